This design comes from an exercise in tuning for small area on the open sky130 flow, not from production work.
At most, simulation tests tie the RTL to the original design; equivalence was not proved.
Runs are listed by start time; runs that overlapped did not see each other's results, and the first one shown may already differ from the original design.
Not every run is shown, and edits may drop behaviour that the tests do not exercise.
For runs 5, 6 and 21, only the layout was checked, not whether the RTL still works.
The clock port is modelled as an ideal driver; clocking choices that lean on that would not hold on a real chip.
Power and IR drop assume default switching activity.

<file path="flow/config.mk">
export PLATFORM = sky130hd
export DESIGN_NAME = fifo
export DESIGN_NICKNAME = fifo
export VERILOG_FILES = /design/flow/design.v
export SDC_FILE = /design/flow/constraint.sdc
export NUM_CORES = 4
export LEC_CHECK = 0
export CAP_MARGIN = 20
export CORE_MARGIN = 2
export CORE_UTILIZATION = 40
export PLACE_DENSITY = 0.6
export SLEW_MARGIN = 20
</file>
<file path="flow/constraint.sdc">
create_clock -name core_clock -period 5.0 [get_ports {clk}]
set_input_delay 1.0000 -clock core_clock [delete_from_list [all_inputs] [get_ports {clk}]]
set_output_delay 1.0000 -clock core_clock [all_outputs]
set_load 0.01 [all_outputs]
</file>
<file path="flow/design.v">
module fifo (clk,reset,renb,wenb,din,dout,empty,full);
  input logic clk, reset;
  input logic renb, wenb;
  input logic [7:0] din;
  output logic [7:0] dout;
  output logic empty, full;
  integer i;
  logic [7:0] mem[16];
  logic [4:0] rpr, wpr;
  always @(posedge clk) begin
    if (reset) begin
      rpr  <= 5'b0;
      wpr <= 5'b0;
    end else if (renb && ~empty) begin
      rpr <= rpr + 1;
    end else if (wenb && ~full) begin
      wpr <= wpr + 1;
    end
  end
  always @(posedge clk) begin
    if (reset) begin
      for (i = 0; i < 16; i = i + 1) begin
        mem[i]   <= 8'b0;
        dout <= 8'b0;
      end
    end else begin
      if (renb && ~empty) dout <= mem[rpr[3:0]];
      else if (wenb && ~full) mem[wpr[3:0]] <= din;
    end
  end
  assign empty = (rpr == wpr);
  assign full  = (rpr == {~wpr[4], wpr[3:0]});
endmodule
</file>
<file path="flow/run.sh">
#!/bin/bash
# synth_recipe.tcl (not shown) runs the flow's synth.tcl, then flattens the netlist and writes it again
# the make line also repeats each setting of config.mk as NAME=value (left out here)
make -C /OpenROAD-flow-scripts/flow DESIGN_CONFIG=/design/flow/config.mk WORK_HOME=/design/flow/orfs CLKGATE_MAP_FILE= SYNTH_SCRIPT=/design/flow/synth_recipe.tcl finish
</file>
==> notes.md, run 1 <==
* First-pass GRT wire length at around 24,000 um
* Max Clock Freq at 325.0 MHz
* Largest net degree at the start of global routing at 46
* Total Wirelength at approximately 16,000 um
* Avg Inst Size Synth at 13.22 um^2
* CP required at approximately 4 ns
* Die height at 132.8 um
* CP delay by family, top: flip-flops
* Aggregate global routing overflow at 0
* Worst setup EP type: primary output
* Final setup vio count at 0
* DRC Markers at 0
* PortBufs at 21
* Number of synthesized flops with an enable pin at around 130
* Final Instance Area at 7652 um^2
* Number of antenna violations at the first check in global routing at 0
* Clk slew on worst S/H paths at roughly 0.060 ns
* Post-DP Area at 6987 um^2
* CP Launch Type: register
* Ys async rst share at 0%
* Final slew viol count at 0
* CORE AREA at ~16,000 um^2
* Post_cts resized at 0
* Cells along the critical path: xnor2_1 -> nand4_1 -> nor2_1 -> clkdlybuf4s50_1
* Unrepaired setup endpoints after global routing: no
* Fin Setup TNS at 0 ns
* Util after Layout at 46.64%
* Die width at around 130 um
* PwrDens at between 400 and 500 nW/um^2
* Worst Skew at roughly 0.0076 ns
* Leak Pwr at around 2.6 nW
* Die Area at approximately 18,000 um^2
* Crit path kind: register to primary output
* Via density at between 5 and 6
* H-tree depth at 4
* Tot GR Track Use at between 10% and 20%
* Clock tree buffer depth at 2
* VDD IR max at 0.2642 mV
* Layout overhead on the synthesized area at 15.33%
* Wire length per cell at roughly 21 um
* Post-route setup slack at ~1.9 ns
* Status: no timing/DRC/antenna violations
* Measured slew at the worst slew-check pin at between 0.6 and 0.7 ns
* Buf/Inv on CP at 1
* Initial DRC count at about 430
* CTS Sinks at 146
* Clk latency of the worst-skew pair at between 0.4 and 0.5 ns
* GPL Wtd Cong at ~0.86
* Post-synth cell types at 39
* Dpl cells at 712
* Most used DFF post-synth: edfxtp_1
* Worst min path class: register to register
* CP max FO at 8
* DR pass1 iterations at 5
* Part of the Yosys area used for sequential elements at 63.36%
* Yosys reg bits at between 100 and 150
* Final Non-Filler Cells at 744
* DRT antenna net count at 0
* Boundary Pins at 22
* Endpoints failing hold at 0
* Post-Place Worst Slack at ~1.6 ns
* Max_slew headroom at 53.18%
* Period utilization at 61.54%
* Setup bufs post-CTS at 0
* Post-Syn Area at 6635 um^2
* Max_cap viols at 0
* Fill cells at around 1,400
* TritonCTS Buffers at 17
* Root buf cell: clkbuf_16
* Number of global-route vias before repair at 4,134
* Synth warn at 1
* Syn Nets at 519
* Initial Util at between 40 and 50%
* Fraction of layout cells with a size suffix above 1 at between 10% and 20%
* Nets at 528
* Max incr delay on CP at 0.56 ns
* DP HPWL at approximately 11,000 um
* Final min period at about 3.1 ns
* FP Rows at 47
* CP arrival at ~2.1 ns
* Slowest CP cell: dfxtp_1
* Antenna cells at 0
* Routed vias at between 4,000 and 5,000
* Cells after Synth at approximately 500
* Post-CTS Hold Fix Bufs at 0
* CTS tree: built
## flip-flops by register name, summed over array words and instances, names as in the netlist
name  flops
wpr       5
mem     128
rpr       5
dout      8
## logic make-up after synthesis
| family | synth area share, % |
|---|---|
| compound gates | 5.884 |
| xor+xnor | 1.188 |
| fa+ha+maj | 0.9429 |
| buf+inv | 2.602 |
| flops | 63.36 |
| mux | 11.52 |
| simple gates | 14.50 |
## cell usage after synthesis, types with 5 or more instances
| master | instances | share of area [%] |
|---|---|---|
| nand2_1 | 33 | 1.9 |
| edfxtp_1 | 128 | 58 |
| xnor2_1 | 7 | 0.92 |
| mux4_2 | 32 | 11 |
| a21o_1 | 22 | 2.5 |
| clkbuf_1 | 14 | 0.79 |
| dfxtp_1 | 18 | 5.4 |
| a21oi_1 | 12 | 0.91 |
| a22oi_1 | 16 | 1.8 |
| nor2_1 | 137 | 7.8 |
| ha_1 | 5 | 0.94 |
| nor2b_1 | 7 | 0.66 |
| buf_2 | 17 | 1.3 |
| nand2b_1 | 13 | 1.2 |
## power breakdown
group	internal, mW	switching, mW
combinational	0.269	0.366
clock	0.955	0.483
sequential	1.40	0.0379
total	2.62	0.887
## layer usage
| metal | vias to the layer above | part of all wire, % | track usage [%] |
|---|---|---|---|
| met3 | 30 | 6.3 | 4.943 |
| met1 | 2095 | 44 | 25.62 |
| met2 | 147 | 47 | 30.31 |
| met4 | 0 | 2.4 | 7.168 |
| met5 | - | 0 | 0 |
| li1 | 1850 | - | - |
## worst reg2reg max path, stage by stage (launching register included)
cell and delay [ns]:
dfxtp_1 0.56, xnor2_1 0.19, and4_4 0.28, mux2i_4 0.62, nand4_2 0.40, nand2b_1 0.46
## layout make-up
cell class | count | area (um^2) | share of cell area (%)
clock inverters | 12 | 209.0 | 2.731
clock buffers | 20 | 456.7 | 5.968
repair buffers | 25 | 240.2 | 3.139
well taps | 220 | 275.3 | 3.597
inverters | 2 | 7.507 | 0.09810
flip-flops and latches | 146 | 4205 | 54.95
multi-input cells | 319 | 2258 | 29.51
## path summary, 6_finish.rpt
check | cells after the start | startpoint | slack (ns) | endpoint
hold reg to reg | 2 | dout[3] | 0.45 | dout[3]
setup reg to reg | 5 | rpr[3] | 2.14 | mem[7][5]
hold / removal | 2 | dout[3] | 0.45 | dout[3]
setup / recovery | 4 | rpr[3] | 1.92 | full
## through the flow
step                power (mW)  hold WS [ns]
global route             3.626        0.4739
global placement         2.083        0.4495
detailed placement       2.094        0.4499
finish                   3.507        0.4544
CTS                      3.514        0.4581
floorplan                1.906        0.4805
## cells in the final DEF, fill, tap and decap left out, types with 2 or more instances in the layout
master and count:
nor2_1 137, edfxtp_1 128, nand2_1 33, mux4_2 32
a21o_1 22, clkdlybuf4s50_1 21, clkbuf_16 17, dfxtp_1 17
a22oi_1 16, nand2b_1 13, a21oi_1 12, xnor2_1 7
nor2b_1 7, bufinv_16 6, ha_1 5, clkinv_2 5
and3_1 4, nand3_2 4, buf_4 4, nand4_2 3
nor3_1 3, nand3_1 3, inv_1 2, nand4_1 2
xor2_1 2, and2_1 2, clkbuf_8 2
==> run 2, diff against run 1 <==
==> flow/design.v (replaced) <==
module fifo (clk,reset,renb,wenb,din,dout,empty,full);
  input logic clk, reset;
  input logic renb, wenb;
  input logic [7:0] din;
  output logic [7:0] dout;
  output logic empty, full;
  logic [7:0] mem[16];
  logic [3:0] rp;
  logic rd, wr;
  assign rd = renb & ~empty;
  assign wr = wenb & ~full & ~rd;
  assign full = ~empty & (&rp);
  always @(posedge clk) begin
    if (reset) begin
      rp    <= 4'hf;
      empty <= 1'b1;
    end else if (rd) begin
      rp    <= rp - 4'd1;
      empty <= (rp == 4'd0);
    end else if (wr) begin
      rp    <= rp + 4'd1;
      empty <= 1'b0;
    end
  end
  always @(posedge clk) begin
    if (reset) dout <= 8'b0;
    else if (rd) dout <= mem[rp];
  end
  integer i;
  always @(posedge clk) begin
    if (wr & ~reset) begin
      mem[0] <= din;
      for (i = 1; i < 16; i = i + 1) mem[i] <= mem[i-1];
    end
  end
endmodule
==> run 2 against run 1 <==
Die area down 16%. Critical path depth unchanged. Combinational power down 23%. Critical path type unchanged. Highest routed layer unchanged.
==> notes.md, run 2 <==
* Largest register FFs at 128 (unchanged)
* Clk slew on worst S/H paths at 0.05 ns (about the same)
* Measured slew at the worst slew-check pin at 1.074 ns (+0.3862 ns)
* Ys async rst share at 0% (unchanged)
* PwrDens at 501.5 nW/um^2 (+9.4%)
* Post-Place Worst Slack at 1.566 ns (+0.008480 ns)
* Fraction of layout cells with a size suffix above 1 at 11.96% (-3.1 points)
* Initial DRC count at 249 (-42%)
* H-tree depth at 4 (unchanged)
* Initial Util at 41.29% (+0.85 points)
* DRT antenna net count at 0 (unchanged)
* Commonest non-fill, non-tap cells in the layout: edfxtp_1, clkdlybuf4s50_1, nand2_1
* Main combinational cell family by area after synthesis: compound AO/OA/AOI/OAI gates
* Util after Layout at 48.94% (+2.3 points)
* Post-synth top cells: edfxtp_1, nand2_1, buf_2, a22oi_1
* Clk latency of the worst-skew pair at 0.42 ns (about the same)
* Slowest CP cell: ha_1
* Largest net degree at the start of global routing at 65 (+41%)
* Die width at 121.4 um (-8.6%)
* Root buf cell: clkbuf_16
* CP max FO at 23 (+15)
* PortBufs at 21 (unchanged)
* CP Launch Type: register
* Max Clock Freq at 256.9 MHz (-21%)
* Yosys reg bits at 141 (-3.4%)
* Post-synth cell types at 50 (+28%)
* Aggregate global routing overflow at 0 (unchanged)
* Portion of netlist area occupied by mux cells at 1.975% (-9.5 points)
* Avg Inst Size Synth at 15.48 um^2 (+17%)
* Die height at 121.4 um (-8.6%)
* Most flops, register: mem
* GPL Wtd Cong at 0.7894 (-8.5%)
* Via density at 5.798 (+4.6%)
* CTS tree: built
* Number of global-route vias before repair at 3,282 (-21%)
* Worst setup EP type: primary output
* Max incr delay on CP at 0.90 ns (+0.34 ns)
* Cell with the most instances after synthesis: edfxtp_1
* Endpoints failing hold at 0 (unchanged)
* Final slew viol count at 0 (unchanged)
* CORE AREA at 13,350 um^2 (-19%)
* Syn Nets at 373 (-28%)
* Synth warn at 2 (+1)
* Unrepaired setup endpoints after global routing: no
* Top Registers: mem x128, dout x8, rp x4
* DR pass1 iterations at 5 (unchanged)
* Post-CTS Hold Fix Bufs at 0 (unchanged)
* Nets at 397 (-25%)
* VDD IR max at 0.1976 mV (-25%)
* Layout overhead on the synthesized area at 18.52%
* Most used DFF post-synth: edfxtp_1
* Wire length per cell at 20.48 um (-4.4%)
* Worst Skew at 0.008652 ns (+0.001006 ns)
* Routed vias at 3,299 (-20%)
* Number of synthesized flops with an enable pin at 128 (unchanged)
* CTS Sinks at 141 (-3.4%)
* FF+latch area at 4104 um^2 (-2.4%)
* Fill cells at 1,158 (-19%)
* Area of the multi-input gates at 1271 um^2 (-44%)
* Post-route setup slack at 1.107 ns (-0.8156 ns)
* Boundary Pins at 22 (unchanged)
* Final min period at 3.893 ns (+0.8156 ns)
* Area fraction of the dominant cell type after synthesis at 69.74% (+12 points)
* DRC Markers at 0 (unchanged)
* Cells along the critical path: ha_1 -> nand2_2 -> nor3_1 -> clkdlybuf4s50_1
* Crit path kind: register to primary output
* Part of the Yosys area used for sequential elements at 74.46% (+11 points)
* Compound-cell area share of the yosys netlist at 12.69% (+6.8 points)
* Area leader, netlist: edfxtp_1
* Final setup vio count at 0 (unchanged)
* Max_slew headroom at 28.42% (-25 points)
* Cells after Synth at 356 (-29%)
* Number of antenna violations at the first check in global routing at 0 (unchanged)
* CP required at 4.00 ns (about the same)
* Setup bufs post-CTS at 0 (unchanged)
* Max_cap viols at 0 (unchanged)
* TritonCTS Buffers at 17 (unchanged)
* Period utilization at 77.86% (+16 points)
* CP arrival at 2.89 ns (+0.81 ns)
* Post_cts resized at 0 (unchanged)
* Antenna cells at 0 (unchanged)
* First-pass GRT wire length at 18,510 um (-23%)
* Most common cell after layout, fill and taps aside: edfxtp_1
* FP Rows at 42 (-11%)
* Buf/Inv on CP at 1 (unchanged)
* Dominant cells by area after synthesis: edfxtp_1, dfxtp_1, a22oi_1
* Clock tree buffer depth at 2 (unchanged)
* CP delay by family, top: adder cells
* Status: no timing/DRC/antenna violations
* Post-Syn Area at 5512 um^2 (-17%)
* Post-Synth Adder-Cell Area at 1.135% (+0.19 points)
* Fin Setup TNS at 0 ns (unchanged)
* Simple-gate share of the synthesized area at 6.583% (-7.9 points)
* Post-Synth XOR/XNOR Area at 0.4767% (-0.71 points)
* Worst min path class: register to register
* Tot GR Track Use at 16.99% (-2.2 points)
* Total Wirelength at 11,650 um (-27%)
* Die Area at 14,730 um^2 (-16%)
* DP HPWL at 6830 um (-41%)
* Leak Pwr at 2.168 nW (-17%)
[run 2: layout make-up]
type / count / share of cell area (%)
flip-flops and latches: 141 / 62.82
multi-input cells: 185 / 19.46
clock buffers: 20 / 6.838
repair buffers: 30 / 4.252
well taps: 176 / 3.371
clock inverters: 12 / 2.969
inverters: 5 / 0.2873
[run 2: where the power goes]
| part | total [mW] | switching [mW] | internal (mW) |
|---|---|---|---|
| clock | 1.36 | 0.466 | 0.895 |
| sequential | 1.43 | 0.0459 | 1.38 |
| combinational | 0.490 | 0.307 | 0.184 |
[run 2: metrics by stage]
| step | area, um^2 | total power, mW | cells | hold slack (ns) |
|---|---|---|---|---|
| floorplan | 5523 | 1.788 | 356 | 0.4187 |
| global placement | 5892 | 1.927 | 537 | 0.4273 |
| detailed placement | 5892 | 1.937 | 537 | 0.4319 |
| CTS | 6533 | 3.292 | 569 | 0.4485 |
| global route | 6533 | 3.401 | 569 | 0.4498 |
| finish | 6533 | 3.276 | 569 | 0.4468 |
[run 2: routing by layer]
metal / global-route usage, % / up-vias / part of all wire, %
li1: - / 1492 / -
met2: 25.04 / 120 / 46
met1: 24.32 / 1671 / 47
met3: 4.182 / 16 / 5.8
met5: 0 / - / 0
met4: 6.609 / 0 / 1.6
[run 2: worst paths after layout]
kind | from | end | slack [ns] | depth (start not counted)
min | mem[5][7] | mem[6][7] | 0.45 | 0
max reg2reg | rp[0] | mem[11][6] | 1.90 | 5
max | rp[0] | full | 1.11 | 4
min reg2reg | mem[5][7] | mem[6][7] | 0.45 | 0
[run 2: kinds of logic after synthesis]
| logic type | count (synthesis) |
|---|---|
| flops | 141 |
| mux | 10 |
| simple gates | 73 |
| fa+ha+maj | 5 |
| buf+inv | 30 |
| xor+xnor | 3 |
| compound gates | 94 |
==> run 3, diff against run 2 <==
==> flow/flow/run.sh (new file) <==
#!/bin/bash
# Standard ORFS layout with a lighter clock tree (small clock buffers, no dummy
# loads) and minimum-size port buffers. Each make run logs to its own file here.
set -euo pipefail
export CTS_ARGS="-sink_clustering_enable -repair_clock_nets -dont_use_dummy_load -buf_list sky130_fd_sc_hd__clkbuf_4"
export BUFFER_PORTS_ARGS="-buffer_cell sky130_fd_sc_hd__buf_1"
bash standard.sh synth > make_synth.log 2>&1
bash standard.sh finish > make_finish.log 2>&1
==> flow/standard.sh (new file) <==
#!/bin/bash
# synth_recipe.tcl (not shown) runs the flow's synth.tcl, then flattens the netlist and writes it again
# the make line also repeats each setting of config.mk as NAME=value (left out here)
make -C /OpenROAD-flow-scripts/flow DESIGN_CONFIG=/design/flow/config.mk WORK_HOME=/design/flow/orfs CLKGATE_MAP_FILE= SYNTH_SCRIPT=/design/flow/synth_recipe.tcl "${@:-finish}"
removed: flow/run.sh
==> run 3 against run 2 <==
Fmax up 32%. Final area down 9.8%. Area after synthesis unchanged. Final cell count down 2.5%. Sequential share of layout area up 6.8 points. Critical path depth down 1.
==> notes.md, run 3 <==
* Status: no timing/DRC/antenna violations
* Cells along the critical path: nand2_2 -> nor3_1 -> buf_1
* PortBufs at 21 (unchanged)
* Met1 Use GR at 24.30% (about the same)
* Tot GR Track Use at 16.79% (-0.20 points)
* Most flops, register: mem
* Clk slew on worst S/H paths at 0.12 ns (+0.07 ns)
* Max incr delay on CP at 0.71 ns (-0.19 ns)
* Yosys reg bits at 141 (unchanged)
* Syn Nets at 373 (unchanged)
* Grt peak-use layer: met1
* CP Launch Type: register
* Setup bufs post-CTS at 0 (unchanged)
* Aggregate global routing overflow at 0 (unchanged)
* Wire length per cell at 20.60 um (+0.57%)
* PwrDens at 404.7 nW/um^2 (-19%)
* Most used DFF post-synth: edfxtp_1
* Fraction of layout cells with a size suffix above 1 at 8.995% (-3.0 points)
* Boundary Pins at 22 (unchanged)
* Part of the Yosys area used for sequential elements at 74.46% (unchanged)
* Most common cell after layout, fill and taps aside: edfxtp_1
* DR pass1 iterations at 5 (unchanged)
* GRT met3 Usage at 4.370% (+0.19 points)
* Worst setup EP type: primary output
* Post-Syn Area at 5512 um^2 (unchanged)
* Tot Pwr at 2.384 mW (-27%)
* Area fraction of the dominant cell type after synthesis at 69.74% (unchanged)
* Total Wirelength at 11,430 um (-1.9%)
* Dominant cells by area after synthesis: edfxtp_1, dfxtp_1, a22oi_1
* GPL Wtd Cong at 0.7414 (-6.1%)
* FP Rows at 42 (unchanged)
* Final min period at 2.941 ns (-0.9520 ns)
* Largest register FFs at 128 (unchanged)
* Avg Inst Size Synth at 15.48 um^2 (unchanged)
* Initial Util at 41.29% (unchanged)
* Slowest CP cell: dfxtp_1
* CORE AREA at 13,350 um^2 (unchanged)
* Leak Pwr at 1.882 nW (-13%)
* Fin Setup TNS at 0 ns (unchanged)
* Die height at 121.4 um (unchanged)
* DP HPWL at 6731 um (-1.4%)
* Nets at 397 (unchanged)
* Cell with the most instances after synthesis: edfxtp_1
* Synth warn at 2 (unchanged)
* Clock tree buffer depth at 2 (unchanged)
* Max_slew headroom at 27.91% (-0.51 points)
* CP required at 4.00 ns (about the same)
* Via density at 5.773 (-0.43%)
* DRT antenna net count at 0 (unchanged)
* Post_cts resized at 0 (unchanged)
* Clk latency of the worst-skew pair at 0.54 ns (+0.12 ns)
* Met2 GRT Util at 23.88% (-1.2 points)
* Max Clock Freq at 340.0 MHz (+32%)
* Routed vias at 3,204 (-2.9%)
* Measured slew at the worst slew-check pin at 1.079 ns (+0.005400 ns)
* Crit path kind: register to primary output
* Number of global-route vias before repair at 3,263 (-0.58%)
* TritonCTS Buffers at 17 (unchanged)
* Final setup vio count at 0 (unchanged)
* Worst min path class: register to register
* Post-CTS Hold Fix Bufs at 0 (unchanged)
* Ys async rst share at 0% (unchanged)
* DRC Markers at 0 (unchanged)
* VDD IR max at 0.1823 mV (-7.7%)
* Post-synth top cells: edfxtp_1, nand2_1, buf_2, a22oi_1
* Buf/Inv on CP at 1 (unchanged)
* Largest net degree at the start of global routing at 77 (+18%)
* Endpoints failing hold at 0 (unchanged)
* Post-synth cell types at 50 (unchanged)
* Worst Skew at 0.02676 ns (+0.01811 ns)
* Top Registers: mem x128, dout x8, rp x4
* Number of synthesized flops with an enable pin at 128 (unchanged)
* Die width at 121.4 um (unchanged)
* CTS tree: built
* Unrepaired setup endpoints after global routing: no
* Commonest non-fill, non-tap cells in the layout: edfxtp_1, buf_1, nand2_1
* Layout overhead on the synthesized area at 6.879%
* Period utilization at 58.82% (-19 points)
* Die Area at 14,730 um^2 (unchanged)
* CTS Sinks at 141 (unchanged)
* Util after Layout at 44.13% (-4.8 points)
* CP delay by family, top: flip-flops
* Number of antenna violations at the first check in global routing at 1 (+1)
* Initial DRC count at 257 (+3.2%)
* First-pass GRT wire length at 18,230 um (-1.5%)
* Area leader, netlist: edfxtp_1
* CP max FO at 14 (-39%)
* Root buf cell: clkbuf_4
* Cells after Synth at 356 (unchanged)
* Final slew viol count at 0 (unchanged)
* CP arrival at 1.94 ns (-0.95 ns)
* Max_cap viols at 0 (unchanged)
* H-tree depth at 4 (unchanged)
[run 3: cell count changes in the layout (fill, tap and decap cells not counted), sizes merged]
cell           change
buf               +21
clkdlybuf4s50     -21
bufinv             -5
clkinv             -5
clkbuf             -3
clkinvlp           -2
diode              +1
[run 3: metal layers]
layer	vias up	wire length, um
met3	17	771
met1	1578	5402
met2	134	5034
li1	1475	-
met5	-	0
met4	0	223
[run 3: path summary, 6_finish.rpt]
check | end | start | slack [ns] | cells after the start
setup / recovery | full | rp[2] | 2.06 | 3
hold / removal | mem[15][0] | mem[14][0] | 0.44 | 0
setup reg to reg | mem[12][4] | rp[2] | 2.45 | 4
hold reg to reg | mem[15][0] | mem[14][0] | 0.44 | 0
[run 3: kinds of logic (layout without fill, tap and decap cells)]
| family | count (synthesis) | after routing | share of synthesized area (%) |
|---|---|---|---|
| buffers and inverters | 30 | 52 | 2.679 |
| other | 0 | 1 | 0 |
| XOR/XNOR | 3 | 3 | 0.4768 |
| AO/OA/AOI/OAI | 94 | 94 | 12.69 |
| AND/OR/NAND/NOR | 73 | 73 | 6.584 |
| adder cells (fa/ha/maj) | 5 | 5 | 1.135 |
| flip-flops | 141 | 141 | 74.46 |
| multiplexers | 10 | 10 | 1.975 |
[run 3: power breakdown]
| part | total, mW | switching [mW] | internal [mW] |
|---|---|---|---|
| combinational | 0.467 | 0.301 | 0.166 |
| clock | 0.487 | 0.332 | 0.155 |
| sequential | 1.43 | 0.0531 | 1.38 |
| total | 2.38 | 0.686 | 1.70 |
[run 3: through the flow]
stage	cells	hold WS (ns)	setup WS [ns]	cell area, um^2
2_1_floorplan	356	0.4187	0.1318	5523
3_3_place_gp	537	0.4305	2.257	5761
3_5_place_dp	537	0.4342	2.181	5761
4_1_cts	554	0.4473	2.054	5888
5_1_grt	555	0.4469	1.882	5891
6_report	555	0.4363	2.059	5891
[run 3: worst reg2reg max path, cell delays in order, from the launching register on]
cell	delay (ns)
dfxtp_1	0.71
nand2_2	0.32
o31ai_2	0.56
nor3_4	0.08
buf_4	0.41
[run 3: layout make-up]
cell class / count / area, um^2
fill: 1266 / 7457
clock buffer: 17 / 127.6
inverter: 5 / 18.77
sequential: 141 / 4104
timing repair buffer: 30 / 146.4
antenna: 1 / 2.502
tap: 176 / 220.2
multi-input combinational: 185 / 1271
==> run 4, diff against run 3 <==
--- a/flow/design.v
+++ b/flow/design.v
@@ -22,9 +22,14 @@
       empty <= 1'b0;
     end
   end
+  logic [7:0] rdata;
+  always_comb begin
+    rdata = 8'b0;
+    for (int k = 0; k < 16; k++)
+      rdata = rdata | ({8{~reset && rp == k}} & mem[k]);
+  end
   always @(posedge clk) begin
-    if (reset) dout <= 8'b0;
-    else if (rd) dout <= mem[rp];
+    if (rd | reset) dout <= rdata;
   end
   integer i;
   always @(posedge clk) begin
==> flow/flow/run.sh (replaced) <==
#!/bin/bash
# The standard layout with three changes:
#  - synthesis maps logic with an area-oriented ABC script (flow/synth.tcl);
#  - clock tree of small clock buffers without dummy loads;
#  - minimum-size port buffers.
# Each make run writes its full output to its own log file here.
set -euo pipefail
work=$(pwd)
export AREA_ABC_SCRIPT=$work/flow/area.abc
export FLOW_SYNTH_TCL=$work/synth_recipe.tcl
export CTS_ARGS="-sink_clustering_enable -repair_clock_nets -dont_use_dummy_load -buf_list sky130_fd_sc_hd__clkbuf_4"
export BUFFER_PORTS_ARGS="-buffer_cell sky130_fd_sc_hd__buf_1"
sed "s#SYNTH_SCRIPT=[^ ]*#SYNTH_SCRIPT=$work/flow/synth.tcl#" standard.sh > own_standard.sh
grep -q "SYNTH_SCRIPT=$work/flow/synth.tcl" own_standard.sh
bash own_standard.sh synth > make_synth.log 2>&1
bash own_standard.sh finish > make_finish.log 2>&1
==> flow/flow/area.abc (new file) <==
strash
&get -n
&st
&dch
&nf -R 1000
&put
strash
&get -n
&st
&dch
&nf -R 1000
&put
==> flow/flow/synth.tcl (new file) <==
# The standard synthesis (synth_recipe.tcl, sourced unchanged) with one
# difference: Yosys's abc call maps the logic with flow/area.abc, an
# area-oriented ABC script, in place of ORFS's speed script.
proc abc {args} {
  set i [lsearch -exact $args -script]
  if { $i >= 0 } { lset args [expr {$i + 1}] $::env(AREA_ABC_SCRIPT) }
  puts "abc (area script): $args"
  yosys abc {*}$args
}
source $::env(FLOW_SYNTH_TCL)
==> run 4 against run 3 <==
Synthesized cell count shrank 24%. Final cell count shrank 12%. Final area shrank 5.5%. Still clean on timing, DRC and antenna. Largest cell class unchanged. Routed wire length shrank 12%. First-iteration DRC count grew 30%. Non-clock buffer count shrank 5. Count of clock-buffer cells in the layout is the same.
==> notes.md, run 4 <==
* Area fraction of the dominant cell type after synthesis at 80.51% (+11 points)
* Total Wirelength at 10,080 um (-12%)
* GPL Wtd Cong at 0.7993 (+7.8%)
* Endpoints failing hold at 0 (unchanged)
* Max_cap viols at 0 (unchanged)
* DRT antenna net count at 0 (unchanged)
* Fin Setup TNS at 0 ns (unchanged)
* Max_slew headroom at 30.82% (+2.9 points)
* TritonCTS Buffers at 17 (unchanged)
* Root buf cell: clkbuf_4
* Most flops, register: mem
* Number of antenna violations at the first check in global routing at 0 (-1)
* R2R Setup Slk at 2.38 ns (-0.07 ns)
* H-tree depth at 4 (unchanged)
* VDD IR max at 0.1262 mV (-31%)
* Wire length per cell at 20.74 um (+0.70%)
* Initial Util at 40.52% (-0.77 points)
* Initial DRC count at 333 (+30%)
* Die width at 116.6 um (-3.9%)
* Post_cts resized at 0 (unchanged)
* Synth warn at 2 (unchanged)
* Crit path kind: primary input to register
* Clk slew on worst S/H paths at 0.11 ns (about the same)
* Period utilization at 55.86% (-3.0 points)
* CORE AREA at 12,520 um^2 (-6.2%)
* Fraction of layout cells with a size suffix above 1 at 7.348% (-1.6 points)
* Post-Syn Area at 5072 um^2 (-8.0%)
* Avg Inst Size Synth at 18.72 um^2 (+21%)
* Clock tree buffer depth at 2 (unchanged)
* Largest net degree at the start of global routing at 61 (-21%)
* Reg2reg end: mem[8][4]
* Final setup vio count at 0 (unchanged)
* Unrepaired setup endpoints after global routing: no
* Post-CTS Hold Fix Bufs at 0 (unchanged)
* Aggregate global routing overflow at 0 (unchanged)
* DRC Markers at 0 (unchanged)
* Final min period at 2.793 ns (-0.1479 ns)
* Area leader, netlist: edfxtp_1
* Cell with the most instances after synthesis: edfxtp_1
* Part of the Yosys area used for sequential elements at 82.49% (+8.0 points)
* CP max FO at 60 (+46)
* CP required at 5.21 ns (+1.21 ns)
* Largest register FFs at 128 (unchanged)
* Status: no timing/DRC/antenna violations
* CP Launch Type: primary input
* Tot GR Track Use at 15.85% (-0.94 points)
* Boundary Pins at 22 (unchanged)
* Area of the multi-input gates at 893.4 um^2 (-30%)
* Nets at 332 (-16%)
* Worst Setup EP: mem[8][4]
* Max Clock Freq at 358.0 MHz (+5.3%)
* Number of global-route vias before repair at 2,645 (-19%)
* CTS tree: built
* PortBufs at 21 (unchanged)
* Top Registers: mem x128, dout x8, rp x4
* Number of synthesized flops with an enable pin at 136 (+6.3%)
* Via density at 5.660 (-1.9%)
* Ys async rst share at 0% (unchanged)
* Dominant cells by area after synthesis: edfxtp_1, a222oi_1, a22oi_1
* DR pass1 iterations at 8 (+3)
* First-pass GRT wire length at 15,320 um (-16%)
* Tot Pwr at 2.087 mW (-12%)
* Measured slew at the worst slew-check pin at 1.035 ns (-0.04389 ns)
* R2r startpoint: empty
* Most used DFF post-synth: edfxtp_1
* CP arrival at 3.00 ns (+1.06 ns)
* Layout overhead on the synthesized area at 9.694%
* Post-synth cell types at 24 (-52%)
* FF+latch area at 4184 um^2 (+2.0%)
* PwrDens at 375.1 nW/um^2 (-7.3%)
* Worst Skew at 0.03544 ns (+0.008679 ns)
* Worst min path class: register to register
* Setup crit start: reset
* Commonest non-fill, non-tap cells in the layout: edfxtp_1, a222oi_1, a22oi_1, buf_1, clkbuf_4
* Setup bufs post-CTS at 0 (unchanged)
* Reg2Reg Depth at 4 (unchanged)
* Leak Pwr at 1.722 nW (-8.5%)
* Post-synth top cells: edfxtp_1, a222oi_1, a22oi_1, nor2_1, nand2_1
* DP HPWL at 6095 um (-9.5%)
* Clk latency of the worst-skew pair at 0.55 ns (about the same)
* Final slew viol count at 0 (unchanged)
* Die height at 116.6 um (-3.9%)
* Most common cell after layout, fill and taps aside: edfxtp_1
* FP Rows at 41 (-2.4%)
* Syn Nets at 288 (-23%)
* Fill cells at 1,128 (-11%)
* Yosys reg bits at 141 (unchanged)
* CTS Sinks at 141 (unchanged)
* Worst setup EP type: register
* Hold Startpoint: mem[3][2]
* Die Area at 13,600 um^2 (-7.7%)
* Cells after Synth at 271 (-24%)
* Routed vias at 2,751 (-14%)
run 4: critical path: stages:
cell,delay (ns)
buf_1,0.19
nand2b_1,0.47
nor2_4,0.91
buf_12,0.38
run 4: layout make-up:
cell class / count / share of cell area [%]
Tap cell: 172 / 3.868
Timing Repair Buffer: 25 / 2.406
Multi-Input combinational cell: 128 / 16.06
Clock buffer: 17 / 2.294
Antenna cell: 1 / 0.04497
Inverter: 2 / 0.1349
Sequential cell: 141 / 75.20
run 4: worst min path at each step:
stage,endpoint,slack [ns],cells after the start
6_report,mem[4][2],0.42,0
5_1_grt,mem[8][0],0.43,0
4_1_cts,mem[8][0],0.42,0
3_5_place_dp,mem[8][0],0.44,0
3_3_place_gp,mem[11][6],0.43,0
2_1_floorplan,mem[10][4],0.43,0
run 4: per-stage QoR:
stage	setup slack (ns)	instance area [um^2]	std cells	utilization (%)	hold WS, ns
after floorplan	1.261	5080	271	-	0.4252
after detailed placement	1.609	5434	468	43.41	0.4353
final	2.207	5564	486	44.45	0.4204
after global placement	1.756	5434	468	43.41	0.4279
after global routing	2.046	5562	485	44.43	0.4315
after CTS	2.186	5562	485	44.43	0.4186
run 4: cells by family after synthesis:
| logic type | Yosys count | synth area share [%] |
|---|---|---|
| and+or+nand+nor | 60 | 5.994 |
| xor gates and xnor gates | 1 | 0.1727 |
| buffers and inverters | 2 | 0.1481 |
| DFF | 141 | 82.49 |
| adders and majority gates | 5 | 1.233 |
| AOI/OAI and AO/OA | 62 | 9.965 |
run 4: power by group:
group | switching (mW) | internal (mW) | total, mW
Clock | 0.335 | 0.155 | 0.490
Combinational | 0.109 | 0.0531 | 0.162
Sequential | 0.0457 | 1.39 | 1.43
Total | 0.490 | 1.60 | 2.09
run 4: per-layer routing:
| layer | GRT usage [%] | up-vias | wire (um) |
|---|---|---|---|
| met1 | 21.10 | 1351 | 4300 |
| met5 | 0 | - | 0 |
| met3 | 6.902 | 12 | 1069 |
| met4 | 5.961 | 0 | 163 |
| li1 | - | 1240 | - |
| met2 | 23.22 | 148 | 4547 |
==> run 5, diff against run 4 <==
--- a/flow/design.v
+++ b/flow/design.v
@@ -11,22 +11,23 @@
   assign wr = wenb & ~full & ~rd;
   assign full = ~empty & (&rp);
   always @(posedge clk) begin
-    if (reset) begin
-      rp    <= 4'hf;
-      empty <= 1'b1;
-    end else if (rd) begin
-      rp    <= rp - 4'd1;
-      empty <= (rp == 4'd0);
-    end else if (wr) begin
-      rp    <= rp + 4'd1;
-      empty <= 1'b0;
+    if (reset | rd | wr) begin
+      rp    <= reset ? 4'hf : rd ? rp - 4'd1 : rp + 4'd1;
+      empty <= reset | (rd & (rp == 4'd0));
+    end
+  end
+  logic [3:0] lo, hi;
+  always_comb begin
+    for (int k = 0; k < 4; k++) begin
+      lo[k] = (rp[1:0] == k);
+      hi[k] = (rp[3:2] == k) & ~reset;
     end
   end
   logic [7:0] rdata;
   always_comb begin
     rdata = 8'b0;
     for (int k = 0; k < 16; k++)
-      rdata = rdata | ({8{~reset && rp == k}} & mem[k]);
+      rdata = rdata | ({8{hi[k/4] & lo[k%4]}} & mem[k]);
   end
   always @(posedge clk) begin
     if (rd | reset) dout <= rdata;
--- a/flow/flow/run.sh
+++ b/flow/flow/run.sh
@@ -1,12 +1,13 @@
 #!/bin/bash
 # The standard layout with three changes:
-#  - synthesis maps logic with an area-oriented ABC script (flow/synth.tcl);
+#  - synthesis maps logic with area-oriented ABC scripts (flow/synth.tcl);
 #  - clock tree of small clock buffers without dummy loads;
 #  - minimum-size port buffers.
 # Each make run writes its full output to its own log file here.
 set -euo pipefail
 work=$(pwd)
-export AREA_ABC_SCRIPT=$work/flow/area.abc
+export OWN_FLOW_DIR=$work/flow
+export OWN_FLOW_WORK=$work
 export FLOW_SYNTH_TCL=$work/synth_recipe.tcl
 export CTS_ARGS="-sink_clustering_enable -repair_clock_nets -dont_use_dummy_load -buf_list sky130_fd_sc_hd__clkbuf_4"
 export BUFFER_PORTS_ARGS="-buffer_cell sky130_fd_sc_hd__buf_1"
==> flow/flow/abc1.abc (new file) <==
strash
&get -n
&st
&dch
&nf -R 1000
&put
strash
&get -n
&st
&dch
&nf -R 1000
&put
==> flow/flow/abc2.abc (new file) <==
strash
&get -n
&st
&dc2
&dch -f
&nf -R 2000
&put
==> flow/flow/abc3.abc (new file) <==
strash
balance
rewrite
refactor
balance
rewrite
rewrite -z
balance
refactor -z
rewrite -z
balance
&get -n
&st
&dch
&nf -R 1000
&put
==> flow/flow/abc4.abc (new file) <==
strash
dch
amap
topo
==> flow/flow/synth.tcl (replaced) <==
# The standard synthesis (synth_recipe.tcl, sourced unchanged) with one
# difference: Yosys's abc call maps the logic with each of the area-oriented
# ABC scripts flow/abc*.abc in turn and keeps the mapping with the smallest
# cell area.
proc abc {args} {
  set i [lsearch -exact $args -script]
  set lib [lindex $args [expr {[lsearch -exact $args -liberty] + 1}]]
  yosys design -save my_pre_abc
  set best ""
  set best_area 1e18
  foreach s [lsort [glob $::env(OWN_FLOW_DIR)/abc*.abc]] {
    yosys design -load my_pre_abc
    set a $args
    lset a [expr {$i + 1}] $s
    yosys abc {*}$a
    yosys tee -q -o $::env(OWN_FLOW_WORK)/abc_try.txt stat -liberty $lib
    set f [open $::env(OWN_FLOW_WORK)/abc_try.txt]
    set txt [read $f]
    close $f
    regexp {Chip area for module[^:]*:\s*([0-9.]+)} $txt -> area
    puts "abc script $s: area $area"
    if { $area < $best_area } {
      set best_area $area
      set best $s
    }
  }
  puts "abc script chosen: $best (area $best_area)"
  yosys design -load my_pre_abc
  lset args [expr {$i + 1}] $best
  yosys abc {*}$args
}
source $::env(FLOW_SYNTH_TCL)
removed: flow/flow/area.abc
==> run 5 against run 4 <==
Largest power group unchanged. Still clean on timing, DRC and antenna. Register-to-register slack got worse by 0.06 ns. Clock power down 3%. Area after synthesis decreased by 0.25%.
==> notes.md, run 5 <==
* Worst Skew at 0.01805 ns (-0.01739 ns)
* Post-Synth Adder-Cell Area at 0.8902% (-0.34 points)
* Die Area at 13,570 um^2 (-0.24%)
* Area fraction of the dominant cell type after synthesis at 83.68% (+3.2 points)
* Largest net degree at the start of global routing at 70 (+15%)
* Fraction of layout cells with a size suffix above 1 at 6.931% (-0.42 points)
* Endpoints failing hold at 0 (unchanged)
* Final setup vio count at 0 (unchanged)
* H-tree depth at 4 (unchanged)
* Hold Startpoint: mem[1][7]
* Unrepaired setup endpoints after global routing: no
* DP HPWL at 5365 um (-12%)
* Simple-gate share of the synthesized area at 4.896% (-1.1 points)
* PwrDens at 373.8 nW/um^2 (-0.33%)
* Initial DRC count at 288 (-14%)
* Most used DFF post-synth: edfxtp_1
* DRC Markers at 0 (unchanged)
* Hold EP: mem[2][7]
* Nets at 320 (-3.6%)
* Commonest non-fill, non-tap cells in the layout: edfxtp_1, a22oi_1, buf_1
* CORE AREA at 12,470 um^2 (-0.41%)
* Area of the multi-input gates at 822.0 um^2 (-8.0%)
* Cell with the most instances after synthesis: edfxtp_1
* Tot Pwr at 2.059 mW (-1.3%)
* CP arrival at 3.19 ns (+0.19 ns)
* Post-CTS Hold Fix Bufs at 0 (unchanged)
* Setup crit start: reset
* R2r startpoint: rp[3]
* Dominant cells by area after synthesis: edfxtp_1, a22oi_1, a222oi_1
* Max_slew headroom at 28.91% (-1.9 points)
* DR pass1 iterations at 6 (-2)
* Antenna cells at 0 (-1)
* Main combinational cell family by area after synthesis: compound AO/OA/AOI/OAI gates
* Total Wirelength at 8101 um (-20%)
* CTS Sinks at 141 (unchanged)
* Post-Synth XOR/XNOR Area at 0.1731% (+0.00043 points)
* CP Launch Type: primary input
* Max_cap viols at 0 (unchanged)
* Via density at 5.394 (-4.7%)
* PortBufs at 21 (unchanged)
* Hold depth at 0 (unchanged)
* Max Clock Freq at 350.6 MHz (-2.1%)
* Worst setup EP type: register
* First-pass GRT wire length at 13,190 um (-14%)
* FP Rows at 41 (unchanged)
* Area leader, netlist: edfxtp_1
* Post-Place Worst Slack at 1.668 ns (+0.05859 ns)
* Most common cell after layout, fill and taps aside: edfxtp_1
* Fin Setup TNS at 0 ns (unchanged)
* Final min period at 2.853 ns (+0.05961 ns)
* Wire length per cell at 17.05 um (-18%)
* Syn Nets at 277 (-3.8%)
* Cells after Synth at 262 (-3.3%)
* CP required at 5.34 ns (+0.13 ns)
* Post-Syn Area at 5060 um^2 (-0.25%)
* Compound-cell area share of the yosys netlist at 10.14% (+0.17 points)
* CTS tree: built
* Post_cts resized at 0 (unchanged)
* Largest register FFs at 128 (unchanged)
* Die width at 116.5 um (-0.12%)
* Aggregate global routing overflow at 0 (unchanged)
* Number of synthesized flops with an enable pin at 141 (+3.7%)
* Period utilization at 57.05% (+1.2 points)
* Measured slew at the worst slew-check pin at 1.058 ns (+0.02296 ns)
* DRT antenna net count at 0 (unchanged)
* CP max FO at 10 (-83%)
* Setup bufs post-CTS at 0 (unchanged)
* Post-synth top cells: edfxtp_1, a22oi_1, a222oi_1, nor2_1
* Layout overhead on the synthesized area at 8.877%
* Routed vias at 2,562 (-6.9%)
* Worst min path class: register to register
* Avg Inst Size Synth at 19.31 um^2 (+3.2%)
* R2R Setup Slk at 2.32 ns (-0.06 ns)
* Most flops, register: mem
* Root buf cell: clkbuf_4
* Part of the Yosys area used for sequential elements at 83.68% (+1.2 points)
* Status: no timing/DRC/antenna violations
* Clk slew on worst S/H paths at 0.10 ns (about the same)
* Top Registers: mem x128, dout x8, rp x4
* Post-route setup slack at 2.147 ns (-0.05961 ns)
* Number of global-route vias before repair at 2,539 (-4.0%)
* Die height at 116.5 um (-0.12%)
* Clock tree buffer depth at 2 (unchanged)
* GPL Wtd Cong at 0.7341 (-8.2%)
* Synth warn at 2 (unchanged)
* Crit path kind: primary input to register
* Post-synth cell types at 21 (-13%)
* Portion of netlist area occupied by mux cells at 0% (unchanged)
* FF+latch area at 4234 um^2 (+1.2%)
* Tot GR Track Use at 13.05% (-2.8 points)
* Reg2reg end: dout[4]
* Reg2Reg Depth at 6 (+2)
* Initial Util at 40.59% (+0.066 points)
* Final slew viol count at 0 (unchanged)
* Yosys reg bits at 141 (unchanged)
* Boundary Pins at 22 (unchanged)
* Fill cells at 1,108 (-1.8%)
* Ys async rst share at 0% (unchanged)
* TritonCTS Buffers at 17 (unchanged)
* Number of antenna violations at the first check in global routing at 0 (unchanged)
* VDD IR max at 0.1846 mV (+46%)
* Clk latency of the worst-skew pair at 0.49 ns (-0.06 ns)
* Leak Pwr at 1.681 nW (-2.4%)
[run 5: changes by cell type after synthesis, sizes merged, moves of 4 or more]
cell / change
nand2: -5
a221oi: +4
nand3: +4
dfxtp: -5
a222oi: -9
edfxtp: +5
a22oi: +11
nand2b: -5
[run 5: through the flow]
step	cells	hold WS, ns	utilization [%]	instance area, um^2
2_1_floorplan	262	0.4252	-	5067
3_3_place_gp	457	0.4298	43.13	5376
3_5_place_dp	457	0.4349	43.13	5376
4_1_cts	474	0.4457	44.15	5504
5_1_grt	475	0.4626	44.19	5509
6_report	475	0.4442	44.19	5509
[run 5: logic make-up after synthesis]
group / count (synthesis)
buf+inv: 3
fa+ha+maj: 3
compound gates: 63
simple gates: 51
flops: 141
xor+xnor: 1
[run 5: critical path, stage by stage]
cell	delay [ns]
buf_1	0.18
or3_1	0.42
nor3_1	0.83
a222oi_1	0.34
nand4_1	0.21
a221oi_1	0.08
nand3_1	0.13
[run 5: worst max path at each step]
stage | slack (ns) | end | cells past startpoint
floorplan | 1.03 | mem[0][0] | 3
finish | 2.15 | dout[4] | 7
global placement | 1.74 | dout[3] | 7
detailed placement | 1.67 | dout[4] | 7
global route | 2.03 | dout[0] | 7
CTS | 2.20 | dout[0] | 7
[run 5: per-layer routing]
layer	wire [um]	track usage (%)
met5	0	0
met2	3700	18.76
met3	509	4.255
met1	3808	18.72
met4	82	4.762
[run 5: layout make-up]
type,instances,area share [%]
tap,172,3.906
inverter,3,0.2044
timing repair buffer,24,1.794
sequential,141,76.86
clock buffer,17,2.317
multi-input combinational,118,14.92
[run 5: power breakdown]
part           internal, mW  switching, mW
logic                0.0500          0.109
registers              1.39         0.0354
clock network         0.156          0.319
==> run 6, diff against run 5 <==
--- a/flow/config.mk
+++ b/flow/config.mk
@@ -7,6 +7,6 @@
 export LEC_CHECK = 0
 export CAP_MARGIN = 20
 export CORE_MARGIN = 2
-export CORE_UTILIZATION = 40
-export PLACE_DENSITY = 0.6
+export CORE_UTILIZATION = 65
+export PLACE_DENSITY = 0.8
 export SLEW_MARGIN = 20
==> run 6 against run 5 <==
First-iteration DRC count grew 20%. Clock power is 1% lower. Synthesized cell count did not move. Largest power group unchanged.
==> notes.md, run 6 <==
* Antenna cells at 0 (unchanged)
* Endpoints failing hold at 0 (unchanged)
* CP required at 5.34 ns (about the same)
* Final Instance Area at 5416 um^2 (-1.7%)
* Largest register FFs at 128 (unchanged)
* Post-Syn Area at 5060 um^2 (unchanged)
* DRT antenna net count at 0 (unchanged)
* FP Rows at 32 (-22%)
* Aggregate global routing overflow at 0 (unchanged)
* Number of synthesized flops with an enable pin at 141 (unchanged)
* Number of antenna violations at the first check in global routing at 0 (unchanged)
* Max_cap viols at 0 (unchanged)
* CTS tree: built
* CP max FO at 10 (unchanged)
* DRC Markers at 0 (unchanged)
* Cell with the most instances after synthesis: edfxtp_1
* Slowest CP cell: nor3_1
* Clk slew on worst S/H paths at 0.09 ns (about the same)
* GPL Wtd Cong at 0.7784 (+6.0%)
* Post-DP Area at 5289 um^2 (-1.6%)
* Post-Place Worst Slack at 1.778 ns (+0.1103 ns)
* Via density at 6.502 (+21%)
* Main combinational cell family by area after synthesis: compound AO/OA/AOI/OAI gates
* Final min period at 2.757 ns (-0.09554 ns)
* VDD IR max at 0.2184 mV (+18%)
* Post_cts resized at 0 (unchanged)
* CP Launch Type: primary input
* Leak Pwr at 1.675 nW (-0.33%)
* Measured slew at the worst slew-check pin at 1.038 ns (-0.02029 ns)
* CP delay by family, top: simple AND/OR/NAND/NOR gates
* Yosys reg bits at 141 (unchanged)
* Commonest non-fill, non-tap cells in the layout: edfxtp_1, a22oi_1, buf_1
* Clock tree buffer depth at 2 (unchanged)
* DP HPWL at 5510 um (+2.7%)
* Fin Setup TNS at 0 ns (unchanged)
* Ys async rst share at 0% (unchanged)
* Setup bufs post-CTS at 0 (unchanged)
* Part of the Yosys area used for sequential elements at 83.68% (unchanged)
* Syn Nets at 277 (unchanged)
* Total Wirelength at 8085 um (-0.20%)
* CP arrival at 3.10 ns (-0.09 ns)
* Final slew viol count at 0 (unchanged)
* Layout overhead on the synthesized area at 7.047%
* Area fraction of the dominant cell type after synthesis at 83.68% (unchanged)
* Max incr delay on CP at 0.78 ns (-0.05 ns)
* Worst min path class: register to register
* Max Clock Freq at 362.7 MHz (+3.5%)
* Simple-gate share of the synthesized area at 4.896% (unchanged)
* Worst setup EP type: register
* TritonCTS Buffers at 17 (unchanged)
* Clk latency of the worst-skew pair at 0.50 ns (about the same)
* Fraction of layout cells with a size suffix above 1 at 6.623% (-0.31 points)
* Dominant cells by area after synthesis: edfxtp_1, a22oi_1, a222oi_1
* Nets at 319 (-0.31%)
* CTS Sinks at 141 (unchanged)
* Post-Synth XOR/XNOR Area at 0.1731% (unchanged)
* Area of the multi-input gates at 822.0 um^2 (unchanged)
* FF+latch area at 4234 um^2 (unchanged)
* Post-Synth Adder-Cell Area at 0.8902% (unchanged)
* Post-synth top cells: edfxtp_1, a22oi_1, a222oi_1, nor2_1
* Post-route setup slack at 2.243 ns (+0.09554 ns)
* Unrepaired setup endpoints after global routing: no
* H-tree depth at 4 (unchanged)
* Most common cell after layout, fill and taps aside: edfxtp_1
* Fill cells at 479 (-57%)
* Area leader, netlist: edfxtp_1
* Boundary Pins at 22 (unchanged)
* Post-CTS Hold Fix Bufs at 0 (unchanged)
* PwrDens at 379.2 nW/um^2 (+1.4%)
* Max_slew headroom at 30.80% (+1.9 points)
* Final setup vio count at 0 (unchanged)
* Worst Skew at 0.03767 ns (+0.01962 ns)
* Wire length per cell at 20.01 um (+17%)
* Period utilization at 55.14% (-1.9 points)
* Root buf cell: clkbuf_4
* Cells after Synth at 262 (unchanged)
* Crit path kind: primary input to register
* Routed vias at 2,627 (+2.5%)
* Portion of netlist area occupied by mux cells at 0% (unchanged)
* CORE AREA at 7647 um^2 (-39%)
* Die Area at 8506 um^2 (-37%)
* PortBufs at 21 (unchanged)
* Die width at 92.23 um (-21%)
* Initial DRC count at 347 (+20%)
* DR pass1 iterations at 5 (-1)
* Synth warn at 2 (unchanged)
* Largest net degree at the start of global routing at 88 (+26%)
* Status: no timing/DRC/antenna violations
* Most flops, register: mem
* Cells along the critical path: buf_1 -> or3_1 -> nor3_1 -> a222oi_1 -> nand4_1 -> a221oi_1 -> nand3_1
* First-pass GRT wire length at 13,300 um (+0.79%)
* Top Registers: mem x128, dout x8, rp x4
* Initial Util at 66.16% (+26 points)
* Avg Inst Size Synth at 19.31 um^2 (unchanged)
* Number of global-route vias before repair at 2,674 (+5.3%)
* Die height at 92.23 um (-21%)
* Tot GR Track Use at 20.90% (+7.8 points)
* Compound-cell area share of the yosys netlist at 10.14% (unchanged)
* Buf/Inv on CP at 1 (unchanged)
* Post-synth cell types at 21 (unchanged)
* Most used DFF post-synth: edfxtp_1
==> run 6: area by class of cell <==
class	instances	area share [%]
flip-flops and latches	141	78.17
multi-input cells	118	15.18
clock buffers	17	2.356
well taps	102	2.356
repair buffers	23	1.733
inverters	3	0.2079
==> run 6: metal layers <==
metal | vias up | global-route usage [%] | share of wire, %
li1 | 1210 | - | -
met1 | 1297 | 27.98 | 42
met2 | 113 | 34.19 | 51
met3 | 7 | 4.355 | 6.4
met4 | 0 | 8.458 | 0.63
met5 | - | 0 | 0
==> run 6: final timing paths <==
check | from | to | slack (ns) | depth (start not counted)
max reg2reg | rp[3] | dout[3] | 2.39 | 6
min | mem[10][6] | mem[11][6] | 0.43 | 0
min reg2reg | mem[10][6] | mem[11][6] | 0.43 | 0
max | reset | dout[3] | 2.24 | 7
==> run 6: cell families after synthesis <==
family / after synthesis
AO/OA/AOI/OAI: 63
flip-flops: 141
adder cells (fa/ha/maj): 3
buffers and inverters: 3
AND/OR/NAND/NOR: 51
XOR/XNOR: 1
==> run 6: per-stage QoR <==
stage | utilization (%) | hold slack [ns] | cells | power (mW)
2_1_floorplan | - | 0.4252 | 262 | 1.552
3_3_place_gp | 69.16 | 0.4276 | 387 | 1.598
3_5_place_dp | 69.16 | 0.4343 | 387 | 1.612
4_1_cts | 70.83 | 0.4252 | 404 | 2.066
5_1_grt | 70.83 | 0.4513 | 404 | 2.135
6_report | 70.83 | 0.4256 | 404 | 2.054
==> run 6: where the power goes <==
part	leakage (nW)	switching, mW	total, mW	internal (mW)
Clock	0.0782	0.313	0.469	0.156
Sequential	1.32	0.0394	1.43	1.39
Combinational	0.281	0.105	0.155	0.0500
Total	1.68	0.457	2.05	1.60
==> run 6: worst reg2reg max path, stage by stage, from the launching register on <==
cell	delay, ns
edfxtp_1	0.51
or3_1	0.47
nor3_1	0.78
a222oi_1	0.34
nand4_1	0.19
a221oi_1	0.07
nand3_1	0.12
==> run 7, diff against run 6 <==
==> flow/design.v (replaced) <==
module fifo (clk,reset,renb,wenb,din,dout,empty,full);
  input logic clk, reset;
  input logic renb, wenb;
  input logic [7:0] din;
  output logic [7:0] dout;
  output logic empty, full;
  logic [7:0] mem[16];
  logic [3:0] rp;
  logic rd, wr;
  assign rd = renb & ~empty;
  assign wr = wenb & ~full & ~rd;
  assign full = ~empty & (&rp);
  always @(posedge clk) begin
    rp    <= (rp + {rd, rd, rd, rd | wr}) | {4{reset}};
    empty <= reset | (rd & (rp == 4'd0)) | (empty & ~wr);
  end
  logic [7:0] rdata;
  always_comb begin
    rdata = 8'b0;
    for (int k = 0; k < 16; k++)
      rdata = rdata | ({8{~reset && rp == k}} & mem[k]);
  end
  always @(posedge clk) begin
    if (rd | reset) dout <= rdata;
  end
  integer i;
  always @(posedge clk) begin
    if (wr) begin
      mem[0] <= din;
      for (i = 1; i < 16; i = i + 1) mem[i] <= mem[i-1];
    end
  end
endmodule
--- a/flow/config.mk
+++ b/flow/config.mk
@@ -7,6 +7,6 @@
 export LEC_CHECK = 0
 export CAP_MARGIN = 20
 export CORE_MARGIN = 2
-export CORE_UTILIZATION = 65
-export PLACE_DENSITY = 0.8
+export CORE_UTILIZATION = 40
+export PLACE_DENSITY = 0.6
 export SLEW_MARGIN = 20
==> run 7 against run 6 <==
Critical path depth decreased by 4. Register-to-register slack improved by 0.21 ns. First-iteration DRC count decreased by 11%. Largest power group unchanged.
==> notes.md, run 7 <==
* Status: no timing/DRC/antenna violations
* Simple-gate share of the synthesized area at 4.834% (-0.062 points)
* Post-Syn Area at 5021 um^2 (-0.77%)
* Fraction of layout cells with a size suffix above 1 at 7.309% (+0.69 points)
* Util after Layout at 45.25% (-26 points)
* H-tree depth at 4 (unchanged)
* Clk pwr share at 20.0% (-2.8 points)
* Final min period at 2.700 ns (-0.05681 ns)
* Most common cell after layout, fill and taps aside: edfxtp_1
* Aggregate global routing overflow at 0 (unchanged)
* CTS tree: built
* Max_slew headroom at 34.16% (+3.4 points)
* Switch Pwr at 0.5998 mW (+31%)
* Endpoints failing hold at 0 (unchanged)
* Ys async rst share at 0% (unchanged)
* Hold Startpoint: mem[12][1]
* Clk slew on worst S/H paths at 0.09 ns (about the same)
* VDD IR max at 0.1567 mV (-28%)
* PortBufs at 21 (unchanged)
* Compound-cell area share of the yosys netlist at 10.22% (+0.078 points)
* Setup bufs post-CTS at 0 (unchanged)
* Post-CTS Hold Fix Bufs at 0 (unchanged)
* CP Launch Type: register
* Main combinational cell family by area after synthesis: compound AO/OA/AOI/OAI gates
* FF+latch area at 4184 um^2 (-1.2%)
* First-pass GRT wire length at 13,400 um (+0.77%)
* FP Rows at 40 (+25%)
* Logic pwr share at 11.6% (+4.1 points)
* Cells after Synth at 262 (unchanged)
* Max Clock Freq at 370.3 MHz (+2.1%)
* Clk latency of the worst-skew pair at 0.51 ns (about the same)
* Total Wirelength at 8283 um (+2.4%)
* Final slew viol count at 0 (unchanged)
* DP HPWL at 5429 um (-1.5%)
* Measured slew at the worst slew-check pin at 0.9801 ns (-0.05788 ns)
* Synth warn at 2 (unchanged)
* Number of antenna violations at the first check in global routing at 0 (unchanged)
* Largest register FFs at 128 (unchanged)
* Nets at 319 (unchanged)
* R2r startpoint: rp[1]
* Tot GR Track Use at 13.52% (-7.4 points)
* CORE AREA at 12,110 um^2 (+58%)
* Area of the multi-input gates at 844.6 um^2 (+2.7%)
* Sequential Power Share at 68.3% (-1.3 points)
* Unrepaired setup endpoints after global routing: no
* Root buf cell: clkbuf_4
* Routed vias at 2,580 (-1.8%)
* Dominant cells by area after synthesis: edfxtp_1, a22oi_1, a222oi_1
* Layout overhead on the synthesized area at 9.145%
* CP max FO at 9 (-1)
* Fill cells at 1,102 (+130%)
* Worst setup EP type: primary output
* Yosys reg bits at 141 (unchanged)
* Period utilization at 54.01% (-1.1 points)
* CP required at 4.00 ns (-1.34 ns)
* Boundary Pins at 22 (unchanged)
* TritonCTS Buffers at 17 (unchanged)
* GPL Wtd Cong at 0.8158 (+4.8%)
* Wire length per cell at 17.66 um (-12%)
* Most used DFF post-synth: edfxtp_1
* CP arrival at 1.70 ns (-1.40 ns)
* PwrDens at 433.3 nW/um^2 (+14%)
* Via density at 5.501 (-15%)
* Worst min path class: register to register
* Commonest non-fill, non-tap cells in the layout: edfxtp_1, a22oi_1, buf_1
* Number of synthesized flops with an enable pin at 136 (-3.5%)
* CTS Sinks at 141 (unchanged)
* Int Power at 1.775 mW (+11%)
* DR pass1 iterations at 7 (+2)
* DRC Markers at 0 (unchanged)
* Die height at 116.0 um (+26%)
* Largest net degree at the start of global routing at 129 (+47%)
* Initial Util at 41.46% (-25 points)
* Post-synth top cells: edfxtp_1, a22oi_1, a222oi_1, nor2_1, nand3_1
* Worst Skew at 0.02357 ns (-0.01410 ns)
* Post-Synth XOR/XNOR Area at 0.1744% (+0.0013 points)
* Number of global-route vias before repair at 2,571 (-3.9%)
* Portion of netlist area occupied by mux cells at 0% (unchanged)
* Die Area at 13,470 um^2 (+58%)
* Area leader, netlist: edfxtp_1
* Post-synth cell types at 22 (+4.8%)
* Setup crit start: rp[3]
* Net Sw Frac at 25.26% (+3.0 points)
* Part of the Yosys area used for sequential elements at 83.33% (-0.35 points)
* Most flops, register: mem
* Clock tree buffer depth at 2 (unchanged)
* Initial DRC count at 310 (-11%)
* Final setup vio count at 0 (unchanged)
* Post-Synth Adder-Cell Area at 1.146% (+0.26 points)
* DRT antenna net count at 0 (unchanged)
* Antenna cells at 0 (unchanged)
* Syn Nets at 278 (+0.36%)
* Max_cap viols at 0 (unchanged)
* Avg Inst Size Synth at 19.16 um^2 (-0.77%)
* Area fraction of the dominant cell type after synthesis at 81.34% (-2.3 points)
* Post_cts resized at 0 (unchanged)
* Fin Setup TNS at 0 ns (unchanged)
* Crit path kind: register to primary output
* Leak Pwr at 1.719 nW (+2.6%)
* Die width at 116.0 um (+26%)
* Top Registers: mem x128, dout x8, rp x4
* Cell with the most instances after synthesis: edfxtp_1
## run 7: area by class of cell
cell class | instances | share of cell area, %
Clock buffer | 17 | 2.329
Sequential cell | 141 | 76.35
Inverter | 4 | 0.2740
Timing Repair Buffer | 22 | 1.804
Tap cell | 168 | 3.836
Multi-Input combinational cell | 117 | 15.41
## run 7: critical path, stage by stage, from the launching register on
cell,delay [ns]
dfxtp_1,0.55
nand2_1,0.21
nor3_1,0.27
buf_1,0.18
## run 7: layer usage
layer	global-route usage [%]	vias up	wire length, um
met3	4.289	10	496
met4	6.667	0	120
met5	0	-	0
met1	18.83	1278	3873
met2	19.30	85	3791
li1	-	1207	-
## run 7: path summary, 6_finish.rpt
kind,end,slack [ns],cells past startpoint
worst max-delay path,full,2.30,3
worst min-delay path,mem[13][1],0.44,0
worst max register to register,dout[6],2.60,7
worst min register to register,mem[13][1],0.44,0
## run 7: through the flow
step,power (mW),instances,worst slack [ns],instance area [um^2],hold slack (ns)
floorplan,1.813,262,1.294,5029,0.4252
global placement,1.907,452,1.625,5338,0.4290
detailed placement,1.931,452,1.959,5353,0.4347
CTS,2.401,469,2.273,5480,0.4413
global route,2.501,469,2.151,5480,0.4439
finish,2.374,469,2.300,5480,0.4386
## run 7: logic make-up after synthesis
kind of cell             count (synthesis)
AND/OR/NAND/NOR                         49
buffers and inverters                    4
flip-flops                             141
XOR/XNOR                                 1
AO/OA/AOI/OAI                           63
adder cells (fa/ha/maj)                  4
## run 7: power groups by stage
stage | clock, mW | combinational, mW | sequential (mW)
after detailed placement | 0 | 0.279 | 1.65
after global routing | 0.542 | 0.314 | 1.65
final | 0.476 | 0.276 | 1.62
after floorplan | 0 | 0.178 | 1.64
after global placement | 0 | 0.270 | 1.64
after CTS | 0.498 | 0.280 | 1.62
==> run 8, diff against run 7 <==
--- a/flow/config.mk
+++ b/flow/config.mk
@@ -5,8 +5,8 @@
 export SDC_FILE = /design/flow/constraint.sdc
 export NUM_CORES = 4
 export LEC_CHECK = 0
-export CAP_MARGIN = 20
+export CAP_MARGIN = 5
 export CORE_MARGIN = 2
 export CORE_UTILIZATION = 40
 export PLACE_DENSITY = 0.6
-export SLEW_MARGIN = 20
+export SLEW_MARGIN = 5
==> run 8 against run 7 <==
Combinational power barely moved. Synthesized cell count did not move. First-iteration DRC count up 21%. Worst setup slack got worse by 0.11 ns. Die area unchanged. Flip-flop and latch count stayed put. Clock skew increased by 0.0092 ns. Critical path depth rose by 4. Register-to-register slack got worse by 0.41 ns. Highest routed layer unchanged. Sequential share of layout area increased by 0.21 points. Final area decreased by 0.27%. Final cell count unchanged.
==> notes.md, run 8 <==
* Largest register FFs at 128 (unchanged)
* H-tree depth at 4 (unchanged)
* DR pass1 iterations at 5 (-2)
* Clk latency of the worst-skew pair at 0.51 ns (about the same)
* Post-synth cell types at 22 (unchanged)
* Fill cells at 1,095 (-0.64%)
* Switch Pwr at 0.5953 mW (-0.75%)
* CP max FO at 8 (-1)
* Part of the Yosys area used for sequential elements at 83.33% (unchanged)
* Wire length per cell at 17.63 um (-0.18%)
* Dominant cells by area after synthesis: edfxtp_1, a22oi_1, a222oi_1
* Largest net degree at the start of global routing at 129 (unchanged)
* Period utilization at 56.23% (+2.2 points)
* Final setup vio count at 0 (unchanged)
* Net Sw Frac at 25.12% (-0.14 points)
* Status: no timing/DRC/antenna violations
* Post-Synth XOR/XNOR Area at 0.1744% (unchanged)
* DP HPWL at 5424 um (about the same)
* Yosys reg bits at 141 (unchanged)
* Main combinational cell family by area after synthesis: compound AO/OA/AOI/OAI gates
* Worst Skew at 0.03272 ns (+0.009152 ns)
* Leak Pwr at 1.717 nW (about the same)
* Area of the multi-input gates at 829.5 um^2 (-1.8%)
* Initial DRC count at 376 (+21%)
* Max Clock Freq at 355.7 MHz (-4.0%)
* R2R Setup Slk at 2.19 ns (-0.41 ns)
* Logic pwr share at 11.6% (about the same)
* TritonCTS Buffers at 17 (unchanged)
* Ys async rst share at 0% (unchanged)
* Max_cap viols at 0 (unchanged)
* Int Power at 1.774 mW (about the same)
* Final slew viol count at 0 (unchanged)
* Syn Nets at 278 (unchanged)
* Fraction of layout cells with a size suffix above 1 at 6.312% (-1.0 points)
* Endpoints failing hold at 0 (unchanged)
* Cell with the most instances after synthesis: edfxtp_1
* Final min period at 2.811 ns (+0.1111 ns)
* DRC Markers at 0 (unchanged)
* Die height at 116.0 um (unchanged)
* CP required at 5.35 ns (+1.35 ns)
* Post-CTS Hold Fix Bufs at 0 (unchanged)
* Clk pwr share at 20.0% (about the same)
* Top Registers: mem x128, dout x8, rp x4
* Aggregate global routing overflow at 0 (unchanged)
* Number of global-route vias before repair at 2,455 (-4.5%)
* CTS Sinks at 141 (unchanged)
* PortBufs at 21 (unchanged)
* Boundary Pins at 22 (unchanged)
* Worst hold slack at 0.4279 ns (-0.01071 ns)
* VDD IR max at 0.2032 mV (+30%)
* Most used DFF post-synth: edfxtp_1
* Max_slew headroom at 23.42% (-11 points)
* Post_cts resized at 0 (unchanged)
* Unrepaired setup endpoints after global routing: no
* Sequential Power Share at 68.4% (about the same)
* Tot GR Track Use at 13.62% (+0.096 points)
* CP Launch Type: register
* Worst setup EP type: register
* DRT antenna net count at 0 (unchanged)
* Via density at 5.422 (-1.4%)
* Most flops, register: mem
* Area fraction of the dominant cell type after synthesis at 81.34% (unchanged)
* Portion of netlist area occupied by mux cells at 0% (unchanged)
* Nets at 319 (unchanged)
* Cells after Synth at 262 (unchanged)
* Number of antenna violations at the first check in global routing at 0 (unchanged)
* Simple-gate share of the synthesized area at 4.834% (unchanged)
* CTS tree: built
* Post-Synth Adder-Cell Area at 1.146% (unchanged)
* GPL Wtd Cong at 0.8158 (unchanged)
* FP Rows at 40 (unchanged)
* Commonest non-fill, non-tap cells in the layout: edfxtp_1, a22oi_1, buf_1
* Tot Pwr at 2.370 mW (-0.21%)
* Layout overhead on the synthesized area at 8.846%
* Initial Util at 41.46% (unchanged)
* Avg Inst Size Synth at 19.16 um^2 (unchanged)
* CORE AREA at 12,110 um^2 (unchanged)
* Most common cell after layout, fill and taps aside: edfxtp_1
* Total Wirelength at 8268 um (-0.18%)
* Area leader, netlist: edfxtp_1
* Clock tree buffer depth at 2 (unchanged)
* Post-Syn Area at 5021 um^2 (unchanged)
* Compound-cell area share of the yosys netlist at 10.22% (unchanged)
* Worst min path class: register to register
* Measured slew at the worst slew-check pin at 1.140 ns (+0.1598 ns)
* Synth warn at 2 (unchanged)
* CP arrival at 3.16 ns (+1.46 ns)
* Fin Setup TNS at 0 ns (unchanged)
* Setup bufs post-CTS at 0 (unchanged)
* Hold depth at 0 (unchanged)
* Antenna cells at 0 (unchanged)
* PwrDens at 433.6 nW/um^2 (about the same)
* Die Area at 13,470 um^2 (unchanged)
* Routed vias at 2,543 (-1.4%)
* First-pass GRT wire length at 13,230 um (-1.2%)
* FF+latch area at 4184 um^2 (unchanged)
* Root buf cell: clkbuf_4
* Clk slew on worst S/H paths at 0.10 ns (about the same)
* Reg2Reg Depth at 7 (unchanged)
* Die width at 116.0 um (unchanged)
* Number of synthesized flops with an enable pin at 136 (unchanged)
* Crit path kind: register to register
* Post-synth top cells: edfxtp_1, a22oi_1, a222oi_1, nor2_1, nand3_1
-- run 8: cell count changes in the layout (fill, tap and decap cells not counted) --
cell / delta
nor3_1: +3
nor3_2: -3
-- run 8: layout make-up --
| class | instances | area share [%] |
|---|---|---|
| Timing Repair Buffer | 22 | 1.809 |
| Inverter | 4 | 0.2747 |
| Multi-Input combinational cell | 117 | 15.18 |
| Sequential cell | 141 | 76.56 |
| Clock buffer | 17 | 2.335 |
| Tap cell | 168 | 3.846 |
-- run 8: path summary, 6_finish.rpt --
path              start         end
max               rp[1]     dout[6]
min          mem[10][6]  mem[11][6]
max reg2reg       rp[1]     dout[6]
min reg2reg  mem[10][6]  mem[11][6]
-- run 8: logic make-up after synthesis --
kind of cell             count (synthesis)
flip-flops                             141
AO/OA/AOI/OAI                           63
AND/OR/NAND/NOR                         49
buffers and inverters                    4
adder cells (fa/ha/maj)                  4
XOR/XNOR                                 1
-- run 8: power by group through the flow --
stage | Sequential [mW] | Clock [mW] | Combinational, mW
3_5_place_dp | 1.65 | 0 | 0.279
6_report | 1.62 | 0.474 | 0.275
3_3_place_gp | 1.64 | 0 | 0.270
5_1_grt | 1.64 | 0.552 | 0.312
2_1_floorplan | 1.64 | 0 | 0.178
4_1_cts | 1.62 | 0.501 | 0.279
-- run 8: through the flow --
stage	setup slack (ns)	instances	instance area (um^2)	utilization (%)
2_1_floorplan	1.294	262	5029	-
3_3_place_gp	1.625	452	5338	44.07
3_5_place_dp	1.660	452	5338	44.07
4_1_cts	2.195	469	5465	45.12
5_1_grt	2.015	469	5465	45.12
6_report	2.189	469	5465	45.12
-- run 8: critical path, cell delays in order (launching register included) --
cell and delay, ns:
dfxtp_1 0.43, clkinv_1 0.17, or3_1 0.47, nor3_1 0.89
a222oi_1 0.26, nand4_1 0.23, a221oi_1 0.08, nand3_1 0.13
-- run 8: metal layers --
layer | wire [um] | track usage, % | vias to the layer above
met5 | 0 | 0 | -
met4 | 89 | 4.524 | 0
met3 | 518 | 5.962 | 12
met2 | 3660 | 18.64 | 70
met1 | 4000 | 19.56 | 1252
li1 | - | - | 1209
==> run 9, diff against run 8 <==
--- a/flow/config.mk
+++ b/flow/config.mk
@@ -5,8 +5,8 @@
 export SDC_FILE = /design/flow/constraint.sdc
 export NUM_CORES = 4
 export LEC_CHECK = 0
-export CAP_MARGIN = 5
+export CAP_MARGIN = 0
 export CORE_MARGIN = 2
 export CORE_UTILIZATION = 40
 export PLACE_DENSITY = 0.6
-export SLEW_MARGIN = 5
+export SLEW_MARGIN = 0
==> run 9 against run 8 <==
Count of clock-buffer cells in the layout did not move. Critical path type unchanged. Critical path depth unchanged. Combinational power barely moved. Clock power hardly changed. Non-clock buffer count stayed put. Final area unchanged. Still clean on timing, DRC and antenna. Register-to-register slack about the same. First-iteration DRC count is the same. Largest power group unchanged. Sequential share of layout area did not move. Final cell count is the same. Global-route usage unchanged.
==> notes.md, run 9 <==
* Status: no timing/DRC/antenna violations
* Final min period at 2.811 ns (unchanged)
* Fill cells at 1,095 (unchanged)
* Period utilization at 56.23% (unchanged)
* Max_cap viols at 0 (unchanged)
* Post-synth cell types at 22 (unchanged)
* Routed vias at 2,543 (unchanged)
* FP Rows at 40 (unchanged)
* Most used DFF post-synth: edfxtp_1
* Worst setup EP type: register
* Number of antenna violations at the first check in global routing at 0 (unchanged)
* Area leader, netlist: edfxtp_1
* Post_cts resized at 0 (unchanged)
* Die height at 116.0 um (unchanged)
* Endpoints failing hold at 0 (unchanged)
* DRT antenna net count at 0 (unchanged)
* Initial DRC count at 376 (unchanged)
* Ys async rst share at 0% (unchanged)
* Clk latency of the worst-skew pair at 0.51 ns (about the same)
* Clk slew on worst S/H paths at 0.10 ns (about the same)
* Fin Setup TNS at 0 ns (unchanged)
* Total Wirelength at 8268 um (unchanged)
* Die width at 116.0 um (unchanged)
* Final setup vio count at 0 (unchanged)
* Tot GR Track Use at 13.62% (unchanged)
* Boundary Pins at 22 (unchanged)
* First-pass GRT wire length at 13,230 um (unchanged)
* CTS tree: built
* Post-Syn Area at 5021 um^2 (unchanged)
* VDD IR max at 0.2032 mV (unchanged)
* Cells after Synth at 262 (unchanged)
* Largest register FFs at 128 (unchanged)
* Antenna cells at 0 (unchanged)
* Fraction of layout cells with a size suffix above 1 at 6.312% (unchanged)
* Initial Util at 41.46% (unchanged)
* Commonest non-fill, non-tap cells in the layout: edfxtp_1, a22oi_1, buf_1
* Aggregate global routing overflow at 0 (unchanged)
* Area fraction of the dominant cell type after synthesis at 81.34% (unchanged)
* CTS Sinks at 141 (unchanged)
* TritonCTS Buffers at 17 (unchanged)
* Util after Layout at 45.12% (unchanged)
* Nets at 319 (unchanged)
* DR pass1 iterations at 5 (unchanged)
* Cells along the critical path: clkinv_1 -> or3_1 -> nor3_1 -> a222oi_1 -> nand4_1 -> a221oi_1 -> nand3_1
* Number of global-route vias before repair at 2,455 (unchanged)
* Largest net degree at the start of global routing at 129 (unchanged)
* PwrDens at 433.6 nW/um^2 (unchanged)
* Tot Pwr at 2.370 mW (unchanged)
* Clock tree buffer depth at 2 (unchanged)
* PortBufs at 21 (unchanged)
* R2R Setup Slk at 2.19 ns (about the same)
* DP HPWL at 5424 um (unchanged)
* Part of the Yosys area used for sequential elements at 83.33% (unchanged)
* Yosys reg bits at 141 (unchanged)
* Syn Nets at 278 (unchanged)
* Wire length per cell at 17.63 um (unchanged)
* Synth warn at 2 (unchanged)
* Post-CTS Hold Fix Bufs at 0 (unchanged)
* CP required at 5.35 ns (about the same)
* Worst Skew at 0.03272 ns (unchanged)
* CP max FO at 8 (unchanged)
* DRC Markers at 0 (unchanged)
* Cell with the most instances after synthesis: edfxtp_1
* Measured slew at the worst slew-check pin at 1.140 ns (unchanged)
* Number of synthesized flops with an enable pin at 136 (unchanged)
* Top Registers: mem x128, dout x8, rp x4
* Root buf cell: clkbuf_4
* Worst min path class: register to register
* Slowest CP cell: nor3_1
* Avg Inst Size Synth at 19.16 um^2 (unchanged)
* Post-synth top cells: edfxtp_1, a22oi_1, a222oi_1, nor2_1, nand3_1
* Leak Pwr at 1.717 nW (unchanged)
* Setup bufs post-CTS at 0 (unchanged)
* Most flops, register: mem
* Via density at 5.422 (unchanged)
* CP arrival at 3.16 ns (about the same)
* Layout overhead on the synthesized area at 8.846% (unchanged)
* Max incr delay on CP at 0.89 ns (about the same)
* Die Area at 13,470 um^2 (unchanged)
* Final slew viol count at 0 (unchanged)
* Unrepaired setup endpoints after global routing: no
* GPL Wtd Cong at 0.8158 (unchanged)
* CORE AREA at 12,110 um^2 (unchanged)
* Most common cell after layout, fill and taps aside: edfxtp_1
* Max Clock Freq at 355.7 MHz (unchanged)
* CP Launch Type: register
* Max_slew headroom at 23.42% (unchanged)
* Crit path kind: register to register
* Dominant cells by area after synthesis: edfxtp_1, a22oi_1, a222oi_1
* H-tree depth at 4 (unchanged)
==> run 9: cell counts after synthesis <==
Identical to the previous run, type by type.
==> run 9: power breakdown <==
part	switching (mW)	internal, mW	total (mW)
sequential	0.0903	1.53	1.62
clock	0.319	0.155	0.474
combinational	0.186	0.0894	0.275
==> run 9: cells by family (layout without fill, tap and decap cells) <==
kind of cell	Yosys count	count (layout)	synth area share, %
compound gates	63	63	10.22
xor+xnor	1	1	0.1745
fa+ha+maj	4	4	1.146
buf+inv	4	43	0.2989
flops	141	141	83.33
simple gates	49	49	4.834
==> run 9: through the flow <==
| step | std cells | hold slack (ns) | cell area [um^2] | setup WS (ns) |
|---|---|---|---|---|
| 6_report | 469 | 0.4279 | 5465 | 2.189 |
| 3_5_place_dp | 452 | 0.4370 | 5338 | 1.660 |
| 3_3_place_gp | 452 | 0.4290 | 5338 | 1.625 |
| 4_1_cts | 469 | 0.4302 | 5465 | 2.195 |
| 5_1_grt | 469 | 0.4473 | 5465 | 2.015 |
| 2_1_floorplan | 262 | 0.4252 | 5029 | 1.294 |
==> run 9: critical path: cells and delay by family, from the launching register on <==
| family | cells | cell delay, ns |
|---|---|---|
| AND/OR/NAND/NOR | 4 | 1.72 |
| flip-flops | 1 | 0.43 |
| AO/OA/AOI/OAI | 2 | 0.34 |
| buffers and inverters | 1 | 0.17 |
==> run 9: area by class of cell <==
| type | count | area [um^2] | area share [%] |
|---|---|---|---|
| sequential | 141 | 4184 | 76.56 |
| tap | 168 | 210.2 | 3.846 |
| timing repair buffer | 22 | 98.84 | 1.809 |
| multi-input combinational | 117 | 829.5 | 15.18 |
| clock buffer | 17 | 127.6 | 2.335 |
| inverter | 4 | 15.01 | 0.2747 |
==> run 9: layer usage <==
metal / global-route usage (%) / wire (um) / up-vias
met5: 0 / 0 / -
met4: 4.524 / 89 / 0
met3: 5.962 / 518 / 12
met2: 18.64 / 3660 / 70
met1: 19.56 / 4000 / 1252
li1: - / - / 1209
==> run 9: path summary, 6_finish.rpt <==
kind,cells after the start,end,from
worst max-delay path,7,dout[6],rp[1]
worst min-delay path,0,mem[11][6],mem[10][6]
worst min register to register,0,mem[11][6],mem[10][6]
worst max register to register,7,dout[6],rp[1]
==> run 10, diff against run 9 <==
--- a/flow/flow/run.sh
+++ b/flow/flow/run.sh
@@ -11,6 +11,7 @@
 export FLOW_SYNTH_TCL=$work/synth_recipe.tcl
 export CTS_ARGS="-sink_clustering_enable -repair_clock_nets -dont_use_dummy_load -buf_list sky130_fd_sc_hd__clkbuf_4"
 export BUFFER_PORTS_ARGS="-buffer_cell sky130_fd_sc_hd__buf_1"
+export RECOVER_POWER=100
 sed "s#SYNTH_SCRIPT=[^ ]*#SYNTH_SCRIPT=$work/flow/synth.tcl#" standard.sh > own_standard.sh
 grep -q "SYNTH_SCRIPT=$work/flow/synth.tcl" own_standard.sh
 bash own_standard.sh synth > make_synth.log 2>&1
--- a/flow/config.mk
+++ b/flow/config.mk
@@ -5,8 +5,8 @@
 export SDC_FILE = /design/flow/constraint.sdc
 export NUM_CORES = 4
 export LEC_CHECK = 0
-export CAP_MARGIN = 0
+export CAP_MARGIN = 5
 export CORE_MARGIN = 2
 export CORE_UTILIZATION = 40
 export PLACE_DENSITY = 0.6
-export SLEW_MARGIN = 0
+export SLEW_MARGIN = 5
==> run 10 against run 9 <==
Synthesized cell count is the same. Clock skew is essentially flat. Power is essentially flat. Critical endpoint unchanged. Non-clock buffer count is the same. Final cell count is the same. Still clean on timing, DRC and antenna. Largest cell class unchanged.
==> notes.md, run 10 <==
* Avg Inst Size Synth at 19.16 um^2 (unchanged)
* Top Registers: mem x128, dout x8, rp x4
* Nets at 319 (unchanged)
* Post-CTS Hold Fix Bufs at 0 (unchanged)
* Slowest CP cell: nor3_1
* Unrepaired setup endpoints after global routing: no
* Boundary Pins at 22 (unchanged)
* Cells along the critical path: clkinv_1 -> or3_1 -> nor3_1 -> a222oi_1 -> nand4_1 -> a221oi_1 -> nand3_1
* CP max FO at 8 (unchanged)
* Wire length per cell at 17.62 um (about the same)
* Initial Util at 41.46% (unchanged)
* Die Area at 13,470 um^2 (unchanged)
* CP arrival at 3.21 ns (+0.05 ns)
* Fraction of layout cells with a size suffix above 1 at 5.980% (-0.33 points)
* Reg2reg end: dout[6]
* Post_cts resized at 0 (unchanged)
* Status: no timing/DRC/antenna violations
* Max incr delay on CP at 0.92 ns (+0.03 ns)
* Aggregate global routing overflow at 0 (unchanged)
* Max Clock Freq at 350.5 MHz (-1.5%)
* Fill cells at 1,097 (+0.18%)
* Area of the multi-input gates at 822.0 um^2 (-0.91%)
* CP required at 5.35 ns (about the same)
* Largest net degree at the start of global routing at 129 (unchanged)
* Synth warn at 2 (unchanged)
* Number of antenna violations at the first check in global routing at 0 (unchanged)
* Post-Place Worst Slack at 1.660 ns (unchanged)
* Dpl cells at 452 (unchanged)
* Area leader, netlist: edfxtp_1
* CORE AREA at 12,110 um^2 (unchanged)
* Reg2Reg Depth at 7 (unchanged)
* Part of the Yosys area used for sequential elements at 83.33% (unchanged)
* Buf/Inv on CP at 1 (unchanged)
* Sequential Power Share at 68.4% (about the same)
* Largest register FFs at 128 (unchanged)
* Post-synth cell types at 22 (unchanged)
* Number of synthesized flops with an enable pin at 136 (unchanged)
* DP HPWL at 5424 um (unchanged)
* DRC Markers at 0 (unchanged)
* Layout overhead on the synthesized area at 8.697%
* Int Power at 1.774 mW (about the same)
* Post-Syn Area at 5021 um^2 (unchanged)
* GPL Wtd Cong at 0.8158 (unchanged)
* Final setup vio count at 0 (unchanged)
* Most used DFF post-synth: edfxtp_1
* Clk latency of the worst-skew pair at 0.51 ns (about the same)
* Clk slew on worst S/H paths at 0.10 ns (about the same)
* Yosys reg bits at 141 (unchanged)
* Final Non-Filler Cells at 469 (unchanged)
* Post-route setup slack at 2.147 ns (-0.04165 ns)
* Final min period at 2.853 ns (+0.04165 ns)
* CP Launch Type: register
* Final slew viol count at 0 (unchanged)
* Cells after Synth at 262 (unchanged)
* Worst Skew at 0.03273 ns (+0.00001150 ns)
* Logic pwr share at 11.6% (about the same)
* H-tree depth at 4 (unchanged)
* Clk pwr share at 20.0% (about the same)
* Worst setup EP type: register
* Setup bufs post-CTS at 0 (unchanged)
* Endpoints failing hold at 0 (unchanged)
* Measured slew at the worst slew-check pin at 1.174 ns (+0.03458 ns)
* CTS tree: built
* Hold depth at 0 (unchanged)
* Switch Pwr at 0.5937 mW (-0.28%)
* Via density at 5.441 (+0.35%)
* VDD IR max at 0.2032 mV (about the same)
* Hold EP: mem[11][6]
* Cell with the most instances after synthesis: edfxtp_1
* Crit path kind: register to register
* FP Rows at 40 (unchanged)
* PwrDens at 433.8 nW/um^2 (about the same)
* PortBufs at 21 (unchanged)
* Root buf cell: clkbuf_4
* Die width at 116.0 um (unchanged)
* CP delay by family, top: simple AND/OR/NAND/NOR gates
* First-pass GRT wire length at 13,230 um (unchanged)
* R2R Setup Slk at 2.15 ns (-0.04 ns)
* FF+latch area at 4184 um^2 (unchanged)
* Commonest non-fill, non-tap cells in the layout: edfxtp_1, a22oi_1, buf_1
* CTS Sinks at 141 (unchanged)
* Period utilization at 57.06% (+0.83 points)
* Initial DRC count at 377 (+0.27%)
* DRT antenna net count at 0 (unchanged)
* Tot GR Track Use at 13.62% (unchanged)
* Hold Startpoint: mem[10][6]
* R2r startpoint: rp[1]
* Max_cap viols at 0 (unchanged)
* Total Wirelength at 8266 um (about the same)
* Most flops, register: mem
* Post-synth top cells: edfxtp_1, a22oi_1, a222oi_1, nor2_1, nand3_1
* Dominant cells by area after synthesis: edfxtp_1, a22oi_1, a222oi_1
* DR pass1 iterations at 6 (+1)
* Most common cell after layout, fill and taps aside: edfxtp_1
* Net Sw Frac at 25.07% (-0.049 points)
* Antenna cells at 0 (unchanged)
* Area fraction of the dominant cell type after synthesis at 81.34% (unchanged)
* Syn Nets at 278 (unchanged)
* Number of global-route vias before repair at 2,455 (unchanged)
* Ys async rst share at 0% (unchanged)
* Fin Setup TNS at 0 ns (unchanged)
* Die height at 116.0 um (unchanged)
* Clock tree buffer depth at 2 (unchanged)
* Routed vias at 2,552 (+0.35%)
* Worst min path class: register to register
* Leak Pwr at 1.716 nW (about the same)
* TritonCTS Buffers at 17 (unchanged)
* Max_slew headroom at 21.10% (-2.3 points)
==> run 10: changes by cell type in the layout (fill, tap and decap cells not counted) <==
cell,change
buf_1,-1
clkbuf_1,+1
nor2_1,+1
nor2_4,-1
==> run 10: per-layer routing <==
layer,vias to the layer above,part of all wire (%),track usage [%]
li1,1210,-,-
met1,1256,49,19.56
met2,74,44,18.64
met3,12,6.0,5.962
met4,0,1.1,4.524
met5,-,0,0
==> run 10: worst max-delay path by stage <==
| stage | from | end | cells after the start |
|---|---|---|---|
| after global routing | rp[1] | dout[6] | 7 |
| final | rp[1] | dout[6] | 7 |
| after global placement | reset | dout[6] | 7 |
| after detailed placement | reset | dout[6] | 7 |
| after floorplan | renb | mem[0][0] | 3 |
| after CTS | reset | dout[6] | 7 |
==> run 10: metrics by stage <==
step                util [%]  area [um^2]  hold WS [ns]  power, mW
floorplan                  -         5029        0.4252      1.813
global placement       44.07         5338        0.4290      1.907
detailed placement     44.07         5338        0.4370      1.926
CTS                    45.12         5465        0.4302      2.400
global route           45.06         5458        0.4473      2.504
finish                 45.06         5458        0.4274      2.368
==> run 10: cell type report <==
class | instances | share of cell area, %
flip-flops and latches | 141 | 76.66
multi-input cells | 117 | 15.06
well taps | 168 | 3.851
clock buffers | 17 | 2.338
repair buffers | 22 | 1.811
inverters | 4 | 0.2751
==> run 10: cells by family (layout without fill, tap and decap cells) <==
group | Yosys count | after routing | synth area share [%]
flip-flops | 141 | 141 | 83.33
AO/OA/AOI/OAI | 63 | 63 | 10.22
AND/OR/NAND/NOR | 49 | 49 | 4.834
adder cells (fa/ha/maj) | 4 | 4 | 1.146
buffers and inverters | 4 | 43 | 0.2989
XOR/XNOR | 1 | 1 | 0.1745
==> run 10: worst register-to-register path, cell delays in order, from the launching register on <==
cell and delay (ns):
dfxtp_1 0.43, clkinv_1 0.17, or3_1 0.47, nor3_1 0.92, a222oi_1 0.28, nand4_1 0.23, a221oi_1 0.08, nand3_1 0.13
==> run 10: power groups by stage <==
stage | logic [mW] | registers [mW] | clock network (mW)
global route | 0.310 | 1.64 | 0.552
global placement | 0.270 | 1.64 | 0
CTS | 0.279 | 1.62 | 0.501
finish | 0.274 | 1.62 | 0.474
floorplan | 0.178 | 1.64 | 0
detailed placement | 0.279 | 1.65 | 0
==> run 11, diff against run 10 <==
--- a/flow/config.mk
+++ b/flow/config.mk
@@ -8,5 +8,6 @@
 export CAP_MARGIN = 5
 export CORE_MARGIN = 2
 export CORE_UTILIZATION = 40
+export GPL_TIMING_DRIVEN = 0
 export PLACE_DENSITY = 0.6
 export SLEW_MARGIN = 5
==> run 11 against run 10 <==
Clock skew hardly changed. Final cell count is 0.43% higher. Clock power is 0.8% higher. Flip-flop and latch count stayed put. Combinational power is 3% higher. Sequential share of layout area is 0.66 points lower. Area after synthesis stayed put. Register-to-register slack better by 0.06 ns. Highest routed layer unchanged. Fmax is 2.1% lower.
==> notes.md, run 11 <==
* Most used DFF post-synth: edfxtp_1
* Final slew viol count at 0 (unchanged)
* VDD IR max at 0.1918 mV (-5.6%)
* Part of the Yosys area used for sequential elements at 83.33% (unchanged)
* Post-synth cell types at 22 (unchanged)
* R2r startpoint: rp[3]
* Area fraction of the dominant cell type after synthesis at 81.34% (unchanged)
* CP required at 5.18 ns (-0.17 ns)
* Ys async rst share at 0% (unchanged)
* Simple-gate share of the synthesized area at 4.834% (unchanged)
* Switch Pwr at 0.5955 mW (+0.31%)
* Most common cell after layout, fill and taps aside: edfxtp_1
* Post_cts resized at 0 (unchanged)
* Largest register FFs at 128 (unchanged)
* CTS Sinks at 141 (unchanged)
* Commonest non-fill, non-tap cells in the layout: edfxtp_1, a22oi_1, buf_1
* DR WL met3 at 478 um (-4.2%)
* Util after Layout at 45.45% (+0.39 points)
* Clk pwr share at 20.1% (about the same)
* Hold depth at 0 (unchanged)
* Clock tree buffer depth at 2 (unchanged)
* Die width at 116.0 um (unchanged)
* Setup bufs post-CTS at 0 (unchanged)
* Int Power at 1.781 mW (+0.39%)
* Net Sw Frac at 25.06% (about the same)
* Wire length per cell at 16.87 um (-4.3%)
* Fraction of layout cells with a size suffix above 1 at 6.931% (+0.95 points)
* Hold EP: mem[11][3]
* Worst setup EP type: register
* DP HPWL at 5341 um (-1.5%)
* Via density at 5.433 (-0.15%)
* Status: no timing/DRC/antenna violations
* Die Area at 13,470 um^2 (unchanged)
* Post-Syn Area at 5021 um^2 (unchanged)
* TritonCTS Buffers at 17 (unchanged)
* Worst min path class: register to register
* CORE AREA at 12,110 um^2 (unchanged)
* Uppermost layer routed: met4
* Yosys reg bits at 141 (unchanged)
* PortBufs at 21 (unchanged)
* Met1 WL at 3882 um (-3.5%)
* Clk slew on worst S/H paths at 0.10 ns (about the same)
* Fin Setup TNS at 0 ns (unchanged)
* Compound-cell area share of the yosys netlist at 10.22% (unchanged)
* Largest net degree at the start of global routing at 35 (-73%)
* Total Wirelength at 7948 um (-3.8%)
* Cell with the most instances after synthesis: edfxtp_1
* Logic pwr share at 11.9% (+0.3 points)
* Avg Inst Size Synth at 19.16 um^2 (unchanged)
* Antenna cells at 0 (unchanged)
* GPL Wtd Cong at 0.7551 (-7.4%)
* First-pass GRT wire length at 13,110 um (-0.94%)
* Post-Synth XOR/XNOR Area at 0.1744% (unchanged)
* Area leader, netlist: edfxtp_1
* R2R Setup Slk at 2.21 ns (+0.06 ns)
* Root buf cell: clkbuf_4
* Post-CTS Hold Fix Bufs at 0 (unchanged)
* CTS tree: built
* Aggregate global routing overflow at 0 (unchanged)
* Unrepaired setup endpoints after global routing: no
* Period utilization at 58.26% (+1.2 points)
* Boundary Pins at 22 (unchanged)
* Dominant cells by area after synthesis: edfxtp_1, a22oi_1, a222oi_1
* CP arrival at 3.10 ns (-0.11 ns)
* Tot GR Track Use at 13.08% (-0.54 points)
* FP Rows at 40 (unchanged)
* Cells along the critical path: buf_1 -> nand2b_1 -> clkinv_1 -> nor2_4 -> buf_12 -> buf_12 -> buf_12
* CP max FO at 34 (+26)
* Slowest CP cell: nor2_4
* Number of synthesized flops with an enable pin at 136 (unchanged)
* Worst hold slack at 0.4339 ns (+0.006446 ns)
* Post-synth top cells: edfxtp_1, a22oi_1, a222oi_1, nor2_1, nand3_1
* Most frequent CP cell: buf_12
* Hold Startpoint: mem[10][3]
* Routed vias at 2,559 (+0.27%)
* Crit path kind: primary input to register
* Initial DRC count at 306 (-19%)
* PwrDens at 431.6 nW/um^2 (-0.50%)
* Initial Util at 41.46% (unchanged)
* Layout overhead on the synthesized area at 9.644%
* Post-Synth Adder-Cell Area at 1.146% (unchanged)
* Reg2reg end: mem[1][6]
* Clk latency of the worst-skew pair at 0.49 ns (-0.02 ns)
* Max Clock Freq at 343.3 MHz (-2.1%)
* Synth warn at 2 (unchanged)
* Leak Pwr at 1.736 nW (+1.1%)
* Number of antenna violations at the first check in global routing at 0 (unchanged)
* Max_slew headroom at 31.24% (+10 points)
* Cells after Synth at 262 (unchanged)
* Final min period at 2.913 ns (+0.05978 ns)
* Portion of netlist area occupied by mux cells at 0% (unchanged)
* Syn Nets at 278 (unchanged)
* Endpoints failing hold at 0 (unchanged)
* Measured slew at the worst slew-check pin at 1.024 ns (-0.1509 ns)
* DRC Markers at 0 (unchanged)
* Most flops, register: mem
* Max_cap viols at 0 (unchanged)
* Final setup vio count at 0 (unchanged)
* DR pass1 iterations at 6 (unchanged)
* Number of global-route vias before repair at 2,518 (+2.6%)
* Worst Skew at 0.03254 ns (-0.0001918 ns)
* Sequential Power Share at 68.0% (-0.4 points)
* H-tree depth at 4 (unchanged)
* Top Registers: mem x128, dout x8, rp x4
* DRT antenna net count at 0 (unchanged)
* Tot Pwr at 2.376 mW (+0.37%)
* Max incr delay on CP at 0.80 ns (-0.12 ns)
* Main combinational cell family by area after synthesis: compound AO/OA/AOI/OAI gates
* Met2 WL at 3516 um (-3.7%)
* Nets at 321 (+0.63%)
* Reg2Reg Depth at 7 (unchanged)
* CP Launch Type: primary input
* Die height at 116.0 um (unchanged)
-- run 11: changes by cell type in the layout (fill, tap and decap cells not counted), sizes merged --
| cell | previous run | this run |
|---|---|---|
| buf | 21 | 23 |
-- run 11: worst max path at each step --
| stage | slack [ns] | end | from | cells after the start |
|---|---|---|---|---|
| 6_report | 2.09 | mem[1][6] | renb | 7 |
| 5_1_grt | 1.94 | dout[4] | rp[1] | 7 |
| 3_3_place_gp | 0.48 | mem[1][6] | renb | 4 |
| 3_5_place_dp | 1.55 | mem[3][6] | renb | 7 |
| 4_1_cts | 2.11 | mem[6][4] | renb | 7 |
| 2_1_floorplan | 1.29 | mem[0][0] | renb | 3 |
-- run 11: cells by family after synthesis --
logic type | after synthesis
buf+inv | 4
xor+xnor | 1
fa+ha+maj | 4
flops | 141
compound gates | 63
simple gates | 49
-- run 11: power by group through the flow --
stage          clock [mW]  sequential [mW]  combinational (mW)
2_1_floorplan           0             1.64               0.178
3_3_place_gp            0             1.64               0.262
3_5_place_dp            0             1.64               0.287
4_1_cts             0.499             1.62               0.287
5_1_grt             0.548             1.64               0.321
6_report            0.478             1.61               0.283
-- run 11: cell type report --
cell class	count	area (um^2)
inverters	4	15.01
repair buffers	24	138.9
multi-input cells	117	829.5
well taps	168	210.2
fillers	1068	6606
flip-flops and latches	141	4184
clock buffers	17	127.6
-- run 11: worst max-delay path, delay by kind of cell --
kind	cells	cell delay [ns]
buffers and inverters	5	1.07
and+or+nand+nor	2	0.99
-- run 11: through the flow --
step | instances | setup WS [ns] | area (um^2)
global placement | 451 | 0.4764 | 5318
detailed placement | 454 | 1.547 | 5378
global route | 471 | 1.939 | 5505
floorplan | 262 | 1.294 | 5029
CTS | 471 | 2.112 | 5505
finish | 471 | 2.087 | 5505
-- run 11: per-layer routing --
metal	vias to the layer above	GRT usage (%)
met5	-	0
met4	0	4.127
met3	9	5.021
met2	83	18.64
met1	1253	18.69
li1	1214	-
==> run 12, diff against run 11 <==
==> flow/flow/run.sh (replaced) <==
#!/bin/bash
# The standard layout with these changes:
#  - synthesis maps logic with area-oriented ABC scripts (flow/synth.tcl);
#  - clock tree of small clock buffers without dummy loads;
#  - minimum-size port buffers;
#  - after clock tree synthesis, oversized logic cells are shrunk
#    (flow/post_cts.tcl, flow/downsize.tcl), and global routing's power
#    recovery downsizes cells off the critical path.
# Each make run writes its full output to its own log file here.
set -euo pipefail
work=$(pwd)
export OWN_FLOW_DIR=$work/flow
export OWN_FLOW_WORK=$work
export FLOW_SYNTH_TCL=$work/synth_recipe.tcl
export CTS_ARGS="-sink_clustering_enable -repair_clock_nets -dont_use_dummy_load -buf_list sky130_fd_sc_hd__clkbuf_4"
export BUFFER_PORTS_ARGS="-buffer_cell sky130_fd_sc_hd__buf_1"
export RECOVER_POWER=100
export POST_CTS_TCL=$work/flow/post_cts.tcl
sed "s#SYNTH_SCRIPT=[^ ]*#SYNTH_SCRIPT=$work/flow/synth.tcl#" standard.sh > own_standard.sh
grep -q "SYNTH_SCRIPT=$work/flow/synth.tcl" own_standard.sh
bash own_standard.sh synth > make_synth.log 2>&1
bash own_standard.sh finish > make_finish.log 2>&1
==> flow/flow/downsize.tcl (new file) <==
# Greedy area recovery: swap each logic cell to the smallest cell of the same
# family (same name stem, e.g. nor2_4 -> nor2_1) that keeps the design free of
# max-slew/max-cap violations (with margin) and keeps setup/hold slack above a
# floor.
proc own_downsize { {slack_floor 0.5} {margin 0.7} } {
  set dont_use_pat {*probe* *lpflow*}
  set changed 0
  foreach inst [get_cells *] {
    set name [get_property $inst name]
    set ref [get_property $inst ref_name]
    if { ![regexp {^(sky130_fd_sc_hd__[a-z0-9]+)_([0-9]+)$} $ref -> stem drive] } { continue }
    if { [string match "*df*" $stem] || [string match "*clk*" $stem] || [string match "*tap*" $stem] \
         || [string match "*fill*" $stem] || [string match "*decap*" $stem] || [string match "*diode*" $stem] \
         || [string match "*conb*" $stem] } { continue }
    set cands {}
    foreach lc [get_lib_cells ${stem}_*] {
      set n [get_property $lc name]
      if { ![regexp {_([0-9]+)$} $n -> d] } { continue }
      if { $d >= $drive } { continue }
      lappend cands [list $d $n]
    }
    foreach c [lsort -integer -index 0 $cands] {
      set new [lindex $c 1]
      replace_cell $inst $new
      estimate_parasitics -placement
      set ok 1
      if { [sta::max_slew_violation_count] > 0 || [sta::max_capacitance_violation_count] > 0 } { set ok 0 }
      if { $ok } {
        foreach pin [get_pins -of_objects $inst -filter "direction==output"] {
          set net [get_nets -of_objects $pin]
          if { [get_property $pin slew_max] > 1.5 * $margin } { set ok 0 }
        }
      }
      if { $ok && [sta::worst_slack -max] < $slack_floor } { set ok 0 }
      if { $ok && [sta::worst_slack -min] < 0.1 } { set ok 0 }
      if { $ok } {
        puts "downsize: $name $ref -> $new"
        incr changed
        break
      }
      replace_cell $inst $ref
    }
  }
  estimate_parasitics -placement
  puts "downsize: $changed cells downsized"
}
==> flow/flow/post_cts.tcl (new file) <==
# After clock tree synthesis and its timing repair: shrink logic cells that
# repair made larger than needed, then legalize again.
source $::env(OWN_FLOW_DIR)/downsize.tcl
own_downsize 0.5 0.7
detailed_placement
check_placement -verbose
--- a/flow/config.mk
+++ b/flow/config.mk
@@ -8,6 +8,5 @@
 export CAP_MARGIN = 5
 export CORE_MARGIN = 2
 export CORE_UTILIZATION = 40
-export GPL_TIMING_DRIVEN = 0
 export PLACE_DENSITY = 0.6
 export SLEW_MARGIN = 5
==> run 12 against run 11 <==
Clock power decreased by 0.8%. Count of clock-buffer cells in the layout unchanged. Fmax is 2.1% higher. Worst setup slack improved by 0.059 ns. Critical endpoint is now dout[6]. Largest cell class unchanged. Largest power group unchanged.
==> notes.md, run 12 <==
* Status: no timing/DRC/antenna violations
* Final min period at 2.854 ns (-0.05908 ns)
* Syn Nets at 278 (unchanged)
* Leak Pwr at 1.715 nW (-1.2%)
* Number of antenna violations at the first check in global routing at 0 (unchanged)
* CP required at 5.35 ns (+0.17 ns)
* DRC Markers at 0 (unchanged)
* R2R Setup Slk at 2.15 ns (-0.06 ns)
* Wire length per cell at 17.64 um (+4.5%)
* CORE AREA at 12,110 um^2 (unchanged)
* Number of synthesized flops with an enable pin at 136 (unchanged)
* Top Registers: mem x128, dout x8, rp x4
* Initial DRC count at 377 (+23%)
* Boundary Pins at 22 (unchanged)
* Hold depth at 0 (unchanged)
* Met1 WL at 4012 um (+3.3%)
* Avg Inst Size Synth at 19.16 um^2 (unchanged)
* Cells after Synth at 262 (unchanged)
* Unrepaired setup endpoints after global routing: no
* Most used DFF post-synth: edfxtp_1
* Nets at 319 (-0.62%)
* CTS Sinks at 141 (unchanged)
* Max incr delay on CP at 0.92 ns (+0.12 ns)
* DR pass1 iterations at 7 (+1)
* Fraction of layout cells with a size suffix above 1 at 5.980% (-0.95 points)
* R2r startpoint: rp[1]
* CP arrival at 3.21 ns (+0.11 ns)
* Largest net degree at the start of global routing at 129 (+270%)
* Post-synth cell types at 22 (unchanged)
* Most flops, register: mem
* Final slew viol count at 0 (unchanged)
* Dpl cells at 452 (-0.44%)
* Aggregate global routing overflow at 0 (unchanged)
* Final Non-Filler Cells at 469 (-0.42%)
* VDD IR max at 0.2033 mV (+6.0%)
* Reg2reg end: dout[6]
* DRT antenna net count at 0 (unchanged)
* Max_slew headroom at 21.07% (-10 points)
* Via density at 5.454 (+0.39%)
* Die Area at 13,470 um^2 (unchanged)
* Initial Util at 41.46% (unchanged)
* Met2 WL at 3654 um (+3.9%)
* Ys async rst share at 0% (unchanged)
* CP max FO at 8 (-76%)
* Clk slew on worst S/H paths at 0.10 ns (about the same)
* Commonest non-fill, non-tap cells in the layout: edfxtp_1, a22oi_1, buf_1
* Final setup vio count at 0 (unchanged)
* Hold EP: mem[11][6]
* Tot GR Track Use at 13.63% (+0.55 points)
* Final Instance Area at 5453 um^2 (-0.95%)
* Cell with the most instances after synthesis: edfxtp_1
* Buf/Inv on CP at 1 (-4)
* Uppermost layer routed: met4
* Worst Skew at 0.03273 ns (+0.0001917 ns)
* Area fraction of the dominant cell type after synthesis at 81.34% (unchanged)
* GPL Wtd Cong at 0.8158 (+8.0%)
* FP Rows at 40 (unchanged)
* Total Wirelength at 8271 um (+4.1%)
* Area leader, netlist: edfxtp_1
* DR WL met3 at 514 um (+7.5%)
* CP Launch Type: register
* Cells along the critical path: clkinv_1 -> or3_1 -> nor3_1 -> a222oi_1 -> nand4_1 -> a221oi_1 -> nand3_1
* Die height at 116.0 um (unchanged)
* Most common cell after layout, fill and taps aside: edfxtp_1
* Post-Syn Area at 5021 um^2 (unchanged)
* Fin Setup TNS at 0 ns (unchanged)
* Die width at 116.0 um (unchanged)
* Layout overhead on the synthesized area at 8.597%
* Synth warn at 2 (unchanged)
* Number of global-route vias before repair at 2,459 (-2.3%)
* PortBufs at 21 (unchanged)
* Dominant cells by area after synthesis: edfxtp_1, a22oi_1, a222oi_1
* Worst setup EP type: register
* Endpoints failing hold at 0 (unchanged)
* Slowest CP cell: nor3_1
* First-pass GRT wire length at 13,250 um (+1.1%)
* Util after Layout at 45.02% (-0.43 points)
* Routed vias at 2,558 (-0.039%)
* Yosys reg bits at 141 (unchanged)
* Period utilization at 57.07% (-1.2 points)
* DP HPWL at 5424 um (+1.6%)
* Worst min path class: register to register
* Clk latency of the worst-skew pair at 0.51 ns (+0.02 ns)
* Post-DP Area at 5338 um^2 (-0.74%)
* Part of the Yosys area used for sequential elements at 83.33% (unchanged)
* Post-synth top cells: edfxtp_1, a22oi_1, a222oi_1, nor2_1, nand3_1
* Fill cells at 1,097 (+2.7%)
* CP delay by family, top: simple AND/OR/NAND/NOR gates
* Hold Startpoint: mem[10][6]
* Crit path kind: register to register
* Reg2Reg Depth at 7 (unchanged)
* CTS tree: built
* Antenna cells at 0 (unchanged)
* Max Clock Freq at 350.4 MHz (+2.1%)
* Max_cap viols at 0 (unchanged)
* Largest register FFs at 128 (unchanged)
* Measured slew at the worst slew-check pin at 1.175 ns (+0.1513 ns)
* PwrDens at 434.1 nW/um^2 (+0.56%)
==> run 12: cell counts after synthesis <==
No cell type changed its count.
==> run 12: per-layer routing <==
metal / GRT usage (%) / vias to the layer above
li1: - / 1210
met2: 18.64 / 81
met4: 4.524 / 0
met5: 0 / -
met3: 5.962 / 12
met1: 19.59 / 1255
==> run 12: logic make-up (layout without fill, tap and decap cells) <==
family	after synthesis	in the layout	share of synthesized area [%]
AO/OA/AOI/OAI	63	63	10.22
buffers and inverters	4	43	0.2989
adder cells (fa/ha/maj)	4	4	1.146
flip-flops	141	141	83.33
AND/OR/NAND/NOR	49	49	4.834
XOR/XNOR	1	1	0.1745
==> run 12: how the worst max path moves through the flow <==
stage | to | start | cells after the start | slack [ns]
after floorplan | mem[0][0] | renb | 3 | 1.29
after global placement | dout[6] | reset | 7 | 1.63
after detailed placement | dout[6] | reset | 7 | 1.66
after global routing | dout[6] | rp[1] | 7 | 2.01
final | dout[6] | rp[1] | 7 | 2.15
==> run 12: power breakdown <==
part           switching (mW)  internal [mW]  total, mW  leakage [nW]
combinational           0.185         0.0874      0.272         0.283
clock                   0.318          0.155      0.474        0.0782
sequential             0.0901           1.53       1.62          1.35
total                   0.594           1.77       2.37          1.71
==> run 12: cell type report <==
class / count / area, um^2 / area share (%)
clock buffer: 17 / 127.6 / 2.341
inverter: 4 / 15.01 / 0.2754
multi-input combinational: 117 / 822.0 / 15.08
sequential: 141 / 4184 / 76.73
tap: 168 / 210.2 / 3.855
timing repair buffer: 22 / 93.84 / 1.721
==> run 12: through the flow <==
step	power, mW	hold slack, ns	setup slack, ns
after detailed placement	1.926	0.4370	1.660
after global routing	2.503	0.4473	2.015
after global placement	1.907	0.4290	1.625
final	2.367	0.4286	2.146
after floorplan	1.813	0.4252	1.294
==> run 12: worst reg2reg max path, delay by kind of cell (launching register included) <==
kind	cells	cell delay (ns)
simple gates	4	1.75
buf+inv	1	0.17
flops	1	0.43
compound gates	2	0.36
==> run 13, diff against run 12 <==
--- a/flow/config.mk
+++ b/flow/config.mk
@@ -7,6 +7,6 @@
 export LEC_CHECK = 0
 export CAP_MARGIN = 5
 export CORE_MARGIN = 2
-export CORE_UTILIZATION = 40
-export PLACE_DENSITY = 0.6
+export CORE_UTILIZATION = 70
+export PLACE_DENSITY = 0.9
 export SLEW_MARGIN = 5
==> run 13 against run 12 <==
Still clean on timing, DRC and antenna. Clock power shrank 2%. Sequential share of layout area is 1.3 points higher. Area after synthesis did not move. Global-route usage grew 9.7 points. Synthesized cell count unchanged. Worst hold slack got worse by 0.0016 ns. Core utilization grew 33 points. Critical path depth unchanged. First-iteration DRC count increased by 7.7%. Power about the same. Register-to-register slack better by 0.20 ns. Flip-flop and latch count is the same. Critical path type is now primary input to register. Largest cell class unchanged. Largest power group unchanged. Highest routed layer unchanged.
==> notes.md, run 13 <==
* Status: no timing/DRC/antenna violations
* Most common cell after layout, fill and taps aside: edfxtp_1
* Post-synth cell types at 22 (unchanged)
* Largest net degree at the start of global routing at 129 (unchanged)
* Fill cells at 379 (-65%)
* Clk slew on worst S/H paths at 0.09 ns (about the same)
* Routed vias at 2,670 (+4.4%)
* Final min period at 2.674 ns (-0.1800 ns)
* Total Wirelength at 8316 um (+0.54%)
* Final setup vio count at 0 (unchanged)
* Period utilization at 53.47% (-3.6 points)
* Cells after Synth at 262 (unchanged)
* Die width at 88.70 um (-24%)
* Aggregate global routing overflow at 0 (unchanged)
* Top Registers: mem x128, dout x8, rp x4
* DP HPWL at 5598 um (+3.2%)
* Largest register FFs at 128 (unchanged)
* Max_slew headroom at 29.51% (+8.4 points)
* Initial Util at 73.10% (+32 points)
* Final slew viol count at 0 (unchanged)
* Worst Skew at 0.03432 ns (+0.001586 ns)
* Measured slew at the worst slew-check pin at 1.049 ns (-0.1256 ns)
* Antenna cells at 0 (unchanged)
* Area of the multi-input gates at 822.0 um^2 (unchanged)
* Fraction of layout cells with a size suffix above 1 at 5.980% (unchanged)
* Clk latency of the worst-skew pair at 0.50 ns (about the same)
* Die Area at 7867 um^2 (-42%)
* Worst min path class: register to register
* Unrepaired setup endpoints after global routing: no
* Dominant cells by area after synthesis: edfxtp_1, a22oi_1, a222oi_1
* Part of the Yosys area used for sequential elements at 83.33% (unchanged)
* Layout overhead on the synthesized area at 6.803%
* FP Rows at 30 (-25%)
* Max Clock Freq at 374.0 MHz (+6.7%)
* Syn Nets at 278 (unchanged)
* Wire length per cell at 20.95 um (+19%)
* Nets at 319 (unchanged)
* Fin Setup TNS at 0 ns (unchanged)
* Yosys reg bits at 141 (unchanged)
* Endpoints failing hold at 0 (unchanged)
* Post-DP Area at 5248 um^2 (-1.7%)
* Post-synth top cells: edfxtp_1, a22oi_1, a222oi_1, nor2_1, nand3_1
* Most used DFF post-synth: edfxtp_1
* Avg Inst Size Synth at 19.16 um^2 (unchanged)
* Boundary Pins at 22 (unchanged)
* Via density at 6.725 (+23%)
* FF+latch area at 4184 um^2 (unchanged)
* GPL Wtd Cong at 0.8726 (+7.0%)
* CP max FO at 8 (unchanged)
* First-pass GRT wire length at 13,100 um (-1.1%)
* CP Launch Type: primary input
* Area fraction of the dominant cell type after synthesis at 81.34% (unchanged)
* PwrDens at 440.9 nW/um^2 (+1.6%)
* VDD IR max at 0.2567 mV (+26%)
* Synth warn at 2 (unchanged)
* Tot GR Track Use at 23.38% (+9.7 points)
* PortBufs at 21 (unchanged)
* Final Instance Area at 5363 um^2 (-1.7%)
* CTS Sinks at 141 (unchanged)
* DRT antenna net count at 0 (unchanged)
* Worst setup EP type: register
* Most flops, register: mem
* Number of global-route vias before repair at 2,547 (+3.6%)
* Post-Syn Area at 5021 um^2 (unchanged)
* CP required at 5.34 ns (about the same)
* Number of antenna violations at the first check in global routing at 0 (unchanged)
* DR pass1 iterations at 6 (-1)
* Max_cap viols at 0 (unchanged)
* Area leader, netlist: edfxtp_1
* Util after Layout at 78.07% (+33 points)
* Initial DRC count at 406 (+7.7%)
* Ys async rst share at 0% (unchanged)
* Number of synthesized flops with an enable pin at 136 (unchanged)
* DRC Markers at 0 (unchanged)
* CORE AREA at 6869 um^2 (-43%)
* CTS tree: built
* Crit path kind: primary input to register
* Die height at 88.70 um (-24%)
* Cell with the most instances after synthesis: edfxtp_1
* CP arrival at 3.01 ns (-0.20 ns)
* Leak Pwr at 1.715 nW (unchanged)
* Commonest non-fill, non-tap cells in the layout: edfxtp_1, a22oi_1, buf_1
==> run 13: path summary, 6_finish.rpt <==
kind	slack, ns	end	startpoint	depth (start not counted)
min	0.43	mem[12][1]	mem[11][1]	0
max reg2reg	2.35	dout[6]	rp[1]	7
min reg2reg	0.43	mem[12][1]	mem[11][1]	0
max	2.33	dout[6]	reset	7
==> run 13: critical path, cell delays in order <==
cell      delay (ns)
clkbuf_1        0.15
or3_1           0.40
nor3_1          0.78
a222oi_1        0.30
nand4_1         0.19
a221oi_1        0.07
nand3_1         0.13
==> run 13: logic make-up after synthesis <==
kind of cell / Yosys count / share of synthesized area, %
AOI/OAI and AO/OA: 63 / 10.22
xor gates and xnor gates: 1 / 0.1745
adders and majority gates: 4 / 1.146
buffers and inverters: 4 / 0.2989
DFF: 141 / 83.33
and+or+nand+nor: 49 / 4.834
==> run 13: layout make-up <==
type | count | area share, %
clock buffer | 17 | 2.380
inverter | 4 | 0.2800
multi-input combinational | 117 | 15.33
sequential | 141 | 78.02
tap | 96 | 2.240
timing repair buffer | 22 | 1.750
==> run 13: per-stage QoR <==
stage	cells	total power, mW	hold WS, ns	setup slack [ns]
after floorplan	262	1.813	0.4252	1.294
after global placement	380	1.900	0.4269	2.085
after detailed placement	380	1.929	0.4341	1.893
after global routing	397	2.473	0.4510	2.133
final	397	2.365	0.4270	2.326
==> run 13: routing by layer <==
metal  GRT usage (%)  routed length [um]  vias up
met2           34.12                3953      146
met4           7.851                  79        0
met1           33.67                3593     1308
met5               0                   0        -
met3           8.302                 690        9
li1                -                   -     1207
==> run 13: where the power goes <==
| part | switching, mW | leakage (nW) | total [mW] | internal [mW] |
|---|---|---|---|---|
| clock | 0.308 | 0.0782 | 0.464 | 0.156 |
| sequential | 0.100 | 1.35 | 1.63 | 1.53 |
| combinational | 0.182 | 0.283 | 0.269 | 0.0873 |
==> run 14, diff against run 13 <==
--- a/flow/design.v
+++ b/flow/design.v
@@ -10,15 +10,30 @@
   assign rd = renb & ~empty;
   assign wr = wenb & ~full & ~rd;
   assign full = ~empty & (&rp);
+  logic mv;
+  logic [3:0] t, rp_next;
+  assign mv = rd | wr;
+  assign t  = rp ^ {4{rd}};
+  assign rp_next[0] = rp[0] ^ mv;
+  assign rp_next[1] = rp[1] ^ (mv & t[0]);
+  assign rp_next[2] = rp[2] ^ (mv & t[0] & t[1]);
+  assign rp_next[3] = rp[3] ^ (mv & t[0] & t[1] & t[2]);
   always @(posedge clk) begin
-    rp    <= (rp + {rd, rd, rd, rd | wr}) | {4{reset}};
+    rp    <= rp_next | {4{reset}};
     empty <= reset | (rd & (rp == 4'd0)) | (empty & ~wr);
+  end
+  logic [3:0] lo, hi;
+  always_comb begin
+    for (int k = 0; k < 4; k++) begin
+      lo[k] = (rp[1:0] == k);
+      hi[k] = (rp[3:2] == k) & ~reset;
+    end
   end
   logic [7:0] rdata;
   always_comb begin
     rdata = 8'b0;
     for (int k = 0; k < 16; k++)
-      rdata = rdata | ({8{~reset && rp == k}} & mem[k]);
+      rdata = rdata | ({8{hi[k/4] & lo[k%4]}} & mem[k]);
   end
   always @(posedge clk) begin
     if (rd | reset) dout <= rdata;
==> flow/flow/abc3.abc (replaced) <==
strash
&get -n
&st
&dch
&nf -R 1000
&put
strash
&get -n
&st
&dch
&nf -R 1000
&put
strash
&get -n
&st
&dch
&nf -R 1000
&put
strash
&get -n
&st
&dch
&nf -R 1000
&put
==> flow/flow/abc4.abc (replaced) <==
strash
&get -n
&st
&dch
&nf -R 1000
&put
strash
&get -n
&st
&dch
&nf -R 1000
&put
strash
&get -n
&st
&dch
&nf -R 1000
&put
strash
&get -n
&st
&dch
&nf -R 1000
&put
strash
&get -n
&st
&dch
&nf -R 1000
&put
strash
&get -n
&st
&dch
&nf -R 1000
&put
strash
&get -n
&st
&dch
&nf -R 1000
&put
strash
&get -n
&st
&dch
&nf -R 1000
&put
==> flow/flow/abc5.abc (new file) <==
strash
&get -n
&st
&dch
&nf -R 1000
&put
strash
&get -n
&st
&dch
&nf -R 1000
&put
strash
&get -n
&st
&dch
&nf -R 1000
&put
strash
&get -n
&st
&dch
&nf -R 1000
&put
strash
&get -n
&st
&dch
&nf -R 1000
&put
strash
&get -n
&st
&dch
&nf -R 1000
&put
strash
&get -n
&st
&dch
&nf -R 1000
&put
strash
&get -n
&st
&dch
&nf -R 1000
&put
strash
&get -n
&st
&dch
&nf -R 1000
&put
strash
&get -n
&st
&dch
&nf -R 1000
&put
==> flow/flow/abc6.abc (new file) <==
strash
&get -n
&st
&dch
&nf -R 1000
&put
strash
&get -n
&st
&dch
&nf -R 1000
&put
strash
&get -n
&st
&dch
&nf -R 1000
&put
strash
&get -n
&st
&dch
&nf -R 1000
&put
strash
&get -n
&st
&dch
&nf -R 1000
&put
strash
&get -n
&st
&dch
&nf -R 1000
&put
strash
&get -n
&st
&dch
&nf -R 1000
&put
strash
&get -n
&st
&dch
&nf -R 1000
&put
strash
&get -n
&st
&dch
&nf -R 1000
&put
strash
&get -n
&st
&dch
&nf -R 1000
&put
strash
&get -n
&st
&dch
&nf -R 1000
&put
strash
&get -n
&st
&dch
&nf -R 1000
&put
strash
&get -n
&st
&dch
&nf -R 1000
&put
strash
&get -n
&st
&dch
&nf -R 1000
&put
strash
&get -n
&st
&dch
&nf -R 1000
&put
strash
&get -n
&st
&dch
&nf -R 1000
&put
strash
&get -n
&st
&dch
&nf -R 1000
&put
strash
&get -n
&st
&dch
&nf -R 1000
&put
strash
&get -n
&st
&dch
&nf -R 1000
&put
strash
&get -n
&st
&dch
&nf -R 1000
&put
==> run 14 against run 13 <==
Now fails the layout checks on max-capacitance violations, max-slew violations. Flip-flop and latch count stayed put. Final area is 0.96% lower. Area after synthesis is 1.3% lower. Fmax is 27% lower. Power is 8.0% lower. Critical path type is now register to register.
==> notes.md, run 14 <==
* Max Clock Freq at 272.4 MHz (-27%)
* CTS tree: built
* Unrepaired setup endpoints after global routing: no
* CORE AREA at 6832 um^2 (-0.55%)
* Area fraction of the dominant cell type after synthesis at 82.45% (+1.1 points)
* CTS Sinks at 141 (unchanged)
* PwrDens at 409.7 nW/um^2 (-7.1%)
* Worst min path class: register to register
* Setup crit start: rp[0]
* Slowest CP cell: clkbuf_1
* Initial DRC count at 548 (+35%)
* DR pass1 iterations at 7 (+1)
* DRC Markers at 0 (unchanged)
* Layout overhead on the synthesized area at 7.224%
* Antenna cells at 0 (unchanged)
* Routed vias at 2,830 (+6.0%)
* Yosys reg bits at 141 (unchanged)
* Leak Pwr at 1.700 nW (-0.86%)
* Final slew viol count at 108 (+108)
* Post-synth cell types at 18 (-18%)
* VDD IR max at 0.2505 mV (-2.4%)
* Commonest non-fill, non-tap cells in the layout: edfxtp_1, a222oi_1, buf_1
* Final min period at 3.671 ns (+0.9968 ns)
* Measured slew at the worst slew-check pin at 2.226 ns (+1.177 ns)
* CP max FO at 42 (+34)
* Tot Pwr at 2.176 mW (-8.0%)
* Initial Util at 72.51% (-0.59 points)
* Number of synthesized flops with an enable pin at 136 (unchanged)
* Post-Place Worst Slack at 2.015 ns (+0.1226 ns)
* Wire length per cell at 25.07 um (+20%)
* Dominant cells by area after synthesis: edfxtp_1, a222oi_1, dfxtp_1
* Synth warn at 2 (unchanged)
* Clk slew on worst S/H paths at 0.11 ns (+0.02 ns)
* Sequential Power Share at 70.7% (+1.7 points)
* Final Non-Filler Cells at 394 (-0.76%)
* CP Launch Type: register
* Int Power at 1.666 mW (-6.1%)
* Nets at 312 (-2.2%)
* Net Sw Frac at 23.42% (-1.5 points)
* Post-Syn Area at 4954 um^2 (-1.3%)
* Die height at 88.12 um (-0.65%)
* Boundary Pins at 22 (unchanged)
* Number of global-route vias before repair at 2,717 (+6.7%)
* PortBufs at 21 (unchanged)
* Worst Skew at 0.03665 ns (+0.002333 ns)
* Buf/Inv on CP at 1 (unchanged)
* Status: finished with violations
* Crit path kind: register to register
* Largest net degree at the start of global routing at 65 (-50%)
* Worst setup EP type: register
* Cells along the critical path: nand2_1 -> nor3_1 -> nand2b_1 -> nor2b_4 -> clkbuf_1
* Max_slew headroom at -48.41% (-78 points)
* Fill cells at 396 (+4.5%)
* Area leader, netlist: edfxtp_1
* Logic pwr share at 7.4% (-4.0 points)
* Post-route setup slack at 1.329 ns (-0.9968 ns)
* CP arrival at 3.74 ns (+0.73 ns)
* First-pass GRT wire length at 14,920 um (+14%)
* Part of the Yosys area used for sequential elements at 84.47% (+1.1 points)
* Hold Startpoint: mem[7][2]
* Period utilization at 73.41% (+20 points)
* Tot GR Track Use at 28.00% (+4.6 points)
* Fin Setup TNS at 0 ns (unchanged)
* GPL Wtd Cong at 0.8120 (-6.9%)
* Avg Inst Size Synth at 19.50 um^2 (+1.8%)
* DP HPWL at 6186 um (+10%)
* CP delay by family, top: buffers and inverters
* Most used DFF post-synth: edfxtp_1
* Aggregate global routing overflow at 0 (unchanged)
* Endpoints failing hold at 0 (unchanged)
* Die width at 88.12 um (-0.65%)
* Fraction of layout cells with a size suffix above 1 at 6.376% (+0.40 points)
* Cells after Synth at 254 (-3.1%)
* Max incr delay on CP at 1.65 ns (+0.87 ns)
* Largest register FFs at 128 (unchanged)
* CP required at 5.07 ns (-0.27 ns)
* Post-synth top cells: edfxtp_1, a222oi_1, nand3_1, nor2_1
* Max_cap viols at 2 (+2)
* Ys async rst share at 0% (unchanged)
* FP Rows at 30 (unchanged)
* Total Wirelength at 9876 um (+19%)
* SO Viols: max-capacitance violations, max-slew violations
* Cell with the most instances after synthesis: edfxtp_1
* Via density at 7.183 (+6.8%)
* Most flops, register: mem
* Dpl cells at 377 (-0.79%)
* Final setup vio count at 0 (unchanged)
* Clk latency of the worst-skew pair at 0.51 ns (about the same)
* Top Registers: mem x128, dout x8, rp x4
* Syn Nets at 266 (-4.3%)
* Most common cell after layout, fill and taps aside: edfxtp_1
* Number of antenna violations at the first check in global routing at 0 (unchanged)
* Switch Pwr at 0.5096 mW (-14%)
* DRT antenna net count at 0 (unchanged)
* Util after Layout at 77.75% (-0.32 points)
* Clk pwr share at 21.9% (+2.3 points)
* Die Area at 7765 um^2 (-1.3%)
* R2r startpoint: rp[0]
==> run 14: changes by cell type in the layout (fill, tap and decap cells not counted), moves of 3 or more <==
cell	before	now
a222oi_1	16	32
a22oi_1	32	8
clkbuf_1	1	5
clkinv_1	4	0
ha_1	3	0
nand3_1	10	17
nand4_1	8	0
nor2_1	13	17
==> run 14: area by class of cell <==
class | instances | area (um^2) | area share, %
clock buffers | 17 | 127.6 | 2.403
multi-input cells | 113 | 777.0 | 14.63
flip-flops and latches | 141 | 4184 | 78.78
repair buffers | 27 | 102.6 | 1.932
well taps | 96 | 120.1 | 2.261
==> run 14: final timing paths <==
path                    end  cells after the start  slack, ns
setup / recovery  mem[0][6]                      5       1.33
hold / removal    mem[8][2]                      0       0.45
setup reg to reg  mem[0][6]                      5       1.33
hold reg to reg   mem[8][2]                      0       0.45
==> run 14: metal layers <==
metal	wire [um]	global-route usage, %
met1	3805	37.90
met4	267	11.57
met2	4752	41.46
met3	1050	11.40
met5	0	0
==> run 14: kinds of logic (layout without fill, tap and decap cells) <==
logic type	Yosys count	count (layout)	share of synthesized area, %
buffers and inverters	0	44	0
AND/OR/NAND/NOR	54	54	5.128
flip-flops	141	141	84.47
XOR/XNOR	1	1	0.1768
AO/OA/AOI/OAI	58	58	10.23
==> run 14: through the flow <==
stage          cell area (um^2)  hold WS (ns)
3_5_place_dp               5218        0.4356
2_1_floorplan              4961        0.4252
6_report                   5311        0.4492
3_3_place_gp               5218        0.4306
5_1_grt                    5311        0.4637
==> run 14: power groups by stage <==
stage	clock, mW	sequential, mW	combinational (mW)
after floorplan	0	1.54	0.101
after global routing	0.524	1.55	0.175
final	0.476	1.54	0.161
after detailed placement	0	1.56	0.164
after global placement	0	1.55	0.156
==> run 15, diff against run 14 <==
==> flow/flow/run.sh (replaced) <==
#!/bin/bash
# The standard layout with these changes:
#  - synthesis maps logic with area-oriented ABC scripts (flow/synth.tcl);
#  - clock tree of small clock buffers without dummy loads;
#  - minimum-size port buffers;
#  - global routing's power recovery downsizes cells off the critical path.
# Each make run writes its full output to its own log file here.
set -euo pipefail
work=$(pwd)
export OWN_FLOW_DIR=$work/flow
export OWN_FLOW_WORK=$work
export FLOW_SYNTH_TCL=$work/synth_recipe.tcl
export CTS_ARGS="-sink_clustering_enable -repair_clock_nets -dont_use_dummy_load -buf_list sky130_fd_sc_hd__clkbuf_4"
export BUFFER_PORTS_ARGS="-buffer_cell sky130_fd_sc_hd__buf_1"
export RECOVER_POWER=100
sed "s#SYNTH_SCRIPT=[^ ]*#SYNTH_SCRIPT=$work/flow/synth.tcl#" standard.sh > own_standard.sh
grep -q "SYNTH_SCRIPT=$work/flow/synth.tcl" own_standard.sh
bash own_standard.sh synth > make_synth.log 2>&1
bash own_standard.sh finish > make_finish.log 2>&1
removed: flow/flow/downsize.tcl
removed: flow/flow/post_cts.tcl
==> run 15 against run 14 <==
Still fails the layout checks on max-capacitance violations, max-slew violations. Flip-flop and latch count unchanged. Highest routed layer unchanged. Power fell by 0.24%. Global-route usage is essentially flat. Clock skew is 0.0019 ns lower. First-iteration DRC count rose by 2.0%. Largest cell class unchanged. Non-clock buffer count stayed put. Clock power is 0.8% lower. Sequential power is essentially flat. Final cell count unchanged. Fmax grew 12%. Critical path depth stayed put.
==> notes.md, run 15 <==
* H-tree depth at 4
* Measured slew at the worst slew-check pin at 1.514 ns (-0.7125 ns)
* Crit path kind: register to register
* Commonest non-fill, non-tap cells in the layout: edfxtp_1, a222oi_1, buf_1
* R2r startpoint: rp[0]
* Post-route setup slack at 1.729 ns (+0.3995 ns)
* Clock tree buffer depth at 2
* Die height at 88.12 um (unchanged)
* Post_cts resized at 0
* First-pass GRT wire length at 14,940 um (+0.14%)
* Post-Place Worst Slack at 2.015 ns (unchanged)
* Final min period at 3.271 ns (-0.3995 ns)
* Worst setup EP type: register
* Hold depth at 0 (unchanged)
* Root buf cell: clkbuf_4
* Largest register FFs at 128 (unchanged)
* Portion of netlist area occupied by mux cells at 0% (unchanged)
* Hold Startpoint: mem[7][2]
* Number of synthesized flops with an enable pin at 136 (unchanged)
* Main combinational cell family by area after synthesis: compound AO/OA/AOI/OAI gates
* Max Clock Freq at 305.7 MHz (+12%)
* CP Launch Type: register
* Worst hold slack at 0.4479 ns (-0.001340 ns)
* DP HPWL at 6186 um (unchanged)
* Reg2Reg Depth at 5 (unchanged)
* DRC Markers at 0 (unchanged)
* Sequential Power Share at 70.8% (about the same)
* Status: finished with violations
* DR pass1 iterations at 6 (-1)
* Via density at 7.079 (-1.4%)
* Hold EP: mem[8][2]
* Final setup vio count at 0 (unchanged)
* Syn Nets at 266 (unchanged)
* Tot GR Track Use at 28.04% (+0.041 points)
* Leak Pwr at 1.712 nW (+0.73%)
* Part of the Yosys area used for sequential elements at 84.47% (unchanged)
* Area fraction of the dominant cell type after synthesis at 82.45% (unchanged)
* Logic pwr share at 7.4% (about the same)
* Post-Synth Adder-Cell Area at 0% (unchanged)
* VDD IR max at 0.2503 mV (about the same)
* Total Wirelength at 9822 um (-0.55%)
* Boundary Pins at 22 (unchanged)
* Post-CTS Hold Fix Bufs at 0
* Endpoints failing hold at 0 (unchanged)
* Period utilization at 65.42% (-8.0 points)
* DRT antenna net count at 0 (unchanged)
* Final slew viol count at 65 (-40%)
* CTS Sinks at 141 (unchanged)
* GPL Wtd Cong at 0.8120 (unchanged)
* Layout overhead on the synthesized area at 7.451%
* Switch Pwr at 0.5054 mW (-0.84%)
* Most common cell after layout, fill and taps aside: edfxtp_1
* Routed vias at 2,789 (-1.4%)
* Final Instance Area at 5323 um^2 (+0.21%)
* Max_slew headroom at -0.9137% (+47 points)
* Int Power at 1.665 mW (about the same)
* Initial Util at 72.51% (unchanged)
* TritonCTS Buffers at 17
* PortBufs at 21 (unchanged)
* Most used DFF post-synth: edfxtp_1
* Compound-cell area share of the yosys netlist at 10.23% (unchanged)
* Yosys reg bits at 141 (unchanged)
* CP arrival at 3.36 ns (-0.38 ns)
* Worst Skew at 0.03479 ns (-0.001863 ns)
* Die Area at 7765 um^2 (unchanged)
* Ys async rst share at 0% (unchanged)
* CTS tree: built
* Clk latency of the worst-skew pair at 0.51 ns (about the same)
* Post-DP Area at 5218 um^2 (unchanged)
* Cells after Synth at 254 (unchanged)
* Dominant cells by area after synthesis: edfxtp_1, a222oi_1, dfxtp_1
* Clk slew on worst S/H paths at 0.10 ns (about the same)
* Antenna cells at 0 (unchanged)
* Synth warn at 2 (unchanged)
* Worst min path class: register to register
* R2R Setup Slk at 1.73 ns (+0.40 ns)
* CORE AREA at 6832 um^2 (unchanged)
* Post-synth top cells: edfxtp_1, a222oi_1, nand3_1, nor2_1
* Initial DRC count at 559 (+2.0%)
* Cell with the most instances after synthesis: edfxtp_1
* Largest net degree at the start of global routing at 65 (unchanged)
* Net Sw Frac at 23.28% (-0.14 points)
* Wire length per cell at 24.93 um (-0.55%)
* Simple-gate share of the synthesized area at 5.128% (unchanged)
* Unrepaired setup endpoints after global routing: no
* CP required at 5.09 ns (+0.02 ns)
* Post-synth cell types at 18 (unchanged)
* Clk pwr share at 21.7% (-0.2 points)
* Max_cap viols at 1 (-1)
* Post-Syn Area at 4954 um^2 (unchanged)
* Fin Setup TNS at 0 ns (unchanged)
* Most flops, register: mem
* Avg Inst Size Synth at 19.50 um^2 (unchanged)
* Setup bufs post-CTS at 0
* Post-Synth XOR/XNOR Area at 0.1768% (unchanged)
* Die width at 88.12 um (unchanged)
* Area leader, netlist: edfxtp_1
* CP max FO at 64 (+52%)
* FP Rows at 30 (unchanged)
* Fraction of layout cells with a size suffix above 1 at 7.383% (+1.0 points)
* SO Viols: max-capacitance violations, max-slew violations
* Nets at 312 (unchanged)
* Aggregate global routing overflow at 0 (unchanged)
* Number of antenna violations at the first check in global routing at 0 (unchanged)
* PwrDens at 407.8 nW/um^2 (-0.45%)
* Top Registers: mem x128, dout x8, rp x4
* Reg2reg end: mem[5][0]
* Number of global-route vias before repair at 2,710 (-0.26%)
* Tot Pwr at 2.171 mW (-0.24%)
## run 15: layout make-up
cell class	instances	area, um^2
timing repair buffer	27	113.9
sequential	141	4184
fill	392	1509
multi-input combinational	113	777.0
tap	96	120.1
clock buffer	17	127.6
## run 15: how the worst max path moves through the flow
stage                             to  start  cells after the start
after floorplan                rp[3]   renb                      6
after global placement     mem[0][1]   renb                      4
after detailed placement   mem[6][1]   renb                      4
after CTS                       full  rp[0]                      3
after global routing      mem[15][3]  rp[0]                      5
final                      mem[5][0]  rp[0]                      5
## run 15: worst max-delay path, cell delays in order (launching register included)
cell	delay, ns
dfxtp_1	0.44
nand2_1	0.22
nor3_1	0.08
nand2b_1	0.23
nor2b_4	0.64
clkbuf_2	1.23
## run 15: logic make-up after synthesis
kind of cell,Yosys count
flip-flops,141
AO/OA/AOI/OAI,58
AND/OR/NAND/NOR,54
XOR/XNOR,1
## run 15: power by group through the flow
stage               clock (mW)  combinational [mW]  sequential (mW)
global route             0.524               0.176             1.55
detailed placement           0               0.164             1.56
floorplan                    0               0.101             1.54
CTS                      0.475               0.164             1.53
global placement             0               0.156             1.55
finish                   0.472               0.161             1.54
## run 15: routing by layer
layer | vias to the layer above | part of all wire (%) | track usage (%)
li1 | 1200 | - | -
met1 | 1335 | 38 | 38.17
met2 | 230 | 48 | 41.32
met3 | 24 | 11 | 11.40
met4 | 0 | 1.9 | 11.57
met5 | - | 0 | 0
## run 15: per-stage QoR
stage / util [%] / instances
2_1_floorplan: - / 254
4_1_cts: 78.24 / 394
3_3_place_gp: 76.37 / 377
6_report: 77.91 / 394
3_5_place_dp: 76.37 / 377
5_1_grt: 77.91 / 394
==> run 16, diff against run 15 <==
==> flow/config.mk (replaced) <==
export PLATFORM = sky130hd
export DESIGN_NAME = fifo
export DESIGN_NICKNAME = fifo
export VERILOG_FILES = /design/flow/design.v
export SDC_FILE = /design/flow/constraint.sdc
export NUM_CORES = 4
export LEC_CHECK = 0
export CAP_MARGIN = 20
export CORE_MARGIN = 2
export CORE_UTILIZATION = 40
export PLACE_DENSITY = 0.6
export SLEW_MARGIN = 20
==> run 16 against run 15 <==
The layout still fails its checks (max-capacitance violations, max-slew violations). Worst hold slack got worse by 0.0049 ns. Final area grew 1.8%. Clock skew is 0.0081 ns lower. Largest power group unchanged. Highest routed layer unchanged.
==> notes.md, run 16 <==
* Status: finished with violations
* SO Viols: max-capacitance violations, max-slew violations
* Die width at 115.3 um (+31%)
* PwrDens at 402.0 nW/um^2 (-1.4%)
* Leak Pwr at 1.716 nW (+0.25%)
* Commonest non-fill, non-tap cells in the layout: edfxtp_1, a222oi_1, buf_1
* Largest net degree at the start of global routing at 83 (+28%)
* Layout overhead on the synthesized area at 9.346%
* Fill cells at 1,049 (+170%)
* TritonCTS Buffers at 17 (unchanged)
* CORE AREA at 12,060 um^2 (+77%)
* DRT antenna net count at 0 (unchanged)
* Worst setup EP type: register
* Wire length per cell at 21.85 um (-12%)
* Post-synth top cells: edfxtp_1, a222oi_1, nand3_1, nor2_1
* Post_cts resized at 0 (unchanged)
* Avg Inst Size Synth at 19.50 um^2 (unchanged)
* Final Non-Filler Cells at 466 (+18%)
* Final slew viol count at 83 (+28%)
* Cells along the critical path: nand2_1 -> nor3_1 -> nand2b_1 -> nor2b_4 -> clkbuf_2 -> a21oi_1 -> a21oi_1 -> o21ai_0
* Post-Synth Adder-Cell Area at 0% (unchanged)
* Routed vias at 2,699 (-3.2%)
* Initial DRC count at 539 (-3.6%)
* Setup bufs post-CTS at 0 (unchanged)
* Cell with the most instances after synthesis: edfxtp_1
* VDD IR max at 0.1195 mV (-52%)
* Portion of netlist area occupied by mux cells at 0% (unchanged)
* Crit path kind: register to register
* Hold Startpoint: mem[13][3]
* Nets at 312 (unchanged)
* Post-Synth XOR/XNOR Area at 0.1768% (unchanged)
* Fraction of layout cells with a size suffix above 1 at 7.718% (+0.34 points)
* Initial Util at 41.07% (-31 points)
* Post-Place Worst Slack at 1.908 ns (-0.1071 ns)
* Slowest CP cell: clkbuf_2
* Worst min path class: register to register
* Number of synthesized flops with an enable pin at 136 (unchanged)
* Most flops, register: mem
* FP Rows at 40 (+33%)
* Syn Nets at 266 (unchanged)
* Max Clock Freq at 316.7 MHz (+3.6%)
* Setup crit start: rp[0]
* Post-Syn Area at 4954 um^2 (unchanged)
* Via density at 5.792 (-18%)
* Compound-cell area share of the yosys netlist at 10.23% (unchanged)
* Post-route setup slack at 1.842 ns (+0.1134 ns)
* Clk latency of the worst-skew pair at 0.52 ns (about the same)
* PortBufs at 21 (unchanged)
* Final setup vio count at 0 (unchanged)
* Most frequent CP cell: a21oi_1
* Area fraction of the dominant cell type after synthesis at 82.45% (unchanged)
* Cells after Synth at 254 (unchanged)
* Boundary Pins at 22 (unchanged)
* Ys async rst share at 0% (unchanged)
* Post-synth cell types at 18 (unchanged)
* Post-CTS Hold Fix Bufs at 0 (unchanged)
* Main combinational cell family by area after synthesis: compound AO/OA/AOI/OAI gates
* Most common cell after layout, fill and taps aside: edfxtp_1
* CP Launch Type: register
* Die height at 115.3 um (+31%)
* Root buf cell: clkbuf_4
* Top Registers: mem x128, dout x8, rp x4
* Unrepaired setup endpoints after global routing: no
* Max_cap viols at 1 (unchanged)
* Antenna cells at 0 (unchanged)
* Max_slew headroom at -33.23% (-32 points)
* First-pass GRT wire length at 15,700 um (+5.1%)
* Max incr delay on CP at 1.42 ns (+0.19 ns)
* CTS tree: built
* Fin Setup TNS at 0 ns (unchanged)
* Aggregate global routing overflow at 0 (unchanged)
* DP HPWL at 5889 um (-4.8%)
* Number of global-route vias before repair at 2,637 (-2.7%)
* Tot GR Track Use at 16.60% (-11 points)
* Endpoints failing hold at 0 (unchanged)
* Period utilization at 63.15% (-2.3 points)
* DR pass1 iterations at 6 (unchanged)
* Yosys reg bits at 141 (unchanged)
* CP max FO at 82 (+28%)
* Simple-gate share of the synthesized area at 5.128% (unchanged)
* Dpl cells at 449 (+19%)
* Largest register FFs at 128 (unchanged)
* Dominant cells by area after synthesis: edfxtp_1, a222oi_1, dfxtp_1
* Util after Layout at 44.91% (-33 points)
* Final min period at 3.158 ns (-0.1134 ns)
* Clk slew on worst S/H paths at 0.11 ns (about the same)
* Worst Skew at 0.02667 ns (-0.008119 ns)
* CP required at 5.41 ns (+0.32 ns)
* Measured slew at the worst slew-check pin at 1.998 ns (+0.4848 ns)
* DRC Markers at 0 (unchanged)
* GPL Wtd Cong at 0.7853 (-3.3%)
* Total Wirelength at 10,180 um (+3.6%)
* Synth warn at 2 (unchanged)
* Part of the Yosys area used for sequential elements at 84.47% (unchanged)
* CTS Sinks at 141 (unchanged)
* Most used DFF post-synth: edfxtp_1
* Area leader, netlist: edfxtp_1
* Clock tree buffer depth at 2 (unchanged)
* Die Area at 13,290 um^2 (+71%)
* H-tree depth at 4 (unchanged)
* R2r startpoint: rp[0]
* CP arrival at 3.56 ns (+0.20 ns)
* Number of antenna violations at the first check in global routing at 0 (unchanged)
-- run 16: cell counts after synthesis --
No cell type changed its count.
-- run 16: cells by family (layout without fill, tap and decap cells) --
group / Yosys count / after routing
AND/OR/NAND/NOR: 54 / 54
XOR/XNOR: 1 / 1
flip-flops: 141 / 141
AO/OA/AOI/OAI: 58 / 58
buffers and inverters: 0 / 44
-- run 16: stage by stage --
step	hold slack (ns)	total power, mW	cell area, um^2
finish	0.4430	2.177	5416
global route	0.4460	2.287	5416
CTS	0.4442	2.197	5423
detailed placement	0.4329	1.718	5295
global placement	0.4307	1.712	5295
floorplan	0.4252	1.641	4961
-- run 16: final cells by class --
type	count	area (um^2)	share of cell area, %
clock buffer	17	127.6	2.356
multi-input combinational	113	777.0	14.35
sequential	141	4184	77.25
tap	168	210.2	3.881
timing repair buffer	27	117.6	2.171
-- run 16: final timing paths --
path / cells after the start / endpoint / slack (ns)
max: 8 / rp[1] / 1.84
min: 0 / mem[14][3] / 0.44
max reg2reg: 8 / rp[1] / 1.84
min reg2reg: 0 / mem[14][3] / 0.44
-- run 16: power breakdown --
group / internal (mW) / leakage [nW] / total, mW / switching [mW]
clock network: 0.155 / 0.0782 / 0.483 / 0.328
registers: 1.46 / 1.35 / 1.53 / 0.0702
logic: 0.0470 / 0.287 / 0.160 / 0.113
-- run 16: routing by layer --
metal  routed length, um  GRT usage, %  up-vias
li1                    -             -     1201
met1                4522         24.43     1352
met2                4618         22.98      134
met3                 935         5.430       12
met4                 104         6.426        0
met5                   0             0        -
-- run 16: critical path, delay by kind of cell, from the launching register on --
kind / cells / cell delay (ns)
compound gates: 3 / 0.51
buf+inv: 1 / 1.42
simple gates: 4 / 0.68
flops: 1 / 0.45
==> run 17, diff against run 16 <==
--- a/flow/config.mk
+++ b/flow/config.mk
@@ -7,6 +7,6 @@
 export LEC_CHECK = 0
 export CAP_MARGIN = 20
 export CORE_MARGIN = 2
-export CORE_UTILIZATION = 40
-export PLACE_DENSITY = 0.6
+export CORE_UTILIZATION = 70
+export PLACE_DENSITY = 0.9
 export SLEW_MARGIN = 20
==> run 17 against run 16 <==
Still fails the layout checks on max-capacitance violations, max-slew violations. Fmax fell by 3.5%. Critical path depth fell by 3. Global-route usage rose by 11 points. Die area fell by 42%. Non-clock buffer count did not move. Sequential share of layout area rose by 1.4 points. Synthesized cell count did not move. Worst setup slack got worse by 0.11 ns. Area after synthesis did not move. Power fell by 0.30%. First-iteration DRC count rose by 3.7%. Final cell count fell by 15%. Critical path type unchanged. Largest cell class unchanged.
==> notes.md, run 17 <==
* Max_cap viols at 1 (unchanged)
* Aggregate global routing overflow at 0 (unchanged)
* Main combinational cell family by area after synthesis: compound AO/OA/AOI/OAI gates
* Util after Layout at 77.91% (+33 points)
* CP arrival at 3.36 ns (-0.20 ns)
* Avg Inst Size Synth at 19.50 um^2 (unchanged)
* Max_slew headroom at -0.9137% (+32 points)
* CP Launch Type: register
* Layout overhead on the synthesized area at 7.451%
* Number of antenna violations at the first check in global routing at 0 (unchanged)
* CTS tree: built
* Post-DP Area at 5218 um^2 (-1.5%)
* Initial DRC count at 559 (+3.7%)
* Fin Setup TNS at 0 ns (unchanged)
* Synth warn at 2 (unchanged)
* Tot GR Track Use at 28.04% (+11 points)
* Post-Syn Area at 4954 um^2 (unchanged)
* PwrDens at 407.8 nW/um^2 (+1.5%)
* Simple-gate share of the synthesized area at 5.128% (unchanged)
* Unrepaired setup endpoints after global routing: no
* GPL Wtd Cong at 0.8120 (+3.4%)
* Crit path kind: register to register
* Worst min path class: register to register
* Initial Util at 72.51% (+31 points)
* Cells along the critical path: nand2_1 -> nor3_1 -> nand2b_1 -> nor2b_4 -> clkbuf_2
* Area fraction of the dominant cell type after synthesis at 82.45% (unchanged)
* Root buf cell: clkbuf_4
* Number of global-route vias before repair at 2,710 (+2.8%)
* Max incr delay on CP at 1.23 ns (-0.19 ns)
* Syn Nets at 266 (unchanged)
* Yosys reg bits at 141 (unchanged)
* Ys async rst share at 0% (unchanged)
* CTS Sinks at 141 (unchanged)
* Worst Skew at 0.03479 ns (+0.008119 ns)
* H-tree depth at 4 (unchanged)
* VDD IR max at 0.2503 mV (+110%)
* Fraction of layout cells with a size suffix above 1 at 7.383% (-0.34 points)
* Post_cts resized at 0 (unchanged)
* First-pass GRT wire length at 14,940 um (-4.8%)
* Final setup vio count at 0 (unchanged)
* Part of the Yosys area used for sequential elements at 84.47% (unchanged)
* DR pass1 iterations at 6 (unchanged)
* Cells after Synth at 254 (unchanged)
* Worst setup EP type: register
* Period utilization at 65.42% (+2.3 points)
* Final min period at 3.271 ns (+0.1134 ns)
* Post-CTS Hold Fix Bufs at 0 (unchanged)
* Post-synth top cells: edfxtp_1, a222oi_1, nand3_1, nor2_1
* DP HPWL at 6186 um (+5.0%)
* Number of synthesized flops with an enable pin at 136 (unchanged)
* DRC Markers at 0 (unchanged)
* CP max FO at 64 (-22%)
* TritonCTS Buffers at 17 (unchanged)
* Clk slew on worst S/H paths at 0.10 ns (about the same)
* Compound-cell area share of the yosys netlist at 10.23% (unchanged)
* Final slew viol count at 65 (-22%)
* PortBufs at 21 (unchanged)
* Post-Synth Adder-Cell Area at 0% (unchanged)
* Max Clock Freq at 305.7 MHz (-3.5%)
* CP required at 5.09 ns (-0.32 ns)
* Status: finished with violations
* Antenna cells at 0 (unchanged)
* Boundary Pins at 22 (unchanged)
* Most flops, register: mem
* Most used DFF post-synth: edfxtp_1
* Post-Synth XOR/XNOR Area at 0.1768% (unchanged)
* Measured slew at the worst slew-check pin at 1.514 ns (-0.4848 ns)
* Clock tree buffer depth at 2 (unchanged)
* Commonest non-fill, non-tap cells in the layout: edfxtp_1, a222oi_1, buf_1
* Dominant cells by area after synthesis: edfxtp_1, a222oi_1, dfxtp_1
* Total Wirelength at 9822 um (-3.5%)
* Routed vias at 2,789 (+3.3%)
* Clk latency of the worst-skew pair at 0.51 ns (about the same)
* CORE AREA at 6832 um^2 (-43%)
* Most common cell after layout, fill and taps aside: edfxtp_1
* Leak Pwr at 1.712 nW (-0.25%)
* Top Registers: mem x128, dout x8, rp x4
* SO Viols: max-capacitance violations, max-slew violations
* Final Instance Area at 5323 um^2 (-1.7%)
* Die width at 88.12 um (-24%)
* Wire length per cell at 24.93 um (+14%)
* Die height at 88.12 um (-24%)
* Post-synth cell types at 18 (unchanged)
* Via density at 7.079 (+22%)
* Largest register FFs at 128 (unchanged)
* DRT antenna net count at 0 (unchanged)
* FP Rows at 30 (-25%)
* Largest net degree at the start of global routing at 65 (-22%)
* Portion of netlist area occupied by mux cells at 0% (unchanged)
* Area leader, netlist: edfxtp_1
* Die Area at 7765 um^2 (-42%)
* Tot Pwr at 2.171 mW (-0.30%)
* Slowest CP cell: clkbuf_2
* Setup bufs post-CTS at 0 (unchanged)
* Worst hold slack at 0.4479 ns (+0.004870 ns)
* Endpoints failing hold at 0 (unchanged)
* Nets at 312 (unchanged)
* Cell with the most instances after synthesis: edfxtp_1
## run 17: cell counts after synthesis
Identical to the previous run, type by type.
## run 17: cell type report
class	count	area, um^2
repair buffers	27	113.9
multi-input cells	113	777.0
clock buffers	17	127.6
well taps	96	120.1
fillers	392	1509
flip-flops and latches	141	4184
## run 17: path summary, 6_finish.rpt
path	start	endpoint	cells past startpoint	slack, ns
worst max-delay path	rp[0]	mem[5][0]	5	1.73
worst min-delay path	mem[7][2]	mem[8][2]	0	0.45
worst max register to register	rp[0]	mem[5][0]	5	1.73
worst min register to register	mem[7][2]	mem[8][2]	0	0.45
## run 17: report_power, final
group	internal (mW)	total (mW)	switching (mW)
Combinational	0.0470	0.161	0.114
Sequential	1.46	1.54	0.0748
Clock	0.156	0.472	0.316
Total	1.67	2.17	0.505
## run 17: routing by layer
layer / vias up / wire (um) / GRT usage (%)
met3: 24 / 1105 / 11.40
met5: - / 0 / 0
met1: 1335 / 3771 / 38.17
met2: 230 / 4754 / 41.32
li1: 1200 / - / -
met4: 0 / 190 / 11.57
## run 17: critical path, delay by kind of cell (launching register included)
family,cells,cell delay [ns]
AND/OR/NAND/NOR,4,1.17
flip-flops,1,0.44
buffers and inverters,1,1.23
## run 17: stage by stage
step / instances / setup WS (ns)
floorplan: 254 / 0.9474
global placement: 377 / 2.106
detailed placement: 377 / 2.015
CTS: 394 / 2.350
global route: 394 / 1.560
finish: 394 / 1.729
## run 17: cells by family (layout without fill, tap and decap cells)
family          count (synthesis)  in the layout
compound gates                 58             58
buf+inv                         0             44
xor+xnor                        1              1
simple gates                   54             54
flops                         141            141
==> run 18, diff against run 17 <==
--- a/flow/flow/run.sh
+++ b/flow/flow/run.sh
@@ -3,7 +3,8 @@
 #  - synthesis maps logic with area-oriented ABC scripts (flow/synth.tcl);
 #  - clock tree of small clock buffers without dummy loads;
 #  - minimum-size port buffers;
-#  - global routing's power recovery downsizes cells off the critical path.
+#  - global routing's power recovery downsizes cells off the critical path;
+#  - repair aims at a tighter slew limit (flow/pre_floorplan.tcl).
 # Each make run writes its full output to its own log file here.
 set -euo pipefail
 work=$(pwd)
@@ -13,6 +14,7 @@
 export CTS_ARGS="-sink_clustering_enable -repair_clock_nets -dont_use_dummy_load -buf_list sky130_fd_sc_hd__clkbuf_4"
 export BUFFER_PORTS_ARGS="-buffer_cell sky130_fd_sc_hd__buf_1"
 export RECOVER_POWER=100
+export PRE_FLOORPLAN_TCL=$work/flow/pre_floorplan.tcl
 sed "s#SYNTH_SCRIPT=[^ ]*#SYNTH_SCRIPT=$work/flow/synth.tcl#" standard.sh > own_standard.sh
 grep -q "SYNTH_SCRIPT=$work/flow/synth.tcl" own_standard.sh
 bash own_standard.sh synth > make_synth.log 2>&1
==> flow/flow/pre_floorplan.tcl (new file) <==
set_max_transition 1.0 [current_design]
==> run 18 against run 17 <==
Now clean on timing, DRC and antenna. Register-to-register slack gained 0.82 ns. Worst hold slack improved by 0.0058 ns. Die area did not move. Sequential share of layout area shrank 1.0 points. Sequential power about the same. Combinational power is essentially flat. Highest routed layer unchanged.
==> notes.md, run 18 <==
* Crit path kind: register to primary output
* Post-route setup slack at 2.276 ns (+0.5474 ns)
* Die Area at 7765 um^2 (unchanged)
* Largest register FFs at 128 (unchanged)
* Post-CTS Hold Fix Bufs at 0 (unchanged)
* Cells after Synth at 254 (unchanged)
* Layout overhead on the synthesized area at 8.841%
* Root buf cell: clkbuf_4
* GPL Wtd Cong at 0.9036 (+11%)
* Synth warn at 2 (unchanged)
* CP arrival at 1.72 ns (-1.64 ns)
* Tot Pwr at 2.168 mW (-0.12%)
* Yosys reg bits at 141 (unchanged)
* CP required at 4.00 ns (-1.09 ns)
* DRC Markers at 0 (unchanged)
* Main combinational cell family by area after synthesis: compound AO/OA/AOI/OAI gates
* H-tree depth at 4 (unchanged)
* Number of antenna violations at the first check in global routing at 0 (unchanged)
* CORE AREA at 6832 um^2 (unchanged)
* CP Launch Type: register
* PwrDens at 402.2 nW/um^2 (-1.4%)
* Die height at 88.12 um (unchanged)
* Wire length per cell at 24.26 um (-2.7%)
* DRT antenna net count at 0 (unchanged)
* CTS tree: built
* Max_cap viols at 0 (-1)
* CP max FO at 13 (-80%)
* Most common cell after layout, fill and taps aside: edfxtp_1
* Number of synthesized flops with an enable pin at 136 (unchanged)
* Avg Inst Size Synth at 19.50 um^2 (unchanged)
* Final Non-Filler Cells at 401 (+1.8%)
* Clk latency of the worst-skew pair at 0.49 ns (-0.02 ns)
* TritonCTS Buffers at 17 (unchanged)
* Post-Syn Area at 4954 um^2 (unchanged)
* Worst Skew at 0.03487 ns (+0.00008340 ns)
* Max_slew headroom at 25.43% (+26 points)
* Compound-cell area share of the yosys netlist at 10.23% (unchanged)
* Initial DRC count at 520 (-7.0%)
* Endpoints failing hold at 0 (unchanged)
* Max Clock Freq at 367.2 MHz (+20%)
* Die width at 88.12 um (unchanged)
* Status: no timing/DRC/antenna violations
* Post-Synth Adder-Cell Area at 0% (unchanged)
* Area fraction of the dominant cell type after synthesis at 82.45% (unchanged)
* Final min period at 2.724 ns (-0.5474 ns)
* Post_cts resized at 0 (unchanged)
* FP Rows at 30 (unchanged)
* Part of the Yosys area used for sequential elements at 84.47% (unchanged)
* Clock tree buffer depth at 2 (unchanged)
* Unrepaired setup endpoints after global routing: no
* Via density at 7.244 (+2.3%)
* Post-synth cell types at 18 (unchanged)
* Simple-gate share of the synthesized area at 5.128% (unchanged)
* Clk slew on worst S/H paths at 0.09 ns (about the same)
* Syn Nets at 266 (unchanged)
* Post-Place Worst Slack at 2.038 ns (+0.02303 ns)
* Most used DFF post-synth: edfxtp_1
* Tot GR Track Use at 27.54% (-0.50 points)
* Measured slew at the worst slew-check pin at 0.7457 ns (-0.7680 ns)
* Most flops, register: mem
* Top Registers: mem x128, dout x8, rp x4
* PortBufs at 21 (unchanged)
* Worst min path class: register to register
* Final slew viol count at 0 (-100%)
* Dpl cells at 384 (+1.9%)
* VDD IR max at 0.2576 mV (+2.9%)
* DR pass1 iterations at 9 (+3)
* Fraction of layout cells with a size suffix above 1 at 9.508% (+2.1 points)
* DP HPWL at 6299 um (+1.8%)
* Antenna cells at 0 (unchanged)
* Number of global-route vias before repair at 2,725 (+0.55%)
* Largest net degree at the start of global routing at 131 (+100%)
* Post-synth top cells: edfxtp_1, a222oi_1, nand3_1, nor2_1
* Aggregate global routing overflow at 0 (unchanged)
* Fin Setup TNS at 0 ns (unchanged)
* Setup crit start: rp[0]
* Post-Synth XOR/XNOR Area at 0.1768% (unchanged)
* Util after Layout at 78.92% (+1.0 points)
* Total Wirelength at 9729 um (-0.95%)
* Ys async rst share at 0% (unchanged)
* Final setup vio count at 0 (unchanged)
* Period utilization at 54.47% (-11 points)
* Area leader, netlist: edfxtp_1
* Worst hold slack at 0.4537 ns (+0.005846 ns)
* Routed vias at 2,905 (+4.2%)
* Final Instance Area at 5391 um^2 (+1.3%)
* Post-DP Area at 5270 um^2 (+1.0%)
* Worst setup EP type: primary output
* R2r startpoint: rp[0]
* Nets at 319 (+2.2%)
* Cell with the most instances after synthesis: edfxtp_1
* Dominant cells by area after synthesis: edfxtp_1, a222oi_1, dfxtp_1
* CTS Sinks at 141 (unchanged)
* Initial Util at 72.51% (unchanged)
* Boundary Pins at 22 (unchanged)
* Setup bufs post-CTS at 0 (unchanged)
* First-pass GRT wire length at 14,930 um (about the same)
* Hold Startpoint: mem[11][0]
* Leak Pwr at 1.751 nW (+2.3%)
* Commonest non-fill, non-tap cells in the layout: edfxtp_1, a222oi_1, buf_1
* Portion of netlist area occupied by mux cells at 0% (unchanged)
==> run 18: cell counts after synthesis <==
No cell type changed its count.
==> run 18: layout make-up <==
cell class / instances / area [um^2]
flip-flops and latches: 141 / 4184
fillers: 378 / 1440
multi-input cells: 113 / 782.0
repair buffers: 34 / 177.7
clock buffers: 17 / 127.6
well taps: 96 / 120.1
==> run 18: power breakdown <==
group | switching, mW | total, mW | leakage [nW] | internal [mW]
Clock | 0.309 | 0.465 | 0.0782 | 0.155
Sequential | 0.0788 | 1.54 | 1.35 | 1.46
Combinational | 0.112 | 0.163 | 0.322 | 0.0510
Total | 0.500 | 2.17 | 1.75 | 1.67
==> run 18: path summary, 6_finish.rpt <==
| kind | slack, ns | to | cells past startpoint |
|---|---|---|---|
| setup / recovery | 2.28 | full | 3 |
| hold / removal | 0.45 | mem[12][0] | 0 |
| setup reg to reg | 2.55 | rp[3] | 9 |
| hold reg to reg | 0.45 | mem[12][0] | 0 |
==> run 18: layer usage <==
metal / part of all wire [%] / track usage, %
met5: 0 / 0
met4: 3.0 / 11.85
met3: 12 / 8.954
met2: 47 / 40.98
met1: 38 / 38.46
==> run 18: worst max-delay path, stage by stage, from the launching register on <==
cell	delay [ns]
dfxtp_1	0.58
nand2_1	0.21
nor3_1	0.25
buf_1	0.19
==> run 18: kinds of logic (layout without fill, tap and decap cells) <==
kind of cell              Yosys count  in the layout
and+or+nand+nor                    54             54
xor gates and xnor gates            1              1
DFF                               141            141
AOI/OAI and AO/OA                  58             58
buffers and inverters               0             51
==> run 19, diff against run 18 <==
==> flow/flow/run.sh (replaced) <==
#!/bin/bash
# The standard layout with these changes:
#  - synthesis maps logic with area-oriented ABC scripts (flow/synth.tcl);
#  - clock tree of small clock buffers without dummy loads;
#  - minimum-size port buffers.
# Each make run writes its full output to its own log file here.
set -euo pipefail
work=$(pwd)
export OWN_FLOW_DIR=$work/flow
export OWN_FLOW_WORK=$work
export FLOW_SYNTH_TCL=$work/synth_recipe.tcl
export CTS_ARGS="-sink_clustering_enable -repair_clock_nets -dont_use_dummy_load -buf_list sky130_fd_sc_hd__clkbuf_4"
export BUFFER_PORTS_ARGS="-buffer_cell sky130_fd_sc_hd__buf_1"
sed "s#SYNTH_SCRIPT=[^ ]*#SYNTH_SCRIPT=$work/flow/synth.tcl#" standard.sh > own_standard.sh
grep -q "SYNTH_SCRIPT=$work/flow/synth.tcl" own_standard.sh
bash own_standard.sh synth > make_synth.log 2>&1
bash own_standard.sh finish > make_finish.log 2>&1
--- a/flow/config.mk
+++ b/flow/config.mk
@@ -5,8 +5,8 @@
 export SDC_FILE = /design/flow/constraint.sdc
 export NUM_CORES = 4
 export LEC_CHECK = 0
-export CAP_MARGIN = 20
+export CAP_MARGIN = 5
 export CORE_MARGIN = 2
 export CORE_UTILIZATION = 70
 export PLACE_DENSITY = 0.9
-export SLEW_MARGIN = 20
+export SLEW_MARGIN = 5
removed: flow/flow/pre_floorplan.tcl
==> run 19 against run 18 <==
Still clean on timing, DRC and antenna. Worst setup slack improved by 0.061 ns. Register-to-register slack got worse by 0.11 ns. Non-clock buffer count decreased by 7. Global-route usage increased by 0.50 points. Via count decreased by 4.1%. Worst hold slack got worse by 0.012 ns. Combinational power about the same. Count of clock-buffer cells in the layout unchanged. Clock skew increased by 0.0050 ns. Largest power group unchanged. Highest routed layer unchanged.
==> notes.md, run 19 <==
* Number of global-route vias before repair at 2,710 (-0.55%)
* TritonCTS Buffers at 17 (unchanged)
* Setup bufs post-CTS at 0 (unchanged)
* Avg Inst Size Synth at 19.50 um^2 (unchanged)
* Dominant cells by area after synthesis: edfxtp_1, a222oi_1, dfxtp_1
* Worst Skew at 0.03983 ns (+0.004953 ns)
* Most flops, register: mem
* Post-synth cell types at 18 (unchanged)
* First-pass GRT wire length at 14,940 um (about the same)
* Cells along the critical path: nand2_1 -> nor3_1 -> buf_1
* Max_cap viols at 0 (unchanged)
* CP Launch Type: register
* Largest register FFs at 128 (unchanged)
* Yosys reg bits at 141 (unchanged)
* Fin Setup TNS at 0 ns (unchanged)
* R2r startpoint: rp[0]
* Ys async rst share at 0% (unchanged)
* Syn Nets at 266 (unchanged)
* PortBufs at 21 (unchanged)
* Post_cts resized at 0 (unchanged)
* Die height at 88.12 um (unchanged)
* Hold Startpoint: mem[7][2]
* Number of antenna violations at the first check in global routing at 0 (unchanged)
* Die Area at 7765 um^2 (unchanged)
* Number of synthesized flops with an enable pin at 136 (unchanged)
* Top Registers: mem x128, dout x8, rp x4
* Area fraction of the dominant cell type after synthesis at 82.45% (unchanged)
* Post-Syn Area at 4954 um^2 (unchanged)
* Reg2Reg Depth at 5 (-4)
* Synth warn at 2 (unchanged)
* Measured slew at the worst slew-check pin at 0.9224 ns (+0.1767 ns)
* Wire length per cell at 24.83 um (+2.4%)
* Max incr delay on CP at 0.58 ns (about the same)
* Routed vias at 2,787 (-4.1%)
* Boundary Pins at 22 (unchanged)
* Nets at 312 (-2.2%)
* Post-DP Area at 5218 um^2 (-1.0%)
* Endpoints failing hold at 0 (unchanged)
* Aggregate global routing overflow at 0 (unchanged)
* CP required at 4.00 ns (about the same)
* Cell with the most instances after synthesis: edfxtp_1
* Root buf cell: clkbuf_4
* Setup crit start: rp[0]
* DR pass1 iterations at 6 (-3)
* CTS Sinks at 141 (unchanged)
* Initial DRC count at 514 (-1.2%)
* DRT antenna net count at 0 (unchanged)
* Final Instance Area at 5345 um^2 (-0.86%)
* Total Wirelength at 9784 um (+0.57%)
* Unrepaired setup endpoints after global routing: no
* Initial Util at 72.51% (unchanged)
* GPL Wtd Cong at 0.8120 (-10%)
* Final setup vio count at 0 (unchanged)
* Fill cells at 386 (+2.1%)
* Most used DFF post-synth: edfxtp_1
* Antenna cells at 0 (unchanged)
* Worst hold slack at 0.4416 ns (-0.01210 ns)
* Period utilization at 53.26% (-1.2 points)
* Via density at 7.074 (-2.4%)
* H-tree depth at 4 (unchanged)
* VDD IR max at 0.2497 mV (-3.1%)
* Area leader, netlist: edfxtp_1
* Most common cell after layout, fill and taps aside: edfxtp_1
* PwrDens at 406.6 nW/um^2 (+1.1%)
* Tot GR Track Use at 28.04% (+0.50 points)
* CTS tree: built
* Die width at 88.12 um (unchanged)
* Cells after Synth at 254 (unchanged)
* Leak Pwr at 1.725 nW (-1.5%)
* FP Rows at 30 (unchanged)
* CP max FO at 13 (unchanged)
* Worst setup EP type: primary output
* Part of the Yosys area used for sequential elements at 84.47% (unchanged)
* Clock tree buffer depth at 2 (unchanged)
* CP arrival at 1.66 ns (-0.06 ns)
* Final slew viol count at 0 (unchanged)
* Final min period at 2.663 ns (-0.06079 ns)
* Post-synth top cells: edfxtp_1, a222oi_1, nand3_1, nor2_1
* Layout overhead on the synthesized area at 7.906%
* CORE AREA at 6832 um^2 (unchanged)
* Status: no timing/DRC/antenna violations
* Clk latency of the worst-skew pair at 0.51 ns (+0.02 ns)
* Hold depth at 0 (unchanged)
* Worst min path class: register to register
* DP HPWL at 6186 um (-1.8%)
* Commonest non-fill, non-tap cells in the layout: edfxtp_1, a222oi_1, buf_1
* Slowest CP cell: dfxtp_1
* Crit path kind: register to primary output
* DRC Markers at 0 (unchanged)
* Largest net degree at the start of global routing at 65 (-50%)
* Clk slew on worst S/H paths at 0.11 ns (+0.02 ns)
* Max_slew headroom at 38.28% (+13 points)
* Post-CTS Hold Fix Bufs at 0 (unchanged)
* Max Clock Freq at 375.5 MHz (+2.3%)
* Fraction of layout cells with a size suffix above 1 at 8.054% (-1.5 points)
[run 19: through the flow]
step | power, mW | setup WS (ns) | util (%) | std cells
after global placement | 1.705 | 2.106 | 76.37 | 377
after CTS | 2.173 | 2.350 | 78.24 | 394
after global routing | 2.253 | 2.183 | 78.24 | 394
final | 2.173 | 2.337 | 78.24 | 394
after floorplan | 1.641 | 0.9474 | - | 254
after detailed placement | 1.722 | 2.015 | 76.37 | 377
[run 19: path summary, 6_finish.rpt]
path | end | slack [ns]
worst min-delay path | mem[8][2] | 0.44
worst max register to register | mem[1][1] | 2.44
worst max-delay path | full | 2.34
worst min register to register | mem[8][2] | 0.44
[run 19: cells by family after synthesis]
logic type	share of synthesized area, %
AO/OA/AOI/OAI	10.23
XOR/XNOR	0.1768
flip-flops	84.47
AND/OR/NAND/NOR	5.128
[run 19: area by class of cell]
type / count / area, um^2 / share of cell area, %
clock buffer: 17 / 127.6 / 2.388
sequential: 141 / 4184 / 78.28
multi-input combinational: 113 / 777.0 / 14.54
tap: 96 / 120.1 / 2.247
timing repair buffer: 27 / 136.4 / 2.552
[run 19: worst max-delay path: cells and delay by family (launching register included)]
kind / cells / cell delay, ns
AND/OR/NAND/NOR: 2 / 0.42
flip-flops: 1 / 0.58
buffers and inverters: 1 / 0.18
[run 19: per-layer routing]
metal	part of all wire, %	wire, um	GRT usage, %
met4	2.4	235	11.57
met5	0	0	0
met3	12	1169	11.40
met1	38	3680	38.17
met2	48	4699	41.32
[run 19: power by group]
group	switching [mW]	internal [mW]
Sequential	0.0742	1.46
Combinational	0.114	0.0504
Clock	0.319	0.156
==> run 20, diff against run 19 <==
--- a/flow/config.mk
+++ b/flow/config.mk
@@ -5,8 +5,8 @@
 export SDC_FILE = /design/flow/constraint.sdc
 export NUM_CORES = 4
 export LEC_CHECK = 0
-export CAP_MARGIN = 5
+export CAP_MARGIN = 20
 export CORE_MARGIN = 2
 export CORE_UTILIZATION = 70
 export PLACE_DENSITY = 0.9
-export SLEW_MARGIN = 5
+export SLEW_MARGIN = 20
==> run 20 against run 19 <==
First-iteration DRC count unchanged. Non-clock buffer count did not move. Still clean on timing, DRC and antenna. Synthesized cell count stayed put. Highest routed layer unchanged. Die area unchanged. Global-route usage did not move. Largest cell class unchanged.
==> notes.md, run 20 <==
* Wire length per cell at 24.83 um (unchanged)
* Number of synthesized flops with an enable pin at 136 (unchanged)
* Ys async rst share at 0% (unchanged)
* Cells along the critical path: nand2_1 -> nor3_1 -> buf_1
* Die height at 88.12 um (unchanged)
* Most common cell after layout, fill and taps aside: edfxtp_1
* Avg Inst Size Synth at 19.50 um^2 (unchanged)
* Post-CTS Hold Fix Bufs at 0 (unchanged)
* Buf/Inv on CP at 1 (unchanged)
* Leak Pwr at 1.725 nW (unchanged)
* Yosys reg bits at 141 (unchanged)
* Antenna cells at 0 (unchanged)
* Area of the multi-input gates at 777.0 um^2 (unchanged)
* Cells after Synth at 254 (unchanged)
* CP Launch Type: register
* Max_cap viols at 0 (unchanged)
* Final setup vio count at 0 (unchanged)
* Status: no timing/DRC/antenna violations
* TritonCTS Buffers at 17 (unchanged)
* Endpoints failing hold at 0 (unchanged)
* Post-synth top cells: edfxtp_1, a222oi_1, nand3_1, nor2_1
* H-tree depth at 4 (unchanged)
* Most used DFF post-synth: edfxtp_1
* Die width at 88.12 um (unchanged)
* Area leader, netlist: edfxtp_1
* Clock tree buffer depth at 2 (unchanged)
* Period utilization at 53.26% (unchanged)
* Number of antenna violations at the first check in global routing at 0 (unchanged)
* Tot Pwr at 2.173 mW (unchanged)
* Clk latency of the worst-skew pair at 0.51 ns (about the same)
* Aggregate global routing overflow at 0 (unchanged)
* Sequential Power Share at 70.6% (about the same)
* Fraction of layout cells with a size suffix above 1 at 8.054% (unchanged)
* Slowest CP cell: dfxtp_1
* Worst setup EP type: primary output
* Setup bufs post-CTS at 0 (unchanged)
* PortBufs at 21 (unchanged)
* Unrepaired setup endpoints after global routing: no
* CTS Sinks at 141 (unchanged)
* VDD IR max at 0.2497 mV (unchanged)
* CTS tree: built
* Clk pwr share at 21.8% (about the same)
* Via density at 7.074 (unchanged)
* Dominant cells by area after synthesis: edfxtp_1, a222oi_1, dfxtp_1
* Commonest non-fill, non-tap cells in the layout: edfxtp_1, a222oi_1, buf_1
* Max_slew headroom at 38.28% (unchanged)
* Die Area at 7765 um^2 (unchanged)
* CP delay by family, top: flip-flops
* Clk slew on worst S/H paths at 0.11 ns (about the same)
* PwrDens at 406.6 nW/um^2 (unchanged)
* FF+latch area at 4184 um^2 (unchanged)
* Fin Setup TNS at 0 ns (unchanged)
* Worst Skew at 0.03983 ns (unchanged)
* Synth warn at 2 (unchanged)
* Int Power at 1.666 mW (unchanged)
* Net Sw Frac at 23.33% (unchanged)
* Syn Nets at 266 (unchanged)
* Nets at 312 (unchanged)
* Worst hold slack at 0.4416 ns (unchanged)
* CP required at 4.00 ns (about the same)
* Switch Pwr at 0.5069 mW (unchanged)
* Worst min path class: register to register
* Final slew viol count at 0 (unchanged)
* Fill cells at 386 (unchanged)
* Post_cts resized at 0 (unchanged)
* CORE AREA at 6832 um^2 (unchanged)
* Post-synth cell types at 18 (unchanged)
* Initial Util at 72.51% (unchanged)
* Tot GR Track Use at 28.04% (unchanged)
* Routed vias at 2,787 (unchanged)
* Post-Syn Area at 4954 um^2 (unchanged)
* Largest register FFs at 128 (unchanged)
* Max Clock Freq at 375.5 MHz (unchanged)
* First-pass GRT wire length at 14,940 um (unchanged)
* DRC Markers at 0 (unchanged)
* Most flops, register: mem
* CP max FO at 13 (unchanged)
* Number of global-route vias before repair at 2,710 (unchanged)
* Top Registers: mem x128, dout x8, rp x4
* Crit path kind: register to primary output
* Largest net degree at the start of global routing at 65 (unchanged)
* Initial DRC count at 514 (unchanged)
* Logic pwr share at 7.6% (about the same)
* DR pass1 iterations at 6 (unchanged)
* Final min period at 2.663 ns (unchanged)
* DP HPWL at 6186 um (unchanged)
* FP Rows at 30 (unchanged)
* Part of the Yosys area used for sequential elements at 84.47% (unchanged)
* Boundary Pins at 22 (unchanged)
* Layout overhead on the synthesized area at 7.906% (unchanged)
* DRT antenna net count at 0 (unchanged)
* Total Wirelength at 9784 um (unchanged)
* Root buf cell: clkbuf_4
* GPL Wtd Cong at 0.8120 (unchanged)
* Measured slew at the worst slew-check pin at 0.9224 ns (unchanged)
* Area fraction of the dominant cell type after synthesis at 82.45% (unchanged)
* Max incr delay on CP at 0.58 ns (about the same)
* Cell with the most instances after synthesis: edfxtp_1
* CP arrival at 1.66 ns (about the same)
run 20: power groups by stage:
| stage | clock network [mW] | registers, mW | logic (mW) |
|---|---|---|---|
| 2_1_floorplan | 0 | 1.54 | 0.101 |
| 3_3_place_gp | 0 | 1.55 | 0.156 |
| 3_5_place_dp | 0 | 1.56 | 0.164 |
| 4_1_cts | 0.475 | 1.53 | 0.164 |
| 5_1_grt | 0.524 | 1.55 | 0.180 |
| 6_report | 0.474 | 1.53 | 0.164 |
run 20: per-layer routing:
metal,up-vias,wire (um),GRT usage [%]
li1,1200,-,-
met3,29,1169,11.40
met5,-,0,0
met2,209,4699,41.32
met4,0,235,11.57
met1,1349,3680,38.17
run 20: kinds of logic (layout without fill, tap and decap cells):
logic type      count (synthesis)  count (layout)  share of synthesized area (%)
compound gates                 58              58                          10.23
flops                         141             141                          84.47
buf+inv                         0              44                              0
xor+xnor                        1               1                         0.1768
simple gates                   54              54                          5.128
run 20: cell type report:
cell class | instances | share of cell area [%]
repair buffers | 27 | 2.552
well taps | 96 | 2.247
clock buffers | 17 | 2.388
flip-flops and latches | 141 | 78.28
multi-input cells | 113 | 14.54
run 20: through the flow:
step | area [um^2] | instances | util [%] | setup WS (ns)
finish | 5345 | 394 | 78.24 | 2.337
CTS | 5345 | 394 | 78.24 | 2.350
detailed placement | 5218 | 377 | 76.37 | 2.015
floorplan | 4961 | 254 | - | 0.9474
global placement | 5218 | 377 | 76.37 | 2.106
global route | 5345 | 394 | 78.24 | 2.183
run 20: path summary, 6_finish.rpt:
path | startpoint | end | slack [ns] | cells past startpoint
worst max-delay path | rp[0] | full | 2.34 | 3
worst min-delay path | mem[7][2] | mem[8][2] | 0.44 | 0
worst max register to register | rp[0] | mem[1][1] | 2.44 | 5
worst min register to register | mem[7][2] | mem[8][2] | 0.44 | 0
run 20: worst reg2reg max path, delay by kind of cell, from the launching register on:
family        cells  cell delay, ns
buf+inv           1            0.57
flops             1            0.44
simple gates      4            1.18
==> run 21, diff against run 20 <==
--- a/flow/design.v
+++ b/flow/design.v
@@ -38,11 +38,16 @@
   always @(posedge clk) begin
     if (rd | reset) dout <= rdata;
   end
+  logic wr_hi;
+  assign wr_hi = wr & ~empty & (rp[3] | (&rp[2:0]));
   integer i;
   always @(posedge clk) begin
     if (wr) begin
       mem[0] <= din;
-      for (i = 1; i < 16; i = i + 1) mem[i] <= mem[i-1];
+      for (i = 1; i < 8; i = i + 1) mem[i] <= mem[i-1];
+    end
+    if (wr_hi) begin
+      for (i = 8; i < 16; i = i + 1) mem[i] <= mem[i-1];
     end
   end
 endmodule
==> run 21 against run 20 <==
Still clean. Worst hold slack got worse by 0.0023 ns. Global-route usage rose by 0.56 points. Sequential share of layout area fell by 0.47 points. Flip-flop and latch count did not move.
==> notes.md, run 21 <==
* Status: no timing/DRC/antenna violations
* R2R Setup Slk at 2.15 ns (-0.29 ns)
* Initial Util at 72.95% (+0.44 points)
* Final setup vio count at 0 (unchanged)
* Top Registers: mem x128, dout x8, rp x4
* Cells after Synth at 262 (+3.1%)
* Via density at 7.281 (+2.9%)
* Post-synth top cells: edfxtp_1, a222oi_1, nor2_1, a22oi_1, nand3_1
* CTS tree: built
* Slowest CP cell: nor4_4
* DRC Markers at 0 (unchanged)
* Util after Layout at 78.72% (+0.48 points)
* Dominant cells by area after synthesis: edfxtp_1, a222oi_1, dfxtp_1
* Area fraction of the dominant cell type after synthesis at 81.95% (-0.50 points)
* DP HPWL at 6506 um (+5.2%)
* Int Power at 1.602 mW (-3.8%)
* Worst setup EP type: register
* CTS Sinks at 141 (unchanged)
* Hold Startpoint: mem[14][5]
* Die Area at 7810 um^2 (+0.58%)
* Max_slew headroom at 26.46% (-12 points)
* Max Clock Freq at 350.6 MHz (-6.6%)
* Root buf cell: clkbuf_4
* Switch Pwr at 0.4756 mW (-6.2%)
* Clock tree buffer depth at 2 (unchanged)
* PortBufs at 21 (unchanged)
* Yosys reg bits at 141 (unchanged)
* PwrDens at 386.4 nW/um^2 (-5.0%)
* Commonest non-fill, non-tap cells in the layout: edfxtp_1, a222oi_1, buf_1
* Most common cell after layout, fill and taps aside: edfxtp_1
* Post-Syn Area at 4984 um^2 (+0.61%)
* Number of global-route vias before repair at 2,794 (+3.1%)
* Logic pwr share at 7.0% (-0.6 points)
* Reg2reg end: mem[14][5]
* Cell with the most instances after synthesis: edfxtp_1
* Measured slew at the worst slew-check pin at 1.095 ns (+0.1725 ns)
* Post_cts resized at 0 (unchanged)
* Initial DRC count at 578 (+12%)
* TritonCTS Buffers at 17 (unchanged)
* Layout overhead on the synthesized area at 7.909% (about the same)
* Nets at 320 (+2.6%)
* FP Rows at 30 (unchanged)
* Setup bufs post-CTS at 0 (unchanged)
* R2r startpoint: rp[0]
* DRT antenna net count at 0 (unchanged)
* Fraction of layout cells with a size suffix above 1 at 8.170% (+0.12 points)
* Leak Pwr at 1.696 nW (-1.7%)
* Final min period at 2.852 ns (+0.1896 ns)
* CORE AREA at 6832 um^2 (unchanged)
* First-pass GRT wire length at 15,370 um (+2.9%)
* Most used DFF post-synth: edfxtp_1
* Wire length per cell at 25.43 um (+2.4%)
* Clk pwr share at 22.8% (+1.0 points)
* CP arrival at 3.01 ns (+1.35 ns)
* Routed vias at 2,927 (+5.0%)
* Reg2Reg Depth at 5 (unchanged)
* Max_cap viols at 0 (unchanged)
* Final slew viol count at 0 (unchanged)
* Sequential Power Share at 70.2% (-0.4 points)
* Post-synth cell types at 21 (+3)
* Antenna cells at 0 (unchanged)
* Synth warn at 2 (unchanged)
* H-tree depth at 4 (unchanged)
* Unrepaired setup endpoints after global routing: no
* Crit path kind: register to register
* CP required at 5.16 ns (+1.16 ns)
* Period utilization at 57.05% (+3.8 points)
* Part of the Yosys area used for sequential elements at 83.96% (-0.51 points)
* Clk slew on worst S/H paths at 0.08 ns (-0.03 ns)
* Post-CTS Hold Fix Bufs at 0 (unchanged)
* Aggregate global routing overflow at 0 (unchanged)
* Endpoints failing hold at 0 (unchanged)
* GPL Wtd Cong at 0.8605 (+6.0%)
* Tot GR Track Use at 28.60% (+0.56 points)
* CP Launch Type: register
* VDD IR max at 0.2310 mV (-7.5%)
* Hold EP: mem[15][5]
* DR pass1 iterations at 6 (unchanged)
* Net Sw Frac at 22.89% (-0.44 points)
* Total Wirelength at 10,220 um (+4.5%)
* Most flops, register: mem
* Worst Skew at 0.03513 ns (-0.004694 ns)
* Clk latency of the worst-skew pair at 0.52 ns (about the same)
* Max incr delay on CP at 0.95 ns (+0.37 ns)
* Worst min path class: register to register
* Avg Inst Size Synth at 19.02 um^2 (-2.5%)
* Fin Setup TNS at 0 ns (unchanged)
* Boundary Pins at 22 (unchanged)
* Area leader, netlist: edfxtp_1
* Number of antenna violations at the first check in global routing at 0 (unchanged)
* Ys async rst share at 0% (unchanged)
* Cells along the critical path: nand2_1 -> nor3_1 -> nand2b_1 -> nor4_4 -> buf_4
* Largest net degree at the start of global routing at 35 (-46%)
* Largest register FFs at 128 (unchanged)
* CP max FO at 26 (+13)
* Worst hold slack at 0.4393 ns (-0.002313 ns)
* Number of synthesized flops with an enable pin at 136 (unchanged)
* Die width at 88.38 um (+0.29%)
* Hold depth at 0 (unchanged)
* Die height at 88.38 um (+0.29%)
* Syn Nets at 274 (+3.0%)
[run 21: changes by cell type in the layout (fill, tap and decap cells not counted), moves of 2 or more]
cell	change
nand2_1	+6
a22oi_1	+5
nand3_1	-5
a222oi_1	-4
nand4_1	+4
nor2_1	+2
[run 21: metrics by stage]
step | total power, mW | worst slack, ns | cell area (um^2) | std cells
2_1_floorplan | 1.558 | 1.301 | 5001 | 262
3_3_place_gp | 1.611 | 1.888 | 5250 | 385
3_5_place_dp | 1.627 | 1.782 | 5250 | 385
4_1_cts | 2.080 | 2.196 | 5378 | 402
5_1_grt | 2.142 | 1.980 | 5378 | 402
6_report | 2.078 | 2.148 | 5378 | 402
[run 21: area by class of cell]
type,count,area [um^2]
clock buffer,17,127.6
fill,359,1454
multi-input combinational,121,822.0
sequential,141,4184
tap,96,120.1
timing repair buffer,27,123.9
[run 21: cells by family after synthesis]
family          share of synthesized area [%]
xor+xnor                               0.1758
flops                                   83.96
simple gates                            6.001
compound gates                          9.867
[run 21: how the worst max path moves through the flow]
stage / startpoint / endpoint / slack [ns] / cells past startpoint
2_1_floorplan: renb / rp[3] / 1.30 / 7
3_3_place_gp: reset / dout[2] / 1.89 / 7
3_5_place_dp: reset / dout[2] / 1.78 / 7
4_1_cts: rp[0] / full / 2.20 / 3
5_1_grt: rp[0] / mem[14][5] / 1.98 / 5
6_report: rp[0] / mem[14][5] / 2.15 / 5
[run 21: critical path, delay by kind of cell, from the launching register on]
kind / cells / cell delay (ns)
AND/OR/NAND/NOR: 4 / 1.56
buffers and inverters: 1 / 0.50
flip-flops: 1 / 0.44
[run 21: power by group through the flow]
stage | Combinational (mW) | Sequential (mW) | Clock (mW)
global placement | 0.136 | 1.48 | 0
CTS | 0.144 | 1.46 | 0.479
detailed placement | 0.144 | 1.48 | 0
global route | 0.158 | 1.47 | 0.516
floorplan | 0.0859 | 1.47 | 0
finish | 0.146 | 1.46 | 0.474
[run 21: routing by layer]
| metal | share of wire (%) | GRT usage (%) | vias up |
|---|---|---|---|
| met1 | 38 | 39.96 | 1382 |
| met4 | 3.6 | 12.81 | 0 |
| li1 | - | - | 1224 |
| met3 | 12 | 9.515 | 46 |
| met5 | 0 | 0 | - |
| met2 | 46 | 42.11 | 275 |
==> run 22, diff against run 21 <==
--- a/flow/design.v
+++ b/flow/design.v
@@ -38,16 +38,11 @@
   always @(posedge clk) begin
     if (rd | reset) dout <= rdata;
   end
-  logic wr_hi;
-  assign wr_hi = wr & ~empty & (rp[3] | (&rp[2:0]));
   integer i;
   always @(posedge clk) begin
     if (wr) begin
       mem[0] <= din;
-      for (i = 1; i < 8; i = i + 1) mem[i] <= mem[i-1];
-    end
-    if (wr_hi) begin
-      for (i = 8; i < 16; i = i + 1) mem[i] <= mem[i-1];
+      for (i = 1; i < 16; i = i + 1) mem[i] <= mem[i-1];
     end
   end
 endmodule
==> flow/flow/run.sh (replaced) <==
#!/bin/bash
# The standard layout with these changes:
#  - synthesis maps logic with area-oriented ABC scripts (flow/synth.tcl);
#  - clock tree of small clock buffers without dummy loads;
#  - minimum-size port buffers;
#  - after clock tree synthesis, oversized logic cells and buffers are shrunk
#    (flow/post_cts.tcl, flow/downsize.tcl).
# Each make run writes its full output to its own log file here.
set -euo pipefail
work=$(pwd)
export OWN_FLOW_DIR=$work/flow
export OWN_FLOW_WORK=$work
export FLOW_SYNTH_TCL=$work/synth_recipe.tcl
export CTS_ARGS="-sink_clustering_enable -repair_clock_nets -dont_use_dummy_load -buf_list sky130_fd_sc_hd__clkbuf_4"
export BUFFER_PORTS_ARGS="-buffer_cell sky130_fd_sc_hd__buf_1"
export POST_CTS_TCL=$work/flow/post_cts.tcl
sed "s#SYNTH_SCRIPT=[^ ]*#SYNTH_SCRIPT=$work/flow/synth.tcl#" standard.sh > own_standard.sh
grep -q "SYNTH_SCRIPT=$work/flow/synth.tcl" own_standard.sh
bash own_standard.sh synth > make_synth.log 2>&1
bash own_standard.sh finish > make_finish.log 2>&1
==> flow/flow/downsize.tcl (new file) <==
# Greedy area recovery: swap each logic cell to the smallest cell of the same
# family (same name stem, e.g. nor2_4 -> nor2_1) that keeps the design free of
# max-slew/max-cap violations (with margin) and keeps setup/hold slack above a
# floor.
proc own_downsize { {slack_floor 0.5} {margin 0.7} } {
  set dont_use_pat {*probe* *lpflow*}
  set changed 0
  foreach inst [get_cells *] {
    set name [get_property $inst name]
    set ref [get_property $inst ref_name]
    if { ![regexp {^(sky130_fd_sc_hd__[a-z0-9]+)_([0-9]+)$} $ref -> stem drive] } { continue }
    if { [string match "*df*" $stem] || [string match "*clk*" $stem] || [string match "*tap*" $stem] \
         || [string match "*fill*" $stem] || [string match "*decap*" $stem] || [string match "*diode*" $stem] \
         || [string match "*conb*" $stem] } { continue }
    set cands {}
    foreach lc [get_lib_cells ${stem}_*] {
      set n [get_property $lc name]
      if { ![regexp {_([0-9]+)$} $n -> d] } { continue }
      if { $d >= $drive } { continue }
      lappend cands [list $d $n]
    }
    foreach c [lsort -integer -index 0 $cands] {
      set new [lindex $c 1]
      replace_cell $inst $new
      estimate_parasitics -placement
      set ok 1
      if { [sta::max_slew_violation_count] > 0 || [sta::max_capacitance_violation_count] > 0 } { set ok 0 }
      if { $ok } {
        foreach pin [get_pins -of_objects $inst -filter "direction==output"] {
          set net [get_nets -of_objects $pin]
          if { [get_property $pin slew_max] > 1.5 * $margin } { set ok 0 }
        }
      }
      if { $ok && [sta::worst_slack -max] < $slack_floor } { set ok 0 }
      if { $ok && [sta::worst_slack -min] < 0.1 } { set ok 0 }
      if { $ok } {
        puts "downsize: $name $ref -> $new"
        incr changed
        break
      }
      replace_cell $inst $ref
    }
  }
  estimate_parasitics -placement
  puts "downsize: $changed cells downsized"
}
==> flow/flow/post_cts.tcl (new file) <==
# After clock tree synthesis and its timing repair: shrink logic cells and
# buffers that placement's repair made larger than needed (kept only where the
# estimated output slew stays under 0.6 ns, well inside the library's 1.5 ns,
# since placement estimates run below the final extraction), then legalize.
source $::env(OWN_FLOW_DIR)/downsize.tcl
own_downsize 0.5 0.4
detailed_placement
check_placement -verbose
==> run 22 against run 21 <==
First-iteration DRC count is 13% lower. Worst setup slack better by 0.16 ns. Worst hold slack better by 0.0088 ns. Register-to-register slack better by 0.29 ns. Fmax is 5.9% higher. Via count is 3.1% lower. Count of clock-buffer cells in the layout stayed put. Non-clock buffer count stayed put. Clock power hardly changed. Critical path type is now primary input to register. Largest power group unchanged.
==> notes.md, run 22 <==
* Clk latency of the worst-skew pair at 0.52 ns (about the same)
* PortBufs at 21 (unchanged)
* Post-Syn Area at 4954 um^2 (-0.60%)
* Nets at 312 (-2.5%)
* Wire length per cell at 25.07 um (-1.4%)
* Unrepaired setup endpoints after global routing: no
* DRT antenna net count at 0 (unchanged)
* Die width at 88.12 um (-0.29%)
* CTS Sinks at 141 (unchanged)
* CP required at 5.25 ns (+0.09 ns)
* Status: no timing/DRC/antenna violations
* Initial DRC count at 501 (-13%)
* Clk slew on worst S/H paths at 0.12 ns (+0.04 ns)
* Fin Setup TNS at 0 ns (unchanged)
* GPL Wtd Cong at 0.8120 (-5.6%)
* Final min period at 2.695 ns (-0.1577 ns)
* PwrDens at 408.3 nW/um^2 (+5.7%)
* Cells along the critical path: buf_1 -> or2_0 -> nor3_1 -> buf_1 -> a222oi_1 -> nand3_1 -> a221oi_1 -> nand3_1
* Worst hold slack at 0.4481 ns (+0.008834 ns)
* First-pass GRT wire length at 14,920 um (-3.0%)
* Layout overhead on the synthesized area at 7.426%
* Boundary Pins at 22 (unchanged)
* Max_cap viols at 0 (unchanged)
* Antenna cells at 0 (unchanged)
* Period utilization at 53.89% (-3.2 points)
* Buf/Inv on CP at 2 (+1)
* CORE AREA at 6832 um^2 (unchanged)
* Total Wirelength at 9879 um (-3.4%)
* Tot GR Track Use at 28.00% (-0.60 points)
* Area fraction of the dominant cell type after synthesis at 82.45% (+0.50 points)
* Max incr delay on CP at 0.45 ns (-0.50 ns)
* FP Rows at 30 (unchanged)
* Synth warn at 2 (unchanged)
* Syn Nets at 266 (-2.9%)
* Initial Util at 72.51% (-0.44 points)
* Crit path kind: primary input to register
* Largest register FFs at 128 (unchanged)
* Via density at 7.201 (-1.1%)
* DP HPWL at 6186 um (-4.9%)
* CTS tree: built
* Number of synthesized flops with an enable pin at 136 (unchanged)
* DRC Markers at 0 (unchanged)
* Most flops, register: mem
* CP Launch Type: primary input
* Avg Inst Size Synth at 19.50 um^2 (+2.5%)
* VDD IR max at 0.2516 mV (+8.9%)
* Ys async rst share at 0% (unchanged)
* Post-synth top cells: edfxtp_1, a222oi_1, nand3_1, nor2_1
* Die height at 88.12 um (-0.29%)
* Number of global-route vias before repair at 2,717 (-2.8%)
* Most common cell after layout, fill and taps aside: edfxtp_1
* Max Clock Freq at 371.1 MHz (+5.9%)
* Final setup vio count at 0 (unchanged)
* Yosys reg bits at 141 (unchanged)
* Max_slew headroom at 35.31% (+8.8 points)
* Area leader, netlist: edfxtp_1
* Endpoints failing hold at 0 (unchanged)
* Fill cells at 392 (+9.2%)
* Worst min path class: register to register
* Cell with the most instances after synthesis: edfxtp_1
* Largest net degree at the start of global routing at 65 (+86%)
* Worst setup EP type: register
* Routed vias at 2,837 (-3.1%)
* DR pass1 iterations at 7 (+1)
* Final slew viol count at 0 (unchanged)
* CP arrival at 2.94 ns (-0.07 ns)
* Part of the Yosys area used for sequential elements at 84.47% (+0.51 points)
* Leak Pwr at 1.705 nW (+0.56%)
* Commonest non-fill, non-tap cells in the layout: edfxtp_1, a222oi_1, buf_1
* Post-synth cell types at 18 (-14%)
* Most used DFF post-synth: edfxtp_1
* Cells after Synth at 254 (-3.1%)
* Top Registers: mem x128, dout x8, rp x4
* Dominant cells by area after synthesis: edfxtp_1, a222oi_1, dfxtp_1
* CP delay by family, top: compound AO/OA/AOI/OAI gates
* Number of antenna violations at the first check in global routing at 0 (unchanged)
* Aggregate global routing overflow at 0 (unchanged)
* Fraction of layout cells with a size suffix above 1 at 6.711% (-1.5 points)
* Slowest CP cell: a222oi_1
* CP max FO at 10 (-62%)
* Measured slew at the worst slew-check pin at 0.9668 ns (-0.1281 ns)
* Die Area at 7765 um^2 (-0.58%)
* Worst Skew at 0.03668 ns (+0.001549 ns)
## run 22: final timing paths
check                                  end  slack, ns       start  cells after the start
worst max-delay path               dout[2]       2.31       reset                      8
worst min-delay path            mem[13][5]       0.45  mem[12][5]                      0
worst max register to register  mem[15][7]       2.44       rp[0]                      5
worst min register to register  mem[13][5]       0.45  mem[12][5]                      0
## run 22: cells by family (layout without fill, tap and decap cells)
| kind of cell | after synthesis | in the layout | share of synthesized area, % |
|---|---|---|---|
| DFF | 141 | 141 | 84.47 |
| AOI/OAI and AO/OA | 58 | 58 | 10.23 |
| and+or+nand+nor | 54 | 54 | 5.128 |
| xor gates and xnor gates | 1 | 1 | 0.1768 |
| buffers and inverters | 0 | 44 | 0 |
## run 22: worst register-to-register path: stages, from the launching register on
cell and delay, ns:
dfxtp_1 0.44, nand2_1 0.21, nor3_1 0.08, nand2b_1 0.23
nor2b_4 0.64, buf_6 0.54
## run 22: layout make-up
| type | count | area [um^2] | area share (%) |
|---|---|---|---|
| Multi-Input combinational cell | 113 | 777.0 | 14.60 |
| Clock buffer | 17 | 127.6 | 2.398 |
| Sequential cell | 141 | 4184 | 78.63 |
| Tap cell | 96 | 120.1 | 2.257 |
| Timing Repair Buffer | 27 | 112.6 | 2.116 |
## run 22: report_power, final
| group | leakage, nW | internal, mW | switching (mW) | total [mW] |
|---|---|---|---|---|
| combinational | 0.276 | 0.0481 | 0.114 | 0.162 |
| sequential | 1.35 | 1.46 | 0.0755 | 1.54 |
| clock | 0.0782 | 0.156 | 0.319 | 0.474 |
## run 22: stage by stage
stage	power (mW)	cell area, um^2	setup slack [ns]	utilization [%]	instances
after floorplan	1.641	4961	0.9474	-	254
after global placement	1.705	5218	2.106	76.37	377
after detailed placement	1.722	5218	2.015	76.37	377
after global routing	2.250	5321	2.183	77.89	394
final	2.173	5321	2.305	77.89	394
## run 22: layer usage
layer,vias up,GRT usage (%),part of all wire [%]
met5,-,0,0
li1,1200,-,-
met3,32,11.40,11
met1,1371,37.90,38
met4,0,11.57,2.8
met2,234,41.46,48
==> run 23, diff against run 22 <==
--- a/flow/flow/downsize.tcl
+++ b/flow/flow/downsize.tcl
@@ -1,9 +1,9 @@
 # Greedy area recovery: swap each logic cell to the smallest cell of the same
 # family (same name stem, e.g. nor2_4 -> nor2_1) that keeps the design free of
-# max-slew/max-cap violations (with margin) and keeps setup/hold slack above a
+# max-slew/max-cap violations, keeps the cell's estimated output slew under
+# margin * 1.5 ns (the library limit), and keeps setup/hold slack above a
 # floor.
 proc own_downsize { {slack_floor 0.5} {margin 0.7} } {
-  set dont_use_pat {*probe* *lpflow*}
   set changed 0
   foreach inst [get_cells *] {
     set name [get_property $inst name]
==> run 23 against run 22 <==
Still clean. Global-route usage is the same. Area after synthesis is the same. Clock power is essentially flat. Final cell count is the same. Final area is the same.
==> notes.md, run 23 <==
* CTS tree: built
* Boundary Pins at 22 (unchanged)
* CP arrival at 2.94 ns (about the same)
* Largest net degree at the start of global routing at 65 (unchanged)
* Avg Inst Size Synth at 19.50 um^2 (unchanged)
* PortBufs at 21 (unchanged)
* Fill cells at 392 (unchanged)
* CORE AREA at 6832 um^2 (unchanged)
* Die width at 88.12 um (unchanged)
* Leak Pwr at 1.705 nW (unchanged)
* Tot GR Track Use at 28.00% (unchanged)
* DP HPWL at 6186 um (unchanged)
* Max_cap viols at 0 (unchanged)
* Antenna cells at 0 (unchanged)
* Worst min path class: register to register
* Dominant cells by area after synthesis: edfxtp_1, a222oi_1, dfxtp_1
* Crit path kind: primary input to register
* DR pass1 iterations at 7 (unchanged)
* Synth warn at 2 (unchanged)
* Endpoints failing hold at 0 (unchanged)
* Post-synth cell types at 18 (unchanged)
* Cell with the most instances after synthesis: edfxtp_1
* Nets at 312 (unchanged)
* Number of synthesized flops with an enable pin at 136 (unchanged)
* Dpl cells at 377 (unchanged)
* Via density at 7.201 (unchanged)
* Final Non-Filler Cells at 394 (unchanged)
* Max_slew headroom at 35.31% (unchanged)
* Final slew viol count at 0 (unchanged)
* FP Rows at 30 (unchanged)
* First-pass GRT wire length at 14,920 um (unchanged)
* Measured slew at the worst slew-check pin at 0.9668 ns (unchanged)
* CP required at 5.25 ns (about the same)
* Number of antenna violations at the first check in global routing at 0 (unchanged)
* Top Registers: mem x128, dout x8, rp x4
* CP Launch Type: primary input
* Yosys reg bits at 141 (unchanged)
* Worst Skew at 0.03668 ns (unchanged)
* Most used DFF post-synth: edfxtp_1
* Cells after Synth at 254 (unchanged)
* Clk latency of the worst-skew pair at 0.52 ns (about the same)
* Initial Util at 72.51% (unchanged)
* Final min period at 2.695 ns (unchanged)
* Routed vias at 2,837 (unchanged)
* DRC Markers at 0 (unchanged)
* CTS Sinks at 141 (unchanged)
* Max Clock Freq at 371.1 MHz (unchanged)
* Area fraction of the dominant cell type after synthesis at 82.45% (unchanged)
* Clk slew on worst S/H paths at 0.12 ns (about the same)
* Post-synth top cells: edfxtp_1, a222oi_1, nand3_1, nor2_1
* Area leader, netlist: edfxtp_1
* Ys async rst share at 0% (unchanged)
* CP max FO at 10 (unchanged)
* Fin Setup TNS at 0 ns (unchanged)
* Die Area at 7765 um^2 (unchanged)
* Largest register FFs at 128 (unchanged)
* Status: no timing/DRC/antenna violations
* Post-DP Area at 5218 um^2 (unchanged)
* Post-route setup slack at 2.305 ns (unchanged)
* Part of the Yosys area used for sequential elements at 84.47% (unchanged)
* Final Instance Area at 5321 um^2 (unchanged)
* Util after Layout at 77.89% (unchanged)
* Post-Place Worst Slack at 2.015 ns (unchanged)
* Fraction of layout cells with a size suffix above 1 at 6.711% (unchanged)
* DRT antenna net count at 0 (unchanged)
* Total Wirelength at 9879 um (unchanged)
* VDD IR max at 0.2516 mV (unchanged)
* Commonest non-fill, non-tap cells in the layout: edfxtp_1, a222oi_1, buf_1
* Final setup vio count at 0 (unchanged)
* Die height at 88.12 um (unchanged)
* Wire length per cell at 25.07 um (unchanged)
* Number of global-route vias before repair at 2,717 (unchanged)
* Unrepaired setup endpoints after global routing: no
* Aggregate global routing overflow at 0 (unchanged)
* Post-Syn Area at 4954 um^2 (unchanged)
* Syn Nets at 266 (unchanged)
* Most flops, register: mem
* Most common cell after layout, fill and taps aside: edfxtp_1
* Initial DRC count at 501 (unchanged)
* Period utilization at 53.89% (unchanged)
* Worst setup EP type: register
* GPL Wtd Cong at 0.8120 (unchanged)
* PwrDens at 408.3 nW/um^2 (unchanged)
* Layout overhead on the synthesized area at 7.426% (unchanged)
==> run 23: cell counts in the layout (fill, tap and decap cells not counted) <==
No cell type changed its count.
==> run 23: where the power goes <==
group	internal, mW	switching [mW]
clock network	0.156	0.319
registers	1.46	0.0755
logic	0.0481	0.114
total	1.66	0.508
==> run 23: final timing paths <==
| path | endpoint | slack [ns] | cells after the start | from |
|---|---|---|---|---|
| min reg2reg | mem[13][5] | 0.45 | 0 | mem[12][5] |
| max | dout[2] | 2.31 | 8 | reset |
| max reg2reg | mem[15][7] | 2.44 | 5 | rp[0] |
| min | mem[13][5] | 0.45 | 0 | mem[12][5] |
==> run 23: final cells by class <==
| class | instances | area, um^2 | area share, % |
|---|---|---|---|
| tap | 96 | 120.1 | 2.257 |
| timing repair buffer | 27 | 112.6 | 2.116 |
| clock buffer | 17 | 127.6 | 2.398 |
| multi-input combinational | 113 | 777.0 | 14.60 |
| sequential | 141 | 4184 | 78.63 |
==> run 23: critical path, stage by stage <==
cell and delay [ns]:
buf_1 0.28, or2_0 0.27, nor3_1 0.07, buf_1 0.33, a222oi_1 0.45, nand3_1 0.14
a221oi_1 0.26, nand3_1 0.14
==> run 23: through the flow <==
step	hold WS [ns]	power, mW
after floorplan	0.4252	1.641
final	0.4481	2.173
after detailed placement	0.4356	1.722
after global placement	0.4306	1.705
after global routing	0.4637	2.250
==> run 23: layer usage <==
layer / global-route usage [%] / wire [um]
met1: 37.90 / 3749
met3: 11.40 / 1119
met4: 11.57 / 272
met5: 0 / 0
met2: 41.46 / 4738
==> run 23: kinds of logic after synthesis <==
family,Yosys count,share of synthesized area (%)
simple gates,54,5.128
flops,141,84.47
xor+xnor,1,0.1768
compound gates,58,10.23
==> run 24, diff against run 23 <==
--- a/flow/design.v
+++ b/flow/design.v
@@ -23,21 +23,21 @@
     empty <= reset | (rd & (rp == 4'd0)) | (empty & ~wr);
   end
   logic [3:0] lo, hi;
+  logic hold;
   always_comb begin
     for (int k = 0; k < 4; k++) begin
       lo[k] = (rp[1:0] == k);
-      hi[k] = (rp[3:2] == k) & ~reset;
+      hi[k] = (rp[3:2] == k) & rd & ~reset;
     end
   end
-  logic [7:0] rdata;
+  assign hold = ~rd & ~reset;
+  logic [7:0] dnext;
   always_comb begin
-    rdata = 8'b0;
+    dnext = {8{hold}} & dout;
     for (int k = 0; k < 16; k++)
-      rdata = rdata | ({8{hi[k/4] & lo[k%4]}} & mem[k]);
+      dnext = dnext | ({8{hi[k/4] & lo[k%4]}} & mem[k]);
   end
-  always @(posedge clk) begin
-    if (rd | reset) dout <= rdata;
-  end
+  always @(posedge clk) dout <= dnext;
   integer i;
   always @(posedge clk) begin
     if (wr) begin
==> run 24 against run 23 <==
Fmax fell by 3.6%. Flip-flop and latch count unchanged. Final area decreased by 0.75%. Die area down 0.58%. Largest cell class unchanged. Area after synthesis down 0.61%. Core utilization down 0.16 points. Routed wire length is 4.8% higher. Sequential power shrank 3%. Highest routed layer unchanged. Synthesized cell count increased by 3.1%.
==> notes.md, run 24 <==
* Simple-gate share of the synthesized area at 5.565% (+0.44 points)
* Tot GR Track Use at 29.30% (+1.3 points)
* Routed vias at 2,938 (+3.6%)
* PwrDens at 391.3 nW/um^2 (-4.1%)
* Main combinational cell family by area after synthesis: compound AO/OA/AOI/OAI gates
* Die height at 87.87 um (-0.29%)
* CP max FO at 5 (-5)
* Layout overhead on the synthesized area at 7.268%
* Worst min path class: register to register
* Post-synth top cells: edfxtp_1, a222oi_1, nor2_1, dfxtp_1, a21oi_1
* Post-Syn Area at 4923 um^2 (-0.61%)
* CP Launch Type: primary input
* DRT antenna net count at 0 (unchanged)
* Post-synth cell types at 22 (+4)
* CTS Sinks at 141 (unchanged)
* Via density at 7.327 (+1.8%)
* Measured slew at the worst slew-check pin at 1.007 ns (+0.03983 ns)
* Most used DFF post-synth: edfxtp_1
* Yosys reg bits at 141 (unchanged)
* Slowest CP cell: nor3_1
* Ys async rst share at 0% (unchanged)
* CORE AREA at 6794 um^2 (-0.55%)
* Initial DRC count at 624 (+25%)
* Post-Synth XOR/XNOR Area at 0% (-0.18 points)
* Fill cells at 377 (-3.8%)
* CP arrival at 3.23 ns (+0.29 ns)
* Nets at 319 (+2.2%)
* Leak Pwr at 1.673 nW (-1.9%)
* Aggregate global routing overflow at 0 (unchanged)
* Synth warn at 2 (unchanged)
* Unrepaired setup endpoints after global routing: no
* Die width at 87.87 um (-0.29%)
* Number of global-route vias before repair at 2,781 (+2.4%)
* Status: no timing/DRC/antenna violations
* Top Registers: mem x128, dout x8, rp x4
* Buf/Inv on CP at 2 (unchanged)
* Dominant cells by area after synthesis: edfxtp_1, a222oi_1, dfxtp_1
* FP Rows at 30 (unchanged)
* Post-Synth Adder-Cell Area at 0% (unchanged)
* Worst hold slack at 0.4324 ns (-0.01573 ns)
* DRC Markers at 0 (unchanged)
* Cell with the most instances after synthesis: edfxtp_1
* Clk latency of the worst-skew pair at 0.50 ns (-0.02 ns)
* Cells after Synth at 262 (+3.1%)
* Most flops, register: mem
* VDD IR max at 0.3149 mV (+25%)
* Max Clock Freq at 357.7 MHz (-3.6%)
* Die Area at 7720 um^2 (-0.58%)
* Total Wirelength at 10,350 um (+4.8%)
* Most common cell after layout, fill and taps aside: edfxtp_1
* Endpoints failing hold at 0 (unchanged)
* Largest register FFs at 128 (unchanged)
* Compound-cell area share of the yosys netlist at 11.00% (+0.77 points)
* CP required at 5.43 ns (+0.18 ns)
* Worst setup EP type: register
* Syn Nets at 274 (+3.0%)
* Portion of netlist area occupied by mux cells at 0% (unchanged)
* Area leader, netlist: edfxtp_1
* Max_cap viols at 0 (unchanged)
* Final min period at 2.796 ns (+0.1013 ns)
* DR pass1 iterations at 8 (+1)
* Max incr delay on CP at 0.70 ns (+0.25 ns)
* Crit path kind: primary input to register
* Cells along the critical path: buf_1 -> nand2b_1 -> nor2_1 -> nand3b_1 -> nor3_1 -> buf_1 -> a222oi_1 -> nand4_1 -> a21oi_1 -> nand4_1
* Number of synthesized flops with an enable pin at 128 (-5.9%)
* Fraction of layout cells with a size suffix above 1 at 6.557% (-0.15 points)
* CTS tree: built
* Max_slew headroom at 32.64% (-2.7 points)
* Fin Setup TNS at 0 ns (unchanged)
* Area fraction of the dominant cell type after synthesis at 78.07% (-4.4 points)
* CP delay by family, top: simple AND/OR/NAND/NOR gates
* Initial Util at 72.47% (about the same)
* Largest net degree at the start of global routing at 81 (+25%)
* Period utilization at 55.92% (+2.0 points)
* Boundary Pins at 22 (unchanged)
* First-pass GRT wire length at 15,590 um (+4.5%)
* Worst Skew at 0.02501 ns (-0.01167 ns)
* Final setup vio count at 0 (unchanged)
* Part of the Yosys area used for sequential elements at 83.35% (-1.1 points)
* Wire length per cell at 25.81 um (+2.9%)
* Avg Inst Size Synth at 18.79 um^2 (-3.6%)
* Antenna cells at 0 (unchanged)
* Commonest non-fill, non-tap cells in the layout: edfxtp_1, a222oi_1, buf_1
* DP HPWL at 6370 um (+3.0%)
* Final slew viol count at 0 (unchanged)
* Number of antenna violations at the first check in global routing at 0 (unchanged)
* PortBufs at 21 (unchanged)
* GPL Wtd Cong at 0.8584 (+5.7%)
* Clk slew on worst S/H paths at 0.10 ns (-0.02 ns)
-- run 24: changes by cell type in the layout (fill, tap and decap cells not counted), sizes merged, moves of 2 or more --
cell / change
edfxtp: -8
a22o: +2
a21oi: +6
nand2b: -2
nand4: +6
and4: +3
dfxtp: +8
a221oi: -7
nand3: -9
a22oi: +2
nand2: +3
nand3b: +2
-- run 24: path summary, 6_finish.rpt --
check	from	endpoint	slack [ns]	cells past startpoint
max reg2reg	empty	dout[3]	2.35	9
max	renb	dout[3]	2.20	10
min	mem[8][1]	mem[9][1]	0.43	0
min reg2reg	mem[8][1]	mem[9][1]	0.43	0
-- run 24: power by group --
group / leakage (nW) / switching, mW / internal, mW
Combinational: 0.265 / 0.0739 / 0.0262
Clock: 0.0782 / 0.321 / 0.156
Sequential: 1.33 / 0.0688 / 1.42
-- run 24: cell families (layout without fill, tap and decap cells) --
logic type / Yosys count / after routing
simple gates: 55 / 55
buf+inv: 1 / 44
compound gates: 65 / 65
flops: 141 / 141
-- run 24: worst register-to-register path, delay by kind of cell, from the launching register on --
family                 cells  cell delay (ns)
AOI/OAI and AO/OA          2             0.25
buffers and inverters      1             0.38
DFF                        1             0.35
and+or+nand+nor            6             1.61
-- run 24: metal layers --
layer / track usage, % / routed length [um] / up-vias
met2: 41.46 / 4715 / 283
met3: 10.74 / 1504 / 33
met5: 0 / 0 / -
li1: - / - / 1228
met4: 13.71 / 330 / 0
met1: 41.53 / 3802 / 1394
-- run 24: final cells by class --
class / count / area, um^2 / share of cell area (%)
Tap cell: 96 / 120.1 / 2.274
Inverter: 1 / 3.754 / 0.07107
Clock buffer: 17 / 127.6 / 2.416
Multi-Input combinational cell: 120 / 820.8 / 15.54
Sequential cell: 141 / 4104 / 77.71
Timing Repair Buffer: 26 / 105.1 / 1.990
-- run 24: through the flow --
stage | std cells | power (mW) | cell area [um^2] | util (%) | setup WS [ns]
3_5_place_dp | 384 | 1.613 | 5172 | 76.13 | 1.945
6_report | 401 | 2.067 | 5281 | 77.73 | 2.204
5_1_grt | 401 | 2.131 | 5281 | 77.73 | 2.063
3_3_place_gp | 384 | 1.599 | 5167 | 76.06 | 1.893
2_1_floorplan | 262 | 1.555 | 4931 | - | 0.9602
==> run 25, diff against run 24 <==
--- a/flow/config.mk
+++ b/flow/config.mk
@@ -7,6 +7,6 @@
 export LEC_CHECK = 0
 export CAP_MARGIN = 20
 export CORE_MARGIN = 2
-export CORE_UTILIZATION = 70
-export PLACE_DENSITY = 0.9
+export CORE_UTILIZATION = 60
+export PLACE_DENSITY = 0.8
 export SLEW_MARGIN = 20
==> run 25 against run 24 <==
Still clean on timing, DRC and antenna. Fmax down 0.20%. Clock skew grew 0.010 ns. Count of clock-buffer cells in the layout unchanged. Sequential share of layout area decreased by 0.15 points. Routed wire length fell by 2.6%. Flip-flop and latch count unchanged. Critical endpoint is now dout[2]. Largest cell class unchanged. Highest routed layer unchanged.
==> notes.md, run 25 <==
* Largest net degree at the start of global routing at 82 (+1.2%)
* DRC Markers at 0 (unchanged)
* Cells along the critical path: buf_1 -> nand2b_1 -> nor2_1 -> nand3b_1 -> nor3_1 -> buf_1 -> a222oi_1 -> nand4_1 -> a221oi_1 -> nand3_1
* CTS tree: built
* Most used DFF post-synth: edfxtp_1
* Ys async rst share at 0% (unchanged)
* Worst min path class: register to register
* Total Wirelength at 10,080 um (-2.6%)
* CORE AREA at 8093 um^2 (+19%)
* CP Launch Type: primary input
* Max incr delay on CP at 0.59 ns (-0.11 ns)
* Clk slew on worst S/H paths at 0.09 ns (about the same)
* Post-synth cell types at 22 (unchanged)
* Most common cell after layout, fill and taps aside: edfxtp_1
* Endpoints failing hold at 0 (unchanged)
* PortBufs at 21 (unchanged)
* Unrepaired setup endpoints after global routing: no
* Crit path kind: primary input to register
* Layout overhead on the synthesized area at 7.471%
* Yosys reg bits at 141 (unchanged)
* DR pass1 iterations at 6 (-2)
* Via density at 7.036 (-4.0%)
* Reg2Reg Depth at 9 (unchanged)
* Die Area at 8946 um^2 (+16%)
* Max Clock Freq at 357.0 MHz (-0.20%)
* Worst setup EP type: register
* Largest register FFs at 128 (unchanged)
* Antenna cells at 0 (unchanged)
* Initial DRC count at 563 (-9.8%)
* Cell with the most instances after synthesis: edfxtp_1
* Avg Inst Size Synth at 18.79 um^2 (unchanged)
* Worst Skew at 0.03521 ns (+0.01021 ns)
* Most frequent CP cell: buf_1
* Area leader, netlist: edfxtp_1
* CP arrival at 3.24 ns (about the same)
* Final slew viol count at 0 (unchanged)
* VDD IR max at 0.2452 mV (-22%)
* Final Non-Filler Cells at 411 (+2.5%)
* Die height at 94.59 um (+7.6%)
* Commonest non-fill, non-tap cells in the layout: edfxtp_1, a222oi_1, buf_1
* Max_cap viols at 0 (unchanged)
* CP max FO at 5 (unchanged)
* First-pass GRT wire length at 15,100 um (-3.2%)
* Final min period at 2.801 ns (+0.005530 ns)
* Fraction of layout cells with a size suffix above 1 at 6.209% (-0.35 points)
* Initial Util at 60.84% (-12 points)
* Number of global-route vias before repair at 2,809 (+1.0%)
* Die width at 94.59 um (+7.6%)
* Wire length per cell at 24.52 um (-5.0%)
* Measured slew at the worst slew-check pin at 0.9813 ns (-0.02530 ns)
* Dpl cells at 394 (+2.6%)
* Tot GR Track Use at 24.07% (-5.2 points)
* Aggregate global routing overflow at 0 (unchanged)
* Post-Syn Area at 4923 um^2 (unchanged)
* Area fraction of the dominant cell type after synthesis at 78.07% (unchanged)
* Boundary Pins at 22 (unchanged)
* Final setup vio count at 0 (unchanged)
* DP HPWL at 6095 um (-4.3%)
* Leak Pwr at 1.674 nW (about the same)
* Dominant cells by area after synthesis: edfxtp_1, a222oi_1, dfxtp_1
* Period utilization at 56.03% (+0.11 points)
* FP Rows at 33 (+10%)
* DRT antenna net count at 0 (unchanged)
* Part of the Yosys area used for sequential elements at 83.35% (unchanged)
* Number of antenna violations at the first check in global routing at 0 (unchanged)
* Nets at 320 (+0.31%)
* Most flops, register: mem
* Max_slew headroom at 34.58% (+1.9 points)
* Hold depth at 0 (unchanged)
* Post-synth top cells: edfxtp_1, a222oi_1, nor2_1, dfxtp_1, a21oi_1
* CTS Sinks at 141 (unchanged)
* Fin Setup TNS at 0 ns (unchanged)
* Number of synthesized flops with an enable pin at 128 (unchanged)
* CP required at 5.44 ns (about the same)
* Top Registers: mem x128, dout x8, rp x4
* Clk latency of the worst-skew pair at 0.51 ns (about the same)
* Synth warn at 2 (unchanged)
* Status: no timing/DRC/antenna violations
* Slowest CP cell: nor3_1
* Cells after Synth at 262 (unchanged)
* PwrDens at 389.9 nW/um^2 (-0.38%)
* Routed vias at 2,892 (-1.6%)
* GPL Wtd Cong at 0.8182 (-4.7%)
* Syn Nets at 274 (unchanged)
[run 25: kinds of logic after synthesis]
kind of cell           after synthesis  synth area share, %
buffers and inverters                1              0.07617
DFF                                141                83.35
AOI/OAI and AO/OA                   65                11.00
and+or+nand+nor                     55                5.566
[run 25: routing by layer]
| metal | global-route usage (%) | up-vias | wire, um |
|---|---|---|---|
| met2 | 35.06 | 229 | 4674 |
| met4 | 11.35 | 0 | 206 |
| met1 | 33.37 | 1403 | 3896 |
| met3 | 7.981 | 25 | 1301 |
| met5 | 0 | - | 0 |
| li1 | - | 1235 | - |
[run 25: where the power goes]
group	total (mW)	switching, mW	internal, mW
clock network	0.476	0.320	0.155
logic	0.0986	0.0725	0.0261
registers	1.49	0.0670	1.42
total	2.06	0.460	1.60
[run 25: worst paths after layout]
check	startpoint	end	slack (ns)
setup reg to reg	empty	dout[2]	2.35
setup / recovery	renb	dout[2]	2.20
hold reg to reg	mem[2][3]	mem[3][3]	0.44
hold / removal	mem[2][3]	mem[3][3]	0.44
[run 25: final cells by class]
| type | count | area [um^2] |
|---|---|---|
| Fill cell | 598 | 2801 |
| Timing Repair Buffer | 27 | 108.9 |
| Clock buffer | 17 | 127.6 |
| Tap cell | 105 | 131.4 |
| Multi-Input combinational cell | 120 | 815.8 |
| Inverter | 1 | 3.754 |
| Sequential cell | 141 | 4104 |
[run 25: through the flow]
step	hold slack, ns	util [%]	setup slack, ns	area (um^2)	total power [mW]
after global placement	0.4326	64.08	2.098	5186	1.602
after floorplan	0.4252	-	0.9602	4931	1.555
after global routing	0.4486	65.38	2.068	5291	2.140
after detailed placement	0.4356	64.08	1.959	5186	1.611
final	0.4369	65.38	2.199	5291	2.063
[run 25: critical path: cells and delay by family]
family          cells  cell delay (ns)
buf+inv             2             0.52
compound gates      2             0.22
simple gates        6             1.49
==> run 26, diff against run 25 <==
--- a/flow/config.mk
+++ b/flow/config.mk
@@ -7,6 +7,6 @@
 export LEC_CHECK = 0
 export CAP_MARGIN = 20
 export CORE_MARGIN = 2
-export CORE_UTILIZATION = 60
-export PLACE_DENSITY = 0.8
+export CORE_UTILIZATION = 40
+export PLACE_DENSITY = 0.6
 export SLEW_MARGIN = 20
==> run 26 against run 25 <==
Clock skew increased by 0.0044 ns. Core utilization decreased by 21 points. Critical path type is now register to primary output. Synthesized cell count unchanged. Register-to-register slack improved by 0.18 ns. Die area increased by 48%. Highest routed layer unchanged. Critical path depth decreased by 7. Power increased by 0.56%. Combinational power about the same. Sequential share of layout area decreased by 1.1 points. Area after synthesis unchanged. Worst hold slack improved by 0.0068 ns.
==> notes.md, run 26 <==
* Synth warn at 2 (unchanged)
* Avg Inst Size Synth at 18.79 um^2 (unchanged)
* Largest register FFs at 128 (unchanged)
* Area leader, netlist: edfxtp_1
* Number of global-route vias before repair at 2,775 (-1.2%)
* DRT antenna net count at 0 (unchanged)
* Final min period at 2.739 ns (-0.06269 ns)
* Uppermost layer routed: met4
* Area of the multi-input gates at 820.8 um^2 (+0.61%)
* Aggregate global routing overflow at 0 (unchanged)
* Post-route setup slack at 2.261 ns (+0.06269 ns)
* Leak Pwr at 1.696 nW (+1.3%)
* First-pass GRT wire length at 16,680 um (+10%)
* DP HPWL at 6323 um (+3.7%)
* Die height at 114.9 um (+22%)
* Cells along the critical path: nand2_1 -> nor3_1 -> buf_1
* Final slew viol count at 0 (unchanged)
* CTS Sinks at 141 (unchanged)
* Clk slew on worst S/H paths at 0.11 ns (+0.02 ns)
* Status: no timing/DRC/antenna violations
* Endpoints failing hold at 0 (unchanged)
* Max_slew headroom at 30.66% (-3.9 points)
* Post-Place Worst Slack at 1.890 ns (-0.06972 ns)
* Clk latency of the worst-skew pair at 0.51 ns (about the same)
* Commonest non-fill, non-tap cells in the layout: edfxtp_1, a222oi_1, buf_1
* Antenna cells at 0 (unchanged)
* DR pass1 iterations at 7 (+1)
* CP max FO at 13 (+8)
* Yosys reg bits at 141 (unchanged)
* Syn Nets at 274 (unchanged)
* Cells after Synth at 262 (unchanged)
* Post-synth cell types at 22 (unchanged)
* Max_cap viols at 0 (unchanged)
* Tot Pwr at 2.074 mW (+0.56%)
* Worst setup EP type: primary output
* Layout overhead on the synthesized area at 9.047%
* Slowest CP cell: dfxtp_1
* Part of the Yosys area used for sequential elements at 83.35% (unchanged)
* CP required at 4.00 ns (-1.44 ns)
* Number of antenna violations at the first check in global routing at 0 (unchanged)
* CTS tree: built
* Boundary Pins at 22 (unchanged)
* Wire length per cell at 24.09 um (-1.7%)
* Max Clock Freq at 365.1 MHz (+2.3%)
* PwrDens at 386.4 nW/um^2 (-0.90%)
* Largest net degree at the start of global routing at 81 (-1.2%)
* Cell with the most instances after synthesis: edfxtp_1
* Fraction of layout cells with a size suffix above 1 at 7.792% (+1.6 points)
* Most flops, register: mem
* Dominant cells by area after synthesis: edfxtp_1, a222oi_1, dfxtp_1
* DRC Markers at 0 (unchanged)
* Most common cell after layout, fill and taps aside: edfxtp_1
* Final setup vio count at 0 (unchanged)
* Fill cells at 1,043 (+74%)
* CP arrival at 1.74 ns (-1.50 ns)
* Routed vias at 2,880 (-0.41%)
* PortBufs at 21 (unchanged)
* Initial DRC count at 524 (-6.9%)
* Area fraction of the dominant cell type after synthesis at 78.07% (unchanged)
* Total Wirelength at 10,960 um (+8.8%)
* Unrepaired setup endpoints after global routing: no
* GPL Wtd Cong at 0.8222 (+0.49%)
* Met2 WL at 4762 um (+1.9%)
* CORE AREA at 12,010 um^2 (+48%)
* Die Area at 13,210 um^2 (+48%)
* Post-Syn Area at 4923 um^2 (unchanged)
* Fin Setup TNS at 0 ns (unchanged)
* Met1 WL at 4611 um (+18%)
* Ys async rst share at 0% (unchanged)
* Worst hold slack at 0.4437 ns (+0.006827 ns)
* Post-synth top cells: edfxtp_1, a222oi_1, nor2_1, dfxtp_1, a21oi_1
* Worst min path class: register to register
* CP Launch Type: register
* Max incr delay on CP at 0.60 ns (about the same)
* Tot GR Track Use at 17.69% (-6.4 points)
* DR WL met3 at 1359 um (+4.5%)
* Nets at 322 (+0.63%)
* Crit path kind: register to primary output
* Measured slew at the worst slew-check pin at 1.036 ns (+0.05493 ns)
* Most used DFF post-synth: edfxtp_1
* Worst Skew at 0.03960 ns (+0.004383 ns)
* Util after Layout at 44.70% (-21 points)
* Period utilization at 54.78% (-1.3 points)
* Top Registers: mem x128, dout x8, rp x4
* Initial Util at 40.99% (-20 points)
* FF+latch area at 4104 um^2 (unchanged)
* FP Rows at 40 (+21%)
* Number of synthesized flops with an enable pin at 128 (unchanged)
* Die width at 114.9 um (+22%)
* Via density at 6.330 (-10%)
* VDD IR max at 0.1715 mV (-30%)
## run 26: cell count changes in the layout (fill, tap and decap cells not counted), sizes merged
cell	before	now
buf	27	29
## run 26: per-stage QoR
stage / instances / instance area [um^2]
after global routing: 455 / 5369
final: 455 / 5369
after global placement: 438 / 5271
after floorplan: 262 / 4931
after detailed placement: 438 / 5271
## run 26: kinds of logic (layout without fill, tap and decap cells)
group | count (synthesis) | after routing | synth area share [%]
compound gates | 65 | 65 | 11.00
buf+inv | 1 | 47 | 0.07617
flops | 141 | 141 | 83.35
simple gates | 55 | 55 | 5.566
## run 26: cell type report
type,count,share of cell area (%)
sequential,141,76.44
multi-input combinational,120,15.29
tap,147,3.426
timing repair buffer,29,2.400
clock buffer,17,2.377
inverter,1,0.06991
## run 26: critical path: cells and delay by family, from the launching register on
| kind | cells | cell delay (ns) |
|---|---|---|
| and+or+nand+nor | 2 | 0.47 |
| buffers and inverters | 1 | 0.18 |
| DFF | 1 | 0.60 |
## run 26: power by group
group / switching, mW / internal (mW) / total, mW
combinational: 0.0744 / 0.0277 / 0.102
sequential: 0.0670 / 1.42 / 1.49
clock: 0.329 / 0.156 / 0.485
## run 26: layer usage
layer,global-route usage (%),vias up
met1,26.44,1428
met3,5.430,24
met2,24.12,197
met4,7.149,0
li1,-,1231
met5,0,-
## run 26: worst paths after layout
kind                            cells past startpoint      start   endpoint  slack [ns]
worst min-delay path                                0  mem[4][6]  mem[5][6]        0.44
worst max register to register                      7      empty    dout[1]        2.53
worst min register to register                      0  mem[4][6]  mem[5][6]        0.44
worst max-delay path                                3      rp[0]       full        2.26

## static timing again, ports no longer ideal
How much do the figures lean on ideal ports? The routed layouts below were timed once more, with nothing changed but the port constraints.
Step 1 sets driving cells, clkbuf_16 on the clock port and buf_2 on the other inputs (assumed; they add their load-dependent delay and slew).
Step 2 moves the port delays by t, midway between the first and last clock arrival at a register: inputs arrive t later, outputs are due t later. That takes back most of the time a late clock gives input paths.
Three values: ideal ports, drivers, drivers and shift; two values: the first two.
| run | shift t [ns] | setup WS [ns] | worst hold slack (ns) | worst setup path at the end | worst data-port slew with drivers (ns) |
|---|---|---|---|---|---|
| run 1 | 0.467 | 1.923 / 1.881 / 1.472 | 0.454 / 0.454 / 0.454 | input to register | 0.04 |
| run 2 | 0.454 | 1.107 / 1.068 / 1.521 | 0.447 / 0.447 / 0.447 | register to output | 0.04 |
| run 3 | 0.561 | 2.059 / 2.026 / 2.166 | 0.436 / 0.436 / 0.436 | input to register | 0.03 |
| run 4 | 0.559 | 2.207 / 2.185 / 1.659 | 0.420 / 0.420 / 0.420 | input to register | 0.03 |
| run 5 | 0.509 | 2.147 / 2.161 / 1.652 | 0.444 / 0.444 / 0.444 | input to register | 0.03 |
| run 6 | 0.502 | 2.243 / 2.245 / 1.743 | 0.426 / 0.426 / 0.426 | input to register | 0.03 |
| run 7 | 0.526 | 2.300 / 2.269 / 1.896 | 0.439 / 0.439 / 0.439 | input to register | 0.03 |
| run 8 | 0.532 | 2.189 / 2.189 / 1.681 | 0.428 / 0.428 / 0.428 | input to register | 0.03 |
| run 9 | 0.532 | 2.189 / 2.189 / 1.681 | 0.428 / 0.428 / 0.428 | input to register | 0.03 |
| run 10 | 0.532 | 2.147 / 2.147 / 1.652 | 0.427 / 0.427 / 0.427 | input to register | 0.03 |
| run 11 | 0.502 | 2.087 / 2.093 / 1.590 | 0.434 / 0.434 / 0.434 | input to register | 0.03 |
| run 12 | 0.532 | 2.146 / 2.146 / 1.651 | 0.429 / 0.429 / 0.429 | input to register | 0.03 |
| run 13 | 0.514 | 2.326 / 2.337 / 1.823 | 0.427 / 0.427 / 0.427 | input to register | 0.03 |
| run 14 | 0.524 | 1.329 / 1.329 / 0.903 | 0.449 / 0.449 / 0.449 | input to register | 0.04 |
| run 15 | 0.518 | 1.729 / 1.729 / 1.321 | 0.448 / 0.448 / 0.448 | input to register | 0.04 |
| run 16 | 0.535 | 1.842 / 1.842 / 1.457 | 0.443 / 0.443 / 0.443 | input to register | 0.03 |
| run 17 | 0.518 | 1.729 / 1.729 / 1.321 | 0.448 / 0.448 / 0.448 | input to register | 0.04 |
| run 18 | 0.506 | 2.276 / 2.247 / 1.905 | 0.454 / 0.454 / 0.454 | input to register | 0.03 |
| run 19 | 0.522 | 2.337 / 2.309 / 1.955 | 0.442 / 0.442 / 0.442 | input to register | 0.03 |
| run 20 | 0.522 | 2.337 / 2.309 / 1.955 | 0.442 / 0.442 / 0.442 | input to register | 0.03 |
| run 21 | 0.534 | 2.148 / 2.148 / 1.738 | 0.439 / 0.439 / 0.439 | input to register | 0.03 |
| run 22 | 0.526 | 2.305 / 2.308 / 1.782 | 0.448 / 0.448 / 0.448 | input to register | 0.04 |
| run 23 | 0.526 | 2.305 / 2.308 / 1.782 | 0.448 / 0.448 / 0.448 | input to register | 0.04 |
| run 24 | 0.524 | 2.204 / 2.180 / 1.684 | 0.432 / 0.432 / 0.432 | input to register | 0.04 |
| run 25 | 0.524 | 2.199 / 2.198 / 1.674 | 0.437 / 0.437 / 0.437 | input to register | 0.03 |
| run 26 | 0.526 | 2.261 / 2.229 / 1.839 | 0.444 / 0.444 / 0.444 | input to register | 0.03 |
For run 4, which loses most, drivers alone change the setup slack by -0.022 ns; drivers and shift together by -0.548 ns.
